Source: an optimization exercise on an open RTL-to-GDS flow (aim: small area, a short achievable clock period and few clock cycles per item). Production flows keep margins and buffers that such runs may drop. The RTL was checked by simulation tests, not by an equivalence proof against the original design. Order is by start time. A run may have started before the one above it ended, and the first run may already hold edits. Not every run is shown, and edits may drop behaviour that the tests do not exercise.

<file path="design/flow/design.v">
`default_nettype none
module fsqrt0(
  input wire [9:0] i,
  output reg [22:0] o );
  always @* begin
    case (i)
      10'd0: o = 23'h3504f3;
      10'd1: o = 23'h35322f;
      10'd2: o = 23'h355f5f;
      10'd3: o = 23'h358c84;
      10'd4: o = 23'h35b99e;
      10'd5: o = 23'h35e6ad;
      10'd6: o = 23'h3613b0;
      10'd7: o = 23'h3640a9;
      10'd8: o = 23'h366d96;
      10'd9: o = 23'h369a78;
      10'd10: o = 23'h36c74f;
      10'd11: o = 23'h36f41c;
      10'd12: o = 23'h3720dd;
      10'd13: o = 23'h374d93;
      10'd14: o = 23'h377a3f;
      10'd15: o = 23'h37a6df;
      10'd16: o = 23'h37d375;
      10'd17: o = 23'h380000;
      10'd18: o = 23'h382c80;
      10'd19: o = 23'h3858f6;
      10'd20: o = 23'h388560;
      10'd21: o = 23'h38b1c0;
      10'd22: o = 23'h38de16;
      10'd23: o = 23'h390a61;
      10'd24: o = 23'h3936a1;
      10'd25: o = 23'h3962d6;
      10'd26: o = 23'h398f01;
      10'd27: o = 23'h39bb22;
      10'd28: o = 23'h39e738;
      10'd29: o = 23'h3a1344;
      10'd30: o = 23'h3a3f45;
      10'd31: o = 23'h3a6b3c;
      10'd32: o = 23'h3a9728;
      10'd33: o = 23'h3ac30b;
      10'd34: o = 23'h3aeee2;
      10'd35: o = 23'h3b1ab0;
      10'd36: o = 23'h3b4673;
      10'd37: o = 23'h3b722d;
      10'd38: o = 23'h3b9ddb;
      10'd39: o = 23'h3bc980;
      10'd40: o = 23'h3bf51b;
      10'd41: o = 23'h3c20ab;
      10'd42: o = 23'h3c4c32;
      10'd43: o = 23'h3c77ae;
      10'd44: o = 23'h3ca321;
      10'd45: o = 23'h3cce89;
      10'd46: o = 23'h3cf9e8;
      10'd47: o = 23'h3d253c;
      10'd48: o = 23'h3d5087;
      10'd49: o = 23'h3d7bc7;
      10'd50: o = 23'h3da6fe;
      10'd51: o = 23'h3dd22b;
      10'd52: o = 23'h3dfd4e;
      10'd53: o = 23'h3e2867;
      10'd54: o = 23'h3e5377;
      10'd55: o = 23'h3e7e7d;
      10'd56: o = 23'h3ea979;
      10'd57: o = 23'h3ed46c;
      10'd58: o = 23'h3eff54;
      10'd59: o = 23'h3f2a34;
      10'd60: o = 23'h3f5509;
      10'd61: o = 23'h3f7fd5;
      10'd62: o = 23'h3faa98;
      10'd63: o = 23'h3fd551;
      10'd64: o = 23'h400000;
      10'd65: o = 23'h402aa6;
      10'd66: o = 23'h405542;
      10'd67: o = 23'h407fd5;
      10'd68: o = 23'h40aa5f;
      10'd69: o = 23'h40d4df;
      10'd70: o = 23'h40ff56;
      10'd71: o = 23'h4129c4;
      10'd72: o = 23'h415428;
      10'd73: o = 23'h417e83;
      10'd74: o = 23'h41a8d5;
      10'd75: o = 23'h41d31d;
      10'd76: o = 23'h41fd5c;
      10'd77: o = 23'h422792;
      10'd78: o = 23'h4251bf;
      10'd79: o = 23'h427be3;
      10'd80: o = 23'h42a5fe;
      10'd81: o = 23'h42d00f;
      10'd82: o = 23'h42fa18;
      10'd83: o = 23'h432417;
      10'd84: o = 23'h434e0d;
      10'd85: o = 23'h4377fb;
      10'd86: o = 23'h43a1df;
      10'd87: o = 23'h43cbba;
      10'd88: o = 23'h43f58d;
      10'd89: o = 23'h441f56;
      10'd90: o = 23'h444917;
      10'd91: o = 23'h4472cf;
      10'd92: o = 23'h449c7e;
      10'd93: o = 23'h44c624;
      10'd94: o = 23'h44efc1;
      10'd95: o = 23'h451955;
      10'd96: o = 23'h4542e1;
      10'd97: o = 23'h456c64;
      10'd98: o = 23'h4595de;
      10'd99: o = 23'h45bf50;
      10'd100: o = 23'h45e8b9;
      10'd101: o = 23'h461219;
      10'd102: o = 23'h463b71;
      10'd103: o = 23'h4664c0;
      10'd104: o = 23'h468e06;
      10'd105: o = 23'h46b744;
      10'd106: o = 23'h46e079;
      10'd107: o = 23'h4709a6;
      10'd108: o = 23'h4732ca;
      10'd109: o = 23'h475be6;
      10'd110: o = 23'h4784f9;
      10'd111: o = 23'h47ae04;
      10'd112: o = 23'h47d706;
      10'd113: o = 23'h480000;
      10'd114: o = 23'h4828f2;
      10'd115: o = 23'h4851db;
      10'd116: o = 23'h487abc;
      10'd117: o = 23'h48a394;
      10'd118: o = 23'h48cc64;
      10'd119: o = 23'h48f52c;
      10'd120: o = 23'h491dec;
      10'd121: o = 23'h4946a3;
      10'd122: o = 23'h496f53;
      10'd123: o = 23'h4997f9;
      10'd124: o = 23'h49c098;
      10'd125: o = 23'h49e92f;
      10'd126: o = 23'h4a11bd;
      10'd127: o = 23'h4a3a44;
      10'd128: o = 23'h4a62c2;
      10'd129: o = 23'h4a8b38;
      10'd130: o = 23'h4ab3a6;
      10'd131: o = 23'h4adc0c;
      10'd132: o = 23'h4b046a;
      10'd133: o = 23'h4b2cc0;
      10'd134: o = 23'h4b550e;
      10'd135: o = 23'h4b7d54;
      10'd136: o = 23'h4ba592;
      10'd137: o = 23'h4bcdc8;
      10'd138: o = 23'h4bf5f6;
      10'd139: o = 23'h4c1e1c;
      10'd140: o = 23'h4c463a;
      10'd141: o = 23'h4c6e51;
      10'd142: o = 23'h4c965f;
      10'd143: o = 23'h4cbe66;
      10'd144: o = 23'h4ce665;
      10'd145: o = 23'h4d0e5c;
      10'd146: o = 23'h4d364b;
      10'd147: o = 23'h4d5e33;
      10'd148: o = 23'h4d8613;
      10'd149: o = 23'h4dadeb;
      10'd150: o = 23'h4dd5bb;
      10'd151: o = 23'h4dfd84;
      10'd152: o = 23'h4e2545;
      10'd153: o = 23'h4e4cfe;
      10'd154: o = 23'h4e74b0;
      10'd155: o = 23'h4e9c5a;
      10'd156: o = 23'h4ec3fc;
      10'd157: o = 23'h4eeb97;
      10'd158: o = 23'h4f132a;
      10'd159: o = 23'h4f3ab6;
      10'd160: o = 23'h4f623a;
      10'd161: o = 23'h4f89b7;
      10'd162: o = 23'h4fb12c;
      10'd163: o = 23'h4fd89a;
      10'd164: o = 23'h500000;
      10'd165: o = 23'h50275f;
      10'd166: o = 23'h504eb6;
      10'd167: o = 23'h507606;
      10'd168: o = 23'h509d4e;
      10'd169: o = 23'h50c48f;
      10'd170: o = 23'h50ebc9;
      10'd171: o = 23'h5112fb;
      10'd172: o = 23'h513a26;
      10'd173: o = 23'h51614a;
      10'd174: o = 23'h518866;
      10'd175: o = 23'h51af7c;
      10'd176: o = 23'h51d689;
      10'd177: o = 23'h51fd90;
      10'd178: o = 23'h52248f;
      10'd179: o = 23'h524b87;
      10'd180: o = 23'h527278;
      10'd181: o = 23'h529962;
      10'd182: o = 23'h52c044;
      10'd183: o = 23'h52e71f;
      10'd184: o = 23'h530df3;
      10'd185: o = 23'h5334c0;
      10'd186: o = 23'h535b86;
      10'd187: o = 23'h538245;
      10'd188: o = 23'h53a8fd;
      10'd189: o = 23'h53cfad;
      10'd190: o = 23'h53f657;
      10'd191: o = 23'h541cf9;
      10'd192: o = 23'h544395;
      10'd193: o = 23'h546a29;
      10'd194: o = 23'h5490b6;
      10'd195: o = 23'h54b73d;
      10'd196: o = 23'h54ddbc;
      10'd197: o = 23'h550435;
      10'd198: o = 23'h552aa6;
      10'd199: o = 23'h555111;
      10'd200: o = 23'h557775;
      10'd201: o = 23'h559dd2;
      10'd202: o = 23'h55c427;
      10'd203: o = 23'h55ea77;
      10'd204: o = 23'h5610bf;
      10'd205: o = 23'h563700;
      10'd206: o = 23'h565d3b;
      10'd207: o = 23'h56836e;
      10'd208: o = 23'h56a99b;
      10'd209: o = 23'h56cfc1;
      10'd210: o = 23'h56f5e1;
      10'd211: o = 23'h571bf9;
      10'd212: o = 23'h57420b;
      10'd213: o = 23'h576816;
      10'd214: o = 23'h578e1b;
      10'd215: o = 23'h57b419;
      10'd216: o = 23'h57da10;
      10'd217: o = 23'h580000;
      10'd218: o = 23'h5825ea;
      10'd219: o = 23'h584bcd;
      10'd220: o = 23'h5871a9;
      10'd221: o = 23'h58977f;
      10'd222: o = 23'h58bd4e;
      10'd223: o = 23'h58e317;
      10'd224: o = 23'h5908d9;
      10'd225: o = 23'h592e94;
      10'd226: o = 23'h595449;
      10'd227: o = 23'h5979f8;
      10'd228: o = 23'h599fa0;
      10'd229: o = 23'h59c541;
      10'd230: o = 23'h59eadc;
      10'd231: o = 23'h5a1070;
      10'd232: o = 23'h5a35fe;
      10'd233: o = 23'h5a5b85;
      10'd234: o = 23'h5a8106;
      10'd235: o = 23'h5aa681;
      10'd236: o = 23'h5acbf5;
      10'd237: o = 23'h5af163;
      10'd238: o = 23'h5b16ca;
      10'd239: o = 23'h5b3c2b;
      10'd240: o = 23'h5b6186;
      10'd241: o = 23'h5b86da;
      10'd242: o = 23'h5bac28;
      10'd243: o = 23'h5bd16f;
      10'd244: o = 23'h5bf6b1;
      10'd245: o = 23'h5c1bec;
      10'd246: o = 23'h5c4120;
      10'd247: o = 23'h5c664f;
      10'd248: o = 23'h5c8b77;
      10'd249: o = 23'h5cb099;
      10'd250: o = 23'h5cd5b4;
      10'd251: o = 23'h5cfac9;
      10'd252: o = 23'h5d1fd9;
      10'd253: o = 23'h5d44e2;
      10'd254: o = 23'h5d69e4;
      10'd255: o = 23'h5d8ee1;
      10'd256: o = 23'h5db3d7;
      10'd257: o = 23'h5dd8c7;
      10'd258: o = 23'h5dfdb2;
      10'd259: o = 23'h5e2296;
      10'd260: o = 23'h5e4773;
      10'd261: o = 23'h5e6c4b;
      10'd262: o = 23'h5e911d;
      10'd263: o = 23'h5eb5e8;
      10'd264: o = 23'h5edaae;
      10'd265: o = 23'h5eff6d;
      10'd266: o = 23'h5f2426;
      10'd267: o = 23'h5f48da;
      10'd268: o = 23'h5f6d87;
      10'd269: o = 23'h5f922e;
      10'd270: o = 23'h5fb6cf;
      10'd271: o = 23'h5fdb6b;
      10'd272: o = 23'h600000;
      10'd273: o = 23'h60248f;
      10'd274: o = 23'h604919;
      10'd275: o = 23'h606d9c;
      10'd276: o = 23'h609219;
      10'd277: o = 23'h60b691;
      10'd278: o = 23'h60db03;
      10'd279: o = 23'h60ff6e;
      10'd280: o = 23'h6123d4;
      10'd281: o = 23'h614834;
      10'd282: o = 23'h616c8e;
      10'd283: o = 23'h6190e2;
      10'd284: o = 23'h61b531;
      10'd285: o = 23'h61d979;
      10'd286: o = 23'h61fdbc;
      10'd287: o = 23'h6221f9;
      10'd288: o = 23'h624630;
      10'd289: o = 23'h626a61;
      10'd290: o = 23'h628e8d;
      10'd291: o = 23'h62b2b3;
      10'd292: o = 23'h62d6d3;
      10'd293: o = 23'h62faed;
      10'd294: o = 23'h631f01;
      10'd295: o = 23'h634310;
      10'd296: o = 23'h636719;
      10'd297: o = 23'h638b1c;
      10'd298: o = 23'h63af1a;
      10'd299: o = 23'h63d312;
      10'd300: o = 23'h63f704;
      10'd301: o = 23'h641af1;
      10'd302: o = 23'h643ed8;
      10'd303: o = 23'h6462b9;
      10'd304: o = 23'h648695;
      10'd305: o = 23'h64aa6b;
      10'd306: o = 23'h64ce3b;
      10'd307: o = 23'h64f206;
      10'd308: o = 23'h6515cc;
      10'd309: o = 23'h65398b;
      10'd310: o = 23'h655d45;
      10'd311: o = 23'h6580fa;
      10'd312: o = 23'h65a4a9;
      10'd313: o = 23'h65c852;
      10'd314: o = 23'h65ebf6;
      10'd315: o = 23'h660f95;
      10'd316: o = 23'h66332e;
      10'd317: o = 23'h6656c1;
      10'd318: o = 23'h667a4f;
      10'd319: o = 23'h669dd7;
      10'd320: o = 23'h66c15a;
      10'd321: o = 23'h66e4d8;
      10'd322: o = 23'h670850;
      10'd323: o = 23'h672bc2;
      10'd324: o = 23'h674f2f;
      10'd325: o = 23'h677297;
      10'd326: o = 23'h6795f9;
      10'd327: o = 23'h67b956;
      10'd328: o = 23'h67dcae;
      10'd329: o = 23'h680000;
      10'd330: o = 23'h68234d;
      10'd331: o = 23'h684694;
      10'd332: o = 23'h6869d6;
      10'd333: o = 23'h688d13;
      10'd334: o = 23'h68b04a;
      10'd335: o = 23'h68d37c;
      10'd336: o = 23'h68f6a9;
      10'd337: o = 23'h6919d0;
      10'd338: o = 23'h693cf3;
      10'd339: o = 23'h69600f;
      10'd340: o = 23'h698327;
      10'd341: o = 23'h69a639;
      10'd342: o = 23'h69c946;
      10'd343: o = 23'h69ec4e;
      10'd344: o = 23'h6a0f50;
      10'd345: o = 23'h6a324e;
      10'd346: o = 23'h6a5546;
      10'd347: o = 23'h6a7839;
      10'd348: o = 23'h6a9b26;
      10'd349: o = 23'h6abe0f;
      10'd350: o = 23'h6ae0f2;
      10'd351: o = 23'h6b03d0;
      10'd352: o = 23'h6b26a9;
      10'd353: o = 23'h6b497d;
      10'd354: o = 23'h6b6c4b;
      10'd355: o = 23'h6b8f15;
      10'd356: o = 23'h6bb1d9;
      10'd357: o = 23'h6bd498;
      10'd358: o = 23'h6bf752;
      10'd359: o = 23'h6c1a07;
      10'd360: o = 23'h6c3cb7;
      10'd361: o = 23'h6c5f62;
      10'd362: o = 23'h6c8208;
      10'd363: o = 23'h6ca4a8;
      10'd364: o = 23'h6cc744;
      10'd365: o = 23'h6ce9da;
      10'd366: o = 23'h6d0c6c;
      10'd367: o = 23'h6d2ef8;
      10'd368: o = 23'h6d517f;
      10'd369: o = 23'h6d7402;
      10'd370: o = 23'h6d967f;
      10'd371: o = 23'h6db8f8;
      10'd372: o = 23'h6ddb6b;
      10'd373: o = 23'h6dfdd9;
      10'd374: o = 23'h6e2043;
      10'd375: o = 23'h6e42a7;
      10'd376: o = 23'h6e6507;
      10'd377: o = 23'h6e8761;
      10'd378: o = 23'h6ea9b7;
      10'd379: o = 23'h6ecc07;
      10'd380: o = 23'h6eee53;
      10'd381: o = 23'h6f109a;
      10'd382: o = 23'h6f32dc;
      10'd383: o = 23'h6f5518;
      10'd384: o = 23'h6f7751;
      10'd385: o = 23'h6f9984;
      10'd386: o = 23'h6fbbb2;
      10'd387: o = 23'h6fdddb;
      10'd388: o = 23'h700000;
      10'd389: o = 23'h702220;
      10'd390: o = 23'h70443b;
      10'd391: o = 23'h706651;
      10'd392: o = 23'h708862;
      10'd393: o = 23'h70aa6e;
      10'd394: o = 23'h70cc76;
      10'd395: o = 23'h70ee78;
      10'd396: o = 23'h711076;
      10'd397: o = 23'h713270;
      10'd398: o = 23'h715464;
      10'd399: o = 23'h717654;
      10'd400: o = 23'h71983e;
      10'd401: o = 23'h71ba24;
      10'd402: o = 23'h71dc06;
      10'd403: o = 23'h71fde2;
      10'd404: o = 23'h721fba;
      10'd405: o = 23'h72418d;
      10'd406: o = 23'h72635c;
      10'd407: o = 23'h728525;
      10'd408: o = 23'h72a6ea;
      10'd409: o = 23'h72c8ab;
      10'd410: o = 23'h72ea66;
      10'd411: o = 23'h730c1d;
      10'd412: o = 23'h732dcf;
      10'd413: o = 23'h734f7d;
      10'd414: o = 23'h737126;
      10'd415: o = 23'h7392ca;
      10'd416: o = 23'h73b46a;
      10'd417: o = 23'h73d605;
      10'd418: o = 23'h73f79b;
      10'd419: o = 23'h74192d;
      10'd420: o = 23'h743aba;
      10'd421: o = 23'h745c42;
      10'd422: o = 23'h747dc6;
      10'd423: o = 23'h749f46;
      10'd424: o = 23'h74c0c0;
      10'd425: o = 23'h74e237;
      10'd426: o = 23'h7503a8;
      10'd427: o = 23'h752515;
      10'd428: o = 23'h75467e;
      10'd429: o = 23'h7567e2;
      10'd430: o = 23'h758941;
      10'd431: o = 23'h75aa9c;
      10'd432: o = 23'h75cbf2;
      10'd433: o = 23'h75ed44;
      10'd434: o = 23'h760e91;
      10'd435: o = 23'h762fda;
      10'd436: o = 23'h76511e;
      10'd437: o = 23'h76725e;
      10'd438: o = 23'h769399;
      10'd439: o = 23'h76b4d0;
      10'd440: o = 23'h76d603;
      10'd441: o = 23'h76f731;
      10'd442: o = 23'h77185a;
      10'd443: o = 23'h77397f;
      10'd444: o = 23'h775aa0;
      10'd445: o = 23'h777bbc;
      10'd446: o = 23'h779cd3;
      10'd447: o = 23'h77bde7;
      10'd448: o = 23'h77def6;
      10'd449: o = 23'h780000;
      10'd450: o = 23'h782106;
      10'd451: o = 23'h784208;
      10'd452: o = 23'h786305;
      10'd453: o = 23'h7883fe;
      10'd454: o = 23'h78a4f2;
      10'd455: o = 23'h78c5e3;
      10'd456: o = 23'h78e6ce;
      10'd457: o = 23'h7907b6;
      10'd458: o = 23'h792899;
      10'd459: o = 23'h794978;
      10'd460: o = 23'h796a52;
      10'd461: o = 23'h798b28;
      10'd462: o = 23'h79abfa;
      10'd463: o = 23'h79ccc8;
      10'd464: o = 23'h79ed91;
      10'd465: o = 23'h7a0e56;
      10'd466: o = 23'h7a2f16;
      10'd467: o = 23'h7a4fd2;
      10'd468: o = 23'h7a708b;
      10'd469: o = 23'h7a913e;
      10'd470: o = 23'h7ab1ee;
      10'd471: o = 23'h7ad299;
      10'd472: o = 23'h7af340;
      10'd473: o = 23'h7b13e3;
      10'd474: o = 23'h7b3481;
      10'd475: o = 23'h7b551b;
      10'd476: o = 23'h7b75b1;
      10'd477: o = 23'h7b9643;
      10'd478: o = 23'h7bb6d1;
      10'd479: o = 23'h7bd75a;
      10'd480: o = 23'h7bf7df;
      10'd481: o = 23'h7c1860;
      10'd482: o = 23'h7c38dd;
      10'd483: o = 23'h7c5956;
      10'd484: o = 23'h7c79ca;
      10'd485: o = 23'h7c9a3a;
      10'd486: o = 23'h7cbaa7;
      10'd487: o = 23'h7cdb0f;
      10'd488: o = 23'h7cfb72;
      10'd489: o = 23'h7d1bd2;
      10'd490: o = 23'h7d3c2d;
      10'd491: o = 23'h7d5c85;
      10'd492: o = 23'h7d7cd8;
      10'd493: o = 23'h7d9d27;
      10'd494: o = 23'h7dbd72;
      10'd495: o = 23'h7dddb9;
      10'd496: o = 23'h7dfdfc;
      10'd497: o = 23'h7e1e3b;
      10'd498: o = 23'h7e3e75;
      10'd499: o = 23'h7e5eac;
      10'd500: o = 23'h7e7ede;
      10'd501: o = 23'h7e9f0d;
      10'd502: o = 23'h7ebf37;
      10'd503: o = 23'h7edf5d;
      10'd504: o = 23'h7eff7f;
      10'd505: o = 23'h7f1f9e;
      10'd506: o = 23'h7f3fb8;
      10'd507: o = 23'h7f5fce;
      10'd508: o = 23'h7f7fe0;
      10'd509: o = 23'h7f9fee;
      10'd510: o = 23'h7fbff8;
      10'd511: o = 23'h7fdffe;
      10'd512: o = 23'h0;
      10'd513: o = 23'h1ffc;
      10'd514: o = 23'h3ff0;
      10'd515: o = 23'h5fdc;
      10'd516: o = 23'h7fc0;
      10'd517: o = 23'h9f9c;
      10'd518: o = 23'hbf71;
      10'd519: o = 23'hdf3d;
      10'd520: o = 23'hff02;
      10'd521: o = 23'h11ebf;
      10'd522: o = 23'h13e74;
      10'd523: o = 23'h15e21;
      10'd524: o = 23'h17dc7;
      10'd525: o = 23'h19d64;
      10'd526: o = 23'h1bcfb;
      10'd527: o = 23'h1dc89;
      10'd528: o = 23'h1fc10;
      10'd529: o = 23'h21b8f;
      10'd530: o = 23'h23b06;
      10'd531: o = 23'h25a76;
      10'd532: o = 23'h279df;
      10'd533: o = 23'h2993f;
      10'd534: o = 23'h2b899;
      10'd535: o = 23'h2d7ea;
      10'd536: o = 23'h2f734;
      10'd537: o = 23'h31677;
      10'd538: o = 23'h335b3;
      10'd539: o = 23'h354e6;
      10'd540: o = 23'h37413;
      10'd541: o = 23'h39338;
      10'd542: o = 23'h3b256;
      10'd543: o = 23'h3d16c;
      10'd544: o = 23'h3f07b;
      10'd545: o = 23'h40f83;
      10'd546: o = 23'h42e83;
      10'd547: o = 23'h44d7d;
      10'd548: o = 23'h46c6f;
      10'd549: o = 23'h48b59;
      10'd550: o = 23'h4aa3d;
      10'd551: o = 23'h4c919;
      10'd552: o = 23'h4e7ee;
      10'd553: o = 23'h506bc;
      10'd554: o = 23'h52583;
      10'd555: o = 23'h54443;
      10'd556: o = 23'h562fc;
      10'd557: o = 23'h581ae;
      10'd558: o = 23'h5a058;
      10'd559: o = 23'h5befc;
      10'd560: o = 23'h5dd98;
      10'd561: o = 23'h5fc2e;
      10'd562: o = 23'h61abc;
      10'd563: o = 23'h63944;
      10'd564: o = 23'h657c5;
      10'd565: o = 23'h6763e;
      10'd566: o = 23'h694b1;
      10'd567: o = 23'h6b31d;
      10'd568: o = 23'h6d182;
      10'd569: o = 23'h6efe1;
      10'd570: o = 23'h70e38;
      10'd571: o = 23'h72c89;
      10'd572: o = 23'h74ad3;
      10'd573: o = 23'h76916;
      10'd574: o = 23'h78752;
      10'd575: o = 23'h7a588;
      10'd576: o = 23'h7c3b6;
      10'd577: o = 23'h7e1df;
      10'd578: o = 23'h80000;
      10'd579: o = 23'h81e1b;
      10'd580: o = 23'h83c2f;
      10'd581: o = 23'h85a3c;
      10'd582: o = 23'h87843;
      10'd583: o = 23'h89644;
      10'd584: o = 23'h8b43d;
      10'd585: o = 23'h8d230;
      10'd586: o = 23'h8f01d;
      10'd587: o = 23'h90e03;
      10'd588: o = 23'h92be3;
      10'd589: o = 23'h949bc;
      10'd590: o = 23'h9678e;
      10'd591: o = 23'h9855a;
      10'd592: o = 23'h9a320;
      10'd593: o = 23'h9c0df;
      10'd594: o = 23'h9de98;
      10'd595: o = 23'h9fc4a;
      10'd596: o = 23'ha19f6;
      10'd597: o = 23'ha379c;
      10'd598: o = 23'ha553b;
      10'd599: o = 23'ha72d4;
      10'd600: o = 23'ha9067;
      10'd601: o = 23'haadf3;
      10'd602: o = 23'hacb79;
      10'd603: o = 23'hae8f9;
      10'd604: o = 23'hb0672;
      10'd605: o = 23'hb23e5;
      10'd606: o = 23'hb4152;
      10'd607: o = 23'hb5eb9;
      10'd608: o = 23'hb7c1a;
      10'd609: o = 23'hb9974;
      10'd610: o = 23'hbb6c8;
      10'd611: o = 23'hbd416;
      10'd612: o = 23'hbf15e;
      10'd613: o = 23'hc0ea0;
      10'd614: o = 23'hc2bdc;
      10'd615: o = 23'hc4912;
      10'd616: o = 23'hc6641;
      10'd617: o = 23'hc836b;
      10'd618: o = 23'hca08e;
      10'd619: o = 23'hcbdab;
      10'd620: o = 23'hcdac3;
      10'd621: o = 23'hcf7d4;
      10'd622: o = 23'hd14e0;
      10'd623: o = 23'hd31e5;
      10'd624: o = 23'hd4ee4;
      10'd625: o = 23'hd6bde;
      10'd626: o = 23'hd88d2;
      10'd627: o = 23'hda5bf;
      10'd628: o = 23'hdc2a7;
      10'd629: o = 23'hddf89;
      10'd630: o = 23'hdfc65;
      10'd631: o = 23'he193b;
      10'd632: o = 23'he360b;
      10'd633: o = 23'he52d6;
      10'd634: o = 23'he6f9a;
      10'd635: o = 23'he8c59;
      10'd636: o = 23'hea912;
      10'd637: o = 23'hec5c6;
      10'd638: o = 23'hee273;
      10'd639: o = 23'heff1b;
      10'd640: o = 23'hf1bbd;
      10'd641: o = 23'hf3859;
      10'd642: o = 23'hf54f0;
      10'd643: o = 23'hf7181;
      10'd644: o = 23'hf8e0c;
      10'd645: o = 23'hfaa91;
      10'd646: o = 23'hfc711;
      10'd647: o = 23'hfe38b;
      10'd648: o = 23'h100000;
      10'd649: o = 23'h101c6f;
      10'd650: o = 23'h1038d8;
      10'd651: o = 23'h10553c;
      10'd652: o = 23'h10719a;
      10'd653: o = 23'h108df3;
      10'd654: o = 23'h10aa46;
      10'd655: o = 23'h10c694;
      10'd656: o = 23'h10e2dc;
      10'd657: o = 23'h10ff1e;
      10'd658: o = 23'h111b5b;
      10'd659: o = 23'h113792;
      10'd660: o = 23'h1153c4;
      10'd661: o = 23'h116ff1;
      10'd662: o = 23'h118c18;
      10'd663: o = 23'h11a83a;
      10'd664: o = 23'h11c456;
      10'd665: o = 23'h11e06d;
      10'd666: o = 23'h11fc7e;
      10'd667: o = 23'h12188a;
      10'd668: o = 23'h123491;
      10'd669: o = 23'h125092;
      10'd670: o = 23'h126c8e;
      10'd671: o = 23'h128885;
      10'd672: o = 23'h12a476;
      10'd673: o = 23'h12c062;
      10'd674: o = 23'h12dc48;
      10'd675: o = 23'h12f82a;
      10'd676: o = 23'h131406;
      10'd677: o = 23'h132fdc;
      10'd678: o = 23'h134bae;
      10'd679: o = 23'h13677a;
      10'd680: o = 23'h138341;
      10'd681: o = 23'h139f03;
      10'd682: o = 23'h13babf;
      10'd683: o = 23'h13d677;
      10'd684: o = 23'h13f229;
      10'd685: o = 23'h140dd6;
      10'd686: o = 23'h14297e;
      10'd687: o = 23'h144520;
      10'd688: o = 23'h1460be;
      10'd689: o = 23'h147c56;
      10'd690: o = 23'h1497e9;
      10'd691: o = 23'h14b378;
      10'd692: o = 23'h14cf01;
      10'd693: o = 23'h14ea84;
      10'd694: o = 23'h150603;
      10'd695: o = 23'h15217d;
      10'd696: o = 23'h153cf2;
      10'd697: o = 23'h155861;
      10'd698: o = 23'h1573cc;
      10'd699: o = 23'h158f32;
      10'd700: o = 23'h15aa92;
      10'd701: o = 23'h15c5ee;
      10'd702: o = 23'h15e145;
      10'd703: o = 23'h15fc96;
      10'd704: o = 23'h1617e3;
      10'd705: o = 23'h16332a;
      10'd706: o = 23'h164e6d;
      10'd707: o = 23'h1669ab;
      10'd708: o = 23'h1684e4;
      10'd709: o = 23'h16a018;
      10'd710: o = 23'h16bb47;
      10'd711: o = 23'h16d671;
      10'd712: o = 23'h16f196;
      10'd713: o = 23'h170cb7;
      10'd714: o = 23'h1727d2;
      10'd715: o = 23'h1742e9;
      10'd716: o = 23'h175dfa;
      10'd717: o = 23'h177907;
      10'd718: o = 23'h179410;
      10'd719: o = 23'h17af13;
      10'd720: o = 23'h17ca11;
      10'd721: o = 23'h17e50b;
      10'd722: o = 23'h180000;
      10'd723: o = 23'h181af0;
      10'd724: o = 23'h1835dc;
      10'd725: o = 23'h1850c2;
      10'd726: o = 23'h186ba4;
      10'd727: o = 23'h188681;
      10'd728: o = 23'h18a15a;
      10'd729: o = 23'h18bc2d;
      10'd730: o = 23'h18d6fc;
      10'd731: o = 23'h18f1c6;
      10'd732: o = 23'h190c8c;
      10'd733: o = 23'h19274d;
      10'd734: o = 23'h194209;
      10'd735: o = 23'h195cc1;
      10'd736: o = 23'h197774;
      10'd737: o = 23'h199222;
      10'd738: o = 23'h19accc;
      10'd739: o = 23'h19c771;
      10'd740: o = 23'h19e211;
      10'd741: o = 23'h19fcad;
      10'd742: o = 23'h1a1744;
      10'd743: o = 23'h1a31d7;
      10'd744: o = 23'h1a4c65;
      10'd745: o = 23'h1a66ee;
      10'd746: o = 23'h1a8173;
      10'd747: o = 23'h1a9bf4;
      10'd748: o = 23'h1ab66f;
      10'd749: o = 23'h1ad0e7;
      10'd750: o = 23'h1aeb59;
      10'd751: o = 23'h1b05c8;
      10'd752: o = 23'h1b2032;
      10'd753: o = 23'h1b3a97;
      10'd754: o = 23'h1b54f8;
      10'd755: o = 23'h1b6f54;
      10'd756: o = 23'h1b89ac;
      10'd757: o = 23'h1ba3ff;
      10'd758: o = 23'h1bbe4e;
      10'd759: o = 23'h1bd899;
      10'd760: o = 23'h1bf2df;
      10'd761: o = 23'h1c0d20;
      10'd762: o = 23'h1c275d;
      10'd763: o = 23'h1c4196;
      10'd764: o = 23'h1c5bcb;
      10'd765: o = 23'h1c75fb;
      10'd766: o = 23'h1c9026;
      10'd767: o = 23'h1caa4e;
      10'd768: o = 23'h1cc471;
      10'd769: o = 23'h1cde8f;
      10'd770: o = 23'h1cf8a9;
      10'd771: o = 23'h1d12bf;
      10'd772: o = 23'h1d2cd1;
      10'd773: o = 23'h1d46de;
      10'd774: o = 23'h1d60e7;
      10'd775: o = 23'h1d7aec;
      10'd776: o = 23'h1d94ec;
      10'd777: o = 23'h1daee8;
      10'd778: o = 23'h1dc8e0;
      10'd779: o = 23'h1de2d3;
      10'd780: o = 23'h1dfcc2;
      10'd781: o = 23'h1e16ad;
      10'd782: o = 23'h1e3094;
      10'd783: o = 23'h1e4a77;
      10'd784: o = 23'h1e6455;
      10'd785: o = 23'h1e7e2f;
      10'd786: o = 23'h1e9805;
      10'd787: o = 23'h1eb1d6;
      10'd788: o = 23'h1ecba4;
      10'd789: o = 23'h1ee56d;
      10'd790: o = 23'h1eff32;
      10'd791: o = 23'h1f18f3;
      10'd792: o = 23'h1f32af;
      10'd793: o = 23'h1f4c68;
      10'd794: o = 23'h1f661c;
      10'd795: o = 23'h1f7fcd;
      10'd796: o = 23'h1f9979;
      10'd797: o = 23'h1fb321;
      10'd798: o = 23'h1fccc5;
      10'd799: o = 23'h1fe664;
      10'd800: o = 23'h200000;
      10'd801: o = 23'h201998;
      10'd802: o = 23'h20332b;
      10'd803: o = 23'h204cba;
      10'd804: o = 23'h206646;
      10'd805: o = 23'h207fcd;
      10'd806: o = 23'h209950;
      10'd807: o = 23'h20b2cf;
      10'd808: o = 23'h20cc4a;
      10'd809: o = 23'h20e5c1;
      10'd810: o = 23'h20ff34;
      10'd811: o = 23'h2118a3;
      10'd812: o = 23'h21320e;
      10'd813: o = 23'h214b75;
      10'd814: o = 23'h2164d8;
      10'd815: o = 23'h217e37;
      10'd816: o = 23'h219792;
      10'd817: o = 23'h21b0ea;
      10'd818: o = 23'h21ca3d;
      10'd819: o = 23'h21e38c;
      10'd820: o = 23'h21fcd7;
      10'd821: o = 23'h22161e;
      10'd822: o = 23'h222f61;
      10'd823: o = 23'h2248a1;
      10'd824: o = 23'h2261dc;
      10'd825: o = 23'h227b14;
      10'd826: o = 23'h229447;
      10'd827: o = 23'h22ad77;
      10'd828: o = 23'h22c6a3;
      10'd829: o = 23'h22dfcb;
      10'd830: o = 23'h22f8ef;
      10'd831: o = 23'h23120f;
      10'd832: o = 23'h232b2b;
      10'd833: o = 23'h234443;
      10'd834: o = 23'h235d58;
      10'd835: o = 23'h237669;
      10'd836: o = 23'h238f75;
      10'd837: o = 23'h23a87f;
      10'd838: o = 23'h23c184;
      10'd839: o = 23'h23da85;
      10'd840: o = 23'h23f383;
      10'd841: o = 23'h240c7c;
      10'd842: o = 23'h242572;
      10'd843: o = 23'h243e65;
      10'd844: o = 23'h245753;
      10'd845: o = 23'h24703d;
      10'd846: o = 23'h248924;
      10'd847: o = 23'h24a207;
      10'd848: o = 23'h24bae7;
      10'd849: o = 23'h24d3c2;
      10'd850: o = 23'h24ec9a;
      10'd851: o = 23'h25056e;
      10'd852: o = 23'h251e3e;
      10'd853: o = 23'h25370b;
      10'd854: o = 23'h254fd4;
      10'd855: o = 23'h256899;
      10'd856: o = 23'h25815a;
      10'd857: o = 23'h259a18;
      10'd858: o = 23'h25b2d2;
      10'd859: o = 23'h25cb89;
      10'd860: o = 23'h25e43b;
      10'd861: o = 23'h25fcea;
      10'd862: o = 23'h261596;
      10'd863: o = 23'h262e3d;
      10'd864: o = 23'h2646e1;
      10'd865: o = 23'h265f82;
      10'd866: o = 23'h26781f;
      10'd867: o = 23'h2690b8;
      10'd868: o = 23'h26a94d;
      10'd869: o = 23'h26c1df;
      10'd870: o = 23'h26da6d;
      10'd871: o = 23'h26f2f8;
      10'd872: o = 23'h270b7f;
      10'd873: o = 23'h272402;
      10'd874: o = 23'h273c82;
      10'd875: o = 23'h2754fe;
      10'd876: o = 23'h276d77;
      10'd877: o = 23'h2785ec;
      10'd878: o = 23'h279e5e;
      10'd879: o = 23'h27b6cb;
      10'd880: o = 23'h27cf36;
      10'd881: o = 23'h27e79d;
      10'd882: o = 23'h280000;
      10'd883: o = 23'h281860;
      10'd884: o = 23'h2830bc;
      10'd885: o = 23'h284915;
      10'd886: o = 23'h28616a;
      10'd887: o = 23'h2879bc;
      10'd888: o = 23'h28920a;
      10'd889: o = 23'h28aa54;
      10'd890: o = 23'h28c29b;
      10'd891: o = 23'h28dadf;
      10'd892: o = 23'h28f31f;
      10'd893: o = 23'h290b5c;
      10'd894: o = 23'h292395;
      10'd895: o = 23'h293bcb;
      10'd896: o = 23'h2953fd;
      10'd897: o = 23'h296c2c;
      10'd898: o = 23'h298458;
      10'd899: o = 23'h299c7f;
      10'd900: o = 23'h29b4a4;
      10'd901: o = 23'h29ccc5;
      10'd902: o = 23'h29e4e3;
      10'd903: o = 23'h29fcfd;
      10'd904: o = 23'h2a1514;
      10'd905: o = 23'h2a2d27;
      10'd906: o = 23'h2a4537;
      10'd907: o = 23'h2a5d44;
      10'd908: o = 23'h2a754d;
      10'd909: o = 23'h2a8d53;
      10'd910: o = 23'h2aa555;
      10'd911: o = 23'h2abd54;
      10'd912: o = 23'h2ad550;
      10'd913: o = 23'h2aed48;
      10'd914: o = 23'h2b053d;
      10'd915: o = 23'h2b1d2f;
      10'd916: o = 23'h2b351d;
      10'd917: o = 23'h2b4d08;
      10'd918: o = 23'h2b64f0;
      10'd919: o = 23'h2b7cd4;
      10'd920: o = 23'h2b94b5;
      10'd921: o = 23'h2bac92;
      10'd922: o = 23'h2bc46d;
      10'd923: o = 23'h2bdc44;
      10'd924: o = 23'h2bf417;
      10'd925: o = 23'h2c0be8;
      10'd926: o = 23'h2c23b5;
      10'd927: o = 23'h2c3b7f;
      10'd928: o = 23'h2c5345;
      10'd929: o = 23'h2c6b08;
      10'd930: o = 23'h2c82c8;
      10'd931: o = 23'h2c9a85;
      10'd932: o = 23'h2cb23e;
      10'd933: o = 23'h2cc9f5;
      10'd934: o = 23'h2ce1a8;
      10'd935: o = 23'h2cf957;
      10'd936: o = 23'h2d1104;
      10'd937: o = 23'h2d28ad;
      10'd938: o = 23'h2d4053;
      10'd939: o = 23'h2d57f5;
      10'd940: o = 23'h2d6f95;
      10'd941: o = 23'h2d8731;
      10'd942: o = 23'h2d9eca;
      10'd943: o = 23'h2db660;
      10'd944: o = 23'h2dcdf3;
      10'd945: o = 23'h2de582;
      10'd946: o = 23'h2dfd0f;
      10'd947: o = 23'h2e1498;
      10'd948: o = 23'h2e2c1e;
      10'd949: o = 23'h2e43a0;
      10'd950: o = 23'h2e5b20;
      10'd951: o = 23'h2e729c;
      10'd952: o = 23'h2e8a16;
      10'd953: o = 23'h2ea18c;
      10'd954: o = 23'h2eb8ff;
      10'd955: o = 23'h2ed06f;
      10'd956: o = 23'h2ee7db;
      10'd957: o = 23'h2eff45;
      10'd958: o = 23'h2f16ab;
      10'd959: o = 23'h2f2e0e;
      10'd960: o = 23'h2f456f;
      10'd961: o = 23'h2f5ccc;
      10'd962: o = 23'h2f7426;
      10'd963: o = 23'h2f8b7c;
      10'd964: o = 23'h2fa2d0;
      10'd965: o = 23'h2fba21;
      10'd966: o = 23'h2fd16e;
      10'd967: o = 23'h2fe8b9;
      10'd968: o = 23'h300000;
      10'd969: o = 23'h301744;
      10'd970: o = 23'h302e85;
      10'd971: o = 23'h3045c4;
      10'd972: o = 23'h305cff;
      10'd973: o = 23'h307437;
      10'd974: o = 23'h308b6c;
      10'd975: o = 23'h30a29e;
      10'd976: o = 23'h30b9cc;
      10'd977: o = 23'h30d0f8;
      10'd978: o = 23'h30e821;
      10'd979: o = 23'h30ff47;
      10'd980: o = 23'h31166a;
      10'd981: o = 23'h312d89;
      10'd982: o = 23'h3144a6;
      10'd983: o = 23'h315bc0;
      10'd984: o = 23'h3172d6;
      10'd985: o = 23'h3189ea;
      10'd986: o = 23'h31a0fb;
      10'd987: o = 23'h31b808;
      10'd988: o = 23'h31cf13;
      10'd989: o = 23'h31e61b;
      10'd990: o = 23'h31fd20;
      10'd991: o = 23'h321421;
      10'd992: o = 23'h322b20;
      10'd993: o = 23'h32421c;
      10'd994: o = 23'h325915;
      10'd995: o = 23'h32700b;
      10'd996: o = 23'h3286fe;
      10'd997: o = 23'h329dee;
      10'd998: o = 23'h32b4db;
      10'd999: o = 23'h32cbc5;
      10'd1000: o = 23'h32e2ac;
      10'd1001: o = 23'h32f990;
      10'd1002: o = 23'h331072;
      10'd1003: o = 23'h332750;
      10'd1004: o = 23'h333e2c;
      10'd1005: o = 23'h335504;
      10'd1006: o = 23'h336bda;
      10'd1007: o = 23'h3382ad;
      10'd1008: o = 23'h33997c;
      10'd1009: o = 23'h33b049;
      10'd1010: o = 23'h33c713;
      10'd1011: o = 23'h33dddb;
      10'd1012: o = 23'h33f49f;
      10'd1013: o = 23'h340b60;
      10'd1014: o = 23'h34221f;
      10'd1015: o = 23'h3438db;
      10'd1016: o = 23'h344f93;
      10'd1017: o = 23'h346649;
      10'd1018: o = 23'h347cfc;
      10'd1019: o = 23'h3493ad;
      10'd1020: o = 23'h34aa5a;
      10'd1021: o = 23'h34c105;
      10'd1022: o = 23'h34d7ac;
      10'd1023: o = 23'h34ee51;
      default: o = {23{1'b0}};
    endcase
  end
endmodule
`default_nettype wire
`default_nettype none
module fsqrt1(
  input wire [9:0] i,
  output reg [22:0] o );
  always @* begin
    case (i)
      10'd0: o = 23'h3504f3;
      10'd1: o = 23'h34d7c3;
      10'd2: o = 23'h34aab4;
      10'd3: o = 23'h347dc7;
      10'd4: o = 23'h3450fc;
      10'd5: o = 23'h342452;
      10'd6: o = 23'h33f7c9;
      10'd7: o = 23'h33cb61;
      10'd8: o = 23'h339f19;
      10'd9: o = 23'h3372f3;
      10'd10: o = 23'h3346ed;
      10'd11: o = 23'h331b07;
      10'd12: o = 23'h32ef41;
      10'd13: o = 23'h32c39c;
      10'd14: o = 23'h329816;
      10'd15: o = 23'h326cb0;
      10'd16: o = 23'h32416a;
      10'd17: o = 23'h321643;
      10'd18: o = 23'h31eb3b;
      10'd19: o = 23'h31c053;
      10'd20: o = 23'h319589;
      10'd21: o = 23'h316ade;
      10'd22: o = 23'h314052;
      10'd23: o = 23'h3115e5;
      10'd24: o = 23'h30eb96;
      10'd25: o = 23'h30c165;
      10'd26: o = 23'h309752;
      10'd27: o = 23'h306d5e;
      10'd28: o = 23'h304387;
      10'd29: o = 23'h3019ce;
      10'd30: o = 23'h2ff032;
      10'd31: o = 23'h2fc6b4;
      10'd32: o = 23'h2f9d53;
      10'd33: o = 23'h2f7410;
      10'd34: o = 23'h2f4ae9;
      10'd35: o = 23'h2f21df;
      10'd36: o = 23'h2ef8f2;
      10'd37: o = 23'h2ed022;
      10'd38: o = 23'h2ea76e;
      10'd39: o = 23'h2e7ed7;
      10'd40: o = 23'h2e565c;
      10'd41: o = 23'h2e2dfd;
      10'd42: o = 23'h2e05ba;
      10'd43: o = 23'h2ddd93;
      10'd44: o = 23'h2db587;
      10'd45: o = 23'h2d8d97;
      10'd46: o = 23'h2d65c3;
      10'd47: o = 23'h2d3e0a;
      10'd48: o = 23'h2d166c;
      10'd49: o = 23'h2ceeea;
      10'd50: o = 23'h2cc782;
      10'd51: o = 23'h2ca036;
      10'd52: o = 23'h2c7904;
      10'd53: o = 23'h2c51ed;
      10'd54: o = 23'h2c2af0;
      10'd55: o = 23'h2c040e;
      10'd56: o = 23'h2bdd46;
      10'd57: o = 23'h2bb698;
      10'd58: o = 23'h2b9004;
      10'd59: o = 23'h2b698a;
      10'd60: o = 23'h2b432a;
      10'd61: o = 23'h2b1ce4;
      10'd62: o = 23'h2af6b7;
      10'd63: o = 23'h2ad0a4;
      10'd64: o = 23'h2aaaab;
      10'd65: o = 23'h2a84ca;
      10'd66: o = 23'h2a5f03;
      10'd67: o = 23'h2a3955;
      10'd68: o = 23'h2a13c0;
      10'd69: o = 23'h29ee43;
      10'd70: o = 23'h29c8e0;
      10'd71: o = 23'h29a395;
      10'd72: o = 23'h297e62;
      10'd73: o = 23'h295948;
      10'd74: o = 23'h293446;
      10'd75: o = 23'h290f5d;
      10'd76: o = 23'h28ea8c;
      10'd77: o = 23'h28c5d2;
      10'd78: o = 23'h28a131;
      10'd79: o = 23'h287ca7;
      10'd80: o = 23'h285835;
      10'd81: o = 23'h2833db;
      10'd82: o = 23'h280f98;
      10'd83: o = 23'h27eb6d;
      10'd84: o = 23'h27c759;
      10'd85: o = 23'h27a35c;
      10'd86: o = 23'h277f76;
      10'd87: o = 23'h275ba7;
      10'd88: o = 23'h2737f0;
      10'd89: o = 23'h27144f;
      10'd90: o = 23'h26f0c4;
      10'd91: o = 23'h26cd51;
      10'd92: o = 23'h26a9f4;
      10'd93: o = 23'h2686ad;
      10'd94: o = 23'h26637d;
      10'd95: o = 23'h264063;
      10'd96: o = 23'h261d5f;
      10'd97: o = 23'h25fa72;
      10'd98: o = 23'h25d79a;
      10'd99: o = 23'h25b4d8;
      10'd100: o = 23'h25922c;
      10'd101: o = 23'h256f96;
      10'd102: o = 23'h254d15;
      10'd103: o = 23'h252aaa;
      10'd104: o = 23'h250855;
      10'd105: o = 23'h24e615;
      10'd106: o = 23'h24c3ea;
      10'd107: o = 23'h24a1d4;
      10'd108: o = 23'h247fd3;
      10'd109: o = 23'h245de8;
      10'd110: o = 23'h243c11;
      10'd111: o = 23'h241a4f;
      10'd112: o = 23'h23f8a2;
      10'd113: o = 23'h23d70a;
      10'd114: o = 23'h23b587;
      10'd115: o = 23'h239417;
      10'd116: o = 23'h2372bd;
      10'd117: o = 23'h235177;
      10'd118: o = 23'h233045;
      10'd119: o = 23'h230f27;
      10'd120: o = 23'h22ee1d;
      10'd121: o = 23'h22cd28;
      10'd122: o = 23'h22ac46;
      10'd123: o = 23'h228b78;
      10'd124: o = 23'h226abe;
      10'd125: o = 23'h224a18;
      10'd126: o = 23'h222985;
      10'd127: o = 23'h220907;
      10'd128: o = 23'h21e89b;
      10'd129: o = 23'h21c843;
      10'd130: o = 23'h21a7fe;
      10'd131: o = 23'h2187cd;
      10'd132: o = 23'h2167af;
      10'd133: o = 23'h2147a4;
      10'd134: o = 23'h2127ac;
      10'd135: o = 23'h2107c7;
      10'd136: o = 23'h20e7f5;
      10'd137: o = 23'h20c835;
      10'd138: o = 23'h20a889;
      10'd139: o = 23'h2088ef;
      10'd140: o = 23'h206968;
      10'd141: o = 23'h2049f3;
      10'd142: o = 23'h202a91;
      10'd143: o = 23'h200b41;
      10'd144: o = 23'h1fec04;
      10'd145: o = 23'h1fccd9;
      10'd146: o = 23'h1fadc0;
      10'd147: o = 23'h1f8eb9;
      10'd148: o = 23'h1f6fc4;
      10'd149: o = 23'h1f50e1;
      10'd150: o = 23'h1f3210;
      10'd151: o = 23'h1f1351;
      10'd152: o = 23'h1ef4a4;
      10'd153: o = 23'h1ed608;
      10'd154: o = 23'h1eb77f;
      10'd155: o = 23'h1e9906;
      10'd156: o = 23'h1e7aa0;
      10'd157: o = 23'h1e5c4a;
      10'd158: o = 23'h1e3e06;
      10'd159: o = 23'h1e1fd4;
      10'd160: o = 23'h1e01b3;
      10'd161: o = 23'h1de3a2;
      10'd162: o = 23'h1dc5a3;
      10'd163: o = 23'h1da7b6;
      10'd164: o = 23'h1d89d9;
      10'd165: o = 23'h1d6c0d;
      10'd166: o = 23'h1d4e52;
      10'd167: o = 23'h1d30a7;
      10'd168: o = 23'h1d130e;
      10'd169: o = 23'h1cf585;
      10'd170: o = 23'h1cd80d;
      10'd171: o = 23'h1cbaa5;
      10'd172: o = 23'h1c9d4e;
      10'd173: o = 23'h1c8008;
      10'd174: o = 23'h1c62d1;
      10'd175: o = 23'h1c45ab;
      10'd176: o = 23'h1c2896;
      10'd177: o = 23'h1c0b90;
      10'd178: o = 23'h1bee9b;
      10'd179: o = 23'h1bd1b6;
      10'd180: o = 23'h1bb4e1;
      10'd181: o = 23'h1b981c;
      10'd182: o = 23'h1b7b67;
      10'd183: o = 23'h1b5ec1;
      10'd184: o = 23'h1b422c;
      10'd185: o = 23'h1b25a6;
      10'd186: o = 23'h1b0930;
      10'd187: o = 23'h1aecc9;
      10'd188: o = 23'h1ad073;
      10'd189: o = 23'h1ab42b;
      10'd190: o = 23'h1a97f3;
      10'd191: o = 23'h1a7bcb;
      10'd192: o = 23'h1a5fb2;
      10'd193: o = 23'h1a43a8;
      10'd194: o = 23'h1a27ae;
      10'd195: o = 23'h1a0bc2;
      10'd196: o = 23'h19efe6;
      10'd197: o = 23'h19d419;
      10'd198: o = 23'h19b85b;
      10'd199: o = 23'h199cac;
      10'd200: o = 23'h19810c;
      10'd201: o = 23'h19657b;
      10'd202: o = 23'h1949f8;
      10'd203: o = 23'h192e85;
      10'd204: o = 23'h191320;
      10'd205: o = 23'h18f7ca;
      10'd206: o = 23'h18dc82;
      10'd207: o = 23'h18c149;
      10'd208: o = 23'h18a61f;
      10'd209: o = 23'h188b03;
      10'd210: o = 23'h186ff5;
      10'd211: o = 23'h1854f6;
      10'd212: o = 23'h183a05;
      10'd213: o = 23'h181f23;
      10'd214: o = 23'h18044e;
      10'd215: o = 23'h17e988;
      10'd216: o = 23'h17ced0;
      10'd217: o = 23'h17b426;
      10'd218: o = 23'h17998a;
      10'd219: o = 23'h177efc;
      10'd220: o = 23'h17647c;
      10'd221: o = 23'h174a0a;
      10'd222: o = 23'h172fa5;
      10'd223: o = 23'h17154f;
      10'd224: o = 23'h16fb06;
      10'd225: o = 23'h16e0cb;
      10'd226: o = 23'h16c69e;
      10'd227: o = 23'h16ac7e;
      10'd228: o = 23'h16926c;
      10'd229: o = 23'h167867;
      10'd230: o = 23'h165e70;
      10'd231: o = 23'h164486;
      10'd232: o = 23'h162aa9;
      10'd233: o = 23'h1610da;
      10'd234: o = 23'h15f718;
      10'd235: o = 23'h15dd64;
      10'd236: o = 23'h15c3bc;
      10'd237: o = 23'h15aa22;
      10'd238: o = 23'h159095;
      10'd239: o = 23'h157715;
      10'd240: o = 23'h155da2;
      10'd241: o = 23'h15443c;
      10'd242: o = 23'h152ae3;
      10'd243: o = 23'h151197;
      10'd244: o = 23'h14f857;
      10'd245: o = 23'h14df25;
      10'd246: o = 23'h14c5ff;
      10'd247: o = 23'h14ace6;
      10'd248: o = 23'h1493d9;
      10'd249: o = 23'h147ada;
      10'd250: o = 23'h1461e7;
      10'd251: o = 23'h144900;
      10'd252: o = 23'h143026;
      10'd253: o = 23'h141758;
      10'd254: o = 23'h13fe97;
      10'd255: o = 23'h13e5e3;
      10'd256: o = 23'h13cd3a;
      10'd257: o = 23'h13b49e;
      10'd258: o = 23'h139c0e;
      10'd259: o = 23'h13838b;
      10'd260: o = 23'h136b13;
      10'd261: o = 23'h1352a8;
      10'd262: o = 23'h133a49;
      10'd263: o = 23'h1321f6;
      10'd264: o = 23'h1309af;
      10'd265: o = 23'h12f174;
      10'd266: o = 23'h12d945;
      10'd267: o = 23'h12c122;
      10'd268: o = 23'h12a90b;
      10'd269: o = 23'h129100;
      10'd270: o = 23'h127900;
      10'd271: o = 23'h12610d;
      10'd272: o = 23'h124925;
      10'd273: o = 23'h123148;
      10'd274: o = 23'h121978;
      10'd275: o = 23'h1201b3;
      10'd276: o = 23'h11e9f9;
      10'd277: o = 23'h11d24b;
      10'd278: o = 23'h11baa9;
      10'd279: o = 23'h11a312;
      10'd280: o = 23'h118b87;
      10'd281: o = 23'h117407;
      10'd282: o = 23'h115c92;
      10'd283: o = 23'h114529;
      10'd284: o = 23'h112dca;
      10'd285: o = 23'h111678;
      10'd286: o = 23'h10ff30;
      10'd287: o = 23'h10e7f4;
      10'd288: o = 23'h10d0c3;
      10'd289: o = 23'h10b99c;
      10'd290: o = 23'h10a281;
      10'd291: o = 23'h108b72;
      10'd292: o = 23'h10746d;
      10'd293: o = 23'h105d73;
      10'd294: o = 23'h104684;
      10'd295: o = 23'h102fa0;
      10'd296: o = 23'h1018c6;
      10'd297: o = 23'h1001f8;
      10'd298: o = 23'hfeb35;
      10'd299: o = 23'hfd47c;
      10'd300: o = 23'hfbdce;
      10'd301: o = 23'hfa72a;
      10'd302: o = 23'hf9092;
      10'd303: o = 23'hf7a04;
      10'd304: o = 23'hf6381;
      10'd305: o = 23'hf4d08;
      10'd306: o = 23'hf369a;
      10'd307: o = 23'hf2036;
      10'd308: o = 23'hf09dd;
      10'd309: o = 23'hef38e;
      10'd310: o = 23'hedd4a;
      10'd311: o = 23'hec710;
      10'd312: o = 23'heb0e0;
      10'd313: o = 23'he9abb;
      10'd314: o = 23'he84a0;
      10'd315: o = 23'he6e8f;
      10'd316: o = 23'he5889;
      10'd317: o = 23'he428d;
      10'd318: o = 23'he2c9b;
      10'd319: o = 23'he16b3;
      10'd320: o = 23'he00d5;
      10'd321: o = 23'hdeb01;
      10'd322: o = 23'hdd538;
      10'd323: o = 23'hdbf78;
      10'd324: o = 23'hda9c2;
      10'd325: o = 23'hd9417;
      10'd326: o = 23'hd7e75;
      10'd327: o = 23'hd68dd;
      10'd328: o = 23'hd534f;
      10'd329: o = 23'hd3dcb;
      10'd330: o = 23'hd2851;
      10'd331: o = 23'hd12e0;
      10'd332: o = 23'hcfd79;
      10'd333: o = 23'hce81c;
      10'd334: o = 23'hcd2c9;
      10'd335: o = 23'hcbd7f;
      10'd336: o = 23'hca83f;
      10'd337: o = 23'hc9309;
      10'd338: o = 23'hc7ddc;
      10'd339: o = 23'hc68b9;
      10'd340: o = 23'hc539f;
      10'd341: o = 23'hc3e8f;
      10'd342: o = 23'hc2988;
      10'd343: o = 23'hc148b;
      10'd344: o = 23'hbff97;
      10'd345: o = 23'hbeaad;
      10'd346: o = 23'hbd5cb;
      10'd347: o = 23'hbc0f4;
      10'd348: o = 23'hbac25;
      10'd349: o = 23'hb9760;
      10'd350: o = 23'hb82a4;
      10'd351: o = 23'hb6df1;
      10'd352: o = 23'hb5948;
      10'd353: o = 23'hb44a7;
      10'd354: o = 23'hb3010;
      10'd355: o = 23'hb1b82;
      10'd356: o = 23'hb06fd;
      10'd357: o = 23'haf281;
      10'd358: o = 23'hade0e;
      10'd359: o = 23'hac9a4;
      10'd360: o = 23'hab544;
      10'd361: o = 23'haa0ec;
      10'd362: o = 23'ha8c9d;
      10'd363: o = 23'ha7857;
      10'd364: o = 23'ha641a;
      10'd365: o = 23'ha4fe5;
      10'd366: o = 23'ha3bba;
      10'd367: o = 23'ha2797;
      10'd368: o = 23'ha137d;
      10'd369: o = 23'h9ff6c;
      10'd370: o = 23'h9eb64;
      10'd371: o = 23'h9d764;
      10'd372: o = 23'h9c36d;
      10'd373: o = 23'h9af7f;
      10'd374: o = 23'h99b9a;
      10'd375: o = 23'h987bd;
      10'd376: o = 23'h973e8;
      10'd377: o = 23'h9601c;
      10'd378: o = 23'h94c59;
      10'd379: o = 23'h9389e;
      10'd380: o = 23'h924ec;
      10'd381: o = 23'h91142;
      10'd382: o = 23'h8fda1;
      10'd383: o = 23'h8ea08;
      10'd384: o = 23'h8d677;
      10'd385: o = 23'h8c2ef;
      10'd386: o = 23'h8af6f;
      10'd387: o = 23'h89bf8;
      10'd388: o = 23'h88889;
      10'd389: o = 23'h87522;
      10'd390: o = 23'h861c3;
      10'd391: o = 23'h84e6d;
      10'd392: o = 23'h83b1e;
      10'd393: o = 23'h827d8;
      10'd394: o = 23'h8149b;
      10'd395: o = 23'h80165;
      10'd396: o = 23'h7ee37;
      10'd397: o = 23'h7db12;
      10'd398: o = 23'h7c7f5;
      10'd399: o = 23'h7b4df;
      10'd400: o = 23'h7a1d2;
      10'd401: o = 23'h78ecd;
      10'd402: o = 23'h77bd0;
      10'd403: o = 23'h768da;
      10'd404: o = 23'h755ed;
      10'd405: o = 23'h74308;
      10'd406: o = 23'h7302a;
      10'd407: o = 23'h71d55;
      10'd408: o = 23'h70a87;
      10'd409: o = 23'h6f7c1;
      10'd410: o = 23'h6e503;
      10'd411: o = 23'h6d24d;
      10'd412: o = 23'h6bf9e;
      10'd413: o = 23'h6acf7;
      10'd414: o = 23'h69a58;
      10'd415: o = 23'h687c1;
      10'd416: o = 23'h67532;
      10'd417: o = 23'h662aa;
      10'd418: o = 23'h65029;
      10'd419: o = 23'h63db1;
      10'd420: o = 23'h62b40;
      10'd421: o = 23'h618d6;
      10'd422: o = 23'h60674;
      10'd423: o = 23'h5f41a;
      10'd424: o = 23'h5e1c7;
      10'd425: o = 23'h5cf7c;
      10'd426: o = 23'h5bd38;
      10'd427: o = 23'h5aafc;
      10'd428: o = 23'h598c7;
      10'd429: o = 23'h5869a;
      10'd430: o = 23'h57474;
      10'd431: o = 23'h56255;
      10'd432: o = 23'h5503e;
      10'd433: o = 23'h53e2e;
      10'd434: o = 23'h52c25;
      10'd435: o = 23'h51a24;
      10'd436: o = 23'h5082a;
      10'd437: o = 23'h4f638;
      10'd438: o = 23'h4e44c;
      10'd439: o = 23'h4d268;
      10'd440: o = 23'h4c08b;
      10'd441: o = 23'h4aeb5;
      10'd442: o = 23'h49ce7;
      10'd443: o = 23'h48b1f;
      10'd444: o = 23'h4795f;
      10'd445: o = 23'h467a6;
      10'd446: o = 23'h455f4;
      10'd447: o = 23'h44449;
      10'd448: o = 23'h432a5;
      10'd449: o = 23'h42108;
      10'd450: o = 23'h40f72;
      10'd451: o = 23'h3fde4;
      10'd452: o = 23'h3ec5c;
      10'd453: o = 23'h3dadb;
      10'd454: o = 23'h3c961;
      10'd455: o = 23'h3b7ee;
      10'd456: o = 23'h3a682;
      10'd457: o = 23'h3951d;
      10'd458: o = 23'h383bf;
      10'd459: o = 23'h37268;
      10'd460: o = 23'h36117;
      10'd461: o = 23'h34fce;
      10'd462: o = 23'h33e8b;
      10'd463: o = 23'h32d4f;
      10'd464: o = 23'h31c1a;
      10'd465: o = 23'h30aeb;
      10'd466: o = 23'h2f9c3;
      10'd467: o = 23'h2e8a2;
      10'd468: o = 23'h2d788;
      10'd469: o = 23'h2c675;
      10'd470: o = 23'h2b568;
      10'd471: o = 23'h2a461;
      10'd472: o = 23'h29362;
      10'd473: o = 23'h28269;
      10'd474: o = 23'h27176;
      10'd475: o = 23'h2608b;
      10'd476: o = 23'h24fa6;
      10'd477: o = 23'h23ec7;
      10'd478: o = 23'h22def;
      10'd479: o = 23'h21d1d;
      10'd480: o = 23'h20c52;
      10'd481: o = 23'h1fb8e;
      10'd482: o = 23'h1ead0;
      10'd483: o = 23'h1da18;
      10'd484: o = 23'h1c967;
      10'd485: o = 23'h1b8bc;
      10'd486: o = 23'h1a818;
      10'd487: o = 23'h1977a;
      10'd488: o = 23'h186e2;
      10'd489: o = 23'h17651;
      10'd490: o = 23'h165c6;
      10'd491: o = 23'h15542;
      10'd492: o = 23'h144c4;
      10'd493: o = 23'h1344c;
      10'd494: o = 23'h123da;
      10'd495: o = 23'h1136f;
      10'd496: o = 23'h1030a;
      10'd497: o = 23'hf2ab;
      10'd498: o = 23'he253;
      10'd499: o = 23'hd200;
      10'd500: o = 23'hc1b4;
      10'd501: o = 23'hb16e;
      10'd502: o = 23'ha12e;
      10'd503: o = 23'h90f5;
      10'd504: o = 23'h80c1;
      10'd505: o = 23'h7094;
      10'd506: o = 23'h606d;
      10'd507: o = 23'h504b;
      10'd508: o = 23'h4030;
      10'd509: o = 23'h301b;
      10'd510: o = 23'h200c;
      10'd511: o = 23'h1003;
      10'd512: o = 23'h0;
      10'd513: o = 23'h7fc018;
      10'd514: o = 23'h7f8060;
      10'd515: o = 23'h7f40d7;
      10'd516: o = 23'h7f017e;
      10'd517: o = 23'h7ec253;
      10'd518: o = 23'h7e8358;
      10'd519: o = 23'h7e448b;
      10'd520: o = 23'h7e05ec;
      10'd521: o = 23'h7dc77c;
      10'd522: o = 23'h7d893a;
      10'd523: o = 23'h7d4b25;
      10'd524: o = 23'h7d0d3e;
      10'd525: o = 23'h7ccf84;
      10'd526: o = 23'h7c91f7;
      10'd527: o = 23'h7c5497;
      10'd528: o = 23'h7c1764;
      10'd529: o = 23'h7bda5d;
      10'd530: o = 23'h7b9d83;
      10'd531: o = 23'h7b60d4;
      10'd532: o = 23'h7b2452;
      10'd533: o = 23'h7ae7fb;
      10'd534: o = 23'h7aabcf;
      10'd535: o = 23'h7a6fcf;
      10'd536: o = 23'h7a33f9;
      10'd537: o = 23'h79f84f;
      10'd538: o = 23'h79bccf;
      10'd539: o = 23'h798179;
      10'd540: o = 23'h79464e;
      10'd541: o = 23'h790b4c;
      10'd542: o = 23'h78d075;
      10'd543: o = 23'h7895c7;
      10'd544: o = 23'h785b42;
      10'd545: o = 23'h7820e7;
      10'd546: o = 23'h77e6b5;
      10'd547: o = 23'h77acac;
      10'd548: o = 23'h7772cb;
      10'd549: o = 23'h773913;
      10'd550: o = 23'h76ff83;
      10'd551: o = 23'h76c61b;
      10'd552: o = 23'h768cdc;
      10'd553: o = 23'h7653c4;
      10'd554: o = 23'h761ad3;
      10'd555: o = 23'h75e20a;
      10'd556: o = 23'h75a969;
      10'd557: o = 23'h7570ee;
      10'd558: o = 23'h75389a;
      10'd559: o = 23'h75006d;
      10'd560: o = 23'h74c867;
      10'd561: o = 23'h749087;
      10'd562: o = 23'h7458cd;
      10'd563: o = 23'h742139;
      10'd564: o = 23'h73e9cb;
      10'd565: o = 23'h73b282;
      10'd566: o = 23'h737b60;
      10'd567: o = 23'h734462;
      10'd568: o = 23'h730d8a;
      10'd569: o = 23'h72d6d7;
      10'd570: o = 23'h72a048;
      10'd571: o = 23'h7269de;
      10'd572: o = 23'h723399;
      10'd573: o = 23'h71fd79;
      10'd574: o = 23'h71c77c;
      10'd575: o = 23'h7191a3;
      10'd576: o = 23'h715bef;
      10'd577: o = 23'h71265e;
      10'd578: o = 23'h70f0f1;
      10'd579: o = 23'h70bba7;
      10'd580: o = 23'h708681;
      10'd581: o = 23'h70517d;
      10'd582: o = 23'h701c9d;
      10'd583: o = 23'h6fe7e0;
      10'd584: o = 23'h6fb345;
      10'd585: o = 23'h6f7ecd;
      10'd586: o = 23'h6f4a77;
      10'd587: o = 23'h6f1643;
      10'd588: o = 23'h6ee232;
      10'd589: o = 23'h6eae42;
      10'd590: o = 23'h6e7a74;
      10'd591: o = 23'h6e46c8;
      10'd592: o = 23'h6e133e;
      10'd593: o = 23'h6ddfd5;
      10'd594: o = 23'h6dac8d;
      10'd595: o = 23'h6d7966;
      10'd596: o = 23'h6d4660;
      10'd597: o = 23'h6d137c;
      10'd598: o = 23'h6ce0b7;
      10'd599: o = 23'h6cae14;
      10'd600: o = 23'h6c7b90;
      10'd601: o = 23'h6c492d;
      10'd602: o = 23'h6c16ea;
      10'd603: o = 23'h6be4c8;
      10'd604: o = 23'h6bb2c5;
      10'd605: o = 23'h6b80e2;
      10'd606: o = 23'h6b4f1e;
      10'd607: o = 23'h6b1d7a;
      10'd608: o = 23'h6aebf5;
      10'd609: o = 23'h6aba90;
      10'd610: o = 23'h6a8949;
      10'd611: o = 23'h6a5822;
      10'd612: o = 23'h6a271a;
      10'd613: o = 23'h69f630;
      10'd614: o = 23'h69c565;
      10'd615: o = 23'h6994b8;
      10'd616: o = 23'h69642a;
      10'd617: o = 23'h6933ba;
      10'd618: o = 23'h690368;
      10'd619: o = 23'h68d334;
      10'd620: o = 23'h68a31d;
      10'd621: o = 23'h687325;
      10'd622: o = 23'h68434a;
      10'd623: o = 23'h68138d;
      10'd624: o = 23'h67e3ed;
      10'd625: o = 23'h67b46a;
      10'd626: o = 23'h678505;
      10'd627: o = 23'h6755bd;
      10'd628: o = 23'h672691;
      10'd629: o = 23'h66f782;
      10'd630: o = 23'h66c891;
      10'd631: o = 23'h6699bb;
      10'd632: o = 23'h666b02;
      10'd633: o = 23'h663c66;
      10'd634: o = 23'h660de5;
      10'd635: o = 23'h65df81;
      10'd636: o = 23'h65b139;
      10'd637: o = 23'h65830d;
      10'd638: o = 23'h6554fc;
      10'd639: o = 23'h652707;
      10'd640: o = 23'h64f92e;
      10'd641: o = 23'h64cb70;
      10'd642: o = 23'h649dce;
      10'd643: o = 23'h647047;
      10'd644: o = 23'h6442db;
      10'd645: o = 23'h64158a;
      10'd646: o = 23'h63e854;
      10'd647: o = 23'h63bb39;
      10'd648: o = 23'h638e39;
      10'd649: o = 23'h636153;
      10'd650: o = 23'h633488;
      10'd651: o = 23'h6307d7;
      10'd652: o = 23'h62db41;
      10'd653: o = 23'h62aec5;
      10'd654: o = 23'h628263;
      10'd655: o = 23'h62561b;
      10'd656: o = 23'h6229ed;
      10'd657: o = 23'h61fdd8;
      10'd658: o = 23'h61d1de;
      10'd659: o = 23'h61a5fd;
      10'd660: o = 23'h617a36;
      10'd661: o = 23'h614e88;
      10'd662: o = 23'h6122f3;
      10'd663: o = 23'h60f778;
      10'd664: o = 23'h60cc16;
      10'd665: o = 23'h60a0cc;
      10'd666: o = 23'h60759c;
      10'd667: o = 23'h604a85;
      10'd668: o = 23'h601f87;
      10'd669: o = 23'h5ff4a1;
      10'd670: o = 23'h5fc9d4;
      10'd671: o = 23'h5f9f1f;
      10'd672: o = 23'h5f7483;
      10'd673: o = 23'h5f49ff;
      10'd674: o = 23'h5f1f93;
      10'd675: o = 23'h5ef53f;
      10'd676: o = 23'h5ecb04;
      10'd677: o = 23'h5ea0e0;
      10'd678: o = 23'h5e76d5;
      10'd679: o = 23'h5e4ce1;
      10'd680: o = 23'h5e2305;
      10'd681: o = 23'h5df940;
      10'd682: o = 23'h5dcf93;
      10'd683: o = 23'h5da5fd;
      10'd684: o = 23'h5d7c7f;
      10'd685: o = 23'h5d5318;
      10'd686: o = 23'h5d29c8;
      10'd687: o = 23'h5d0090;
      10'd688: o = 23'h5cd76e;
      10'd689: o = 23'h5cae63;
      10'd690: o = 23'h5c856f;
      10'd691: o = 23'h5c5c92;
      10'd692: o = 23'h5c33cc;
      10'd693: o = 23'h5c0b1c;
      10'd694: o = 23'h5be282;
      10'd695: o = 23'h5bb9ff;
      10'd696: o = 23'h5b9193;
      10'd697: o = 23'h5b693d;
      10'd698: o = 23'h5b40fd;
      10'd699: o = 23'h5b18d3;
      10'd700: o = 23'h5af0bf;
      10'd701: o = 23'h5ac8c1;
      10'd702: o = 23'h5aa0d9;
      10'd703: o = 23'h5a7906;
      10'd704: o = 23'h5a514a;
      10'd705: o = 23'h5a29a3;
      10'd706: o = 23'h5a0212;
      10'd707: o = 23'h59da96;
      10'd708: o = 23'h59b330;
      10'd709: o = 23'h598bde;
      10'd710: o = 23'h5964a3;
      10'd711: o = 23'h593d7c;
      10'd712: o = 23'h59166b;
      10'd713: o = 23'h58ef6e;
      10'd714: o = 23'h58c887;
      10'd715: o = 23'h58a1b4;
      10'd716: o = 23'h587af7;
      10'd717: o = 23'h58544e;
      10'd718: o = 23'h582dba;
      10'd719: o = 23'h58073a;
      10'd720: o = 23'h57e0cf;
      10'd721: o = 23'h57ba78;
      10'd722: o = 23'h579436;
      10'd723: o = 23'h576e08;
      10'd724: o = 23'h5747ee;
      10'd725: o = 23'h5721e9;
      10'd726: o = 23'h56fbf8;
      10'd727: o = 23'h56d61a;
      10'd728: o = 23'h56b051;
      10'd729: o = 23'h568a9b;
      10'd730: o = 23'h5664fa;
      10'd731: o = 23'h563f6c;
      10'd732: o = 23'h5619f2;
      10'd733: o = 23'h55f48c;
      10'd734: o = 23'h55cf39;
      10'd735: o = 23'h55a9f9;
      10'd736: o = 23'h5584cd;
      10'd737: o = 23'h555fb5;
      10'd738: o = 23'h553ab0;
      10'd739: o = 23'h5515be;
      10'd740: o = 23'h54f0df;
      10'd741: o = 23'h54cc13;
      10'd742: o = 23'h54a75a;
      10'd743: o = 23'h5482b5;
      10'd744: o = 23'h545e22;
      10'd745: o = 23'h5439a2;
      10'd746: o = 23'h541535;
      10'd747: o = 23'h53f0db;
      10'd748: o = 23'h53cc93;
      10'd749: o = 23'h53a85e;
      10'd750: o = 23'h53843b;
      10'd751: o = 23'h53602b;
      10'd752: o = 23'h533c2e;
      10'd753: o = 23'h531842;
      10'd754: o = 23'h52f469;
      10'd755: o = 23'h52d0a3;
      10'd756: o = 23'h52acee;
      10'd757: o = 23'h52894c;
      10'd758: o = 23'h5265bb;
      10'd759: o = 23'h52423d;
      10'd760: o = 23'h521ed0;
      10'd761: o = 23'h51fb76;
      10'd762: o = 23'h51d82d;
      10'd763: o = 23'h51b4f6;
      10'd764: o = 23'h5191d1;
      10'd765: o = 23'h516ebd;
      10'd766: o = 23'h514bbb;
      10'd767: o = 23'h5128cb;
      10'd768: o = 23'h5105ec;
      10'd769: o = 23'h50e31e;
      10'd770: o = 23'h50c062;
      10'd771: o = 23'h509db7;
      10'd772: o = 23'h507b1d;
      10'd773: o = 23'h505894;
      10'd774: o = 23'h50361d;
      10'd775: o = 23'h5013b7;
      10'd776: o = 23'h4ff162;
      10'd777: o = 23'h4fcf1d;
      10'd778: o = 23'h4facea;
      10'd779: o = 23'h4f8ac7;
      10'd780: o = 23'h4f68b6;
      10'd781: o = 23'h4f46b5;
      10'd782: o = 23'h4f24c5;
      10'd783: o = 23'h4f02e5;
      10'd784: o = 23'h4ee116;
      10'd785: o = 23'h4ebf58;
      10'd786: o = 23'h4e9daa;
      10'd787: o = 23'h4e7c0c;
      10'd788: o = 23'h4e5a7f;
      10'd789: o = 23'h4e3902;
      10'd790: o = 23'h4e1796;
      10'd791: o = 23'h4df639;
      10'd792: o = 23'h4dd4ed;
      10'd793: o = 23'h4db3b1;
      10'd794: o = 23'h4d9285;
      10'd795: o = 23'h4d7169;
      10'd796: o = 23'h4d505e;
      10'd797: o = 23'h4d2f62;
      10'd798: o = 23'h4d0e76;
      10'd799: o = 23'h4ced99;
      10'd800: o = 23'h4ccccd;
      10'd801: o = 23'h4cac10;
      10'd802: o = 23'h4c8b63;
      10'd803: o = 23'h4c6ac6;
      10'd804: o = 23'h4c4a38;
      10'd805: o = 23'h4c29b9;
      10'd806: o = 23'h4c094b;
      10'd807: o = 23'h4be8eb;
      10'd808: o = 23'h4bc89b;
      10'd809: o = 23'h4ba85a;
      10'd810: o = 23'h4b8829;
      10'd811: o = 23'h4b6807;
      10'd812: o = 23'h4b47f4;
      10'd813: o = 23'h4b27f0;
      10'd814: o = 23'h4b07fc;
      10'd815: o = 23'h4ae816;
      10'd816: o = 23'h4ac83f;
      10'd817: o = 23'h4aa878;
      10'd818: o = 23'h4a88bf;
      10'd819: o = 23'h4a6915;
      10'd820: o = 23'h4a497a;
      10'd821: o = 23'h4a29ee;
      10'd822: o = 23'h4a0a71;
      10'd823: o = 23'h49eb02;
      10'd824: o = 23'h49cba2;
      10'd825: o = 23'h49ac50;
      10'd826: o = 23'h498d0d;
      10'd827: o = 23'h496dd9;
      10'd828: o = 23'h494eb3;
      10'd829: o = 23'h492f9b;
      10'd830: o = 23'h491092;
      10'd831: o = 23'h48f198;
      10'd832: o = 23'h48d2ab;
      10'd833: o = 23'h48b3cd;
      10'd834: o = 23'h4894fd;
      10'd835: o = 23'h48763b;
      10'd836: o = 23'h485787;
      10'd837: o = 23'h4838e2;
      10'd838: o = 23'h481a4a;
      10'd839: o = 23'h47fbc1;
      10'd840: o = 23'h47dd45;
      10'd841: o = 23'h47bed7;
      10'd842: o = 23'h47a078;
      10'd843: o = 23'h478226;
      10'd844: o = 23'h4763e2;
      10'd845: o = 23'h4745ab;
      10'd846: o = 23'h472783;
      10'd847: o = 23'h470968;
      10'd848: o = 23'h46eb5a;
      10'd849: o = 23'h46cd5a;
      10'd850: o = 23'h46af68;
      10'd851: o = 23'h469184;
      10'd852: o = 23'h4673ac;
      10'd853: o = 23'h4655e3;
      10'd854: o = 23'h463826;
      10'd855: o = 23'h461a77;
      10'd856: o = 23'h45fcd6;
      10'd857: o = 23'h45df41;
      10'd858: o = 23'h45c1ba;
      10'd859: o = 23'h45a440;
      10'd860: o = 23'h4586d3;
      10'd861: o = 23'h456974;
      10'd862: o = 23'h454c21;
      10'd863: o = 23'h452edb;
      10'd864: o = 23'h4511a3;
      10'd865: o = 23'h44f477;
      10'd866: o = 23'h44d759;
      10'd867: o = 23'h44ba47;
      10'd868: o = 23'h449d42;
      10'd869: o = 23'h44804a;
      10'd870: o = 23'h44635f;
      10'd871: o = 23'h444681;
      10'd872: o = 23'h4429af;
      10'd873: o = 23'h440cea;
      10'd874: o = 23'h43f031;
      10'd875: o = 23'h43d385;
      10'd876: o = 23'h43b6e6;
      10'd877: o = 23'h439a54;
      10'd878: o = 23'h437dcd;
      10'd879: o = 23'h436154;
      10'd880: o = 23'h4344e6;
      10'd881: o = 23'h432885;
      10'd882: o = 23'h430c31;
      10'd883: o = 23'h42efe9;
      10'd884: o = 23'h42d3ad;
      10'd885: o = 23'h42b77d;
      10'd886: o = 23'h429b59;
      10'd887: o = 23'h427f42;
      10'd888: o = 23'h426337;
      10'd889: o = 23'h424738;
      10'd890: o = 23'h422b45;
      10'd891: o = 23'h420f5e;
      10'd892: o = 23'h41f383;
      10'd893: o = 23'h41d7b4;
      10'd894: o = 23'h41bbf1;
      10'd895: o = 23'h41a03a;
      10'd896: o = 23'h41848f;
      10'd897: o = 23'h4168f0;
      10'd898: o = 23'h414d5c;
      10'd899: o = 23'h4131d5;
      10'd900: o = 23'h411659;
      10'd901: o = 23'h40fae9;
      10'd902: o = 23'h40df84;
      10'd903: o = 23'h40c42b;
      10'd904: o = 23'h40a8de;
      10'd905: o = 23'h408d9c;
      10'd906: o = 23'h407266;
      10'd907: o = 23'h40573b;
      10'd908: o = 23'h403c1c;
      10'd909: o = 23'h402109;
      10'd910: o = 23'h400600;
      10'd911: o = 23'h3feb03;
      10'd912: o = 23'h3fd012;
      10'd913: o = 23'h3fb52c;
      10'd914: o = 23'h3f9a51;
      10'd915: o = 23'h3f7f81;
      10'd916: o = 23'h3f64bd;
      10'd917: o = 23'h3f4a04;
      10'd918: o = 23'h3f2f56;
      10'd919: o = 23'h3f14b3;
      10'd920: o = 23'h3efa1c;
      10'd921: o = 23'h3edf8f;
      10'd922: o = 23'h3ec50e;
      10'd923: o = 23'h3eaa97;
      10'd924: o = 23'h3e902c;
      10'd925: o = 23'h3e75cb;
      10'd926: o = 23'h3e5b76;
      10'd927: o = 23'h3e412b;
      10'd928: o = 23'h3e26eb;
      10'd929: o = 23'h3e0cb6;
      10'd930: o = 23'h3df28c;
      10'd931: o = 23'h3dd86d;
      10'd932: o = 23'h3dbe58;
      10'd933: o = 23'h3da44f;
      10'd934: o = 23'h3d8a4f;
      10'd935: o = 23'h3d705b;
      10'd936: o = 23'h3d5671;
      10'd937: o = 23'h3d3c92;
      10'd938: o = 23'h3d22be;
      10'd939: o = 23'h3d08f4;
      10'd940: o = 23'h3cef34;
      10'd941: o = 23'h3cd57f;
      10'd942: o = 23'h3cbbd5;
      10'd943: o = 23'h3ca235;
      10'd944: o = 23'h3c889f;
      10'd945: o = 23'h3c6f14;
      10'd946: o = 23'h3c5593;
      10'd947: o = 23'h3c3c1d;
      10'd948: o = 23'h3c22b1;
      10'd949: o = 23'h3c094f;
      10'd950: o = 23'h3beff7;
      10'd951: o = 23'h3bd6aa;
      10'd952: o = 23'h3bbd67;
      10'd953: o = 23'h3ba42e;
      10'd954: o = 23'h3b8aff;
      10'd955: o = 23'h3b71db;
      10'd956: o = 23'h3b58c0;
      10'd957: o = 23'h3b3faf;
      10'd958: o = 23'h3b26a9;
      10'd959: o = 23'h3b0dad;
      10'd960: o = 23'h3af4ba;
      10'd961: o = 23'h3adbd2;
      10'd962: o = 23'h3ac2f3;
      10'd963: o = 23'h3aaa1f;
      10'd964: o = 23'h3a9154;
      10'd965: o = 23'h3a7893;
      10'd966: o = 23'h3a5fdc;
      10'd967: o = 23'h3a472f;
      10'd968: o = 23'h3a2e8c;
      10'd969: o = 23'h3a15f2;
      10'd970: o = 23'h39fd62;
      10'd971: o = 23'h39e4dc;
      10'd972: o = 23'h39cc60;
      10'd973: o = 23'h39b3ed;
      10'd974: o = 23'h399b84;
      10'd975: o = 23'h398324;
      10'd976: o = 23'h396ace;
      10'd977: o = 23'h395282;
      10'd978: o = 23'h393a3f;
      10'd979: o = 23'h392206;
      10'd980: o = 23'h3909d6;
      10'd981: o = 23'h38f1af;
      10'd982: o = 23'h38d993;
      10'd983: o = 23'h38c17f;
      10'd984: o = 23'h38a975;
      10'd985: o = 23'h389174;
      10'd986: o = 23'h38797d;
      10'd987: o = 23'h38618f;
      10'd988: o = 23'h3849aa;
      10'd989: o = 23'h3831cf;
      10'd990: o = 23'h3819fd;
      10'd991: o = 23'h380234;
      10'd992: o = 23'h37ea74;
      10'd993: o = 23'h37d2bd;
      10'd994: o = 23'h37bb10;
      10'd995: o = 23'h37a36c;
      10'd996: o = 23'h378bd0;
      10'd997: o = 23'h37743e;
      10'd998: o = 23'h375cb5;
      10'd999: o = 23'h374535;
      10'd1000: o = 23'h372dbf;
      10'd1001: o = 23'h371651;
      10'd1002: o = 23'h36feec;
      10'd1003: o = 23'h36e790;
      10'd1004: o = 23'h36d03d;
      10'd1005: o = 23'h36b8f3;
      10'd1006: o = 23'h36a1b1;
      10'd1007: o = 23'h368a79;
      10'd1008: o = 23'h36734a;
      10'd1009: o = 23'h365c23;
      10'd1010: o = 23'h364505;
      10'd1011: o = 23'h362df0;
      10'd1012: o = 23'h3616e4;
      10'd1013: o = 23'h35ffe0;
      10'd1014: o = 23'h35e8e5;
      10'd1015: o = 23'h35d1f3;
      10'd1016: o = 23'h35bb09;
      10'd1017: o = 23'h35a429;
      10'd1018: o = 23'h358d50;
      10'd1019: o = 23'h357681;
      10'd1020: o = 23'h355fba;
      10'd1021: o = 23'h3548fb;
      10'd1022: o = 23'h353245;
      10'd1023: o = 23'h351b98;
      default: o = {23{1'b0}};
    endcase
  end
endmodule
`default_nettype wire
`default_nettype none
module fsqrt2(
  input wire [12:0] neg, input wire [12:0] one, input wire [12:0] two,
  input wire [22:0] t1, input wire [22:0] t2,
  output wire [22:0] s, output wire [1:0] top );
  wire pp0_0 = ((one[0] & t2[0]) | (two[0] & 1'b0)) ^ neg[0];
  wire pp0_1 = ((one[0] & t2[1]) | (two[0] & t2[0])) ^ neg[0];
  wire pp0_2 = ((one[0] & t2[2]) | (two[0] & t2[1])) ^ neg[0];
  wire pp0_3 = ((one[0] & t2[3]) | (two[0] & t2[2])) ^ neg[0];
  wire pp0_4 = ((one[0] & t2[4]) | (two[0] & t2[3])) ^ neg[0];
  wire pp0_5 = ((one[0] & t2[5]) | (two[0] & t2[4])) ^ neg[0];
  wire pp0_6 = ((one[0] & t2[6]) | (two[0] & t2[5])) ^ neg[0];
  wire pp0_7 = ((one[0] & t2[7]) | (two[0] & t2[6])) ^ neg[0];
  wire pp0_8 = ((one[0] & t2[8]) | (two[0] & t2[7])) ^ neg[0];
  wire pp0_9 = ((one[0] & t2[9]) | (two[0] & t2[8])) ^ neg[0];
  wire pp0_10 = ((one[0] & t2[10]) | (two[0] & t2[9])) ^ neg[0];
  wire pp0_11 = ((one[0] & t2[11]) | (two[0] & t2[10])) ^ neg[0];
  wire pp0_12 = ((one[0] & t2[12]) | (two[0] & t2[11])) ^ neg[0];
  wire pp0_13 = ((one[0] & t2[13]) | (two[0] & t2[12])) ^ neg[0];
  wire pp0_14 = ((one[0] & t2[14]) | (two[0] & t2[13])) ^ neg[0];
  wire pp0_15 = ((one[0] & t2[15]) | (two[0] & t2[14])) ^ neg[0];
  wire pp0_16 = ((one[0] & t2[16]) | (two[0] & t2[15])) ^ neg[0];
  wire pp0_17 = ((one[0] & t2[17]) | (two[0] & t2[16])) ^ neg[0];
  wire pp0_18 = ((one[0] & t2[18]) | (two[0] & t2[17])) ^ neg[0];
  wire pp0_19 = ((one[0] & t2[19]) | (two[0] & t2[18])) ^ neg[0];
  wire pp0_20 = ((one[0] & t2[20]) | (two[0] & t2[19])) ^ neg[0];
  wire pp0_21 = ((one[0] & t2[21]) | (two[0] & t2[20])) ^ neg[0];
  wire pp0_22 = ((one[0] & t2[22]) | (two[0] & t2[21])) ^ neg[0];
  wire pp0_23 = ((one[0] & 1'b1) | (two[0] & t2[22])) ^ neg[0];
  wire pp0_24 = ((one[0] & 1'b0) | (two[0] & 1'b1)) ^ neg[0];
  wire pp0_25 = ((one[0] & 1'b0) | (two[0] & 1'b0)) ^ neg[0];
  wire nneg0 = ~neg[0];
  wire pp1_0 = ((one[1] & t2[0]) | (two[1] & 1'b0)) ^ neg[1];
  wire pp1_1 = ((one[1] & t2[1]) | (two[1] & t2[0])) ^ neg[1];
  wire pp1_2 = ((one[1] & t2[2]) | (two[1] & t2[1])) ^ neg[1];
  wire pp1_3 = ((one[1] & t2[3]) | (two[1] & t2[2])) ^ neg[1];
  wire pp1_4 = ((one[1] & t2[4]) | (two[1] & t2[3])) ^ neg[1];
  wire pp1_5 = ((one[1] & t2[5]) | (two[1] & t2[4])) ^ neg[1];
  wire pp1_6 = ((one[1] & t2[6]) | (two[1] & t2[5])) ^ neg[1];
  wire pp1_7 = ((one[1] & t2[7]) | (two[1] & t2[6])) ^ neg[1];
  wire pp1_8 = ((one[1] & t2[8]) | (two[1] & t2[7])) ^ neg[1];
  wire pp1_9 = ((one[1] & t2[9]) | (two[1] & t2[8])) ^ neg[1];
  wire pp1_10 = ((one[1] & t2[10]) | (two[1] & t2[9])) ^ neg[1];
  wire pp1_11 = ((one[1] & t2[11]) | (two[1] & t2[10])) ^ neg[1];
  wire pp1_12 = ((one[1] & t2[12]) | (two[1] & t2[11])) ^ neg[1];
  wire pp1_13 = ((one[1] & t2[13]) | (two[1] & t2[12])) ^ neg[1];
  wire pp1_14 = ((one[1] & t2[14]) | (two[1] & t2[13])) ^ neg[1];
  wire pp1_15 = ((one[1] & t2[15]) | (two[1] & t2[14])) ^ neg[1];
  wire pp1_16 = ((one[1] & t2[16]) | (two[1] & t2[15])) ^ neg[1];
  wire pp1_17 = ((one[1] & t2[17]) | (two[1] & t2[16])) ^ neg[1];
  wire pp1_18 = ((one[1] & t2[18]) | (two[1] & t2[17])) ^ neg[1];
  wire pp1_19 = ((one[1] & t2[19]) | (two[1] & t2[18])) ^ neg[1];
  wire pp1_20 = ((one[1] & t2[20]) | (two[1] & t2[19])) ^ neg[1];
  wire pp1_21 = ((one[1] & t2[21]) | (two[1] & t2[20])) ^ neg[1];
  wire pp1_22 = ((one[1] & t2[22]) | (two[1] & t2[21])) ^ neg[1];
  wire pp1_23 = ((one[1] & 1'b1) | (two[1] & t2[22])) ^ neg[1];
  wire pp1_24 = ((one[1] & 1'b0) | (two[1] & 1'b1)) ^ neg[1];
  wire pp1_25 = ((one[1] & 1'b0) | (two[1] & 1'b0)) ^ neg[1];
  wire nneg1 = ~neg[1];
  wire pp2_0 = ((one[2] & t2[0]) | (two[2] & 1'b0)) ^ neg[2];
  wire pp2_1 = ((one[2] & t2[1]) | (two[2] & t2[0])) ^ neg[2];
  wire pp2_2 = ((one[2] & t2[2]) | (two[2] & t2[1])) ^ neg[2];
  wire pp2_3 = ((one[2] & t2[3]) | (two[2] & t2[2])) ^ neg[2];
  wire pp2_4 = ((one[2] & t2[4]) | (two[2] & t2[3])) ^ neg[2];
  wire pp2_5 = ((one[2] & t2[5]) | (two[2] & t2[4])) ^ neg[2];
  wire pp2_6 = ((one[2] & t2[6]) | (two[2] & t2[5])) ^ neg[2];
  wire pp2_7 = ((one[2] & t2[7]) | (two[2] & t2[6])) ^ neg[2];
  wire pp2_8 = ((one[2] & t2[8]) | (two[2] & t2[7])) ^ neg[2];
  wire pp2_9 = ((one[2] & t2[9]) | (two[2] & t2[8])) ^ neg[2];
  wire pp2_10 = ((one[2] & t2[10]) | (two[2] & t2[9])) ^ neg[2];
  wire pp2_11 = ((one[2] & t2[11]) | (two[2] & t2[10])) ^ neg[2];
  wire pp2_12 = ((one[2] & t2[12]) | (two[2] & t2[11])) ^ neg[2];
  wire pp2_13 = ((one[2] & t2[13]) | (two[2] & t2[12])) ^ neg[2];
  wire pp2_14 = ((one[2] & t2[14]) | (two[2] & t2[13])) ^ neg[2];
  wire pp2_15 = ((one[2] & t2[15]) | (two[2] & t2[14])) ^ neg[2];
  wire pp2_16 = ((one[2] & t2[16]) | (two[2] & t2[15])) ^ neg[2];
  wire pp2_17 = ((one[2] & t2[17]) | (two[2] & t2[16])) ^ neg[2];
  wire pp2_18 = ((one[2] & t2[18]) | (two[2] & t2[17])) ^ neg[2];
  wire pp2_19 = ((one[2] & t2[19]) | (two[2] & t2[18])) ^ neg[2];
  wire pp2_20 = ((one[2] & t2[20]) | (two[2] & t2[19])) ^ neg[2];
  wire pp2_21 = ((one[2] & t2[21]) | (two[2] & t2[20])) ^ neg[2];
  wire pp2_22 = ((one[2] & t2[22]) | (two[2] & t2[21])) ^ neg[2];
  wire pp2_23 = ((one[2] & 1'b1) | (two[2] & t2[22])) ^ neg[2];
  wire pp2_24 = ((one[2] & 1'b0) | (two[2] & 1'b1)) ^ neg[2];
  wire pp2_25 = ((one[2] & 1'b0) | (two[2] & 1'b0)) ^ neg[2];
  wire nneg2 = ~neg[2];
  wire pp3_0 = ((one[3] & t2[0]) | (two[3] & 1'b0)) ^ neg[3];
  wire pp3_1 = ((one[3] & t2[1]) | (two[3] & t2[0])) ^ neg[3];
  wire pp3_2 = ((one[3] & t2[2]) | (two[3] & t2[1])) ^ neg[3];
  wire pp3_3 = ((one[3] & t2[3]) | (two[3] & t2[2])) ^ neg[3];
  wire pp3_4 = ((one[3] & t2[4]) | (two[3] & t2[3])) ^ neg[3];
  wire pp3_5 = ((one[3] & t2[5]) | (two[3] & t2[4])) ^ neg[3];
  wire pp3_6 = ((one[3] & t2[6]) | (two[3] & t2[5])) ^ neg[3];
  wire pp3_7 = ((one[3] & t2[7]) | (two[3] & t2[6])) ^ neg[3];
  wire pp3_8 = ((one[3] & t2[8]) | (two[3] & t2[7])) ^ neg[3];
  wire pp3_9 = ((one[3] & t2[9]) | (two[3] & t2[8])) ^ neg[3];
  wire pp3_10 = ((one[3] & t2[10]) | (two[3] & t2[9])) ^ neg[3];
  wire pp3_11 = ((one[3] & t2[11]) | (two[3] & t2[10])) ^ neg[3];
  wire pp3_12 = ((one[3] & t2[12]) | (two[3] & t2[11])) ^ neg[3];
  wire pp3_13 = ((one[3] & t2[13]) | (two[3] & t2[12])) ^ neg[3];
  wire pp3_14 = ((one[3] & t2[14]) | (two[3] & t2[13])) ^ neg[3];
  wire pp3_15 = ((one[3] & t2[15]) | (two[3] & t2[14])) ^ neg[3];
  wire pp3_16 = ((one[3] & t2[16]) | (two[3] & t2[15])) ^ neg[3];
  wire pp3_17 = ((one[3] & t2[17]) | (two[3] & t2[16])) ^ neg[3];
  wire pp3_18 = ((one[3] & t2[18]) | (two[3] & t2[17])) ^ neg[3];
  wire pp3_19 = ((one[3] & t2[19]) | (two[3] & t2[18])) ^ neg[3];
  wire pp3_20 = ((one[3] & t2[20]) | (two[3] & t2[19])) ^ neg[3];
  wire pp3_21 = ((one[3] & t2[21]) | (two[3] & t2[20])) ^ neg[3];
  wire pp3_22 = ((one[3] & t2[22]) | (two[3] & t2[21])) ^ neg[3];
  wire pp3_23 = ((one[3] & 1'b1) | (two[3] & t2[22])) ^ neg[3];
  wire pp3_24 = ((one[3] & 1'b0) | (two[3] & 1'b1)) ^ neg[3];
  wire pp3_25 = ((one[3] & 1'b0) | (two[3] & 1'b0)) ^ neg[3];
  wire nneg3 = ~neg[3];
  wire pp4_0 = ((one[4] & t2[0]) | (two[4] & 1'b0)) ^ neg[4];
  wire pp4_1 = ((one[4] & t2[1]) | (two[4] & t2[0])) ^ neg[4];
  wire pp4_2 = ((one[4] & t2[2]) | (two[4] & t2[1])) ^ neg[4];
  wire pp4_3 = ((one[4] & t2[3]) | (two[4] & t2[2])) ^ neg[4];
  wire pp4_4 = ((one[4] & t2[4]) | (two[4] & t2[3])) ^ neg[4];
  wire pp4_5 = ((one[4] & t2[5]) | (two[4] & t2[4])) ^ neg[4];
  wire pp4_6 = ((one[4] & t2[6]) | (two[4] & t2[5])) ^ neg[4];
  wire pp4_7 = ((one[4] & t2[7]) | (two[4] & t2[6])) ^ neg[4];
  wire pp4_8 = ((one[4] & t2[8]) | (two[4] & t2[7])) ^ neg[4];
  wire pp4_9 = ((one[4] & t2[9]) | (two[4] & t2[8])) ^ neg[4];
  wire pp4_10 = ((one[4] & t2[10]) | (two[4] & t2[9])) ^ neg[4];
  wire pp4_11 = ((one[4] & t2[11]) | (two[4] & t2[10])) ^ neg[4];
  wire pp4_12 = ((one[4] & t2[12]) | (two[4] & t2[11])) ^ neg[4];
  wire pp4_13 = ((one[4] & t2[13]) | (two[4] & t2[12])) ^ neg[4];
  wire pp4_14 = ((one[4] & t2[14]) | (two[4] & t2[13])) ^ neg[4];
  wire pp4_15 = ((one[4] & t2[15]) | (two[4] & t2[14])) ^ neg[4];
  wire pp4_16 = ((one[4] & t2[16]) | (two[4] & t2[15])) ^ neg[4];
  wire pp4_17 = ((one[4] & t2[17]) | (two[4] & t2[16])) ^ neg[4];
  wire pp4_18 = ((one[4] & t2[18]) | (two[4] & t2[17])) ^ neg[4];
  wire pp4_19 = ((one[4] & t2[19]) | (two[4] & t2[18])) ^ neg[4];
  wire pp4_20 = ((one[4] & t2[20]) | (two[4] & t2[19])) ^ neg[4];
  wire pp4_21 = ((one[4] & t2[21]) | (two[4] & t2[20])) ^ neg[4];
  wire pp4_22 = ((one[4] & t2[22]) | (two[4] & t2[21])) ^ neg[4];
  wire pp4_23 = ((one[4] & 1'b1) | (two[4] & t2[22])) ^ neg[4];
  wire pp4_24 = ((one[4] & 1'b0) | (two[4] & 1'b1)) ^ neg[4];
  wire pp4_25 = ((one[4] & 1'b0) | (two[4] & 1'b0)) ^ neg[4];
  wire nneg4 = ~neg[4];
  wire pp5_0 = ((one[5] & t2[0]) | (two[5] & 1'b0)) ^ neg[5];
  wire pp5_1 = ((one[5] & t2[1]) | (two[5] & t2[0])) ^ neg[5];
  wire pp5_2 = ((one[5] & t2[2]) | (two[5] & t2[1])) ^ neg[5];
  wire pp5_3 = ((one[5] & t2[3]) | (two[5] & t2[2])) ^ neg[5];
  wire pp5_4 = ((one[5] & t2[4]) | (two[5] & t2[3])) ^ neg[5];
  wire pp5_5 = ((one[5] & t2[5]) | (two[5] & t2[4])) ^ neg[5];
  wire pp5_6 = ((one[5] & t2[6]) | (two[5] & t2[5])) ^ neg[5];
  wire pp5_7 = ((one[5] & t2[7]) | (two[5] & t2[6])) ^ neg[5];
  wire pp5_8 = ((one[5] & t2[8]) | (two[5] & t2[7])) ^ neg[5];
  wire pp5_9 = ((one[5] & t2[9]) | (two[5] & t2[8])) ^ neg[5];
  wire pp5_10 = ((one[5] & t2[10]) | (two[5] & t2[9])) ^ neg[5];
  wire pp5_11 = ((one[5] & t2[11]) | (two[5] & t2[10])) ^ neg[5];
  wire pp5_12 = ((one[5] & t2[12]) | (two[5] & t2[11])) ^ neg[5];
  wire pp5_13 = ((one[5] & t2[13]) | (two[5] & t2[12])) ^ neg[5];
  wire pp5_14 = ((one[5] & t2[14]) | (two[5] & t2[13])) ^ neg[5];
  wire pp5_15 = ((one[5] & t2[15]) | (two[5] & t2[14])) ^ neg[5];
  wire pp5_16 = ((one[5] & t2[16]) | (two[5] & t2[15])) ^ neg[5];
  wire pp5_17 = ((one[5] & t2[17]) | (two[5] & t2[16])) ^ neg[5];
  wire pp5_18 = ((one[5] & t2[18]) | (two[5] & t2[17])) ^ neg[5];
  wire pp5_19 = ((one[5] & t2[19]) | (two[5] & t2[18])) ^ neg[5];
  wire pp5_20 = ((one[5] & t2[20]) | (two[5] & t2[19])) ^ neg[5];
  wire pp5_21 = ((one[5] & t2[21]) | (two[5] & t2[20])) ^ neg[5];
  wire pp5_22 = ((one[5] & t2[22]) | (two[5] & t2[21])) ^ neg[5];
  wire pp5_23 = ((one[5] & 1'b1) | (two[5] & t2[22])) ^ neg[5];
  wire pp5_24 = ((one[5] & 1'b0) | (two[5] & 1'b1)) ^ neg[5];
  wire pp5_25 = ((one[5] & 1'b0) | (two[5] & 1'b0)) ^ neg[5];
  wire nneg5 = ~neg[5];
  wire pp6_0 = ((one[6] & t2[0]) | (two[6] & 1'b0)) ^ neg[6];
  wire pp6_1 = ((one[6] & t2[1]) | (two[6] & t2[0])) ^ neg[6];
  wire pp6_2 = ((one[6] & t2[2]) | (two[6] & t2[1])) ^ neg[6];
  wire pp6_3 = ((one[6] & t2[3]) | (two[6] & t2[2])) ^ neg[6];
  wire pp6_4 = ((one[6] & t2[4]) | (two[6] & t2[3])) ^ neg[6];
  wire pp6_5 = ((one[6] & t2[5]) | (two[6] & t2[4])) ^ neg[6];
  wire pp6_6 = ((one[6] & t2[6]) | (two[6] & t2[5])) ^ neg[6];
  wire pp6_7 = ((one[6] & t2[7]) | (two[6] & t2[6])) ^ neg[6];
  wire pp6_8 = ((one[6] & t2[8]) | (two[6] & t2[7])) ^ neg[6];
  wire pp6_9 = ((one[6] & t2[9]) | (two[6] & t2[8])) ^ neg[6];
  wire pp6_10 = ((one[6] & t2[10]) | (two[6] & t2[9])) ^ neg[6];
  wire pp6_11 = ((one[6] & t2[11]) | (two[6] & t2[10])) ^ neg[6];
  wire pp6_12 = ((one[6] & t2[12]) | (two[6] & t2[11])) ^ neg[6];
  wire pp6_13 = ((one[6] & t2[13]) | (two[6] & t2[12])) ^ neg[6];
  wire pp6_14 = ((one[6] & t2[14]) | (two[6] & t2[13])) ^ neg[6];
  wire pp6_15 = ((one[6] & t2[15]) | (two[6] & t2[14])) ^ neg[6];
  wire pp6_16 = ((one[6] & t2[16]) | (two[6] & t2[15])) ^ neg[6];
  wire pp6_17 = ((one[6] & t2[17]) | (two[6] & t2[16])) ^ neg[6];
  wire pp6_18 = ((one[6] & t2[18]) | (two[6] & t2[17])) ^ neg[6];
  wire pp6_19 = ((one[6] & t2[19]) | (two[6] & t2[18])) ^ neg[6];
  wire pp6_20 = ((one[6] & t2[20]) | (two[6] & t2[19])) ^ neg[6];
  wire pp6_21 = ((one[6] & t2[21]) | (two[6] & t2[20])) ^ neg[6];
  wire pp6_22 = ((one[6] & t2[22]) | (two[6] & t2[21])) ^ neg[6];
  wire pp6_23 = ((one[6] & 1'b1) | (two[6] & t2[22])) ^ neg[6];
  wire pp6_24 = ((one[6] & 1'b0) | (two[6] & 1'b1)) ^ neg[6];
  wire pp6_25 = ((one[6] & 1'b0) | (two[6] & 1'b0)) ^ neg[6];
  wire nneg6 = ~neg[6];
  wire pp7_0 = ((one[7] & t2[0]) | (two[7] & 1'b0)) ^ neg[7];
  wire pp7_1 = ((one[7] & t2[1]) | (two[7] & t2[0])) ^ neg[7];
  wire pp7_2 = ((one[7] & t2[2]) | (two[7] & t2[1])) ^ neg[7];
  wire pp7_3 = ((one[7] & t2[3]) | (two[7] & t2[2])) ^ neg[7];
  wire pp7_4 = ((one[7] & t2[4]) | (two[7] & t2[3])) ^ neg[7];
  wire pp7_5 = ((one[7] & t2[5]) | (two[7] & t2[4])) ^ neg[7];
  wire pp7_6 = ((one[7] & t2[6]) | (two[7] & t2[5])) ^ neg[7];
  wire pp7_7 = ((one[7] & t2[7]) | (two[7] & t2[6])) ^ neg[7];
  wire pp7_8 = ((one[7] & t2[8]) | (two[7] & t2[7])) ^ neg[7];
  wire pp7_9 = ((one[7] & t2[9]) | (two[7] & t2[8])) ^ neg[7];
  wire pp7_10 = ((one[7] & t2[10]) | (two[7] & t2[9])) ^ neg[7];
  wire pp7_11 = ((one[7] & t2[11]) | (two[7] & t2[10])) ^ neg[7];
  wire pp7_12 = ((one[7] & t2[12]) | (two[7] & t2[11])) ^ neg[7];
  wire pp7_13 = ((one[7] & t2[13]) | (two[7] & t2[12])) ^ neg[7];
  wire pp7_14 = ((one[7] & t2[14]) | (two[7] & t2[13])) ^ neg[7];
  wire pp7_15 = ((one[7] & t2[15]) | (two[7] & t2[14])) ^ neg[7];
  wire pp7_16 = ((one[7] & t2[16]) | (two[7] & t2[15])) ^ neg[7];
  wire pp7_17 = ((one[7] & t2[17]) | (two[7] & t2[16])) ^ neg[7];
  wire pp7_18 = ((one[7] & t2[18]) | (two[7] & t2[17])) ^ neg[7];
  wire pp7_19 = ((one[7] & t2[19]) | (two[7] & t2[18])) ^ neg[7];
  wire pp7_20 = ((one[7] & t2[20]) | (two[7] & t2[19])) ^ neg[7];
  wire pp7_21 = ((one[7] & t2[21]) | (two[7] & t2[20])) ^ neg[7];
  wire pp7_22 = ((one[7] & t2[22]) | (two[7] & t2[21])) ^ neg[7];
  wire pp7_23 = ((one[7] & 1'b1) | (two[7] & t2[22])) ^ neg[7];
  wire pp7_24 = ((one[7] & 1'b0) | (two[7] & 1'b1)) ^ neg[7];
  wire pp7_25 = ((one[7] & 1'b0) | (two[7] & 1'b0)) ^ neg[7];
  wire nneg7 = ~neg[7];
  wire pp8_0 = ((one[8] & t2[0]) | (two[8] & 1'b0)) ^ neg[8];
  wire pp8_1 = ((one[8] & t2[1]) | (two[8] & t2[0])) ^ neg[8];
  wire pp8_2 = ((one[8] & t2[2]) | (two[8] & t2[1])) ^ neg[8];
  wire pp8_3 = ((one[8] & t2[3]) | (two[8] & t2[2])) ^ neg[8];
  wire pp8_4 = ((one[8] & t2[4]) | (two[8] & t2[3])) ^ neg[8];
  wire pp8_5 = ((one[8] & t2[5]) | (two[8] & t2[4])) ^ neg[8];
  wire pp8_6 = ((one[8] & t2[6]) | (two[8] & t2[5])) ^ neg[8];
  wire pp8_7 = ((one[8] & t2[7]) | (two[8] & t2[6])) ^ neg[8];
  wire pp8_8 = ((one[8] & t2[8]) | (two[8] & t2[7])) ^ neg[8];
  wire pp8_9 = ((one[8] & t2[9]) | (two[8] & t2[8])) ^ neg[8];
  wire pp8_10 = ((one[8] & t2[10]) | (two[8] & t2[9])) ^ neg[8];
  wire pp8_11 = ((one[8] & t2[11]) | (two[8] & t2[10])) ^ neg[8];
  wire pp8_12 = ((one[8] & t2[12]) | (two[8] & t2[11])) ^ neg[8];
  wire pp8_13 = ((one[8] & t2[13]) | (two[8] & t2[12])) ^ neg[8];
  wire pp8_14 = ((one[8] & t2[14]) | (two[8] & t2[13])) ^ neg[8];
  wire pp8_15 = ((one[8] & t2[15]) | (two[8] & t2[14])) ^ neg[8];
  wire pp8_16 = ((one[8] & t2[16]) | (two[8] & t2[15])) ^ neg[8];
  wire pp8_17 = ((one[8] & t2[17]) | (two[8] & t2[16])) ^ neg[8];
  wire pp8_18 = ((one[8] & t2[18]) | (two[8] & t2[17])) ^ neg[8];
  wire pp8_19 = ((one[8] & t2[19]) | (two[8] & t2[18])) ^ neg[8];
  wire pp8_20 = ((one[8] & t2[20]) | (two[8] & t2[19])) ^ neg[8];
  wire pp8_21 = ((one[8] & t2[21]) | (two[8] & t2[20])) ^ neg[8];
  wire pp8_22 = ((one[8] & t2[22]) | (two[8] & t2[21])) ^ neg[8];
  wire pp8_23 = ((one[8] & 1'b1) | (two[8] & t2[22])) ^ neg[8];
  wire pp8_24 = ((one[8] & 1'b0) | (two[8] & 1'b1)) ^ neg[8];
  wire pp8_25 = ((one[8] & 1'b0) | (two[8] & 1'b0)) ^ neg[8];
  wire nneg8 = ~neg[8];
  wire pp9_0 = ((one[9] & t2[0]) | (two[9] & 1'b0)) ^ neg[9];
  wire pp9_1 = ((one[9] & t2[1]) | (two[9] & t2[0])) ^ neg[9];
  wire pp9_2 = ((one[9] & t2[2]) | (two[9] & t2[1])) ^ neg[9];
  wire pp9_3 = ((one[9] & t2[3]) | (two[9] & t2[2])) ^ neg[9];
  wire pp9_4 = ((one[9] & t2[4]) | (two[9] & t2[3])) ^ neg[9];
  wire pp9_5 = ((one[9] & t2[5]) | (two[9] & t2[4])) ^ neg[9];
  wire pp9_6 = ((one[9] & t2[6]) | (two[9] & t2[5])) ^ neg[9];
  wire pp9_7 = ((one[9] & t2[7]) | (two[9] & t2[6])) ^ neg[9];
  wire pp9_8 = ((one[9] & t2[8]) | (two[9] & t2[7])) ^ neg[9];
  wire pp9_9 = ((one[9] & t2[9]) | (two[9] & t2[8])) ^ neg[9];
  wire pp9_10 = ((one[9] & t2[10]) | (two[9] & t2[9])) ^ neg[9];
  wire pp9_11 = ((one[9] & t2[11]) | (two[9] & t2[10])) ^ neg[9];
  wire pp9_12 = ((one[9] & t2[12]) | (two[9] & t2[11])) ^ neg[9];
  wire pp9_13 = ((one[9] & t2[13]) | (two[9] & t2[12])) ^ neg[9];
  wire pp9_14 = ((one[9] & t2[14]) | (two[9] & t2[13])) ^ neg[9];
  wire pp9_15 = ((one[9] & t2[15]) | (two[9] & t2[14])) ^ neg[9];
  wire pp9_16 = ((one[9] & t2[16]) | (two[9] & t2[15])) ^ neg[9];
  wire pp9_17 = ((one[9] & t2[17]) | (two[9] & t2[16])) ^ neg[9];
  wire pp9_18 = ((one[9] & t2[18]) | (two[9] & t2[17])) ^ neg[9];
  wire pp9_19 = ((one[9] & t2[19]) | (two[9] & t2[18])) ^ neg[9];
  wire pp9_20 = ((one[9] & t2[20]) | (two[9] & t2[19])) ^ neg[9];
  wire pp9_21 = ((one[9] & t2[21]) | (two[9] & t2[20])) ^ neg[9];
  wire pp9_22 = ((one[9] & t2[22]) | (two[9] & t2[21])) ^ neg[9];
  wire pp9_23 = ((one[9] & 1'b1) | (two[9] & t2[22])) ^ neg[9];
  wire pp9_24 = ((one[9] & 1'b0) | (two[9] & 1'b1)) ^ neg[9];
  wire pp9_25 = ((one[9] & 1'b0) | (two[9] & 1'b0)) ^ neg[9];
  wire nneg9 = ~neg[9];
  wire pp10_0 = ((one[10] & t2[0]) | (two[10] & 1'b0)) ^ neg[10];
  wire pp10_1 = ((one[10] & t2[1]) | (two[10] & t2[0])) ^ neg[10];
  wire pp10_2 = ((one[10] & t2[2]) | (two[10] & t2[1])) ^ neg[10];
  wire pp10_3 = ((one[10] & t2[3]) | (two[10] & t2[2])) ^ neg[10];
  wire pp10_4 = ((one[10] & t2[4]) | (two[10] & t2[3])) ^ neg[10];
  wire pp10_5 = ((one[10] & t2[5]) | (two[10] & t2[4])) ^ neg[10];
  wire pp10_6 = ((one[10] & t2[6]) | (two[10] & t2[5])) ^ neg[10];
  wire pp10_7 = ((one[10] & t2[7]) | (two[10] & t2[6])) ^ neg[10];
  wire pp10_8 = ((one[10] & t2[8]) | (two[10] & t2[7])) ^ neg[10];
  wire pp10_9 = ((one[10] & t2[9]) | (two[10] & t2[8])) ^ neg[10];
  wire pp10_10 = ((one[10] & t2[10]) | (two[10] & t2[9])) ^ neg[10];
  wire pp10_11 = ((one[10] & t2[11]) | (two[10] & t2[10])) ^ neg[10];
  wire pp10_12 = ((one[10] & t2[12]) | (two[10] & t2[11])) ^ neg[10];
  wire pp10_13 = ((one[10] & t2[13]) | (two[10] & t2[12])) ^ neg[10];
  wire pp10_14 = ((one[10] & t2[14]) | (two[10] & t2[13])) ^ neg[10];
  wire pp10_15 = ((one[10] & t2[15]) | (two[10] & t2[14])) ^ neg[10];
  wire pp10_16 = ((one[10] & t2[16]) | (two[10] & t2[15])) ^ neg[10];
  wire pp10_17 = ((one[10] & t2[17]) | (two[10] & t2[16])) ^ neg[10];
  wire pp10_18 = ((one[10] & t2[18]) | (two[10] & t2[17])) ^ neg[10];
  wire pp10_19 = ((one[10] & t2[19]) | (two[10] & t2[18])) ^ neg[10];
  wire pp10_20 = ((one[10] & t2[20]) | (two[10] & t2[19])) ^ neg[10];
  wire pp10_21 = ((one[10] & t2[21]) | (two[10] & t2[20])) ^ neg[10];
  wire pp10_22 = ((one[10] & t2[22]) | (two[10] & t2[21])) ^ neg[10];
  wire pp10_23 = ((one[10] & 1'b1) | (two[10] & t2[22])) ^ neg[10];
  wire pp10_24 = ((one[10] & 1'b0) | (two[10] & 1'b1)) ^ neg[10];
  wire pp10_25 = ((one[10] & 1'b0) | (two[10] & 1'b0)) ^ neg[10];
  wire nneg10 = ~neg[10];
  wire pp11_0 = ((one[11] & t2[0]) | (two[11] & 1'b0)) ^ neg[11];
  wire pp11_1 = ((one[11] & t2[1]) | (two[11] & t2[0])) ^ neg[11];
  wire pp11_2 = ((one[11] & t2[2]) | (two[11] & t2[1])) ^ neg[11];
  wire pp11_3 = ((one[11] & t2[3]) | (two[11] & t2[2])) ^ neg[11];
  wire pp11_4 = ((one[11] & t2[4]) | (two[11] & t2[3])) ^ neg[11];
  wire pp11_5 = ((one[11] & t2[5]) | (two[11] & t2[4])) ^ neg[11];
  wire pp11_6 = ((one[11] & t2[6]) | (two[11] & t2[5])) ^ neg[11];
  wire pp11_7 = ((one[11] & t2[7]) | (two[11] & t2[6])) ^ neg[11];
  wire pp11_8 = ((one[11] & t2[8]) | (two[11] & t2[7])) ^ neg[11];
  wire pp11_9 = ((one[11] & t2[9]) | (two[11] & t2[8])) ^ neg[11];
  wire pp11_10 = ((one[11] & t2[10]) | (two[11] & t2[9])) ^ neg[11];
  wire pp11_11 = ((one[11] & t2[11]) | (two[11] & t2[10])) ^ neg[11];
  wire pp11_12 = ((one[11] & t2[12]) | (two[11] & t2[11])) ^ neg[11];
  wire pp11_13 = ((one[11] & t2[13]) | (two[11] & t2[12])) ^ neg[11];
  wire pp11_14 = ((one[11] & t2[14]) | (two[11] & t2[13])) ^ neg[11];
  wire pp11_15 = ((one[11] & t2[15]) | (two[11] & t2[14])) ^ neg[11];
  wire pp11_16 = ((one[11] & t2[16]) | (two[11] & t2[15])) ^ neg[11];
  wire pp11_17 = ((one[11] & t2[17]) | (two[11] & t2[16])) ^ neg[11];
  wire pp11_18 = ((one[11] & t2[18]) | (two[11] & t2[17])) ^ neg[11];
  wire pp11_19 = ((one[11] & t2[19]) | (two[11] & t2[18])) ^ neg[11];
  wire pp11_20 = ((one[11] & t2[20]) | (two[11] & t2[19])) ^ neg[11];
  wire pp11_21 = ((one[11] & t2[21]) | (two[11] & t2[20])) ^ neg[11];
  wire pp11_22 = ((one[11] & t2[22]) | (two[11] & t2[21])) ^ neg[11];
  wire pp11_23 = ((one[11] & 1'b1) | (two[11] & t2[22])) ^ neg[11];
  wire pp11_24 = ((one[11] & 1'b0) | (two[11] & 1'b1)) ^ neg[11];
  wire pp11_25 = ((one[11] & 1'b0) | (two[11] & 1'b0)) ^ neg[11];
  wire nneg11 = ~neg[11];
  wire pp12_0 = ((one[12] & t2[0]) | (two[12] & 1'b0)) ^ neg[12];
  wire pp12_1 = ((one[12] & t2[1]) | (two[12] & t2[0])) ^ neg[12];
  wire pp12_2 = ((one[12] & t2[2]) | (two[12] & t2[1])) ^ neg[12];
  wire pp12_3 = ((one[12] & t2[3]) | (two[12] & t2[2])) ^ neg[12];
  wire pp12_4 = ((one[12] & t2[4]) | (two[12] & t2[3])) ^ neg[12];
  wire pp12_5 = ((one[12] & t2[5]) | (two[12] & t2[4])) ^ neg[12];
  wire pp12_6 = ((one[12] & t2[6]) | (two[12] & t2[5])) ^ neg[12];
  wire pp12_7 = ((one[12] & t2[7]) | (two[12] & t2[6])) ^ neg[12];
  wire pp12_8 = ((one[12] & t2[8]) | (two[12] & t2[7])) ^ neg[12];
  wire pp12_9 = ((one[12] & t2[9]) | (two[12] & t2[8])) ^ neg[12];
  wire pp12_10 = ((one[12] & t2[10]) | (two[12] & t2[9])) ^ neg[12];
  wire pp12_11 = ((one[12] & t2[11]) | (two[12] & t2[10])) ^ neg[12];
  wire pp12_12 = ((one[12] & t2[12]) | (two[12] & t2[11])) ^ neg[12];
  wire pp12_13 = ((one[12] & t2[13]) | (two[12] & t2[12])) ^ neg[12];
  wire pp12_14 = ((one[12] & t2[14]) | (two[12] & t2[13])) ^ neg[12];
  wire pp12_15 = ((one[12] & t2[15]) | (two[12] & t2[14])) ^ neg[12];
  wire pp12_16 = ((one[12] & t2[16]) | (two[12] & t2[15])) ^ neg[12];
  wire pp12_17 = ((one[12] & t2[17]) | (two[12] & t2[16])) ^ neg[12];
  wire pp12_18 = ((one[12] & t2[18]) | (two[12] & t2[17])) ^ neg[12];
  wire pp12_19 = ((one[12] & t2[19]) | (two[12] & t2[18])) ^ neg[12];
  wire pp12_20 = ((one[12] & t2[20]) | (two[12] & t2[19])) ^ neg[12];
  wire pp12_21 = ((one[12] & t2[21]) | (two[12] & t2[20])) ^ neg[12];
  wire pp12_22 = ((one[12] & t2[22]) | (two[12] & t2[21])) ^ neg[12];
  wire pp12_23 = ((one[12] & 1'b1) | (two[12] & t2[22])) ^ neg[12];
  wire pp12_24 = ((one[12] & 1'b0) | (two[12] & 1'b1)) ^ neg[12];
  wire pp12_25 = ((one[12] & 1'b0) | (two[12] & 1'b0)) ^ neg[12];
  wire nneg12 = ~neg[12];
  wire n1 = pp0_24 ^ pp1_22 ^ pp2_20;
  wire n2 = (pp0_24 & pp1_22) | (pp2_20 & (pp0_24 ^ pp1_22));
  wire n3 = pp0_25 ^ pp1_23 ^ pp2_21;
  wire n4 = (pp0_25 & pp1_23) | (pp2_21 & (pp0_25 ^ pp1_23));
  wire n5 = nneg0 ^ pp1_24 ^ pp2_22;
  wire n6 = (nneg0 & pp1_24) | (pp2_22 & (nneg0 ^ pp1_24));
  wire n7 = pp3_20 ^ pp4_18;
  wire n8 = pp3_20 & pp4_18;
  wire n9 = pp1_25 ^ pp2_23 ^ pp3_21;
  wire n10 = (pp1_25 & pp2_23) | (pp3_21 & (pp1_25 ^ pp2_23));
  wire n11 = pp4_19 ^ pp5_17;
  wire n12 = pp4_19 & pp5_17;
  wire n13 = nneg1 ^ pp2_24 ^ pp3_22;
  wire n14 = (nneg1 & pp2_24) | (pp3_22 & (nneg1 ^ pp2_24));
  wire n15 = pp2_25 ^ pp3_23;
  wire n16 = pp2_25 & pp3_23;
  wire n17 = pp0_16 ^ pp1_14;
  wire n18 = pp0_16 & pp1_14;
  wire n19 = pp0_17 ^ pp1_15;
  wire n20 = pp0_17 & pp1_15;
  wire n21 = pp0_18 ^ pp1_16 ^ pp2_14;
  wire n22 = (pp0_18 & pp1_16) | (pp2_14 & (pp0_18 ^ pp1_16));
  wire n23 = pp3_12 ^ pp4_10;
  wire n24 = pp3_12 & pp4_10;
  wire n25 = pp0_19 ^ pp1_17 ^ pp2_15;
  wire n26 = (pp0_19 & pp1_17) | (pp2_15 & (pp0_19 ^ pp1_17));
  wire n27 = pp3_13 ^ pp4_11;
  wire n28 = pp3_13 & pp4_11;
  wire n29 = pp0_20 ^ pp1_18 ^ pp2_16;
  wire n30 = (pp0_20 & pp1_18) | (pp2_16 & (pp0_20 ^ pp1_18));
  wire n31 = pp3_14 ^ pp4_12 ^ pp5_10;
  wire n32 = (pp3_14 & pp4_12) | (pp5_10 & (pp3_14 ^ pp4_12));
  wire n33 = pp6_8 ^ pp7_6;
  wire n34 = pp6_8 & pp7_6;
  wire n35 = pp0_21 ^ pp1_19 ^ pp2_17;
  wire n36 = (pp0_21 & pp1_19) | (pp2_17 & (pp0_21 ^ pp1_19));
  wire n37 = pp3_15 ^ pp4_13 ^ pp5_11;
  wire n38 = (pp3_15 & pp4_13) | (pp5_11 & (pp3_15 ^ pp4_13));
  wire n39 = pp6_9 ^ pp7_7;
  wire n40 = pp6_9 & pp7_7;
  wire n41 = pp0_22 ^ pp1_20 ^ pp2_18;
  wire n42 = (pp0_22 & pp1_20) | (pp2_18 & (pp0_22 ^ pp1_20));
  wire n43 = pp3_16 ^ pp4_14 ^ pp5_12;
  wire n44 = (pp3_16 & pp4_14) | (pp5_12 & (pp3_16 ^ pp4_14));
  wire n45 = pp6_10 ^ pp7_8 ^ pp8_6;
  wire n46 = (pp6_10 & pp7_8) | (pp8_6 & (pp6_10 ^ pp7_8));
  wire n47 = pp9_4 ^ pp10_2;
  wire n48 = pp9_4 & pp10_2;
  wire n49 = pp0_23 ^ pp1_21 ^ pp2_19;
  wire n50 = (pp0_23 & pp1_21) | (pp2_19 & (pp0_23 ^ pp1_21));
  wire n51 = pp3_17 ^ pp4_15 ^ pp5_13;
  wire n52 = (pp3_17 & pp4_15) | (pp5_13 & (pp3_17 ^ pp4_15));
  wire n53 = pp6_11 ^ pp7_9 ^ pp8_7;
  wire n54 = (pp6_11 & pp7_9) | (pp8_7 & (pp6_11 ^ pp7_9));
  wire n55 = pp9_5 ^ pp10_3;
  wire n56 = pp9_5 & pp10_3;
  wire n57 = n1 ^ pp3_18 ^ pp4_16;
  wire n58 = (n1 & pp3_18) | (pp4_16 & (n1 ^ pp3_18));
  wire n59 = pp5_14 ^ pp6_12 ^ pp7_10;
  wire n60 = (pp5_14 & pp6_12) | (pp7_10 & (pp5_14 ^ pp6_12));
  wire n61 = pp8_8 ^ pp9_6 ^ pp10_4;
  wire n62 = (pp8_8 & pp9_6) | (pp10_4 & (pp8_8 ^ pp9_6));
  wire n63 = pp11_2 ^ pp12_0 ^ neg[12];
  wire n64 = (pp11_2 & pp12_0) | (neg[12] & (pp11_2 ^ pp12_0));
  wire n65 = n2 ^ n3 ^ pp3_19;
  wire n66 = (n2 & n3) | (pp3_19 & (n2 ^ n3));
  wire n67 = pp4_17 ^ pp5_15 ^ pp6_13;
  wire n68 = (pp4_17 & pp5_15) | (pp6_13 & (pp4_17 ^ pp5_15));
  wire n69 = pp7_11 ^ pp8_9 ^ pp9_7;
  wire n70 = (pp7_11 & pp8_9) | (pp9_7 & (pp7_11 ^ pp8_9));
  wire n71 = pp10_5 ^ pp11_3 ^ pp12_1;
  wire n72 = (pp10_5 & pp11_3) | (pp12_1 & (pp10_5 ^ pp11_3));
  wire n73 = n4 ^ n5 ^ n7;
  wire n74 = (n4 & n5) | (n7 & (n4 ^ n5));
  wire n75 = pp5_16 ^ pp6_14 ^ pp7_12;
  wire n76 = (pp5_16 & pp6_14) | (pp7_12 & (pp5_16 ^ pp6_14));
  wire n77 = pp8_10 ^ pp9_8 ^ pp10_6;
  wire n78 = (pp8_10 & pp9_8) | (pp10_6 & (pp8_10 ^ pp9_8));
  wire n79 = pp11_4 ^ pp12_2 ^ t1[2];
  wire n80 = (pp11_4 & pp12_2) | (t1[2] & (pp11_4 ^ pp12_2));
  wire n81 = n6 ^ n8 ^ n9;
  wire n82 = (n6 & n8) | (n9 & (n6 ^ n8));
  wire n83 = n11 ^ pp6_15 ^ pp7_13;
  wire n84 = (n11 & pp6_15) | (pp7_13 & (n11 ^ pp6_15));
  wire n85 = pp8_11 ^ pp9_9 ^ pp10_7;
  wire n86 = (pp8_11 & pp9_9) | (pp10_7 & (pp8_11 ^ pp9_9));
  wire n87 = pp11_5 ^ pp12_3 ^ t1[3];
  wire n88 = (pp11_5 & pp12_3) | (t1[3] & (pp11_5 ^ pp12_3));
  wire n89 = n10 ^ n12 ^ n13;
  wire n90 = (n10 & n12) | (n13 & (n10 ^ n12));
  wire n91 = pp4_20 ^ pp5_18 ^ pp6_16;
  wire n92 = (pp4_20 & pp5_18) | (pp6_16 & (pp4_20 ^ pp5_18));
  wire n93 = pp7_14 ^ pp8_12 ^ pp9_10;
  wire n94 = (pp7_14 & pp8_12) | (pp9_10 & (pp7_14 ^ pp8_12));
  wire n95 = pp10_8 ^ pp11_6 ^ pp12_4;
  wire n96 = (pp10_8 & pp11_6) | (pp12_4 & (pp10_8 ^ pp11_6));
  wire n97 = n14 ^ n15 ^ pp4_21;
  wire n98 = (n14 & n15) | (pp4_21 & (n14 ^ n15));
  wire n99 = pp5_19 ^ pp6_17 ^ pp7_15;
  wire n100 = (pp5_19 & pp6_17) | (pp7_15 & (pp5_19 ^ pp6_17));
  wire n101 = pp8_13 ^ pp9_11 ^ pp10_9;
  wire n102 = (pp8_13 & pp9_11) | (pp10_9 & (pp8_13 ^ pp9_11));
  wire n103 = pp11_7 ^ pp12_5 ^ t1[5];
  wire n104 = (pp11_7 & pp12_5) | (t1[5] & (pp11_7 ^ pp12_5));
  wire n105 = n16 ^ nneg2 ^ pp3_24;
  wire n106 = (n16 & nneg2) | (pp3_24 & (n16 ^ nneg2));
  wire n107 = pp4_22 ^ pp5_20 ^ pp6_18;
  wire n108 = (pp4_22 & pp5_20) | (pp6_18 & (pp4_22 ^ pp5_20));
  wire n109 = pp7_16 ^ pp8_14 ^ pp9_12;
  wire n110 = (pp7_16 & pp8_14) | (pp9_12 & (pp7_16 ^ pp8_14));
  wire n111 = pp10_10 ^ pp11_8 ^ pp12_6;
  wire n112 = (pp10_10 & pp11_8) | (pp12_6 & (pp10_10 ^ pp11_8));
  wire n113 = pp3_25 ^ pp4_23 ^ pp5_21;
  wire n114 = (pp3_25 & pp4_23) | (pp5_21 & (pp3_25 ^ pp4_23));
  wire n115 = pp6_19 ^ pp7_17 ^ pp8_15;
  wire n116 = (pp6_19 & pp7_17) | (pp8_15 & (pp6_19 ^ pp7_17));
  wire n117 = pp9_13 ^ pp10_11 ^ pp11_9;
  wire n118 = (pp9_13 & pp10_11) | (pp11_9 & (pp9_13 ^ pp10_11));
  wire n119 = pp12_7 ^ t1[7];
  wire n120 = pp12_7 & t1[7];
  wire n121 = nneg3 ^ pp4_24 ^ pp5_22;
  wire n122 = (nneg3 & pp4_24) | (pp5_22 & (nneg3 ^ pp4_24));
  wire n123 = pp6_20 ^ pp7_18 ^ pp8_16;
  wire n124 = (pp6_20 & pp7_18) | (pp8_16 & (pp6_20 ^ pp7_18));
  wire n125 = pp9_14 ^ pp10_12 ^ pp11_10;
  wire n126 = (pp9_14 & pp10_12) | (pp11_10 & (pp9_14 ^ pp10_12));
  wire n127 = pp4_25 ^ pp5_23 ^ pp6_21;
  wire n128 = (pp4_25 & pp5_23) | (pp6_21 & (pp4_25 ^ pp5_23));
  wire n129 = pp7_19 ^ pp8_17 ^ pp9_15;
  wire n130 = (pp7_19 & pp8_17) | (pp9_15 & (pp7_19 ^ pp8_17));
  wire n131 = pp10_13 ^ pp11_11;
  wire n132 = pp10_13 & pp11_11;
  wire n133 = nneg4 ^ pp5_24 ^ pp6_22;
  wire n134 = (nneg4 & pp5_24) | (pp6_22 & (nneg4 ^ pp5_24));
  wire n135 = pp7_20 ^ pp8_18 ^ pp9_16;
  wire n136 = (pp7_20 & pp8_18) | (pp9_16 & (pp7_20 ^ pp8_18));
  wire n137 = pp5_25 ^ pp6_23 ^ pp7_21;
  wire n138 = (pp5_25 & pp6_23) | (pp7_21 & (pp5_25 ^ pp6_23));
  wire n139 = pp8_19 ^ pp9_17;
  wire n140 = pp8_19 & pp9_17;
  wire n141 = nneg5 ^ pp6_24 ^ pp7_22;
  wire n142 = (nneg5 & pp6_24) | (pp7_22 & (nneg5 ^ pp6_24));
  wire n143 = pp6_25 ^ pp7_23;
  wire n144 = pp6_25 & pp7_23;
  wire n145 = pp0_10 ^ pp1_8;
  wire n146 = pp0_10 & pp1_8;
  wire n147 = pp0_11 ^ pp1_9;
  wire n148 = pp0_11 & pp1_9;
  wire n149 = pp0_12 ^ pp1_10 ^ pp2_8;
  wire n150 = (pp0_12 & pp1_10) | (pp2_8 & (pp0_12 ^ pp1_10));
  wire n151 = pp3_6 ^ pp4_4;
  wire n152 = pp3_6 & pp4_4;
  wire n153 = pp0_13 ^ pp1_11 ^ pp2_9;
  wire n154 = (pp0_13 & pp1_11) | (pp2_9 & (pp0_13 ^ pp1_11));
  wire n155 = pp3_7 ^ pp4_5;
  wire n156 = pp3_7 & pp4_5;
  wire n157 = pp0_14 ^ pp1_12 ^ pp2_10;
  wire n158 = (pp0_14 & pp1_12) | (pp2_10 & (pp0_14 ^ pp1_12));
  wire n159 = pp3_8 ^ pp4_6 ^ pp5_4;
  wire n160 = (pp3_8 & pp4_6) | (pp5_4 & (pp3_8 ^ pp4_6));
  wire n161 = pp6_2 ^ pp7_0;
  wire n162 = pp6_2 & pp7_0;
  wire n163 = pp0_15 ^ pp1_13 ^ pp2_11;
  wire n164 = (pp0_15 & pp1_13) | (pp2_11 & (pp0_15 ^ pp1_13));
  wire n165 = pp3_9 ^ pp4_7 ^ pp5_5;
  wire n166 = (pp3_9 & pp4_7) | (pp5_5 & (pp3_9 ^ pp4_7));
  wire n167 = pp6_3 ^ pp7_1;
  wire n168 = pp6_3 & pp7_1;
  wire n169 = n17 ^ pp2_12 ^ pp3_10;
  wire n170 = (n17 & pp2_12) | (pp3_10 & (n17 ^ pp2_12));
  wire n171 = pp4_8 ^ pp5_6 ^ pp6_4;
  wire n172 = (pp4_8 & pp5_6) | (pp6_4 & (pp4_8 ^ pp5_6));
  wire n173 = pp7_2 ^ pp8_0 ^ neg[8];
  wire n174 = (pp7_2 & pp8_0) | (neg[8] & (pp7_2 ^ pp8_0));
  wire n175 = n18 ^ n19 ^ pp2_13;
  wire n176 = (n18 & n19) | (pp2_13 & (n18 ^ n19));
  wire n177 = pp3_11 ^ pp4_9 ^ pp5_7;
  wire n178 = (pp3_11 & pp4_9) | (pp5_7 & (pp3_11 ^ pp4_9));
  wire n179 = pp6_5 ^ pp7_3 ^ pp8_1;
  wire n180 = (pp6_5 & pp7_3) | (pp8_1 & (pp6_5 ^ pp7_3));
  wire n181 = n20 ^ n21 ^ n23;
  wire n182 = (n20 & n21) | (n23 & (n20 ^ n21));
  wire n183 = pp5_8 ^ pp6_6 ^ pp7_4;
  wire n184 = (pp5_8 & pp6_6) | (pp7_4 & (pp5_8 ^ pp6_6));
  wire n185 = pp8_2 ^ pp9_0 ^ neg[9];
  wire n186 = (pp8_2 & pp9_0) | (neg[9] & (pp8_2 ^ pp9_0));
  wire n187 = n22 ^ n24 ^ n25;
  wire n188 = (n22 & n24) | (n25 & (n22 ^ n24));
  wire n189 = n27 ^ pp5_9 ^ pp6_7;
  wire n190 = (n27 & pp5_9) | (pp6_7 & (n27 ^ pp5_9));
  wire n191 = pp7_5 ^ pp8_3 ^ pp9_1;
  wire n192 = (pp7_5 & pp8_3) | (pp9_1 & (pp7_5 ^ pp8_3));
  wire n193 = n26 ^ n28 ^ n29;
  wire n194 = (n26 & n28) | (n29 & (n26 ^ n28));
  wire n195 = n31 ^ n33 ^ pp8_4;
  wire n196 = (n31 & n33) | (pp8_4 & (n31 ^ n33));
  wire n197 = pp9_2 ^ pp10_0 ^ neg[10];
  wire n198 = (pp9_2 & pp10_0) | (neg[10] & (pp9_2 ^ pp10_0));
  wire n199 = n30 ^ n32 ^ n34;
  wire n200 = (n30 & n32) | (n34 & (n30 ^ n32));
  wire n201 = n35 ^ n37 ^ n39;
  wire n202 = (n35 & n37) | (n39 & (n35 ^ n37));
  wire n203 = pp8_5 ^ pp9_3 ^ pp10_1;
  wire n204 = (pp8_5 & pp9_3) | (pp10_1 & (pp8_5 ^ pp9_3));
  wire n205 = n36 ^ n38 ^ n40;
  wire n206 = (n36 & n38) | (n40 & (n36 ^ n38));
  wire n207 = n41 ^ n43 ^ n45;
  wire n208 = (n41 & n43) | (n45 & (n41 ^ n43));
  wire n209 = n47 ^ pp11_0 ^ neg[11];
  wire n210 = (n47 & pp11_0) | (neg[11] & (n47 ^ pp11_0));
  wire n211 = n42 ^ n44 ^ n46;
  wire n212 = (n42 & n44) | (n46 & (n42 ^ n44));
  wire n213 = n48 ^ n49 ^ n51;
  wire n214 = (n48 & n49) | (n51 & (n48 ^ n49));
  wire n215 = n53 ^ n55 ^ pp11_1;
  wire n216 = (n53 & n55) | (pp11_1 & (n53 ^ n55));
  wire n217 = n50 ^ n52 ^ n54;
  wire n218 = (n50 & n52) | (n54 & (n50 ^ n52));
  wire n219 = n56 ^ n57 ^ n59;
  wire n220 = (n56 & n57) | (n59 & (n56 ^ n57));
  wire n221 = n61 ^ n63 ^ t1[0];
  wire n222 = (n61 & n63) | (t1[0] & (n61 ^ n63));
  wire n223 = n58 ^ n60 ^ n62;
  wire n224 = (n58 & n60) | (n62 & (n58 ^ n60));
  wire n225 = n64 ^ n65 ^ n67;
  wire n226 = (n64 & n65) | (n67 & (n64 ^ n65));
  wire n227 = n69 ^ n71 ^ t1[1];
  wire n228 = (n69 & n71) | (t1[1] & (n69 ^ n71));
  wire n229 = n66 ^ n68 ^ n70;
  wire n230 = (n66 & n68) | (n70 & (n66 ^ n68));
  wire n231 = n72 ^ n73 ^ n75;
  wire n232 = (n72 & n73) | (n75 & (n72 ^ n73));
  wire n233 = n77 ^ n79 ^ 1'b1;
  wire n234 = (n77 & n79) | (1'b1 & (n77 ^ n79));
  wire n235 = n74 ^ n76 ^ n78;
  wire n236 = (n74 & n76) | (n78 & (n74 ^ n76));
  wire n237 = n80 ^ n81 ^ n83;
  wire n238 = (n80 & n81) | (n83 & (n80 ^ n81));
  wire n239 = n85 ^ n87 ^ 1'b1;
  wire n240 = (n85 & n87) | (1'b1 & (n85 ^ n87));
  wire n241 = n82 ^ n84 ^ n86;
  wire n242 = (n82 & n84) | (n86 & (n82 ^ n84));
  wire n243 = n88 ^ n89 ^ n91;
  wire n244 = (n88 & n89) | (n91 & (n88 ^ n89));
  wire n245 = n93 ^ n95 ^ t1[4];
  wire n246 = (n93 & n95) | (t1[4] & (n93 ^ n95));
  wire n247 = n90 ^ n92 ^ n94;
  wire n248 = (n90 & n92) | (n94 & (n90 ^ n92));
  wire n249 = n96 ^ n97 ^ n99;
  wire n250 = (n96 & n97) | (n99 & (n96 ^ n97));
  wire n251 = n101 ^ n103 ^ 1'b1;
  wire n252 = (n101 & n103) | (1'b1 & (n101 ^ n103));
  wire n253 = n98 ^ n100 ^ n102;
  wire n254 = (n98 & n100) | (n102 & (n98 ^ n100));
  wire n255 = n104 ^ n105 ^ n107;
  wire n256 = (n104 & n105) | (n107 & (n104 ^ n105));
  wire n257 = n109 ^ n111 ^ t1[6];
  wire n258 = (n109 & n111) | (t1[6] & (n109 ^ n111));
  wire n259 = n106 ^ n108 ^ n110;
  wire n260 = (n106 & n108) | (n110 & (n106 ^ n108));
  wire n261 = n112 ^ n113 ^ n115;
  wire n262 = (n112 & n113) | (n115 & (n112 ^ n113));
  wire n263 = n117 ^ n119 ^ 1'b1;
  wire n264 = (n117 & n119) | (1'b1 & (n117 ^ n119));
  wire n265 = n114 ^ n116 ^ n118;
  wire n266 = (n114 & n116) | (n118 & (n114 ^ n116));
  wire n267 = n120 ^ n121 ^ n123;
  wire n268 = (n120 & n121) | (n123 & (n120 ^ n121));
  wire n269 = n125 ^ pp12_8 ^ t1[8];
  wire n270 = (n125 & pp12_8) | (t1[8] & (n125 ^ pp12_8));
  wire n271 = n122 ^ n124 ^ n126;
  wire n272 = (n122 & n124) | (n126 & (n122 ^ n124));
  wire n273 = n127 ^ n129 ^ n131;
  wire n274 = (n127 & n129) | (n131 & (n127 ^ n129));
  wire n275 = pp12_9 ^ t1[9] ^ 1'b1;
  wire n276 = (pp12_9 & t1[9]) | (1'b1 & (pp12_9 ^ t1[9]));
  wire n277 = n128 ^ n130 ^ n132;
  wire n278 = (n128 & n130) | (n132 & (n128 ^ n130));
  wire n279 = n133 ^ n135 ^ pp10_14;
  wire n280 = (n133 & n135) | (pp10_14 & (n133 ^ n135));
  wire n281 = pp11_12 ^ pp12_10 ^ t1[10];
  wire n282 = (pp11_12 & pp12_10) | (t1[10] & (pp11_12 ^ pp12_10));
  wire n283 = n134 ^ n136 ^ n137;
  wire n284 = (n134 & n136) | (n137 & (n134 ^ n136));
  wire n285 = n139 ^ pp10_15 ^ pp11_13;
  wire n286 = (n139 & pp10_15) | (pp11_13 & (n139 ^ pp10_15));
  wire n287 = pp12_11 ^ t1[11] ^ 1'b1;
  wire n288 = (pp12_11 & t1[11]) | (1'b1 & (pp12_11 ^ t1[11]));
  wire n289 = n138 ^ n140 ^ n141;
  wire n290 = (n138 & n140) | (n141 & (n138 ^ n140));
  wire n291 = pp8_20 ^ pp9_18 ^ pp10_16;
  wire n292 = (pp8_20 & pp9_18) | (pp10_16 & (pp8_20 ^ pp9_18));
  wire n293 = pp11_14 ^ pp12_12 ^ t1[12];
  wire n294 = (pp11_14 & pp12_12) | (t1[12] & (pp11_14 ^ pp12_12));
  wire n295 = n142 ^ n143 ^ pp8_21;
  wire n296 = (n142 & n143) | (pp8_21 & (n142 ^ n143));
  wire n297 = pp9_19 ^ pp10_17 ^ pp11_15;
  wire n298 = (pp9_19 & pp10_17) | (pp11_15 & (pp9_19 ^ pp10_17));
  wire n299 = pp12_13 ^ t1[13] ^ 1'b1;
  wire n300 = (pp12_13 & t1[13]) | (1'b1 & (pp12_13 ^ t1[13]));
  wire n301 = n144 ^ nneg6 ^ pp7_24;
  wire n302 = (n144 & nneg6) | (pp7_24 & (n144 ^ nneg6));
  wire n303 = pp8_22 ^ pp9_20 ^ pp10_18;
  wire n304 = (pp8_22 & pp9_20) | (pp10_18 & (pp8_22 ^ pp9_20));
  wire n305 = pp11_16 ^ pp12_14 ^ t1[14];
  wire n306 = (pp11_16 & pp12_14) | (t1[14] & (pp11_16 ^ pp12_14));
  wire n307 = pp7_25 ^ pp8_23 ^ pp9_21;
  wire n308 = (pp7_25 & pp8_23) | (pp9_21 & (pp7_25 ^ pp8_23));
  wire n309 = pp10_19 ^ pp11_17 ^ pp12_15;
  wire n310 = (pp10_19 & pp11_17) | (pp12_15 & (pp10_19 ^ pp11_17));
  wire n311 = t1[15] ^ 1'b1;
  wire n312 = t1[15] & 1'b1;
  wire n313 = nneg7 ^ pp8_24 ^ pp9_22;
  wire n314 = (nneg7 & pp8_24) | (pp9_22 & (nneg7 ^ pp8_24));
  wire n315 = pp10_20 ^ pp11_18 ^ pp12_16;
  wire n316 = (pp10_20 & pp11_18) | (pp12_16 & (pp10_20 ^ pp11_18));
  wire n317 = pp8_25 ^ pp9_23 ^ pp10_21;
  wire n318 = (pp8_25 & pp9_23) | (pp10_21 & (pp8_25 ^ pp9_23));
  wire n319 = pp11_19 ^ pp12_17;
  wire n320 = pp11_19 & pp12_17;
  wire n321 = nneg8 ^ pp9_24 ^ pp10_22;
  wire n322 = (nneg8 & pp9_24) | (pp10_22 & (nneg8 ^ pp9_24));
  wire n323 = pp9_25 ^ pp10_23;
  wire n324 = pp9_25 & pp10_23;
  wire n325 = pp0_6 ^ pp1_4;
  wire n326 = pp0_6 & pp1_4;
  wire n327 = pp0_7 ^ pp1_5;
  wire n328 = pp0_7 & pp1_5;
  wire n329 = pp0_8 ^ pp1_6 ^ pp2_4;
  wire n330 = (pp0_8 & pp1_6) | (pp2_4 & (pp0_8 ^ pp1_6));
  wire n331 = pp3_2 ^ pp4_0;
  wire n332 = pp3_2 & pp4_0;
  wire n333 = pp0_9 ^ pp1_7 ^ pp2_5;
  wire n334 = (pp0_9 & pp1_7) | (pp2_5 & (pp0_9 ^ pp1_7));
  wire n335 = pp3_3 ^ pp4_1;
  wire n336 = pp3_3 & pp4_1;
  wire n337 = n145 ^ pp2_6 ^ pp3_4;
  wire n338 = (n145 & pp2_6) | (pp3_4 & (n145 ^ pp2_6));
  wire n339 = pp4_2 ^ pp5_0 ^ neg[5];
  wire n340 = (pp4_2 & pp5_0) | (neg[5] & (pp4_2 ^ pp5_0));
  wire n341 = n146 ^ n147 ^ pp2_7;
  wire n342 = (n146 & n147) | (pp2_7 & (n146 ^ n147));
  wire n343 = pp3_5 ^ pp4_3 ^ pp5_1;
  wire n344 = (pp3_5 & pp4_3) | (pp5_1 & (pp3_5 ^ pp4_3));
  wire n345 = n148 ^ n149 ^ n151;
  wire n346 = (n148 & n149) | (n151 & (n148 ^ n149));
  wire n347 = pp5_2 ^ pp6_0 ^ neg[6];
  wire n348 = (pp5_2 & pp6_0) | (neg[6] & (pp5_2 ^ pp6_0));
  wire n349 = n150 ^ n152 ^ n153;
  wire n350 = (n150 & n152) | (n153 & (n150 ^ n152));
  wire n351 = n155 ^ pp5_3 ^ pp6_1;
  wire n352 = (n155 & pp5_3) | (pp6_1 & (n155 ^ pp5_3));
  wire n353 = n154 ^ n156 ^ n157;
  wire n354 = (n154 & n156) | (n157 & (n154 ^ n156));
  wire n355 = n159 ^ n161 ^ neg[7];
  wire n356 = (n159 & n161) | (neg[7] & (n159 ^ n161));
  wire n357 = n158 ^ n160 ^ n162;
  wire n358 = (n158 & n160) | (n162 & (n158 ^ n160));
  wire n359 = n163 ^ n165 ^ n167;
  wire n360 = (n163 & n165) | (n167 & (n163 ^ n165));
  wire n361 = n164 ^ n166 ^ n168;
  wire n362 = (n164 & n166) | (n168 & (n164 ^ n166));
  wire n363 = n169 ^ n171 ^ n173;
  wire n364 = (n169 & n171) | (n173 & (n169 ^ n171));
  wire n365 = n170 ^ n172 ^ n174;
  wire n366 = (n170 & n172) | (n174 & (n170 ^ n172));
  wire n367 = n175 ^ n177 ^ n179;
  wire n368 = (n175 & n177) | (n179 & (n175 ^ n177));
  wire n369 = n176 ^ n178 ^ n180;
  wire n370 = (n176 & n178) | (n180 & (n176 ^ n178));
  wire n371 = n181 ^ n183 ^ n185;
  wire n372 = (n181 & n183) | (n185 & (n181 ^ n183));
  wire n373 = n182 ^ n184 ^ n186;
  wire n374 = (n182 & n184) | (n186 & (n182 ^ n184));
  wire n375 = n187 ^ n189 ^ n191;
  wire n376 = (n187 & n189) | (n191 & (n187 ^ n189));
  wire n377 = n188 ^ n190 ^ n192;
  wire n378 = (n188 & n190) | (n192 & (n188 ^ n190));
  wire n379 = n193 ^ n195 ^ n197;
  wire n380 = (n193 & n195) | (n197 & (n193 ^ n195));
  wire n381 = n194 ^ n196 ^ n198;
  wire n382 = (n194 & n196) | (n198 & (n194 ^ n196));
  wire n383 = n199 ^ n201 ^ n203;
  wire n384 = (n199 & n201) | (n203 & (n199 ^ n201));
  wire n385 = n200 ^ n202 ^ n204;
  wire n386 = (n200 & n202) | (n204 & (n200 ^ n202));
  wire n387 = n205 ^ n207 ^ n209;
  wire n388 = (n205 & n207) | (n209 & (n205 ^ n207));
  wire n389 = n206 ^ n208 ^ n210;
  wire n390 = (n206 & n208) | (n210 & (n206 ^ n208));
  wire n391 = n211 ^ n213 ^ n215;
  wire n392 = (n211 & n213) | (n215 & (n211 ^ n213));
  wire n393 = n212 ^ n214 ^ n216;
  wire n394 = (n212 & n214) | (n216 & (n212 ^ n214));
  wire n395 = n217 ^ n219 ^ n221;
  wire n396 = (n217 & n219) | (n221 & (n217 ^ n219));
  wire n397 = n218 ^ n220 ^ n222;
  wire n398 = (n218 & n220) | (n222 & (n218 ^ n220));
  wire n399 = n223 ^ n225 ^ n227;
  wire n400 = (n223 & n225) | (n227 & (n223 ^ n225));
  wire n401 = n224 ^ n226 ^ n228;
  wire n402 = (n224 & n226) | (n228 & (n224 ^ n226));
  wire n403 = n229 ^ n231 ^ n233;
  wire n404 = (n229 & n231) | (n233 & (n229 ^ n231));
  wire n405 = n230 ^ n232 ^ n234;
  wire n406 = (n230 & n232) | (n234 & (n230 ^ n232));
  wire n407 = n235 ^ n237 ^ n239;
  wire n408 = (n235 & n237) | (n239 & (n235 ^ n237));
  wire n409 = n236 ^ n238 ^ n240;
  wire n410 = (n236 & n238) | (n240 & (n236 ^ n238));
  wire n411 = n241 ^ n243 ^ n245;
  wire n412 = (n241 & n243) | (n245 & (n241 ^ n243));
  wire n413 = n242 ^ n244 ^ n246;
  wire n414 = (n242 & n244) | (n246 & (n242 ^ n244));
  wire n415 = n247 ^ n249 ^ n251;
  wire n416 = (n247 & n249) | (n251 & (n247 ^ n249));
  wire n417 = n248 ^ n250 ^ n252;
  wire n418 = (n248 & n250) | (n252 & (n248 ^ n250));
  wire n419 = n253 ^ n255 ^ n257;
  wire n420 = (n253 & n255) | (n257 & (n253 ^ n255));
  wire n421 = n254 ^ n256 ^ n258;
  wire n422 = (n254 & n256) | (n258 & (n254 ^ n256));
  wire n423 = n259 ^ n261 ^ n263;
  wire n424 = (n259 & n261) | (n263 & (n259 ^ n261));
  wire n425 = n260 ^ n262 ^ n264;
  wire n426 = (n260 & n262) | (n264 & (n260 ^ n262));
  wire n427 = n265 ^ n267 ^ n269;
  wire n428 = (n265 & n267) | (n269 & (n265 ^ n267));
  wire n429 = n266 ^ n268 ^ n270;
  wire n430 = (n266 & n268) | (n270 & (n266 ^ n268));
  wire n431 = n271 ^ n273 ^ n275;
  wire n432 = (n271 & n273) | (n275 & (n271 ^ n273));
  wire n433 = n272 ^ n274 ^ n276;
  wire n434 = (n272 & n274) | (n276 & (n272 ^ n274));
  wire n435 = n277 ^ n279 ^ n281;
  wire n436 = (n277 & n279) | (n281 & (n277 ^ n279));
  wire n437 = n278 ^ n280 ^ n282;
  wire n438 = (n278 & n280) | (n282 & (n278 ^ n280));
  wire n439 = n283 ^ n285 ^ n287;
  wire n440 = (n283 & n285) | (n287 & (n283 ^ n285));
  wire n441 = n284 ^ n286 ^ n288;
  wire n442 = (n284 & n286) | (n288 & (n284 ^ n286));
  wire n443 = n289 ^ n291 ^ n293;
  wire n444 = (n289 & n291) | (n293 & (n289 ^ n291));
  wire n445 = n290 ^ n292 ^ n294;
  wire n446 = (n290 & n292) | (n294 & (n290 ^ n292));
  wire n447 = n295 ^ n297 ^ n299;
  wire n448 = (n295 & n297) | (n299 & (n295 ^ n297));
  wire n449 = n296 ^ n298 ^ n300;
  wire n450 = (n296 & n298) | (n300 & (n296 ^ n298));
  wire n451 = n301 ^ n303 ^ n305;
  wire n452 = (n301 & n303) | (n305 & (n301 ^ n303));
  wire n453 = n302 ^ n304 ^ n306;
  wire n454 = (n302 & n304) | (n306 & (n302 ^ n304));
  wire n455 = n307 ^ n309 ^ n311;
  wire n456 = (n307 & n309) | (n311 & (n307 ^ n309));
  wire n457 = n308 ^ n310 ^ n312;
  wire n458 = (n308 & n310) | (n312 & (n308 ^ n310));
  wire n459 = n313 ^ n315 ^ t1[16];
  wire n460 = (n313 & n315) | (t1[16] & (n313 ^ n315));
  wire n461 = n314 ^ n316 ^ n317;
  wire n462 = (n314 & n316) | (n317 & (n314 ^ n316));
  wire n463 = n319 ^ t1[17] ^ 1'b1;
  wire n464 = (n319 & t1[17]) | (1'b1 & (n319 ^ t1[17]));
  wire n465 = n318 ^ n320 ^ n321;
  wire n466 = (n318 & n320) | (n321 & (n318 ^ n320));
  wire n467 = pp11_20 ^ pp12_18 ^ t1[18];
  wire n468 = (pp11_20 & pp12_18) | (t1[18] & (pp11_20 ^ pp12_18));
  wire n469 = n322 ^ n323 ^ pp11_21;
  wire n470 = (n322 & n323) | (pp11_21 & (n322 ^ n323));
  wire n471 = pp12_19 ^ t1[19] ^ 1'b1;
  wire n472 = (pp12_19 & t1[19]) | (1'b1 & (pp12_19 ^ t1[19]));
  wire n473 = n324 ^ nneg9 ^ pp10_24;
  wire n474 = (n324 & nneg9) | (pp10_24 & (n324 ^ nneg9));
  wire n475 = pp11_22 ^ pp12_20 ^ t1[20];
  wire n476 = (pp11_22 & pp12_20) | (t1[20] & (pp11_22 ^ pp12_20));
  wire n477 = pp10_25 ^ pp11_23 ^ pp12_21;
  wire n478 = (pp10_25 & pp11_23) | (pp12_21 & (pp10_25 ^ pp11_23));
  wire n479 = t1[21] ^ 1'b1;
  wire n480 = t1[21] & 1'b1;
  wire n481 = nneg10 ^ pp11_24 ^ pp12_22;
  wire n482 = (nneg10 & pp11_24) | (pp12_22 & (nneg10 ^ pp11_24));
  wire n483 = pp0_4 ^ pp1_2;
  wire n484 = pp0_4 & pp1_2;
  wire n485 = pp0_5 ^ pp1_3;
  wire n486 = pp0_5 & pp1_3;
  wire n487 = n325 ^ pp2_2 ^ pp3_0;
  wire n488 = (n325 & pp2_2) | (pp3_0 & (n325 ^ pp2_2));
  wire n489 = n326 ^ n327 ^ pp2_3;
  wire n490 = (n326 & n327) | (pp2_3 & (n326 ^ n327));
  wire n491 = n328 ^ n329 ^ n331;
  wire n492 = (n328 & n329) | (n331 & (n328 ^ n329));
  wire n493 = n330 ^ n332 ^ n333;
  wire n494 = (n330 & n332) | (n333 & (n330 ^ n332));
  wire n495 = n334 ^ n336 ^ n337;
  wire n496 = (n334 & n336) | (n337 & (n334 ^ n336));
  wire n497 = n338 ^ n340 ^ n341;
  wire n498 = (n338 & n340) | (n341 & (n338 ^ n340));
  wire n499 = n342 ^ n344 ^ n345;
  wire n500 = (n342 & n344) | (n345 & (n342 ^ n344));
  wire n501 = n346 ^ n348 ^ n349;
  wire n502 = (n346 & n348) | (n349 & (n346 ^ n348));
  wire n503 = n350 ^ n352 ^ n353;
  wire n504 = (n350 & n352) | (n353 & (n350 ^ n352));
  wire n505 = n354 ^ n356 ^ n357;
  wire n506 = (n354 & n356) | (n357 & (n354 ^ n356));
  wire n507 = n358 ^ n360 ^ n361;
  wire n508 = (n358 & n360) | (n361 & (n358 ^ n360));
  wire n509 = n362 ^ n364 ^ n365;
  wire n510 = (n362 & n364) | (n365 & (n362 ^ n364));
  wire n511 = n366 ^ n368 ^ n369;
  wire n512 = (n366 & n368) | (n369 & (n366 ^ n368));
  wire n513 = n370 ^ n372 ^ n373;
  wire n514 = (n370 & n372) | (n373 & (n370 ^ n372));
  wire n515 = n374 ^ n376 ^ n377;
  wire n516 = (n374 & n376) | (n377 & (n374 ^ n376));
  wire n517 = n378 ^ n380 ^ n381;
  wire n518 = (n378 & n380) | (n381 & (n378 ^ n380));
  wire n519 = n382 ^ n384 ^ n385;
  wire n520 = (n382 & n384) | (n385 & (n382 ^ n384));
  wire n521 = n386 ^ n388 ^ n389;
  wire n522 = (n386 & n388) | (n389 & (n386 ^ n388));
  wire n523 = n390 ^ n392 ^ n393;
  wire n524 = (n390 & n392) | (n393 & (n390 ^ n392));
  wire n525 = n394 ^ n396 ^ n397;
  wire n526 = (n394 & n396) | (n397 & (n394 ^ n396));
  wire n527 = n398 ^ n400 ^ n401;
  wire n528 = (n398 & n400) | (n401 & (n398 ^ n400));
  wire n529 = n402 ^ n404 ^ n405;
  wire n530 = (n402 & n404) | (n405 & (n402 ^ n404));
  wire n531 = n406 ^ n408 ^ n409;
  wire n532 = (n406 & n408) | (n409 & (n406 ^ n408));
  wire n533 = n410 ^ n412 ^ n413;
  wire n534 = (n410 & n412) | (n413 & (n410 ^ n412));
  wire n535 = n414 ^ n416 ^ n417;
  wire n536 = (n414 & n416) | (n417 & (n414 ^ n416));
  wire n537 = n418 ^ n420 ^ n421;
  wire n538 = (n418 & n420) | (n421 & (n418 ^ n420));
  wire n539 = n422 ^ n424 ^ n425;
  wire n540 = (n422 & n424) | (n425 & (n422 ^ n424));
  wire n541 = n426 ^ n428 ^ n429;
  wire n542 = (n426 & n428) | (n429 & (n426 ^ n428));
  wire n543 = n430 ^ n432 ^ n433;
  wire n544 = (n430 & n432) | (n433 & (n430 ^ n432));
  wire n545 = n434 ^ n436 ^ n437;
  wire n546 = (n434 & n436) | (n437 & (n434 ^ n436));
  wire n547 = n438 ^ n440 ^ n441;
  wire n548 = (n438 & n440) | (n441 & (n438 ^ n440));
  wire n549 = n442 ^ n444 ^ n445;
  wire n550 = (n442 & n444) | (n445 & (n442 ^ n444));
  wire n551 = n446 ^ n448 ^ n449;
  wire n552 = (n446 & n448) | (n449 & (n446 ^ n448));
  wire n553 = n450 ^ n452 ^ n453;
  wire n554 = (n450 & n452) | (n453 & (n450 ^ n452));
  wire n555 = n454 ^ n456 ^ n457;
  wire n556 = (n454 & n456) | (n457 & (n454 ^ n456));
  wire n557 = n458 ^ n460 ^ n461;
  wire n558 = (n458 & n460) | (n461 & (n458 ^ n460));
  wire n559 = n462 ^ n464 ^ n465;
  wire n560 = (n462 & n464) | (n465 & (n462 ^ n464));
  wire n561 = n466 ^ n468 ^ n469;
  wire n562 = (n466 & n468) | (n469 & (n466 ^ n468));
  wire n563 = n470 ^ n472 ^ n473;
  wire n564 = (n470 & n472) | (n473 & (n470 ^ n472));
  wire n565 = n474 ^ n476 ^ n477;
  wire n566 = (n474 & n476) | (n477 & (n474 ^ n476));
  wire n567 = n478 ^ n480 ^ n481;
  wire n568 = (n478 & n480) | (n481 & (n478 ^ n480));
  wire n569 = n482 ^ pp11_25;
  wire n570 = n482 & pp11_25;
  wire n571 = pp0_2 ^ pp1_0;
  wire n572 = pp0_2 & pp1_0;
  wire n573 = pp0_3 ^ pp1_1;
  wire n574 = pp0_3 & pp1_1;
  wire n575 = n483 ^ pp2_0 ^ neg[2];
  wire n576 = (n483 & pp2_0) | (neg[2] & (n483 ^ pp2_0));
  wire n577 = n484 ^ n485 ^ pp2_1;
  wire n578 = (n484 & n485) | (pp2_1 & (n484 ^ n485));
  wire n579 = n486 ^ n487 ^ neg[3];
  wire n580 = (n486 & n487) | (neg[3] & (n486 ^ n487));
  wire n581 = n488 ^ n489 ^ pp3_1;
  wire n582 = (n488 & n489) | (pp3_1 & (n488 ^ n489));
  wire n583 = n490 ^ n491 ^ neg[4];
  wire n584 = (n490 & n491) | (neg[4] & (n490 ^ n491));
  wire n585 = n492 ^ n493 ^ n335;
  wire n586 = (n492 & n493) | (n335 & (n492 ^ n493));
  wire n587 = n494 ^ n495 ^ n339;
  wire n588 = (n494 & n495) | (n339 & (n494 ^ n495));
  wire n589 = n496 ^ n497 ^ n343;
  wire n590 = (n496 & n497) | (n343 & (n496 ^ n497));
  wire n591 = n498 ^ n499 ^ n347;
  wire n592 = (n498 & n499) | (n347 & (n498 ^ n499));
  wire n593 = n500 ^ n501 ^ n351;
  wire n594 = (n500 & n501) | (n351 & (n500 ^ n501));
  wire n595 = n502 ^ n503 ^ n355;
  wire n596 = (n502 & n503) | (n355 & (n502 ^ n503));
  wire n597 = n504 ^ n505 ^ n359;
  wire n598 = (n504 & n505) | (n359 & (n504 ^ n505));
  wire n599 = n506 ^ n507 ^ n363;
  wire n600 = (n506 & n507) | (n363 & (n506 ^ n507));
  wire n601 = n508 ^ n509 ^ n367;
  wire n602 = (n508 & n509) | (n367 & (n508 ^ n509));
  wire n603 = n510 ^ n511 ^ n371;
  wire n604 = (n510 & n511) | (n371 & (n510 ^ n511));
  wire n605 = n512 ^ n513 ^ n375;
  wire n606 = (n512 & n513) | (n375 & (n512 ^ n513));
  wire n607 = n514 ^ n515 ^ n379;
  wire n608 = (n514 & n515) | (n379 & (n514 ^ n515));
  wire n609 = n516 ^ n517 ^ n383;
  wire n610 = (n516 & n517) | (n383 & (n516 ^ n517));
  wire n611 = n518 ^ n519 ^ n387;
  wire n612 = (n518 & n519) | (n387 & (n518 ^ n519));
  wire n613 = n520 ^ n521 ^ n391;
  wire n614 = (n520 & n521) | (n391 & (n520 ^ n521));
  wire n615 = n522 ^ n523 ^ n395;
  wire n616 = (n522 & n523) | (n395 & (n522 ^ n523));
  wire n617 = n524 ^ n525 ^ n399;
  wire n618 = (n524 & n525) | (n399 & (n524 ^ n525));
  wire n619 = n526 ^ n527 ^ n403;
  wire n620 = (n526 & n527) | (n403 & (n526 ^ n527));
  wire n621 = n528 ^ n529 ^ n407;
  wire n622 = (n528 & n529) | (n407 & (n528 ^ n529));
  wire n623 = n530 ^ n531 ^ n411;
  wire n624 = (n530 & n531) | (n411 & (n530 ^ n531));
  wire n625 = n532 ^ n533 ^ n415;
  wire n626 = (n532 & n533) | (n415 & (n532 ^ n533));
  wire n627 = n534 ^ n535 ^ n419;
  wire n628 = (n534 & n535) | (n419 & (n534 ^ n535));
  wire n629 = n536 ^ n537 ^ n423;
  wire n630 = (n536 & n537) | (n423 & (n536 ^ n537));
  wire n631 = n538 ^ n539 ^ n427;
  wire n632 = (n538 & n539) | (n427 & (n538 ^ n539));
  wire n633 = n540 ^ n541 ^ n431;
  wire n634 = (n540 & n541) | (n431 & (n540 ^ n541));
  wire n635 = n542 ^ n543 ^ n435;
  wire n636 = (n542 & n543) | (n435 & (n542 ^ n543));
  wire n637 = n544 ^ n545 ^ n439;
  wire n638 = (n544 & n545) | (n439 & (n544 ^ n545));
  wire n639 = n546 ^ n547 ^ n443;
  wire n640 = (n546 & n547) | (n443 & (n546 ^ n547));
  wire n641 = n548 ^ n549 ^ n447;
  wire n642 = (n548 & n549) | (n447 & (n548 ^ n549));
  wire n643 = n550 ^ n551 ^ n451;
  wire n644 = (n550 & n551) | (n451 & (n550 ^ n551));
  wire n645 = n552 ^ n553 ^ n455;
  wire n646 = (n552 & n553) | (n455 & (n552 ^ n553));
  wire n647 = n554 ^ n555 ^ n459;
  wire n648 = (n554 & n555) | (n459 & (n554 ^ n555));
  wire n649 = n556 ^ n557 ^ n463;
  wire n650 = (n556 & n557) | (n463 & (n556 ^ n557));
  wire n651 = n558 ^ n559 ^ n467;
  wire n652 = (n558 & n559) | (n467 & (n558 ^ n559));
  wire n653 = n560 ^ n561 ^ n471;
  wire n654 = (n560 & n561) | (n471 & (n560 ^ n561));
  wire n655 = n562 ^ n563 ^ n475;
  wire n656 = (n562 & n563) | (n475 & (n562 ^ n563));
  wire n657 = n564 ^ n565 ^ n479;
  wire n658 = (n564 & n565) | (n479 & (n564 ^ n565));
  wire n659 = n566 ^ n567 ^ t1[22];
  wire n660 = (n566 & n567) | (t1[22] & (n566 ^ n567));
  wire n661 = n568 ^ n569 ^ pp12_23;
  wire n662 = (n568 & n569) | (pp12_23 & (n568 ^ n569));
  wire [47:0] ra = {n660, n658, n656, n654, n652, n650, n648, n646, n644, n642, n640, n638, n636, n634, n632, n630, n628, n626, n624, n622, n620, n618, n616, n614, n612, n610, n608, n606, n604, n602, n600, n598, n596, n594, n592, n590, n588, n586, n584, n582, n580, n578, n576, n574, n572, n571, pp0_1, pp0_0};
  wire [47:0] rb = {n661, n659, n657, n655, n653, n651, n649, n647, n645, n643, n641, n639, n637, n635, n633, n631, n629, n627, n625, n623, n621, n619, n617, n615, n613, n611, n609, n607, n605, n603, n601, n599, n597, n595, n593, n591, n589, n587, n585, n583, n581, n579, n577, n575, n573, neg[1], 1'b0, neg[0]};
  wire [47:0] sum = ra + rb;
  assign s = sum[47:25];
  assign top = sum[47:46];
endmodule
`default_nettype wire
`default_nettype none
module fsqrt (
  input wire clk,
  input wire ready,
  input wire [31:0] x1,
  output reg [31:0] y_reg,
  output reg valid
  );
  wire [9:0] idx = {x1[23], x1[22:14]};
  wire [22:0] t1, t2;
  fsqrt0 u0(idx, t1);
  fsqrt1 u1(idx, t2);
  wire [7:0] e1 = x1[30:23];
  wire [7:0] eabs = e1[7] ? e1 - 8'd127 : 8'd128 - e1;
  wire [7:0] ehalf = eabs >> 1;
  wire [7:0] e = e1[7] ? 8'd127 + ehalf : 8'd127 - ehalf;
  wire sh24 = x1[23] & (|x1[22:14]);
  wire [25:0] mp = sh24 ? {2'b01, x1[22:0], 1'b0} : {1'b1, x1[22:0], 2'b0};   
  wire [26:0] mb = {1'b0, mp};
  reg [12:0] neg, one, two;
  integer j;
  always @* begin
    for (j = 0; j < 13; j = j + 1) begin
      neg[j] = mb[2*j+2] & ~(mb[2*j+1] & mb[2*j]);
      one[j] = mb[2*j+1] ^ mb[2*j];
      two[j] = (mb[2*j+2] & ~mb[2*j+1] & ~mb[2*j]) | (~mb[2*j+2] & mb[2*j+1] & mb[2*j]);
    end
  end
  reg s_r, ones_r;
  reg [7:0] e_r;
  reg [22:0] y1_r, y2_r;
  reg [12:0] neg_r, one_r, two_r;
  always @(posedge clk) begin
    valid <= ready;
    s_r <= x1[31];
    e_r <= e;
    ones_r <= &x1[22:2];
    y1_r <= t1;
    y2_r <= t2;
    neg_r <= neg;
    one_r <= one;
    two_r <= two;
  end
  wire [22:0] sm;
  wire [1:0] top;
  fsqrt2 u2(neg_r, one_r, two_r, y1_r, y2_r, sm, top);
  wire [22:0] r = (ones_r && top == 2'b00) ? 23'h7fffff : sm;
  always @* y_reg = {s_r, e_r, r};
endmodule
`default_nettype wire
</file>
<file path="design/flow/constraint.sdc">
create_clock -name core_clock -period 8.0 [get_ports {clk}]
set_input_delay 1.6000 -clock core_clock [delete_from_list [all_inputs] [get_ports {clk}]]
set_output_delay 1.6000 -clock core_clock [all_outputs]
set_load 0.01 [all_outputs]
</file>
<file path="design/flow/config.mk">
export PLATFORM = sky130hd
export DESIGN_NAME = fsqrt
export DESIGN_NICKNAME = fsqrt
export VERILOG_FILES = /design/flow/design.v
export SDC_FILE = /design/flow/constraint.sdc
export NUM_CORES = 4
export LEC_CHECK = 0
export CAP_MARGIN = 40
export CORE_MARGIN = 2
export CORE_UTILIZATION = 35
export PLACE_DENSITY = 0.55
export SLEW_MARGIN = 40
export SYNTH_MEMORY_MAX_BITS = 262144
</file>
<file path="design/flow/run.sh">
#!/bin/bash
# synth_recipe.tcl (not shown) runs the flow's synth.tcl, then flattens the netlist and writes it again
# the make line also repeats each setting of config.mk as NAME=value (left out here)
make -C /OpenROAD-flow-scripts/flow DESIGN_CONFIG=/design/flow/config.mk WORK_HOME=/design/flow/orfs CLKGATE_MAP_FILE= SYNTH_SCRIPT=/design/flow/synth_recipe.tcl finish
</file>
==> flow_metrics.env, run 1 <==
export IMPL_grt_pass1_wl_um=949000
export IMPL_cts_root_buf="clkbuf_16"
export IMPL_clock_sinks=95
export IMPL_syn_area_um2=49100
export IMPL_chipHeight_um=378
export IMPL_gp_congestion=1.51
export IMPL_cts_buffers=9
export IMPL_grt_overflow_total=4695
export IMPL_yosysWarnings=3
export IMPL_synth_xor_area_frac=0.0596
export IMPL_syn_inst=7412
export IMPL_synth_nets=7858
export IMPL_synth_top_family_by_area="compound AO/OA/AOI/OAI gates"
export IMPL_synth_edf_count=0
export IMPL_syn_area_per_cell_um2=6.62
export IMPL_synth_seq_cells=95
export IMPL_stop_error="[ERROR GRT-0116] Global routing finished with congestion. Check the congestion regions in the DRC Viewer."
export IMPL_stop_stage="5_1_grt"
export IMPL_ys_seq_area_frac=0.0388
export IMPL_die_x_um=378
export IMPL_ioPinCount=67
export IMPL_synthMuxAreaShare=0.0219
export IMPL_ctsHoldBuffers=0
export IMPL_synth_simple_gate_area_frac=0.202
export IMPL_rows=137
export IMPL_cts_buffer_depth=2
export IMPL_dp_cells=9463
export IMPL_yosys_area_share_adder=0.148
export IMPL_synth_distinct_cells=109
export IMPL_io_buffers=66
export IMPL_initial_core_util=0.352
export IMPL_synth_ff_type="dfxtp_1"
export IMPL_synth_compound_area_frac=0.421
export IMPL_status="aborted with a tool error"
export IMPL_grtUsageTotal=0.939
export IMPL_synthArstFlopShare=0
export IMPL_place_hpwl_um=454000
export IMPL_grt_pass1_vias=92091
export IMPL_grt_max_degree=120
export IMPL_htreeDepth=3
-- per-stage QoR --
stage	setup WS (ns)	hold WS [ns]	area, um^2	utilization
after floorplan	0.00589	1.63	49100	-
after global placement	-0.337	2.05	57100	0.410
after detailed placement	-0.431	2.06	57700	0.414
after CTS	-0.265	1.59	58400	0.419
-- cell families after synthesis --
kind of cell,count (synthesis)
flops,95
xor+xnor,333
compound gates,3089
mux,73
simple gates,2124
buf+inv,1285
fa+ha+maj,413
-- worst min-delay path by stage --
stage	endpoint	startpoint	slack, ns
3_3_place_gp	valid	ready	2.05
4_1_cts	valid	ready	1.59
2_1_floorplan	s_r	x1[31]	1.63
3_5_place_dp	s_r	x1[31]	2.06
-- repair_timing --
item / CTS
buffers inserted: 8
endpoints found under the setup margin: 23
cloned: 2
gates resized for setup: 156
pin swaps: 47
-- cells in the mapped netlist, drive strengths merged (40+ instances only) --
cell type | n | share of area
buf | 399 | 0.041
clkbuf | 497 | 0.038
xnor2 | 303 | 0.054
nor2b | 55 | 0.0072
a221oi | 68 | 0.012
nand2b | 70 | 0.0091
mux2i | 40 | 0.0082
a211oi | 131 | 0.020
a31oi | 156 | 0.020
nor3 | 303 | 0.032
o211ai | 115 | 0.018
nand2 | 607 | 0.047
a21o | 45 | 0.0069
a21oi | 686 | 0.072
o221ai | 65 | 0.012
nor2 | 556 | 0.043
or3 | 46 | 0.0059
o311ai | 123 | 0.022
nand4 | 52 | 0.0066
o32ai | 46 | 0.0082
o31ai | 60 | 0.0095
a22oi | 297 | 0.045
dfxtp | 95 | 0.039
o22ai | 66 | 0.0084
ha | 136 | 0.035
fa | 276 | 0.11
nand3 | 273 | 0.028
inv | 385 | 0.029
o21ai | 739 | 0.076
a311oi | 114 | 0.020
-- metal layers --
layer	track usage	GRT overflow
met5	0.739	59
met4	0.941	1078
met3	0.876	674
met2	1.03	2213
met1	0.919	671
Testbench counts, summed over its fixed seeds: cycles 12,000, items 12,000.
==> run 2: too many edits to list; what changed since run 1 <==
design/flow/design.v: 3145 -> 4315 lines; modules unchanged: 0
  fsqrt0: edited, 1033 -> 1613 lines, not shown
  fsqrt1: edited, 1033 -> 1625 lines, shown in part
  fsqrt2: edited, 1023 -> 1021 lines
  fsqrt: edited, 48 -> 48 lines
==> module fsqrt1 as of run 2, first 57 of 1625 lines <==
module fsqrt1(
  input wire [9:0] i,
  output wire [22:0] o );
  wire [6:0] h = i[9:3];
  wire [2:0] l = i[2:0];
  function [22:0] ta(input [6:0] k);
    begin
      case (k)
        7'd0: ta = 23'd4913932;
        7'd1: ta = 23'd5005542;
        7'd2: ta = 23'd5095061;
        7'd3: ta = 23'd5182569;
        7'd4: ta = 23'd5268140;
        7'd5: ta = 23'd5351843;
        7'd6: ta = 23'd5433747;
        7'd7: ta = 23'd5513913;
        7'd8: ta = 23'd5592404;
        7'd9: ta = 23'd5669277;
        7'd10: ta = 23'd5744586;
        7'd11: ta = 23'd5818383;
        7'd12: ta = 23'd5890720;
        7'd13: ta = 23'd5961642;
        7'd14: ta = 23'd6031197;
        7'd15: ta = 23'd6099426;
        7'd16: ta = 23'd6166372;
        7'd17: ta = 23'd6232074;
        7'd18: ta = 23'd6296571;
        7'd19: ta = 23'd6359899;
        7'd20: ta = 23'd6422092;
        7'd21: ta = 23'd6483185;
        7'd22: ta = 23'd6543209;
        7'd23: ta = 23'd6602195;
        7'd24: ta = 23'd6660173;
        7'd25: ta = 23'd6717171;
        7'd26: ta = 23'd6773216;
        7'd27: ta = 23'd6828335;
        7'd28: ta = 23'd6882553;
        7'd29: ta = 23'd6935894;
        7'd30: ta = 23'd6988381;
        7'd31: ta = 23'd7040038;
        7'd32: ta = 23'd7090885;
        7'd33: ta = 23'd7140944;
        7'd34: ta = 23'd7190234;
        7'd35: ta = 23'd7238776;
        7'd36: ta = 23'd7286588;
        7'd37: ta = 23'd7333689;
        7'd38: ta = 23'd7380094;
        7'd39: ta = 23'd7425823;
        7'd40: ta = 23'd7470890;
        7'd41: ta = 23'd7515312;
        7'd42: ta = 23'd7559104;
        7'd43: ta = 23'd7602280;
        7'd44: ta = 23'd7644855;
        7'd45: ta = 23'd7686843;
        7'd46: ta = 23'd7728258;
        7'd47: ta = 23'd7769111;
        7'd48: ta = 23'd7809416;
==> module fsqrt2, changes in run 2 <==
@@ -325,7 +325,6 @@
   wire pp11_23 = ((one[11] & 1'b1) | (two[11] & t2[22])) ^ neg[11];
   wire pp11_24 = ((one[11] & 1'b0) | (two[11] & 1'b1)) ^ neg[11];
   wire pp11_25 = ((one[11] & 1'b0) | (two[11] & 1'b0)) ^ neg[11];
-  wire nneg11 = ~neg[11];
   wire pp12_0 = ((one[12] & t2[0]) | (two[12] & 1'b0)) ^ neg[12];
   wire pp12_1 = ((one[12] & t2[1]) | (two[12] & t2[0])) ^ neg[12];
   wire pp12_2 = ((one[12] & t2[2]) | (two[12] & t2[1])) ^ neg[12];
@@ -352,7 +351,6 @@
   wire pp12_23 = ((one[12] & 1'b1) | (two[12] & t2[22])) ^ neg[12];
   wire pp12_24 = ((one[12] & 1'b0) | (two[12] & 1'b1)) ^ neg[12];
   wire pp12_25 = ((one[12] & 1'b0) | (two[12] & 1'b0)) ^ neg[12];
-  wire nneg12 = ~neg[12];
   wire n1 = pp0_24 ^ pp1_22 ^ pp2_20;
   wire n2 = (pp0_24 & pp1_22) | (pp2_20 & (pp0_24 ^ pp1_22));
   wire n3 = pp0_25 ^ pp1_23 ^ pp2_21;
@@ -1015,9 +1013,9 @@
   wire n660 = (n566 & n567) | (t1[22] & (n566 ^ n567));
   wire n661 = n568 ^ n569 ^ pp12_23;
   wire n662 = (n568 & n569) | (pp12_23 & (n568 ^ n569));
-  wire [47:0] ra = {n660, n658, n656, n654, n652, n650, n648, n646, n644, n642, n640, n638, n636, n634, n632, n630, n628, n626, n624, n622, n620, n618, n616, n614, n612, n610, n608, n606, n604, n602, n600, n598, n596, n594, n592, n590, n588, n586, n584, n582, n580, n578, n576, n574, n572, n571, pp0_1, pp0_0};
-  wire [47:0] rb = {n661, n659, n657, n655, n653, n651, n649, n647, n645, n643, n641, n639, n637, n635, n633, n631, n629, n627, n625, n623, n621, n619, n617, n615, n613, n611, n609, n607, n605, n603, n601, n599, n597, n595, n593, n591, n589, n587, n585, n583, n581, n579, n577, n575, n573, neg[1], 1'b0, neg[0]};
-  wire [47:0] sum = ra + rb;
+  wire [47:0] nra = {n660, n658, n656, n654, n652, n650, n648, n646, n644, n642, n640, n638, n636, n634, n632, n630, n628, n626, n624, n622, n620, n618, n616, n614, n612, n610, n608, n606, n604, n602, n600, n598, n596, n594, n592, n590, n588, n586, n584, n582, n580, n578, n576, n574, n572, n571, pp0_1, pp0_0};
+  wire [47:0] nrb = {n661, n659, n657, n655, n653, n651, n649, n647, n645, n643, n641, n639, n637, n635, n633, n631, n629, n627, n625, n623, n621, n619, n617, n615, n613, n611, n609, n607, n605, n603, n601, n599, n597, n595, n593, n591, n589, n587, n585, n583, n581, n579, n577, n575, n573, neg[1], 1'b0, neg[0]};
+  wire [47:0] sum = nra + nrb;
   assign s = sum[47:25];
   assign top = sum[47:46];
 endmodule
==> module fsqrt, changes in run 2 <==
@@ -25,7 +25,7 @@
       two[j] = (mb[2*j+2] & ~mb[2*j+1] & ~mb[2*j]) | (~mb[2*j+2] & mb[2*j+1] & mb[2*j]);
     end
   end
-  reg s_r, ones_r;
+  reg s_r, sat_r;
   reg [7:0] e_r;
   reg [22:0] y1_r, y2_r;
   reg [12:0] neg_r, one_r, two_r;
@@ -33,7 +33,7 @@
     valid <= ready;
     s_r <= x1[31];
     e_r <= e;
-    ones_r <= &x1[22:2];
+    sat_r <= ~x1[23] & (&x1[22:2]) & (x1[1] | x1[0]);
     y1_r <= t1;
     y2_r <= t2;
     neg_r <= neg;
@@ -43,6 +43,6 @@
   wire [22:0] sm;
   wire [1:0] top;
   fsqrt2 u2(neg_r, one_r, two_r, y1_r, y2_r, sm, top);
-  wire [22:0] r = (ones_r && top == 2'b00) ? 23'h7fffff : sm;
+  wire [22:0] r = sm | {23{sat_r}};
   always @* y_reg = {s_r, e_r, r};
 endmodule
--- a/design/flow/config.mk
+++ b/design/flow/config.mk
@@ -7,7 +7,7 @@
 export LEC_CHECK = 0
 export CAP_MARGIN = 40
 export CORE_MARGIN = 2
-export CORE_UTILIZATION = 35
-export PLACE_DENSITY = 0.55
+export CORE_UTILIZATION = 25
+export PLACE_DENSITY = 0.35
 export SLEW_MARGIN = 40
 export SYNTH_MEMORY_MAX_BITS = 262144
==> run 2 against run 1 <==
Now fails the layout checks on negative setup slack. Synthesized area shrank 26%. Synthesized cell count shrank 33%.
==> flow_metrics.env, run 2 <==
export IMPL_worstMarginPinSlew_ns=0.957
export IMPL_cts_buffers=9
export IMPL_ys_seq_area_frac=0.0524
export IMPL_period_minus_slack_ns=8.31
export IMPL_grtUsageTotal=0.379
export IMPL_grt_pass1_vias=45349
export IMPL_viasPerCell=5.65
export IMPL_grt_pass1_wl_um=386000
export IMPL_layout_setup_ws_ns=-0.307
export IMPL_reg_top3="y1_r: 23 flops, y2_r: 23 flops"
export IMPL_yosysMostFrequentCell="inv_1"
export IMPL_crit_type="reg2out"
export IMPL_synth_ff_type="dfxtp_1"
export IMPL_synth_edf_count=0
export IMPL_clk_pin_slew_ns=0.09
export IMPL_final_cell_mix="1298 x buf_4, 539 x inv_1, 372 x fa_1, 346 x nand2_1, 336 x o21ai_0"
export IMPL_critPathLaunchType="flip-flop"
export IMPL_hp_class="in2reg"
export IMPL_post_drt_wl_per_cell_um=36.1
export IMPL_die_x_um=385
export IMPL_place_hpwl_um=236000
export IMPL_antenna_found_initial=28
export IMPL_synth_seq_cells=95
export IMPL_synth_top_cell_area_share=0.214
export IMPL_max_stage_delay_ns=0.63
export IMPL_critPathRequiredTime_ns=6.40
export IMPL_synth_nets=5578
export IMPL_drtAntennaViolNets=0
export IMPL_ff_latch_area_um2=1950
export IMPL_finalCritPeriodShare=1.04
export IMPL_synthTopCellsByCount="558 x inv_1, 388 x fa_1, 374 x o21ai_0"
export IMPL_timing_hold_violations_final=0
export IMPL_fill_cells=15516
export IMPL_rows=139
export IMPL_min_from="x1[31]"
export IMPL_finalWirelength_um=286000
export IMPL_drc_errors=0
export IMPL_chipHeight_um=385
export IMPL_first_pass_iters=7
export IMPL_drt_iter0_drc=4929
export IMPL_synthTopCellsByArea="fa_1 21%, xnor2_1 8.0%, ha_1 7.0%, a22oi_1 5.9%, inv_1 5.8%"
export IMPL_rsz0062_at_grt="yes"
export IMPL_yosysWarnings=3
export IMPL_layout_commonest_cell="buf_4"
export IMPL_fmax_mhz=120
export IMPL_drv_slew=0
export IMPL_io_buffers=66
export IMPL_cp_arrival_ns=6.71
export IMPL_synth_distinct_cells=90
export IMPL_critPathMaxFanout=4
export IMPL_crit_end="y_reg[16]"
export IMPL_syn_to_final_growth_pct=41.7
export IMPL_status="failed layout checks"
export IMPL_initial_core_util=0.252
export IMPL_via_count=44669
export IMPL_synthArstFlopShare=0
export IMPL_critPathMostFrequentCell="fa_1"
export IMPL_syn_area_um2=36300
export IMPL_core_area_um2=144000
export IMPL_utilization=0.358
export IMPL_slowest_stage="fa_1"
export IMPL_ioPinCount=67
export IMPL_fin_setup_tns_ns=-3.06
export IMPL_clock_sinks=95
export IMPL_setup_worst_path_start="y2_r[20]"
export IMPL_htreeDepth=3
export IMPL_drive_gt1_frac=0.304
export IMPL_syn_inst=4953
export IMPL_grt_max_degree=68
export IMPL_final_nets=6611
export IMPL_synth_top_cell_by_area="fa_1"
export IMPL_tritoncts="done"
export IMPL_fin_cells=7906
export IMPL_grt_overflow_total=0
export IMPL_cts_buffer_depth=2
export IMPL_gp_congestion=1.06
export IMPL_pre_cts_slack_ns=-1.61
export IMPL_dp_cells=7846
export IMPL_setup_viol_count_final=14
export IMPL_syn_area_per_cell_um2=7.33
export IMPL_die_area_um2=148000
export IMPL_cts_root_buf="clkbuf_16"
export IMPL_multi_input_area_um2=31600
export IMPL_critical_path_endpoint_type="output port"
export IMPL_ctsHoldBuffers=0
export IMPL_drv_cap=0
export IMPL_so_faults="negative setup slack"
export IMPL_maxSlewHeadroom=0.355
run 2: changes by cell type after synthesis, moves of 170 or more:
cell	change
nor3_1	-201
inv_1	+186
o21ai_0	-329
a21oi_1	-316
nor2_1	-219
nand3_1	-170
clkbuf_1	-183
nand2_1	-235
run 2: worst max-delay path, delay by kind of cell (launching register included):
family | cells | cell delay (ns)
adders and majority gates | 7 | 3.16
buffers and inverters | 9 | 0.91
AOI/OAI and AO/OA | 7 | 1.14
xor gates and xnor gates | 2 | 0.29
and+or+nand+nor | 3 | 0.45
DFF | 1 | 0.37
run 2: area by class of cell:
cell class / instances / share of cell area
Clock inverter: 7 / 0.00187
Tap cell: 1903 / 0.0463
Inverter: 573 / 0.0420
Timing Repair Buffer: 1513 / 0.253
Clock buffer: 9 / 0.00438
Multi-Input combinational cell: 3794 / 0.614
Antenna cell: 12 / 0.000583
Sequential cell: 95 / 0.0378
run 2: kinds of logic after synthesis:
group           count (synthesis)  synth area share
buf+inv                      1064             0.116
mux                            42            0.0155
flops                          95            0.0524
xor+xnor                      374            0.0902
compound gates               1625             0.294
fa+ha+maj                     591             0.284
simple gates                 1162             0.148
run 2: per-layer routing:
layer | vias up | track usage | wire length, um
met5 | - | 0 | 99
met2 | 2453 | 0.591 | 125000
met1 | 22166 | 0.463 | 113000
li1 | 19251 | - | -
met3 | 785 | 0.0656 | 20400
met4 | 14 | 0.293 | 27400
run 2: worst min-delay path by stage:
stage	cells past startpoint	endpoint	slack (ns)
after CTS	1	s_r	1.62
after floorplan	0	s_r	1.63
after detailed placement	1	s_r	2.05
final	1	s_r	1.64
after global routing	1	s_r	1.63
after global placement	1	s_r	2.05
run 2: timing repair:
action                     in CTS  in global routing
setup endpoints to repair      50                 53
setup buffers                  11                 17
pin swaps                      64                 90
resized for setup             244                228
cloned                          0                  3
run 2: metrics by stage:
| stage | cell area, um^2 | hold slack, ns |
|---|---|---|
| 6_report | 51500 | 1.64 |
| 5_1_grt | 51400 | 1.63 |
| 4_1_cts | 50300 | 1.62 |
| 3_5_place_dp | 49200 | 2.05 |
| 3_3_place_gp | 49200 | 2.05 |
| 2_1_floorplan | 36400 | 1.63 |
Testbench counts for the RTL of run 2, summed over its fixed seeds: cycles 12,000, items 12,000.
Power of run 2 is not shown: default switching activity piles up to over one toggle a cycle in this logic, so the estimate is an artifact.
==> run 3: changes to the inputs <==
--- a/design/flow/config.mk
+++ b/design/flow/config.mk
@@ -7,7 +7,7 @@
 export LEC_CHECK = 0
 export CAP_MARGIN = 40
 export CORE_MARGIN = 2
-export CORE_UTILIZATION = 25
-export PLACE_DENSITY = 0.35
+export CORE_UTILIZATION = 12
+export PLACE_DENSITY = 0.2
 export SLEW_MARGIN = 40
 export SYNTH_MEMORY_MAX_BITS = 262144
==> run 3 against run 2 <==
The layout still fails its checks (negative setup slack). Fmax rose by 2.6%. Count of clock-buffer cells in the layout did not move. Cell count rose by 28%. Non-clock buffer count rose by 162. Critical path depth did not move. Flip-flop and latch count did not move. Critical path type unchanged.
==> flow_metrics.env, run 3 <==
export IMPL_synth_top_family_by_area="compound AO/OA/AOI/OAI gates"
export IMPL_core_area_um2=301000
export IMPL_finalWirelength_um=326000
export IMPL_cts_buffer_depth=2
export IMPL_syn_to_final_growth_pct=54.2
export IMPL_cp_arrival_ns=6.50
export IMPL_viasPerCell=4.42
export IMPL_critPathRequiredTime_ns=6.40
export IMPL_so_faults="negative setup slack"
export IMPL_rsz0062_at_grt="yes"
export IMPL_place_hpwl_um=273000
export IMPL_die_x_um=554
export IMPL_finalCritPeriodShare=1.01
export IMPL_synth_nets=5578
export IMPL_htreeDepth=3
export IMPL_synthTopCellsByCount="558 x inv_1, 388 x fa_1, 374 x o21ai_0"
export IMPL_syn_area_um2=36300
export IMPL_synthMuxAreaShare=0.0155
export IMPL_synth_top_cell_by_area="fa_1"
export IMPL_synth_seq_cells=95
export IMPL_worstMarginPinSlew_ns=0.989
export IMPL_syn_area_per_cell_um2=7.33
export IMPL_status="failed layout checks"
export IMPL_initial_core_util=0.121
export IMPL_setup_viol_count_final=8
export IMPL_die_area_um2=307000
export IMPL_syn_inst=4953
export IMPL_grt_pass1_wl_um=434000
export IMPL_yosysWarnings=3
export IMPL_layout_setup_ws_ns=-0.0993
export IMPL_yosys_area_share_adder=0.284
export IMPL_cts_buffers=9
export IMPL_grt_overflow_total=0
export IMPL_ctsHoldBuffers=0
export IMPL_clock_sinks=95
export IMPL_drt_iter0_drc=4097
export IMPL_synth_ff_type="dfxtp_1"
export IMPL_maxSlewHeadroom=0.334
export IMPL_critPathMaxFanout=7
export IMPL_critPathLaunchType="flip-flop"
export IMPL_synth_top_cell_area_share=0.214
export IMPL_grt_max_degree=61
export IMPL_crit_type="reg2out"
export IMPL_final_cell_mix="1430 x buf_4, 530 x inv_1, 363 x fa_1, 342 x nand2_1, 319 x o21ai_0"
export IMPL_drtAntennaViolNets=0
export IMPL_drc_errors=0
export IMPL_reg_top3="y1_r: 23 flops, y2_r: 23 flops"
export IMPL_layout_commonest_cell="buf_4"
export IMPL_synth_simple_gate_area_frac=0.148
export IMPL_clk_pin_slew_ns=0.08
export IMPL_hp_class="in2reg"
export IMPL_fin_cells=10122
export IMPL_io_buffers=66
export IMPL_timing_hold_violations_final=0
export IMPL_tritoncts="done"
export IMPL_synth_distinct_cells=90
export IMPL_fmax_mhz=123
export IMPL_synth_edf_count=0
export IMPL_yosysMostFrequentCell="inv_1"
export IMPL_first_pass_iters=6
export IMPL_slowest_stage="fa_2"
export IMPL_final_nets=6773
export IMPL_grtUsageTotal=0.206
export IMPL_ys_seq_area_frac=0.0524
export IMPL_synth_xor_area_frac=0.0902
export IMPL_post_drt_wl_per_cell_um=32.2
export IMPL_synthArstFlopShare=0
export IMPL_antenna_found_initial=23
export IMPL_via_count=44690
export IMPL_drv_cap=0
export IMPL_ioPinCount=67
export IMPL_dp_cells=10062
export IMPL_drive_gt1_frac=0.339
export IMPL_critical_path_endpoint_type="output port"
export IMPL_cts_root_buf="clkbuf_16"
export IMPL_chipHeight_um=554
export IMPL_rows=201
export IMPL_synthTopCellsByArea="fa_1 21%, xnor2_1 8.0%, ha_1 7.0%, a22oi_1 5.9%, inv_1 5.8%"
export IMPL_period_minus_slack_ns=8.10
export IMPL_grt_pass1_vias=46586
export IMPL_synth_compound_area_frac=0.294
export IMPL_drv_slew=0
export IMPL_gp_congestion=0.974
export IMPL_max_stage_delay_ns=0.58
[run 3: critical path, delay by kind of cell (launching register included)]
kind,cells,cell delay [ns]
fa+ha+maj,7,3.06
flops,1,0.39
simple gates,1,0.07
compound gates,8,1.35
buf+inv,10,1.00
xor+xnor,2,0.24
[run 3: layer usage]
layer / track usage / vias to the layer above / routed length [um]
li1: - / 19557 / -
met1: 0.269 / 22995 / 144000
met2: 0.335 / 1661 / 147000
met3: 0.0199 / 469 / 14400
met4: 0.107 / 8 / 21200
met5: 0 / - / 65
[run 3: worst paths after layout]
check / to / from / cells past startpoint
setup / recovery: y_reg[14] / y2_r[22] / 28
hold / removal: valid / ready / 1
[run 3: final cells by class]
cell class              instances  area, um^2
clock inverters                 7        72.6
diodes                         11        27.5
clock buffers                   9         225
inverters                     573        2170
well taps                    3958        4950
flip-flops and latches         95        1950
repair buffers               1675       14500
multi-input cells            3794       32100
fillers                     34046      245000
[run 3: per-stage QoR]
stage	setup slack [ns]	hold WS, ns	cell area [um^2]	util	setup TNS (ns)
finish	-0.0993	1.64	56000	0.186	-0.548
global route	-0.425	1.62	56000	0.186	-4.71
CTS	-0.390	1.60	54600	0.182	-3.62
detailed placement	-1.33	2.05	53200	0.177	-49.66
global placement	-1.36	2.05	53200	0.177	-55.55
floorplan	-0.00985	1.63	36400	-	-0.00985
[run 3: cell families (layout without fill, tap and decap cells)]
group,Yosys count,in the layout
compound gates,1625,1625
xor+xnor,374,374
fa+ha+maj,591,591
buf+inv,1064,2264
flops,95,95
mux,42,42
other cells,0,11
simple gates,1162,1162
[run 3: repair_timing]
action | in CTS | in global routing
pin swaps | 74 | 126
gates cloned | 2 | 2
buffers inserted | 7 | 24
setup endpoints to repair | 57 | 52
gates resized for setup | 323 | 298
Power of run 3 is left out for the same reason.
--- run 4: outline of the changes from run 3 ---
design/flow/design.v: 4315 -> 3145 lines; modules unchanged: 1
  fsqrt0: edited, 1613 -> 1033 lines, shown in part
  fsqrt1: edited, 1625 -> 1033 lines, not shown
  fsqrt2: edited, 1021 -> 1023 lines
==> module fsqrt0 as of run 4, first 62 of 1033 lines <==
module fsqrt0(
  input wire [9:0] i,
  output reg [22:0] o );
  always @* begin
    case (i)
      10'd0: o = 23'h3504f3;
      10'd1: o = 23'h35322f;
      10'd2: o = 23'h355f5f;
      10'd3: o = 23'h358c84;
      10'd4: o = 23'h35b99e;
      10'd5: o = 23'h35e6ad;
      10'd6: o = 23'h3613b0;
      10'd7: o = 23'h3640a9;
      10'd8: o = 23'h366d96;
      10'd9: o = 23'h369a78;
      10'd10: o = 23'h36c74f;
      10'd11: o = 23'h36f41c;
      10'd12: o = 23'h3720dd;
      10'd13: o = 23'h374d93;
      10'd14: o = 23'h377a3f;
      10'd15: o = 23'h37a6df;
      10'd16: o = 23'h37d375;
      10'd17: o = 23'h380000;
      10'd18: o = 23'h382c80;
      10'd19: o = 23'h3858f6;
      10'd20: o = 23'h388560;
      10'd21: o = 23'h38b1c0;
      10'd22: o = 23'h38de16;
      10'd23: o = 23'h390a61;
      10'd24: o = 23'h3936a1;
      10'd25: o = 23'h3962d6;
      10'd26: o = 23'h398f01;
      10'd27: o = 23'h39bb22;
      10'd28: o = 23'h39e738;
      10'd29: o = 23'h3a1344;
      10'd30: o = 23'h3a3f45;
      10'd31: o = 23'h3a6b3c;
      10'd32: o = 23'h3a9728;
      10'd33: o = 23'h3ac30b;
      10'd34: o = 23'h3aeee2;
      10'd35: o = 23'h3b1ab0;
      10'd36: o = 23'h3b4673;
      10'd37: o = 23'h3b722d;
      10'd38: o = 23'h3b9ddb;
      10'd39: o = 23'h3bc980;
      10'd40: o = 23'h3bf51b;
      10'd41: o = 23'h3c20ab;
      10'd42: o = 23'h3c4c32;
      10'd43: o = 23'h3c77ae;
      10'd44: o = 23'h3ca321;
      10'd45: o = 23'h3cce89;
      10'd46: o = 23'h3cf9e8;
      10'd47: o = 23'h3d253c;
      10'd48: o = 23'h3d5087;
      10'd49: o = 23'h3d7bc7;
      10'd50: o = 23'h3da6fe;
      10'd51: o = 23'h3dd22b;
      10'd52: o = 23'h3dfd4e;
      10'd53: o = 23'h3e2867;
      10'd54: o = 23'h3e5377;
      10'd55: o = 23'h3e7e7d;
      10'd56: o = 23'h3ea979;
==> module fsqrt2, changes in run 4 <==
@@ -325,6 +325,7 @@
   wire pp11_23 = ((one[11] & 1'b1) | (two[11] & t2[22])) ^ neg[11];
   wire pp11_24 = ((one[11] & 1'b0) | (two[11] & 1'b1)) ^ neg[11];
   wire pp11_25 = ((one[11] & 1'b0) | (two[11] & 1'b0)) ^ neg[11];
+  wire nneg11 = ~neg[11];
   wire pp12_0 = ((one[12] & t2[0]) | (two[12] & 1'b0)) ^ neg[12];
   wire pp12_1 = ((one[12] & t2[1]) | (two[12] & t2[0])) ^ neg[12];
   wire pp12_2 = ((one[12] & t2[2]) | (two[12] & t2[1])) ^ neg[12];
@@ -351,6 +352,7 @@
   wire pp12_23 = ((one[12] & 1'b1) | (two[12] & t2[22])) ^ neg[12];
   wire pp12_24 = ((one[12] & 1'b0) | (two[12] & 1'b1)) ^ neg[12];
   wire pp12_25 = ((one[12] & 1'b0) | (two[12] & 1'b0)) ^ neg[12];
+  wire nneg12 = ~neg[12];
   wire n1 = pp0_24 ^ pp1_22 ^ pp2_20;
   wire n2 = (pp0_24 & pp1_22) | (pp2_20 & (pp0_24 ^ pp1_22));
   wire n3 = pp0_25 ^ pp1_23 ^ pp2_21;
@@ -1013,9 +1015,9 @@
   wire n660 = (n566 & n567) | (t1[22] & (n566 ^ n567));
   wire n661 = n568 ^ n569 ^ pp12_23;
   wire n662 = (n568 & n569) | (pp12_23 & (n568 ^ n569));
-  wire [47:0] nra = {n660, n658, n656, n654, n652, n650, n648, n646, n644, n642, n640, n638, n636, n634, n632, n630, n628, n626, n624, n622, n620, n618, n616, n614, n612, n610, n608, n606, n604, n602, n600, n598, n596, n594, n592, n590, n588, n586, n584, n582, n580, n578, n576, n574, n572, n571, pp0_1, pp0_0};
-  wire [47:0] nrb = {n661, n659, n657, n655, n653, n651, n649, n647, n645, n643, n641, n639, n637, n635, n633, n631, n629, n627, n625, n623, n621, n619, n617, n615, n613, n611, n609, n607, n605, n603, n601, n599, n597, n595, n593, n591, n589, n587, n585, n583, n581, n579, n577, n575, n573, neg[1], 1'b0, neg[0]};
-  wire [47:0] sum = nra + nrb;
+  wire [47:0] ra = {n660, n658, n656, n654, n652, n650, n648, n646, n644, n642, n640, n638, n636, n634, n632, n630, n628, n626, n624, n622, n620, n618, n616, n614, n612, n610, n608, n606, n604, n602, n600, n598, n596, n594, n592, n590, n588, n586, n584, n582, n580, n578, n576, n574, n572, n571, pp0_1, pp0_0};
+  wire [47:0] rb = {n661, n659, n657, n655, n653, n651, n649, n647, n645, n643, n641, n639, n637, n635, n633, n631, n629, n627, n625, n623, n621, n619, n617, n615, n613, n611, n609, n607, n605, n603, n601, n599, n597, n595, n593, n591, n589, n587, n585, n583, n581, n579, n577, n575, n573, neg[1], 1'b0, neg[0]};
+  wire [47:0] sum = ra + rb;
   assign s = sum[47:25];
   assign top = sum[47:46];
 endmodule
--- a/design/flow/config.mk
+++ b/design/flow/config.mk
@@ -7,7 +7,7 @@
 export LEC_CHECK = 0
 export CAP_MARGIN = 40
 export CORE_MARGIN = 2
-export CORE_UTILIZATION = 12
-export PLACE_DENSITY = 0.2
+export CORE_UTILIZATION = 25
+export PLACE_DENSITY = 0.35
 export SLEW_MARGIN = 40
 export SYNTH_MEMORY_MAX_BITS = 262144
==> run 4 against run 3 <==
The run now fails in 5_1_grt. Synthesized cell count rose by 48%. Synthesized area grew 36%.
==> flow_metrics.env, run 4 <==
export IMPL_cts_buffer_depth=2
export IMPL_stop_stage="5_1_grt"
export IMPL_cts_buffers=9
export IMPL_gp_congestion=1.33
export IMPL_grtUsageTotal=0.716
export IMPL_grt_max_degree=146
export IMPL_synth_nets=7762
export IMPL_syn_area_um2=49300
export IMPL_synth_seq_cells=95
export IMPL_ioPinCount=67
export IMPL_synth_top_cell_area_share=0.112
export IMPL_io_buffers=66
export IMPL_place_hpwl_um=511000
export IMPL_cts_root_buf="clkbuf_16"
export IMPL_synth_edf_count=0
export IMPL_yosysMostFrequentCell="a21oi_1"
export IMPL_synthTopCellsByCount="700 x a21oi_1, 671 x o21ai_0, 551 x nand2_1"
export IMPL_synthTopCellsByArea="fa_1 11%, a21oi_1 7.1%, o21ai_0 6.8%, xnor2_1 5.5%, a22oi_1 4.5%"
export IMPL_status="aborted with a tool error"
export IMPL_syn_inst=7316
export IMPL_syn_area_per_cell_um2=6.73
export IMPL_die_x_um=448
export IMPL_htreeDepth=3
export IMPL_synth_distinct_cells=125
export IMPL_chipHeight_um=448
export IMPL_synth_top_cell_by_area="fa_1"
export IMPL_yosysWarnings=3
export IMPL_clock_sinks=95
export IMPL_synthArstFlopShare=0
export IMPL_grt_pass1_wl_um=953000
export IMPL_ys_seq_area_frac=0.0386
export IMPL_rows=162
export IMPL_grt_overflow_total=137
export IMPL_stop_error="[ERROR GRT-0116] Global routing finished with congestion. Check the congestion regions in the DRC Viewer."
export IMPL_synth_ff_type="dfxtp_1"
export IMPL_initial_core_util=0.252
export IMPL_grt_pass1_vias=84794
run 4: cell types whose count changed after synthesis, moves of 96 or more:
| cell | before | now |
|---|---|---|
| a21oi_1 | 354 | 700 |
| a311oi_1 | 36 | 138 |
| a31oi_1 | 65 | 161 |
| buf_2 | 114 | 296 |
| clkbuf_1 | 314 | 451 |
| fa_1 | 388 | 276 |
| inv_1 | 558 | 359 |
| nand2_1 | 361 | 551 |
| nand3_1 | 102 | 236 |
| nor2_1 | 326 | 516 |
| nor3_1 | 89 | 268 |
| o21ai_0 | 374 | 671 |
run 4: logic make-up after synthesis:
family | share of synthesized area
AO/OA/AOI/OAI | 0.430
XOR/XNOR | 0.0599
adder cells (fa/ha/maj) | 0.147
AND/OR/NAND/NOR | 0.190
flip-flops | 0.0386
buffers and inverters | 0.113
multiplexers | 0.0215
run 4: worst min-delay path by stage:
stage,depth (start not counted),end,slack (ns),startpoint
2_1_floorplan,0,s_r,1.63,x1[31]
3_3_place_gp,1,s_r,2.05,x1[31]
3_5_place_dp,1,valid,2.05,ready
4_1_cts,1,valid,1.56,ready
run 4: timing repair:
action / in CTS
setup buffers: 21
gates resized for setup: 178
pin swaps: 61
endpoints found under the setup margin: 23
hold buffers: 0
run 4: metal layers:
metal  overflow  track usage
met5          0        0.423
met4         54        0.671
met2         82        0.851
met3          1        0.585
met1          0        0.728
run 4: per-stage QoR:
stage,instance area [um^2],util,setup slack (ns),TNS [ns],instances
after floorplan,49300,-,0.000148,0,7316
after global placement,60700,0.311,-1.16,-10.69,10424
after detailed placement,61200,0.313,-0.792,-6.15,10435
after CTS,62100,0.318,-0.262,-1.80,10472
Testbench counts for the RTL of run 4, summed over its fixed seeds: cycles 12,000, items 12,000.
==> run 5: changes to the inputs <==
==> design/flow/design.v: back to that of run 2 <==
==> design/flow/config.mk (replaced) <==
export PLATFORM = sky130hd
export DESIGN_NAME = fsqrt
export DESIGN_NICKNAME = fsqrt
export VERILOG_FILES = /design/flow/design.v
export SDC_FILE = /design/flow/constraint.sdc
export NUM_CORES = 4
export LEC_CHECK = 0
export CAP_MARGIN = 10
export CORE_MARGIN = 2
export CORE_UTILIZATION = 25
export PLACE_DENSITY = 0.35
export SLEW_MARGIN = 10
export SYNTH_MEMORY_MAX_BITS = 262144
==> run 5 against run 4 <==
The layout now fails its checks (negative setup slack). Synthesized cell count fell by 32%. Synthesized area shrank 26%.
==> flow_metrics.env, run 5 <==
export IMPL_status="failed layout checks"
export IMPL_so_faults="negative setup slack"
export IMPL_max_stage_delay_ns=0.55
export IMPL_viasPerCell=5.68
export IMPL_gp_congestion=1.06
export IMPL_whs_ns=1.65
export IMPL_setup_viol_count_final=14
export IMPL_drc_errors=0
export IMPL_antenna_found_initial=18
export IMPL_drive_gt1_frac=0.302
export IMPL_die_area_um2=148000
export IMPL_synthMuxAreaShare=0.0155
export IMPL_clk_pin_slew_ns=0.08
export IMPL_synth_xor_area_frac=0.0902
export IMPL_synthTopCellsByArea="fa_1 21%, xnor2_1 8.0%, ha_1 7.0%, a22oi_1 5.9%, inv_1 5.8%"
export IMPL_fmax_mhz=120
export IMPL_hp_class="in2reg"
export IMPL_rsz0062_at_grt="yes"
export IMPL_synth_distinct_cells=90
export IMPL_reg_top3="y1_r: 23 flops, y2_r: 23 flops"
export IMPL_worstMarginPinSlew_ns=1.31
export IMPL_cts_root_buf="clkbuf_16"
export IMPL_yosys_area_share_adder=0.284
export IMPL_post_drt_wl_per_cell_um=36.2
export IMPL_hold_depth=1
export IMPL_synth_top_cell_area_share=0.214
export IMPL_dp_cells=7845
export IMPL_grt_overflow_total=0
export IMPL_grt_max_degree=68
export IMPL_synth_edf_count=0
export IMPL_drv_cap=0
export IMPL_synth_compound_area_frac=0.294
export IMPL_core_area_um2=144000
export IMPL_cp_arrival_ns=6.71
export IMPL_period_minus_slack_ns=8.31
export IMPL_io_buffers=66
export IMPL_syn_to_final_growth_pct=41.4
export IMPL_critPathMostFrequentCell="fa_1"
export IMPL_finalCritPeriodShare=1.04
export IMPL_layout_commonest_cell="buf_4"
export IMPL_ioPinCount=67
export IMPL_fin_setup_tns_ns=-2.97
export IMPL_htreeDepth=3
export IMPL_fin_cells=7897
export IMPL_fill_cells=15649
export IMPL_place_hpwl_um=237000
export IMPL_synth_top_cell_by_area="fa_1"
export IMPL_drv_slew=0
export IMPL_chipHeight_um=385
export IMPL_grt_pass1_wl_um=386000
export IMPL_timing_hold_violations_final=0
export IMPL_holdPathEnd="valid"
export IMPL_ff_latch_area_um2=1940
export IMPL_critPathMaxFanout=5
export IMPL_crit_type="reg2out"
export IMPL_yosysMostFrequentCell="inv_1"
export IMPL_cts_buffers=9
export IMPL_synth_nets=5578
export IMPL_syn_area_per_cell_um2=7.33
export IMPL_layout_setup_ws_ns=-0.311
export IMPL_synth_simple_gate_area_frac=0.148
export IMPL_maxSlewHeadroom=0.120
export IMPL_final_nets=6603
export IMPL_critPathLaunchType="flip-flop"
export IMPL_clock_sinks=95
export IMPL_first_pass_iters=7
export IMPL_synthArstFlopShare=0
export IMPL_syn_area_um2=36300
export IMPL_critical_path_endpoint_type="output port"
export IMPL_multi_input_area_um2=31600
export IMPL_grtUsageTotal=0.377
export IMPL_synth_top_family_by_area="compound AO/OA/AOI/OAI gates"
export IMPL_final_cell_mix="1293 x buf_4, 543 x inv_1, 376 x fa_1, 350 x nand2_1, 337 x o21ai_0"
export IMPL_synth_seq_cells=95
export IMPL_min_from="ready"
export IMPL_syn_inst=4953
export IMPL_slowest_stage="fa_1"
export IMPL_drtAntennaViolNets=0
export IMPL_yosysWarnings=3
export IMPL_via_count=44832
export IMPL_cts_buffer_depth=2
export IMPL_drt_iter0_drc=4866
export IMPL_critPathRequiredTime_ns=6.40
export IMPL_ys_seq_area_frac=0.0524
export IMPL_rows=139
export IMPL_grt_pass1_vias=45257
export IMPL_die_x_um=385
export IMPL_tritoncts="done"
export IMPL_initial_core_util=0.252
export IMPL_synth_ff_type="dfxtp_1"
export IMPL_synthTopCellsByCount="558 x inv_1, 388 x fa_1, 374 x o21ai_0"
export IMPL_finalWirelength_um=286000
-- run 5: cell types whose count changed after synthesis, sizes merged, moves of 134 or more --
cell	delta
nor3	-187
nor2	-203
buf	-273
nand2	-197
nand3	-134
a21oi	-355
o21ai	-328
clkbuf	-138
inv	+192
-- run 5: worst max-delay path by stage --
stage	endpoint	slack, ns	startpoint
4_1_cts	y_reg[22]	-0.48	y2_r[20]
3_5_place_dp	y_reg[16]	-1.60	neg_r[3]
2_1_floorplan	y2_r[22]	-0.01	x1[19]
3_3_place_gp	y_reg[16]	-1.62	neg_r[1]
5_1_grt	y_reg[22]	-0.61	two_r[1]
6_report	y_reg[14]	-0.31	y2_r[22]
-- run 5: cells by family after synthesis --
logic type                 count (synthesis)
AOI/OAI and AO/OA                       1625
DFF                                       95
xor gates and xnor gates                 374
and+or+nand+nor                         1162
muxes                                     42
buffers and inverters                   1064
adders and majority gates                591
-- run 5: cell type report --
class	instances	share of cell area
antenna	11	0.000536
clock buffer	9	0.00439
clock inverter	7	0.00151
inverter	573	0.0421
multi-input combinational	3794	0.615
sequential	95	0.0379
tap	1903	0.0464
timing repair buffer	1505	0.252
-- run 5: through the flow --
stage / instance area [um^2] / utilization / setup slack, ns
2_1_floorplan: 36400 / - / -0.00985
6_report: 51300 / 0.357 / -0.311
3_5_place_dp: 49200 / 0.342 / -1.60
3_3_place_gp: 49200 / 0.342 / -1.62
4_1_cts: 50100 / 0.349 / -0.484
5_1_grt: 51300 / 0.357 / -0.612
-- run 5: worst max-delay path: cells and delay by family (launching register included) --
family,cells,cell delay (ns)
flops,1,0.37
simple gates,3,0.30
compound gates,6,1.27
buf+inv,11,1.33
xor+xnor,2,0.28
fa+ha+maj,6,2.78
-- run 5: routing by layer --
layer | track usage | share of wire
met4 | 0.295 | 0.095
met3 | 0.0600 | 0.066
met1 | 0.461 | 0.40
met2 | 0.591 | 0.44
met5 | 0 | 0.00014
-- run 5: timing repair --
| action | 4_1_cts | 5_1_grt |
|---|---|---|
| pin swaps | 57 | 76 |
| gates resized for setup | 249 | 228 |
| gates cloned | 0 | 3 |
| hold buffers | 0 | 0 |
| endpoints found under the setup margin | 52 | 52 |
| buffers inserted | 7 | 16 |
Testbench counts for the RTL of run 5, summed over its fixed seeds: cycles 12,000, items 12,000.
Power of run 5 is left out for the same reason.
--- run 6: outline of the changes from run 5 ---
design/flow/design.v: 4315 -> 4760 lines; modules unchanged: 0
  fsqrt0: edited, 1613 -> 1844 lines, not shown
  fsqrt1: edited, 1625 -> 1781 lines, not shown
  fsqrt2: edited, 1021 -> 1075 lines, shown in part
  fsqrt: edited, 48 -> 52 lines
==> module fsqrt2 as of run 6, first 21 of 1075 lines <==
module fsqrt2(
  input wire [7:0] ng, input wire [7:0] x1, input wire [7:0] x2,
  input wire [7:0] x3, input wire [7:0] x4,
  input wire [24:0] m1, input wire [26:0] m3, input wire [23:0] y1m,
  output wire [22:0] s );
  wire pp0_0 = ((x1[0] & m1[0]) | (x3[0] & m3[0])) ^ ng[0];
  wire pp0_1 = ((x1[0] & m1[1]) | (x2[0] & m1[0]) | (x3[0] & m3[1])) ^ ng[0];
  wire pp0_2 = ((x1[0] & m1[2]) | (x2[0] & m1[1]) | (x3[0] & m3[2]) | (x4[0] & m1[0])) ^ ng[0];
  wire pp0_3 = ((x1[0] & m1[3]) | (x2[0] & m1[2]) | (x3[0] & m3[3]) | (x4[0] & m1[1])) ^ ng[0];
  wire pp0_4 = ((x1[0] & m1[4]) | (x2[0] & m1[3]) | (x3[0] & m3[4]) | (x4[0] & m1[2])) ^ ng[0];
  wire pp0_5 = ((x1[0] & m1[5]) | (x2[0] & m1[4]) | (x3[0] & m3[5]) | (x4[0] & m1[3])) ^ ng[0];
  wire pp0_6 = ((x1[0] & m1[6]) | (x2[0] & m1[5]) | (x3[0] & m3[6]) | (x4[0] & m1[4])) ^ ng[0];
  wire pp0_7 = ((x1[0] & m1[7]) | (x2[0] & m1[6]) | (x3[0] & m3[7]) | (x4[0] & m1[5])) ^ ng[0];
  wire pp0_8 = ((x1[0] & m1[8]) | (x2[0] & m1[7]) | (x3[0] & m3[8]) | (x4[0] & m1[6])) ^ ng[0];
  wire pp0_9 = ((x1[0] & m1[9]) | (x2[0] & m1[8]) | (x3[0] & m3[9]) | (x4[0] & m1[7])) ^ ng[0];
  wire pp0_10 = ((x1[0] & m1[10]) | (x2[0] & m1[9]) | (x3[0] & m3[10]) | (x4[0] & m1[8])) ^ ng[0];
  wire pp0_11 = ((x1[0] & m1[11]) | (x2[0] & m1[10]) | (x3[0] & m3[11]) | (x4[0] & m1[9])) ^ ng[0];
  wire pp0_12 = ((x1[0] & m1[12]) | (x2[0] & m1[11]) | (x3[0] & m3[12]) | (x4[0] & m1[10])) ^ ng[0];
  wire pp0_13 = ((x1[0] & m1[13]) | (x2[0] & m1[12]) | (x3[0] & m3[13]) | (x4[0] & m1[11])) ^ ng[0];
  wire pp0_14 = ((x1[0] & m1[14]) | (x2[0] & m1[13]) | (x3[0] & m3[14]) | (x4[0] & m1[12])) ^ ng[0];
  wire pp0_15 = ((x1[0] & m1[15]) | (x2[0] & m1[14]) | (x3[0] & m3[15]) | (x4[0] & m1[13])) ^ ng[0];
==> module fsqrt as of run 6 <==
module fsqrt (
  input wire clk,
  input wire ready,
  input wire [31:0] x1,
  output reg [31:0] y_reg,
  output reg valid
  );
  wire [9:0] idx = {x1[23], x1[22:14]};
  wire sh24 = x1[23] & (|x1[22:14]);
  wire [24:0] mp = sh24 ? {2'b01, x1[22:0]} : {1'b1, x1[22:0], 1'b0};
  wire [26:0] m3 = {2'b00, mp} + {1'b0, mp, 1'b0};
  wire [23:0] y1m;
  wire [22:0] t2;
  fsqrt0 u0(idx, mp[23:0], y1m);
  fsqrt1 u1(idx, t2);
  wire [7:0] e1 = x1[30:23];
  wire [7:0] eabs = e1[7] ? e1 - 8'd127 : 8'd128 - e1;
  wire [7:0] ehalf = eabs >> 1;
  wire [7:0] e = e1[7] ? 8'd127 + ehalf : 8'd127 - ehalf;
  reg s_r, sat_r;
  reg [7:0] e_r;
  reg [24:0] m1_r;
  reg [26:0] m3_r;
  reg [23:0] y1m_r;
  reg [22:0] y2_r;
  always @(posedge clk) begin
    valid <= ready;
    s_r <= x1[31];
    e_r <= e;
    sat_r <= ~x1[23] & (&x1[22:2]) & (x1[1] | x1[0]);
    m1_r <= mp;
    m3_r <= m3;
    y1m_r <= y1m;
    y2_r <= t2;
  end
  wire [24:0] yb = {1'b1, y2_r, 1'b0};
  reg [7:0] ng, x1s, x2s, x3s, x4s;
  integer j;
  always @* begin
    for (j = 0; j < 8; j = j + 1) begin
      ng[j] = yb[3*j+3];
      x1s[j] = (yb[3*j+1] ^ yb[3*j]) & ~(yb[3*j+2] ^ yb[3*j+3]);
      x2s[j] = ~(yb[3*j+1] ^ yb[3*j]) & (yb[3*j+2] ^ yb[3*j+1]);
      x3s[j] = (yb[3*j+1] ^ yb[3*j]) & (yb[3*j+2] ^ yb[3*j+3]);
      x4s[j] = ~(yb[3*j+1] ^ yb[3*j]) & ~(yb[3*j+2] ^ yb[3*j+1]) & (yb[3*j+3] ^ yb[3*j+2]);
    end
  end
  wire [22:0] sm;
  fsqrt2 u2(ng, x1s, x2s, x3s, x4s, m1_r, m3_r, y1m_r, sm);
  wire [22:0] r = sm | {23{sat_r}};
  always @* y_reg = {s_r, e_r, r};
endmodule
==> run 6 against run 5 <==
Still fails the layout checks on negative setup slack. Fmax increased by 0.61%. First-iteration DRC count grew 8.1%. Core utilization is 0.93 points higher. Flip-flop and latch count up 14. Worst hold slack worse by 0.0049 ns. Sequential share of layout area is 0.53 points higher. Via count rose by 4.9%. Synthesized cell count up 1.6%.
==> flow_metrics.env, run 6 <==
export IMPL_syn_inst=5032
export IMPL_synth_edf_count=0
export IMPL_largest_reg_flops=27
export IMPL_critPathLaunchType="flip-flop"
export IMPL_die_x_um=380
export IMPL_so_faults="negative setup slack"
export IMPL_viasPerCell=5.85
export IMPL_cts_buffers=9
export IMPL_critPathRequiredTime_ns=6.40
export IMPL_hp_class="in2reg"
export IMPL_layout_commonest_cell="buf_4"
export IMPL_syn_area_per_cell_um2=7.02
export IMPL_final_cell_mix="1426 x buf_4, 464 x nand2_1, 445 x inv_1, 402 x o21ai_0, 333 x a21oi_1"
export IMPL_layout_setup_ws_ns=-0.261
export IMPL_critical_path_endpoint_type="output port"
export IMPL_grtUsageTotal=0.389
export IMPL_syn_area_um2=35300
export IMPL_critPathMaxFanout=5
export IMPL_reg_top3="m3_r: 27 flops, m1_r: 24 flops, y1m_r: 24 flops"
export IMPL_dp_cells=7975
export IMPL_maxSlewHeadroom=0.229
export IMPL_htreeDepth=3
export IMPL_drt_iter0_drc=5258
export IMPL_ys_seq_area_frac=0.0617
export IMPL_yosysMostFrequentCell="nand2_1"
export IMPL_drv_cap=0
export IMPL_fmax_mhz=121
export IMPL_synth_ff_type="dfxtp_1"
export IMPL_fin_cells=8035
export IMPL_status="failed layout checks"
export IMPL_syn_to_final_growth_pct=44.9
export IMPL_gp_congestion=1.08
export IMPL_synth_top_cell_by_area="fa_1"
export IMPL_grt_pass1_wl_um=394000
export IMPL_die_area_um2=144000
export IMPL_period_minus_slack_ns=8.26
export IMPL_drc_errors=0
export IMPL_critPathMostFrequentCell="fa_1"
export IMPL_grt_pass1_vias=46683
export IMPL_io_buffers=66
export IMPL_post_drt_wl_per_cell_um=36.1
export IMPL_ctsHoldBuffers=0
export IMPL_timing_hold_violations_final=0
export IMPL_grt_max_degree=71
export IMPL_ioPinCount=67
export IMPL_regMostFlops="m3_r"
export IMPL_clk_pin_slew_ns=0.09
export IMPL_rows=137
export IMPL_grt_overflow_total=0
export IMPL_rsz0062_at_grt="yes"
export IMPL_dpl_instance_area_um2=49000
export IMPL_fin_area_um2=51200
export IMPL_max_stage_delay_ns=0.51
export IMPL_synth_distinct_cells=92
export IMPL_drive_gt1_frac=0.318
export IMPL_place_hpwl_um=239000
export IMPL_final_nets=6639
export IMPL_synth_nets=5524
export IMPL_synth_seq_cells=109
export IMPL_slowest_stage="fa_1"
export IMPL_finalWirelength_um=290000
export IMPL_utilization=0.366
export IMPL_worstMarginPinSlew_ns=1.14
export IMPL_drtAntennaViolNets=0
export IMPL_crit_type="reg2out"
export IMPL_synth_top_cell_area_share=0.137
export IMPL_cts_buffer_depth=2
export IMPL_chipHeight_um=380
export IMPL_via_count=47022
export IMPL_synthArstFlopShare=0
export IMPL_synthTopCellsByArea="fa_1 14%, ha_1 7.6%, dfxtp_1 6.2%, xnor2_1 6.1%, o21ai_0 6.1%"
export IMPL_synthTopCellsByCount="481 x nand2_1, 461 x inv_1, 430 x o21ai_0"
export IMPL_tritoncts="done"
export IMPL_first_pass_iters=6
export IMPL_cts_root_buf="clkbuf_16"
export IMPL_antenna_found_initial=30
export IMPL_drv_slew=0
export IMPL_initial_core_util=0.253
export IMPL_finalCritPeriodShare=1.03
export IMPL_fin_setup_tns_ns=-1.50
export IMPL_clock_sinks=109
export IMPL_core_area_um2=140000
export IMPL_yosysWarnings=3
export IMPL_cp_arrival_ns=6.66
export IMPL_setup_viol_count_final=11
==> run 6: cell count changes in the layout (fill, tap and decap cells not counted), sizes merged, moves of 52 or more <==
cell    change
inv        -99
and2       -52
a22oi     -195
nand2     +119
o21ai      +64
fa        -146
xnor2      -86
a221oi    +159
a22o      +165
buf       +128
==> run 6: final cells by class <==
cell class | count | area, um^2
Tap cell | 1876 | 2350
Antenna cell | 7 | 17.5
Timing Repair Buffer | 1631 | 13800
Clock buffer | 9 | 225
Fill cell | 15261 | 88700
Clock inverter | 7 | 77.6
Multi-Input combinational cell | 3928 | 30800
Inverter | 468 | 1770
Sequential cell | 109 | 2210
==> run 6: path summary, 6_finish.rpt <==
path / depth (start not counted) / end / slack, ns / startpoint
worst max-delay path: 28 / y_reg[14] / -0.26 / y2_r[8]
worst min-delay path: 1 / valid / 1.64 / ready
==> run 6: worst max-delay path: cells and delay by family (launching register included) <==
family | cells | cell delay, ns
and+or+nand+nor | 7 | 1.76
xor gates and xnor gates | 2 | 0.27
adders and majority gates | 5 | 2.15
DFF | 1 | 0.38
buffers and inverters | 8 | 0.75
AOI/OAI and AO/OA | 6 | 0.94
==> run 6: through the flow <==
step	setup WS [ns]	hold slack (ns)
final	-0.261	1.64
after floorplan	-0.0126	1.63
after CTS	-0.276	1.63
after global routing	-0.479	1.64
after global placement	-1.13	2.05
after detailed placement	-1.04	2.06
==> run 6: timing repair <==
item                       in CTS  in global routing
gates resized for setup       278                170
setup buffers                  29                 13
setup endpoints to repair      54                 58
gates cloned                    1                  1
pin swaps                      77                 56
==> run 6: logic make-up after synthesis <==
logic type / after synthesis / share of synthesized area
flops: 109 / 0.0617
simple gates: 1210 / 0.151
fa+ha+maj: 458 / 0.214
buf+inv: 995 / 0.109
mux: 81 / 0.0283
compound gates: 1876 / 0.361
xor+xnor: 303 / 0.0751
==> run 6: metal layers <==
metal | up-vias | global-route usage | part of all wire
met5 | - | 0 | 0.00068
met4 | 32 | 0.326 | 0.10
met3 | 906 | 0.0585 | 0.070
met2 | 2680 | 0.631 | 0.45
met1 | 23034 | 0.453 | 0.38
li1 | 20370 | - | -
Testbench counts for the RTL of run 6, summed over its fixed seeds: cycles 12,000, items 12,000.
Power of run 6 is left out for the same reason.
==> run 7: changes to the inputs <==
==> design/flow/config.mk (replaced) <==
export PLATFORM = sky130hd
export DESIGN_NAME = fsqrt
export DESIGN_NICKNAME = fsqrt
export VERILOG_FILES = /design/flow/design.v
export SDC_FILE = /design/flow/constraint.sdc
export NUM_CORES = 4
export LEC_CHECK = 0
export ABC_AREA = 1
export CAP_MARGIN = 20
export CORE_MARGIN = 2
export CORE_UTILIZATION = 25
export CTS_CLUSTER_DIAMETER = 150
export CTS_CLUSTER_SIZE = 40
export PLACE_DENSITY = 0.35
export SETUP_SLACK_MARGIN = 0.2
export SLEW_MARGIN = 20
export SYNTH_MEMORY_MAX_BITS = 262144
==> run 7 against run 6 <==
The run now finishes clean. Synthesized area rose by 1.5%. Fmax is 5.9% higher. Critical path depth increased by 4. First-iteration DRC count is 26% higher. Worst hold slack got worse by 0.037 ns. Non-clock buffer count shrank 158. Cell area grew 0.34%. Core utilization decreased by 0.41 points. Die area up 1.5%. Sequential share of layout area hardly changed. Flip-flop and latch count did not move. Largest cell class unchanged. Highest routed layer unchanged.
==> flow_metrics.env, run 7 <==
export IMPL_ys_seq_area_frac=0.0608
export IMPL_tritoncts="done"
export IMPL_yosysWarnings=3
export IMPL_syn_area_um2=35900
export IMPL_pre_cts_slack_ns=-0.707
export IMPL_drtAntennaViolNets=0
export IMPL_hp_class="in2reg"
export IMPL_largest_reg_flops=27
export IMPL_viasPerCell=5.75
export IMPL_chipHeight_um=383
export IMPL_critPathMaxFanout=3
export IMPL_cts_buffers=9
export IMPL_final_cell_mix="1347 x nand2_1, 1297 x buf_4, 860 x inv_1, 388 x a21oi_1, 383 x nor2_1"
export IMPL_highest_layer="met5"
export IMPL_wirelength_met1_um=122000
export IMPL_antenna_found_initial=29
export IMPL_synth_ff_type="dfxtp_1"
export IMPL_finalWirelength_um=335000
export IMPL_grt_pass1_vias=50531
export IMPL_fin_cells=8987
export IMPL_synth_simple_gate_area_frac=0.261
export IMPL_cts_buffer_depth=2
export IMPL_wl_met2_um=144000
export IMPL_period_minus_slack_ns=7.80
export IMPL_fill_cells=15877
export IMPL_fmax_mhz=128
export IMPL_yosysMostFrequentCell="nand2_1"
export IMPL_critPathRequiredTime_ns=6.40
export IMPL_synthMuxAreaShare=0.000279
export IMPL_gp_congestion=1.12
export IMPL_via_count=51673
export IMPL_clock_sinks=109
export IMPL_synth_seq_cells=109
export IMPL_post_drt_wl_per_cell_um=37.3
export IMPL_reg_top3="m3_r: 27 flops, m1_r: 24 flops, y1m_r: 24 flops"
export IMPL_final_nets=7574
export IMPL_status="finished clean"
export IMPL_htreeDepth=3
export IMPL_rows=138
export IMPL_clk_pin_slew_ns=0.09
export IMPL_ctsHoldBuffers=0
export IMPL_worstMarginPinSlew_ns=1.19
export IMPL_setup_viol_count_final=0
export IMPL_die_area_um2=147000
export IMPL_synth_edf_count=0
export IMPL_grt_max_degree=81
export IMPL_place_hpwl_um=275000
export IMPL_core_area_um2=142000
export IMPL_drc_errors=0
export IMPL_syn_inst=5922
export IMPL_drt_iter0_drc=6644
export IMPL_drv_slew=0
export IMPL_synth_top_family_by_area="simple AND/OR/NAND/NOR gates"
export IMPL_dpl_instance_area_um2=48800
export IMPL_dp_cells=8904
export IMPL_grt_overflow_total=0
export IMPL_syn_to_final_growth_pct=43.3
export IMPL_syn_area_per_cell_um2=6.06
export IMPL_synth_nets=6414
export IMPL_max_stage_delay_ns=0.52
export IMPL_synth_compound_area_frac=0.259
export IMPL_synthTopCellsByArea="nand2_1 14%, fa_1 14%, inv_1 9.5%, ha_1 7.5%, xor2_1 6.3%"
export IMPL_synth_top_cell_by_area="nand2_1"
export IMPL_synth_distinct_cells=72
export IMPL_initial_core_util=0.253
export IMPL_slowest_stage="fa_1"
export IMPL_rsz0062_at_grt="yes"
export IMPL_dr_wl_met3_um=29400
export IMPL_synthArstFlopShare=0
export IMPL_cp_arrival_ns=6.20
export IMPL_synthTopCellsByCount="1385 x nand2_1, 906 x inv_1, 448 x nor2_1"
export IMPL_fin_area_um2=51400
export IMPL_layout_commonest_cell="nand2_1"
export IMPL_whs_ns=1.61
export IMPL_crit_type="reg2out"
export IMPL_critPathMostFrequentCell="inv_1"
export IMPL_ioPinCount=67
export IMPL_io_buffers=66
export IMPL_drv_cap=0
export IMPL_grt_pass1_wl_um=446000
export IMPL_cts_root_buf="clkbuf_16"
export IMPL_die_x_um=383
export IMPL_finalCritPeriodShare=0.975
export IMPL_yosys_area_share_adder=0.210
export IMPL_drive_gt1_frac=0.265
export IMPL_synth_top_cell_area_share=0.145
export IMPL_timing_hold_violations_final=0
export IMPL_maxSlewHeadroom=0.207
export IMPL_first_pass_iters=8
export IMPL_regMostFlops="m3_r"
export IMPL_critPathLaunchType="flip-flop"
export IMPL_layout_setup_ws_ns=0.200
export IMPL_grtUsageTotal=0.448
export IMPL_synth_xor_area_frac=0.0708
export IMPL_critical_path_endpoint_type="output port"
==> run 7: cell count changes after synthesis, sizes merged, moves of 94 or more <==
| cell | before | now |
|---|---|---|
| xnor2 | 246 | 34 |
| a22o | 185 | 7 |
| xor2 | 57 | 256 |
| nor2 | 341 | 461 |
| nand2 | 481 | 1397 |
| inv | 466 | 927 |
| o2111ai | 10 | 104 |
| a221oi | 190 | 36 |
| nand3 | 96 | 318 |
| clkbuf | 400 | 185 |
==> run 7: cells by family (layout without fill, tap and decap cells) <==
family	after synthesis	count (layout)
AO/OA/AOI/OAI	1498	1498
XOR/XNOR	290	290
adder cells (fa/ha/maj)	458	458
buffers and inverters	1270	2434
flip-flops	109	109
multiplexers	1	1
other	0	11
AND/OR/NAND/NOR	2296	2296
==> run 7: path summary, 6_finish.rpt <==
path / from / to / slack, ns / depth (start not counted)
setup / recovery: y2_r[8] / y_reg[22] / 0.20 / 32
hold / removal: x1[31] / s_r / 1.61 / 1
==> run 7: per-stage QoR <==
stage / utilization / TNS (ns)
after floorplan: - / 0
after global placement: 0.344 / -35.80
after detailed placement: 0.344 / -16.29
after CTS: 0.352 / 0
after global routing: 0.362 / -0.0182
final: 0.362 / 0
==> run 7: worst max-delay path, delay by kind of cell, from the launching register on <==
kind	cells	cell delay, ns
xor gates and xnor gates	1	0.18
adders and majority gates	5	2.08
buffers and inverters	11	1.10
AOI/OAI and AO/OA	6	0.92
and+or+nand+nor	9	1.06
DFF	1	0.40
==> run 7: layout make-up <==
class | instances | area (um^2) | share of cell area
diodes | 11 | 27.5 | 0.000536
inverters | 946 | 3580 | 0.0697
repair buffers | 1473 | 12400 | 0.241
multi-input cells | 4543 | 30500 | 0.594
flip-flops and latches | 109 | 2210 | 0.0430
clock buffers | 9 | 225 | 0.00438
well taps | 1890 | 2360 | 0.0460
clock inverters | 6 | 48.8 | 0.000950
==> run 7: timing repair <==
| item | in CTS | in global routing |
|---|---|---|
| hold endpoints to repair | 0 | 0 |
| resized for setup | 271 | 309 |
| setup buffers | 28 | 26 |
| gates cloned | 1 | 1 |
| pin swaps | 39 | 118 |
| endpoints found under the setup margin | 25 | 62 |
==> run 7: metal layers <==
metal,vias up,track usage
met5,-,0
li1,22026,-
met3,1149,0.115
met4,26,0.425
met2,3260,0.693
met1,25212,0.500
Power of run 7 is left out for the same reason.
==> run 8: changes to the inputs <==
--- a/design/flow/config.mk
+++ b/design/flow/config.mk
@@ -8,10 +8,10 @@
 export ABC_AREA = 1
 export CAP_MARGIN = 20
 export CORE_MARGIN = 2
-export CORE_UTILIZATION = 25
+export CORE_UTILIZATION = 40
 export CTS_CLUSTER_DIAMETER = 150
 export CTS_CLUSTER_SIZE = 40
-export PLACE_DENSITY = 0.35
+export PLACE_DENSITY = 0.55
 export SETUP_SLACK_MARGIN = 0.2
 export SLEW_MARGIN = 20
 export SYNTH_MEMORY_MAX_BITS = 262144
==> run 8 against run 7 <==
The flow now stops in 5_1_grt. Synthesized area unchanged. Synthesized cell count unchanged.
==> flow_metrics.env, run 8 <==
export IMPL_stop_error="[ERROR GRT-0116] Global routing finished with congestion. Check the congestion regions in the DRC Viewer."
export IMPL_gp_congestion=1.30
export IMPL_cts_buffer_depth=2
export IMPL_htreeDepth=3
export IMPL_grt_max_degree=79
export IMPL_cts_buffers=9
export IMPL_cts_root_buf="clkbuf_16"
export IMPL_yosysMostFrequentCell="nand2_1"
export IMPL_synthTopCellsByArea="nand2_1 14%, fa_1 14%, inv_1 9.5%, ha_1 7.5%, xor2_1 6.3%"
export IMPL_dpl_instance_area_um2=44300
export IMPL_rows=109
export IMPL_synth_nets=6414
export IMPL_synth_distinct_cells=72
export IMPL_initial_core_util=0.405
export IMPL_synthArstFlopShare=0
export IMPL_synth_top_cell_area_share=0.145
export IMPL_place_hpwl_um=218000
export IMPL_synthTopCellsByCount="1385 x nand2_1, 906 x inv_1, 448 x nor2_1"
export IMPL_status="aborted with a tool error"
export IMPL_synth_edf_count=0
export IMPL_yosysWarnings=3
export IMPL_syn_inst=5922
export IMPL_ioPinCount=67
export IMPL_chipHeight_um=303
export IMPL_ys_seq_area_frac=0.0608
export IMPL_die_x_um=303
export IMPL_stop_stage="5_1_grt"
export IMPL_clock_sinks=109
export IMPL_io_buffers=66
export IMPL_synth_seq_cells=109
export IMPL_syn_area_per_cell_um2=6.06
export IMPL_synth_top_cell_by_area="nand2_1"
export IMPL_syn_area_um2=35900
export IMPL_synth_ff_type="dfxtp_1"
export IMPL_ctsHoldBuffers=0
run 8: cell counts after synthesis:
Identical to the previous run, type by type.
run 8: per-stage QoR:
step / setup slack (ns) / util / std cells / setup TNS (ns)
after floorplan: 0.763 / - / 5922 / 0
after global placement: -0.167 / 0.500 / 7777 / -1.41
after detailed placement: -0.180 / 0.500 / 7777 / -2.30
after CTS: 0.0106 / 0.509 / 7803 / 0
run 8: cells by family after synthesis:
kind of cell | after synthesis | share of synthesized area
AND/OR/NAND/NOR | 2296 | 0.261
AO/OA/AOI/OAI | 1498 | 0.259
buffers and inverters | 1270 | 0.138
adder cells (fa/ha/maj) | 458 | 0.210
XOR/XNOR | 290 | 0.0708
flip-flops | 109 | 0.0608
multiplexers | 1 | 0.000279
run 8: how the worst max path moves through the flow:
| stage | depth (start not counted) | from | to |
|---|---|---|---|
| global placement | 22 | y2_r[5] | y_reg[21] |
| detailed placement | 22 | y2_r[5] | y_reg[21] |
| CTS | 27 | y2_r[2] | y_reg[21] |
| floorplan | 31 | x1[19] | y1m_r[22] |
run 8: what timing repair did:
| item | 4_1_cts |
|---|---|
| endpoints found under the setup margin | 23 |
| gates cloned | 1 |
| resized for setup | 152 |
| endpoints found under the hold margin | 0 |
| buffers inserted | 9 |
| pin swaps | 7 |
==> run 9: changes to the inputs <==
--- a/design/flow/config.mk
+++ b/design/flow/config.mk
@@ -8,10 +8,11 @@
 export ABC_AREA = 1
 export CAP_MARGIN = 20
 export CORE_MARGIN = 2
-export CORE_UTILIZATION = 40
+export CORE_UTILIZATION = 33
 export CTS_CLUSTER_DIAMETER = 150
 export CTS_CLUSTER_SIZE = 40
-export PLACE_DENSITY = 0.55
+export GPL_ROUTABILITY_DRIVEN = 1
+export PLACE_DENSITY = 0.45
 export SETUP_SLACK_MARGIN = 0.2
 export SLEW_MARGIN = 20
 export SYNTH_MEMORY_MAX_BITS = 262144
==> run 9 against run 8 <==
Now clean on timing, DRC and antenna. Synthesized area stayed put. Synthesized cell count unchanged.
==> flow_metrics.env, run 9 <==
export IMPL_status="finished clean"
export IMPL_synthTopCellsByCount="1385 x nand2_1, 906 x inv_1, 448 x nor2_1"
export IMPL_die_x_um=334
export IMPL_hold_depth=1
export IMPL_clock_sinks=109
export IMPL_first_pass_iters=10
export IMPL_slowest_stage="fa_1"
export IMPL_htreeDepth=3
export IMPL_cts_buffer_depth=2
export IMPL_setup_worst_path_start="y2_r[17]"
export IMPL_via_count=54485
export IMPL_syn_to_final_growth_pct=40.6
export IMPL_syn_inst=5922
export IMPL_ctsHoldBuffers=0
export IMPL_yosysWarnings=3
export IMPL_rsz0062_at_grt="yes"
export IMPL_critPathMostFrequentCell="fa_1"
export IMPL_rows=120
export IMPL_post_drt_wl_per_cell_um=36.8
export IMPL_max_stage_delay_ns=0.49
export IMPL_synth_xor_area_frac=0.0708
export IMPL_tritoncts="done"
export IMPL_synth_edf_count=0
export IMPL_drv_slew=0
export IMPL_period_minus_slack_ns=7.86
export IMPL_io_buffers=66
export IMPL_cts_root_buf="clkbuf_16"
export IMPL_fill_cells=11245
export IMPL_ioPinCount=67
export IMPL_yosys_area_share_adder=0.210
export IMPL_fmax_mhz=127
export IMPL_synth_seq_cells=109
export IMPL_largest_reg_flops=27
export IMPL_critical_path_endpoint_type="output port"
export IMPL_drc_errors=0
export IMPL_ys_seq_area_frac=0.0608
export IMPL_synthMuxAreaShare=0.000279
export IMPL_clk_pin_slew_ns=0.09
export IMPL_syn_area_um2=35900
export IMPL_setup_viol_count_final=0
export IMPL_synthArstFlopShare=0
export IMPL_synth_simple_gate_area_frac=0.261
export IMPL_drive_gt1_frac=0.260
export IMPL_grtUsageTotal=0.545
export IMPL_hp_class="in2reg"
export IMPL_final_cell_mix="1348 x nand2_1, 1224 x buf_4, 846 x inv_1, 403 x a21oi_1, 380 x nor2_1"
export IMPL_ff_latch_area_um2=2220
export IMPL_worstMarginPinSlew_ns=1.37
export IMPL_fin_setup_tns_ns=0
export IMPL_synth_nets=6414
export IMPL_synth_compound_area_frac=0.259
export IMPL_reg_top3="m3_r: 27 flops, m1_r: 24 flops, y1m_r: 24 flops"
export IMPL_crit_type="reg2out"
export IMPL_timing_hold_violations_final=0
export IMPL_drt_iter0_drc=9415
export IMPL_critPathLaunchType="flip-flop"
export IMPL_finalWirelength_um=310000
export IMPL_maxSlewHeadroom=0.0764
export IMPL_cp_arrival_ns=6.26
export IMPL_grt_pass1_wl_um=424000
export IMPL_die_area_um2=111000
export IMPL_place_hpwl_um=243000
export IMPL_synth_ff_type="dfxtp_1"
export IMPL_chipHeight_um=334
export IMPL_synth_distinct_cells=72
export IMPL_gp_congestion=1.22
export IMPL_multi_input_area_um2=30700
export IMPL_syn_area_per_cell_um2=6.06
export IMPL_grt_max_degree=69
export IMPL_min_from="x1[31]"
export IMPL_initial_core_util=0.334
export IMPL_synth_top_cell_area_share=0.145
export IMPL_critPathMaxFanout=11
export IMPL_yosysMostFrequentCell="nand2_1"
export IMPL_antenna_found_initial=31
export IMPL_layout_commonest_cell="nand2_1"
export IMPL_synth_top_cell_by_area="nand2_1"
export IMPL_synth_top_family_by_area="simple AND/OR/NAND/NOR gates"
export IMPL_viasPerCell=6.46
export IMPL_regMostFlops="m3_r"
export IMPL_final_nets=7500
export IMPL_finalCritPeriodShare=0.983
export IMPL_drv_cap=0
export IMPL_cts_buffers=9
export IMPL_critPathRequiredTime_ns=6.40
export IMPL_synthTopCellsByArea="nand2_1 14%, fa_1 14%, inv_1 9.5%, ha_1 7.5%, xor2_1 6.3%"
export IMPL_drtAntennaViolNets=0
export IMPL_core_area_um2=108000
export IMPL_grt_pass1_vias=51990
export IMPL_grt_overflow_total=0
run 9: cell counts after synthesis:
No cell type changed its count.
run 9: layout make-up:
class / instances / share of cell area
Antenna cell: 20 / 0.000992
Clock buffer: 10 / 0.00474
Clock inverter: 6 / 0.00109
Inverter: 946 / 0.0716
Multi-Input combinational cell: 4543 / 0.609
Sequential cell: 109 / 0.0441
Tap cell: 1403 / 0.0348
Timing Repair Buffer: 1399 / 0.234
run 9: stage by stage:
step                      cells  hold WS, ns  cell area [um^2]  setup slack, ns  utilization
after floorplan            5922         1.63             35900            0.763            -
after global placement     8322         2.05             47200           -0.530        0.439
after detailed placement   8322         2.06             47200           -0.495        0.439
after CTS                  8357         1.58             48300            0.111        0.449
after global routing       8419         1.60             50400          -0.0193        0.469
final                      8436         1.60             50400            0.138        0.469
run 9: critical path, delay by kind of cell (launching register included):
kind,cells,cell delay [ns]
adder cells (fa/ha/maj),5,2.32
buffers and inverters,11,1.46
XOR/XNOR,2,0.37
AND/OR/NAND/NOR,3,0.34
flip-flops,1,0.34
AO/OA/AOI/OAI,7,0.94
run 9: kinds of logic (layout without fill, tap and decap cells):
logic type	Yosys count	in the layout
AOI/OAI and AO/OA	1498	1498
and+or+nand+nor	2296	2296
muxes	1	1
DFF	109	109
other	0	20
buffers and inverters	1270	2361
xor gates and xnor gates	290	290
adders and majority gates	458	458
run 9: layer usage:
layer / wire, um / share of wire / track usage
met1: 102000 / 0.33 / 0.573
met5: 123 / 0.00040 / 0.00651
met3: 42000 / 0.14 / 0.259
met4: 39900 / 0.13 / 0.519
met2: 126000 / 0.41 / 0.793
run 9: timing repair:
action / 4_1_cts / 5_1_grt
buffers inserted: 15 / 51
gates resized for setup: 190 / 445
cloned: 4 / 6
pin swaps: 36 / 133
endpoints found under the setup margin: 28 / 65
run 9: final timing paths:
kind / end / slack, ns
setup / recovery: y_reg[10] / 0.14
hold / removal: s_r / 1.60
Power of run 9 is left out for the same reason.
==> run 10: changes to the inputs <==
--- a/design/flow/config.mk
+++ b/design/flow/config.mk
@@ -8,11 +8,12 @@
 export ABC_AREA = 1
 export CAP_MARGIN = 20
 export CORE_MARGIN = 2
-export CORE_UTILIZATION = 33
+export CORE_UTILIZATION = 30
 export CTS_CLUSTER_DIAMETER = 150
 export CTS_CLUSTER_SIZE = 40
-export GPL_ROUTABILITY_DRIVEN = 1
-export PLACE_DENSITY = 0.45
+export GPL_TIMING_DRIVEN = 0
+export PLACE_DENSITY = 0.42
 export SETUP_SLACK_MARGIN = 0.2
 export SLEW_MARGIN = 20
 export SYNTH_MEMORY_MAX_BITS = 262144
+export TNS_END_PERCENT = 0
==> run 10 against run 9 <==
The run now fails in 5_1_grt. Synthesized cell count stayed put. Synthesized area stayed put.
==> flow_metrics.env, run 10 <==
export IMPL_initial_core_util=0.303
export IMPL_status="aborted with a tool error"
export IMPL_clock_sinks=109
export IMPL_die_x_um=350
export IMPL_stop_stage="5_1_grt"
export IMPL_synthTopCellsByCount="1385 x nand2_1, 906 x inv_1, 448 x nor2_1"
export IMPL_yosysWarnings=3
export IMPL_ctsHoldBuffers=0
export IMPL_cts_buffer_depth=2
export IMPL_syn_area_per_cell_um2=6.06
export IMPL_gp_congestion=1.23
export IMPL_cts_root_buf="clkbuf_16"
export IMPL_ioPinCount=67
export IMPL_chipHeight_um=350
export IMPL_cts_buffers=9
export IMPL_rows=126
export IMPL_synth_nets=6414
export IMPL_synthTopCellsByArea="nand2_1 14%, fa_1 14%, inv_1 9.5%, ha_1 7.5%, xor2_1 6.3%"
export IMPL_dp_cells=7612
export IMPL_place_hpwl_um=287000
export IMPL_grt_max_degree=23
export IMPL_synth_seq_cells=109
export IMPL_synth_ff_type="dfxtp_1"
export IMPL_ys_seq_area_frac=0.0608
export IMPL_yosysMostFrequentCell="nand2_1"
export IMPL_io_buffers=64
export IMPL_synth_top_cell_area_share=0.145
export IMPL_stop_error="[ERROR GRT-0116] Global routing finished with congestion. Check the congestion regions in the DRC Viewer."
export IMPL_synthArstFlopShare=0
export IMPL_syn_inst=5922
export IMPL_synth_edf_count=0
export IMPL_synth_top_cell_by_area="nand2_1"
export IMPL_synth_distinct_cells=72
export IMPL_syn_area_um2=35900
export IMPL_htreeDepth=3
run 10: worst max path at each step:
stage | end | slack [ns] | depth (start not counted)
4_1_cts | y2_r[22] | -0.04 | 30
3_5_place_dp | y2_r[22] | -4.73 | 35
3_3_place_gp | y2_r[22] | -5.61 | 34
2_1_floorplan | y1m_r[22] | 0.76 | 31
run 10: logic make-up after synthesis:
group                    synth area share
AND/OR/NAND/NOR                     0.261
AO/OA/AOI/OAI                       0.259
buffers and inverters               0.138
adder cells (fa/ha/maj)             0.210
XOR/XNOR                           0.0708
flip-flops                         0.0608
multiplexers                     0.000279
run 10: repair_timing:
item	CTS
cloned	0
setup endpoints to repair	93
buffers inserted	108
resized for setup	999
pin swaps	97
hold endpoints to repair	0
run 10: metrics by stage:
step                      instance area [um^2]  utilization  setup slack (ns)
after floorplan                          35900            -             0.763
after global placement                   38500        0.325             -5.61
after detailed placement                 39000        0.330             -4.73
after CTS                                43500        0.368           -0.0426
==> run 11: changes to the inputs <==
==> design/flow/config.mk (replaced) <==
export PLATFORM = sky130hd
export DESIGN_NAME = fsqrt
export DESIGN_NICKNAME = fsqrt
export VERILOG_FILES = /design/flow/design.v
export SDC_FILE = /design/flow/constraint.sdc
export NUM_CORES = 4
export LEC_CHECK = 0
export ABC_AREA = 1
export CAP_MARGIN = 25
export CORE_MARGIN = 2
export CORE_UTILIZATION = 36
export CTS_CLUSTER_DIAMETER = 150
export CTS_CLUSTER_SIZE = 40
export GPL_ROUTABILITY_DRIVEN = 1
export PLACE_DENSITY = 0.5
export SETUP_SLACK_MARGIN = 0.15
export SLEW_MARGIN = 25
export SYNTH_MEMORY_MAX_BITS = 262144
export TNS_END_PERCENT = 0
==> run 11 against run 10 <==
Synthesized area stayed put. The run again fails in 5_1_grt. Synthesized cell count stayed put.
==> flow_metrics.env, run 11 <==
export IMPL_grt_max_degree=89
export IMPL_die_x_um=320
export IMPL_cts_buffers=9
export IMPL_cts_buffer_depth=2
export IMPL_synth_nets=6414
export IMPL_syn_inst=5922
export IMPL_synthTopCellsByCount="1385 x nand2_1, 906 x inv_1, 448 x nor2_1"
export IMPL_stop_error="[ERROR GRT-0232] Routing congestion too high. Check the congestion heatmap in the GUI."
export IMPL_pre_cts_slack_ns=-0.505
export IMPL_ys_seq_area_frac=0.0608
export IMPL_yosysWarnings=3
export IMPL_yosysMostFrequentCell="nand2_1"
export IMPL_stop_stage="5_1_grt"
export IMPL_chipHeight_um=320
export IMPL_synth_edf_count=0
export IMPL_synthTopCellsByArea="nand2_1 14%, fa_1 14%, inv_1 9.5%, ha_1 7.5%, xor2_1 6.3%"
export IMPL_synthArstFlopShare=0
export IMPL_worst_ep_kind="register data pin"
export IMPL_dp_cells=8057
export IMPL_syn_area_um2=35900
export IMPL_initial_core_util=0.364
export IMPL_rows=115
export IMPL_ctsHoldBuffers=0
export IMPL_synth_top_cell_by_area="nand2_1"
export IMPL_clock_sinks=109
export IMPL_synth_top_cell_area_share=0.145
export IMPL_status="aborted with a tool error"
export IMPL_synth_ff_type="dfxtp_1"
export IMPL_synth_seq_cells=109
export IMPL_place_hpwl_um=233000
export IMPL_grt_worst_endpoint="y2_r[17]$_DFF_P_/D"
export IMPL_ioPinCount=67
export IMPL_cts_root_buf="clkbuf_16"
export IMPL_io_buffers=66
export IMPL_synth_distinct_cells=72
export IMPL_htreeDepth=3
export IMPL_gp_congestion=1.24
export IMPL_syn_area_per_cell_um2=6.06
==> run 11: cells by family after synthesis <==
kind of cell               synth area share
and+or+nand+nor                       0.261
AOI/OAI and AO/OA                     0.259
buffers and inverters                 0.138
adders and majority gates             0.210
xor gates and xnor gates             0.0708
DFF                                  0.0608
muxes                              0.000279
==> run 11: stage by stage <==
stage                     area [um^2]  TNS [ns]
after detailed placement        45800     -5.69
after CTS                       46600    -0.152
after global placement          45800     -3.69
after floorplan                 35900         0
==> run 11: worst max path at each step <==
stage / from / end / slack, ns
CTS: y2_r[18] / y_reg[20] / -0.07
detailed placement: x1[17] / y2_r[5] / -0.51
global placement: x1[17] / y2_r[5] / -0.57
floorplan: x1[19] / y1m_r[22] / 0.76
==> run 11: what timing repair did <==
action,in CTS
pin swaps,13
gates cloned,2
setup endpoints to repair,29
gates resized for setup,111
setup buffers,12
==> run 12: changes to the inputs <==
--- a/design/flow/config.mk
+++ b/design/flow/config.mk
@@ -8,12 +8,11 @@
 export ABC_AREA = 1
 export CAP_MARGIN = 25
 export CORE_MARGIN = 2
-export CORE_UTILIZATION = 36
+export CORE_UTILIZATION = 25
 export CTS_CLUSTER_DIAMETER = 150
 export CTS_CLUSTER_SIZE = 40
-export GPL_ROUTABILITY_DRIVEN = 1
-export PLACE_DENSITY = 0.5
-export SETUP_SLACK_MARGIN = 0.15
+export PLACE_DENSITY = 0.35
+export SETUP_SLACK_MARGIN = 0.0
 export SLEW_MARGIN = 25
 export SYNTH_MEMORY_MAX_BITS = 262144
 export TNS_END_PERCENT = 0
==> run 12 against run 11 <==
The run now finishes clean. Synthesized area unchanged. Synthesized cell count unchanged.
==> flow_metrics.env, run 12 <==
export IMPL_fmax_mhz=127
export IMPL_ys_seq_area_frac=0.0608
export IMPL_critPathMaxFanout=20
export IMPL_drtAntennaViolNets=0
export IMPL_via_count=51802
export IMPL_synthTopCellsByCount="1385 x nand2_1, 906 x inv_1, 448 x nor2_1"
export IMPL_die_x_um=383
export IMPL_finalCritPeriodShare=0.984
export IMPL_synthTopCellsByArea="nand2_1 14%, fa_1 14%, inv_1 9.5%, ha_1 7.5%, xor2_1 6.3%"
export IMPL_ctsHoldBuffers=0
export IMPL_status="finished clean"
export IMPL_synth_distinct_cells=72
export IMPL_drive_gt1_frac=0.237
export IMPL_yosysWarnings=3
export IMPL_finalWirelength_um=336000
export IMPL_io_buffers=66
export IMPL_gp_congestion=1.12
export IMPL_cts_buffers=9
export IMPL_syn_area_um2=35900
export IMPL_grt_pass1_wl_um=446000
export IMPL_synth_seq_cells=109
export IMPL_layout_commonest_cell="nand2_1"
export IMPL_worstMarginPinSlew_ns=1.25
export IMPL_rsz0062_at_grt="yes"
export IMPL_clk_pin_slew_ns=0.09
export IMPL_initial_core_util=0.253
export IMPL_drv_slew=0
export IMPL_grt_max_degree=81
export IMPL_grt_overflow_total=0
export IMPL_crit_type="reg2out"
export IMPL_htreeDepth=3
export IMPL_critical_path_endpoint_type="output port"
export IMPL_timing_hold_violations_final=0
export IMPL_ioPinCount=67
export IMPL_synth_nets=6414
export IMPL_clock_sinks=109
export IMPL_setup_worst_path_start="y2_r[6]"
export IMPL_antenna_found_initial=26
export IMPL_critPathMostFrequentCell="nand2_1"
export IMPL_cp_top_family="adder cells"
export IMPL_final_nets=7541
export IMPL_dp_cells=8905
export IMPL_path_buf_inv=7
export IMPL_grtUsageTotal=0.448
export IMPL_pre_cts_slack_ns=-0.744
export IMPL_fill_cells=15926
export IMPL_synth_top_cell_area_share=0.145
export IMPL_critPathLaunchType="flip-flop"
export IMPL_setup_viol_count_final=0
export IMPL_synth_ff_type="dfxtp_1"
export IMPL_ff_latch_area_um2=2200
export IMPL_chipHeight_um=383
export IMPL_drt_iter0_drc=6535
export IMPL_synth_edf_count=0
export IMPL_cp_arrival_ns=6.27
export IMPL_fin_cells=8967
export IMPL_synthArstFlopShare=0
export IMPL_critPathRequiredTime_ns=6.40
export IMPL_die_area_um2=147000
export IMPL_multi_input_area_um2=29700
export IMPL_hp_class="in2reg"
export IMPL_syn_inst=5922
export IMPL_largest_reg_flops=27
export IMPL_post_drt_wl_per_cell_um=37.5
export IMPL_synth_top_cell_by_area="nand2_1"
export IMPL_first_pass_iters=6
export IMPL_tritoncts="done"
export IMPL_grt_pass1_vias=50374
export IMPL_syn_to_final_growth_pct=40.1
export IMPL_reg_top3="m3_r: 27 flops, m1_r: 24 flops, y1m_r: 24 flops"
export IMPL_final_cell_mix="1371 x nand2_1, 1279 x buf_4, 893 x inv_1, 405 x a21oi_1, 404 x nor2_1"
export IMPL_min_from="x1[31]"
export IMPL_regMostFlops="m3_r"
export IMPL_max_stage_delay_ns=0.60
export IMPL_maxSlewHeadroom=0.170
export IMPL_drv_cap=0
export IMPL_syn_area_per_cell_um2=6.06
export IMPL_period_minus_slack_ns=7.87
export IMPL_layout_setup_ws_ns=0.126
export IMPL_yosysMostFrequentCell="nand2_1"
export IMPL_cts_buffer_depth=2
export IMPL_slowest_stage="fa_2"
export IMPL_core_area_um2=142000
export IMPL_cts_root_buf="clkbuf_16"
export IMPL_viasPerCell=5.78
export IMPL_drc_errors=0
export IMPL_place_hpwl_um=275000
export IMPL_rows=138
## run 12: cell families after synthesis
| family | Yosys count | share of synthesized area |
|---|---|---|
| fa+ha+maj | 458 | 0.210 |
| simple gates | 2296 | 0.261 |
| flops | 109 | 0.0608 |
| buf+inv | 1270 | 0.138 |
| mux | 1 | 0.000279 |
| xor+xnor | 290 | 0.0708 |
| compound gates | 1498 | 0.259 |
## run 12: metal layers
layer / track usage / up-vias / part of all wire
met3: 0.110 / 1075 / 0.088
li1: - / 21988 / -
met4: 0.428 / 18 / 0.12
met5: 0 / - / 0.00033
met2: 0.692 / 3452 / 0.43
met1: 0.503 / 25269 / 0.36
## run 12: stage by stage
step / utilization / TNS, ns / hold WS (ns) / area (um^2)
2_1_floorplan: - / 0 / 1.63 / 35900
5_1_grt: 0.354 / -0.771 / 1.59 / 50200
6_report: 0.354 / 0 / 1.60 / 50300
3_3_place_gp: 0.344 / -35.80 / 2.05 / 48800
3_5_place_dp: 0.344 / -17.49 / 2.06 / 48800
4_1_cts: 0.348 / -4.05 / 1.58 / 49400
## run 12: final timing paths
check | endpoint | slack, ns | cells after the start
max | y_reg[14] | 0.13 | 26
min | s_r | 1.60 | 1
## run 12: timing repair
action / CTS / global route
gates resized for setup: 78 / 214
endpoints found under the hold margin: 0 / 0
setup endpoints to repair: 25 / 50
gates cloned: 0 / 2
buffers inserted: 12 / 7
pin swaps: 4 / 37
## run 12: area by class of cell
cell class / count / share of cell area
antenna: 24 / 0.00119
sequential: 109 / 0.0437
clock buffer: 9 / 0.00448
timing repair buffer: 1440 / 0.240
tap: 1890 / 0.0470
clock inverter: 6 / 0.000971
inverter: 946 / 0.0710
multi-input combinational: 4543 / 0.591
Power of run 12 is left out for the same reason.
==> run 13: changes to the inputs <==
--- a/design/flow/design.v
+++ b/design/flow/design.v
@@ -4729,7 +4729,8 @@
   reg [24:0] m1_r;
   reg [26:0] m3_r;
   reg [23:0] y1m_r;
-  reg [22:0] y2_r;
+  reg [23:0] ex_r;    
+  reg [6:0] yn_r;     
   always @(posedge clk) begin
     valid <= ready;
     s_r <= x1[31];
@@ -4738,18 +4739,18 @@
     m1_r <= mp;
     m3_r <= m3;
     y1m_r <= y1m;
-    y2_r <= t2;
+    ex_r <= {1'b1, t2} ^ {t2, 1'b0};
+    yn_r <= {t2[20], t2[17], t2[14], t2[11], t2[8], t2[5], t2[2]};
   end
-  wire [24:0] yb = {1'b1, y2_r, 1'b0};
-  reg [7:0] ng, x1s, x2s, x3s, x4s;
+  wire [7:0] ng = {1'b1, yn_r};
+  reg [7:0] x1s, x2s, x3s, x4s;
   integer j;
   always @* begin
     for (j = 0; j < 8; j = j + 1) begin
-      ng[j] = yb[3*j+3];
-      x1s[j] = (yb[3*j+1] ^ yb[3*j]) & ~(yb[3*j+2] ^ yb[3*j+3]);
-      x2s[j] = ~(yb[3*j+1] ^ yb[3*j]) & (yb[3*j+2] ^ yb[3*j+1]);
-      x3s[j] = (yb[3*j+1] ^ yb[3*j]) & (yb[3*j+2] ^ yb[3*j+3]);
-      x4s[j] = ~(yb[3*j+1] ^ yb[3*j]) & ~(yb[3*j+2] ^ yb[3*j+1]) & (yb[3*j+3] ^ yb[3*j+2]);
+      x1s[j] = ex_r[3*j] & ~ex_r[3*j+2];
+      x2s[j] = ~ex_r[3*j] & ex_r[3*j+1];
+      x3s[j] = ex_r[3*j] & ex_r[3*j+2];
+      x4s[j] = ~ex_r[3*j] & ~ex_r[3*j+1] & ex_r[3*j+2];
     end
   end
   wire [22:0] sm;
==> design/flow/config.mk (replaced) <==
export PLATFORM = sky130hd
export DESIGN_NAME = fsqrt
export DESIGN_NICKNAME = fsqrt
export VERILOG_FILES = /design/flow/design.v
export SDC_FILE = /design/flow/constraint.sdc
export NUM_CORES = 4
export LEC_CHECK = 0
export ABC_AREA = 1
export CAP_MARGIN = 20
export CORE_MARGIN = 2
export CORE_UTILIZATION = 25
export CTS_CLUSTER_DIAMETER = 150
export CTS_CLUSTER_SIZE = 40
export PLACE_DENSITY = 0.35
export SETUP_SLACK_MARGIN = 0.2
export SLEW_MARGIN = 20
export SYNTH_MEMORY_MAX_BITS = 262144
==> run 13 against run 12 <==
Worst setup slack improved by 0.055 ns. Global-route usage up 1.3 points. Flip-flop and latch count rose by 8. Non-clock buffer count down 11. Via count barely moved. Count of clock-buffer cells in the layout grew 9. Worst hold slack got worse by 0.084 ns. Still clean on timing, DRC and antenna. Die area up 0.19%. First-iteration DRC count grew 1.0%. Core utilization rose by 0.19 points. Critical path depth grew 7.
==> flow_metrics.env, run 13 <==
export IMPL_synth_ff_type="dfxtp_1"
export IMPL_fin_area_um2=51000
export IMPL_ioPinCount=67
export IMPL_synth_simple_gate_area_frac=0.237
export IMPL_yosysMostFrequentCell="inv_1"
export IMPL_initial_core_util=0.251
export IMPL_synth_distinct_cells=72
export IMPL_critPathLaunchType="primary input"
export IMPL_hp_class="in2reg"
export IMPL_synth_top_family_by_area="compound AO/OA/AOI/OAI gates"
export IMPL_synth_nets=6267
export IMPL_drt_iter0_drc=6602
export IMPL_antenna_found_initial=40
export IMPL_setup_viol_count_final=0
export IMPL_synthTopCellsByCount="953 x inv_1, 924 x nand2_1, 621 x nor2_1"
export IMPL_cp_top_family="buffers and inverters"
export IMPL_drive_gt1_frac=0.267
export IMPL_clock_sinks=117
export IMPL_period_minus_slack_ns=7.82
export IMPL_grt_pass1_vias=50513
export IMPL_htreeDepth=4
export IMPL_maxSlewHeadroom=0.0674
export IMPL_path_buf_inv=14
export IMPL_drv_cap=0
export IMPL_tritoncts="done"
export IMPL_layout_commonest_cell="buf_4"
export IMPL_status="finished clean"
export IMPL_syn_area_um2=35900
export IMPL_grt_overflow_total=0
export IMPL_ys_seq_area_frac=0.0652
export IMPL_synthTopCellsByArea="fa_1 13%, inv_1 10%, nand2_1 9.7%, ha_1 7.4%, o21ai_0 7.1%"
export IMPL_grtUsageTotal=0.461
export IMPL_rows=139
export IMPL_synth_seq_cells=117
export IMPL_synth_xor_area_frac=0.0732
export IMPL_critPathMostFrequentCell="buf_4"
export IMPL_synthMuxAreaShare=0.000557
export IMPL_gp_congestion=1.12
export IMPL_syn_to_final_growth_pct=41.8
export IMPL_fill_cells=16014
export IMPL_final_cell_mix="1258 x buf_4, 917 x inv_1, 896 x nand2_1, 564 x nor2_1, 439 x o21ai_0"
export IMPL_syn_area_per_cell_um2=6.22
export IMPL_synth_edf_count=0
export IMPL_max_stage_delay_ns=0.55
export IMPL_synth_top_cell_area_share=0.135
export IMPL_synth_compound_area_frac=0.268
export IMPL_worstMarginPinSlew_ns=1.39
export IMPL_slowest_stage="fa_1"
export IMPL_cts_root_buf="clkbuf_16"
export IMPL_die_x_um=383
export IMPL_final_nets=7391
export IMPL_synth_top_cell_by_area="fa_1"
export IMPL_regMostFlops="m3_r"
export IMPL_utilization=0.356
export IMPL_die_area_um2=147000
export IMPL_clk_pin_slew_ns=0.08
export IMPL_drc_errors=0
export IMPL_io_buffers=66
export IMPL_synthArstFlopShare=0
export IMPL_viasPerCell=5.87
export IMPL_critical_path_endpoint_type="flip-flop"
export IMPL_ctsHoldBuffers=0
export IMPL_first_pass_iters=9
export IMPL_grt_pass1_wl_um=455000
export IMPL_dpl_instance_area_um2=48400
export IMPL_core_area_um2=143000
export IMPL_via_count=51818
export IMPL_yosys_area_share_adder=0.209
export IMPL_fmax_mhz=128
export IMPL_largest_reg_flops=27
export IMPL_finalCritPeriodShare=0.977
export IMPL_chipHeight_um=383
export IMPL_yosysWarnings=3
export IMPL_cp_arrival_ns=8.25
export IMPL_post_drt_wl_per_cell_um=39.2
export IMPL_critPathRequiredTime_ns=8.43
export IMPL_critPathMaxFanout=6
export IMPL_cts_buffers=17
export IMPL_place_hpwl_um=286000
export IMPL_grt_max_degree=49
export IMPL_syn_inst=5779
export IMPL_finalWirelength_um=346000
export IMPL_drv_slew=0
export IMPL_drtAntennaViolNets=0
export IMPL_timing_hold_violations_final=0
export IMPL_rsz0062_at_grt="yes"
export IMPL_cts_buffer_depth=2
export IMPL_crit_type="in2reg"
-- run 13: cell count changes in the layout (fill, tap and decap cells not counted), moves of 23 or more --
| cell | change |
|---|---|
| nand2_1 | -475 |
| nor2_1 | +160 |
| a221oi_1 | +119 |
| a21oi_1 | -103 |
| o21ai_0 | +80 |
| o2111ai_1 | -77 |
| o221ai_1 | -48 |
| o21ai_1 | +30 |
| inv_2 | +28 |
| a221oi_2 | +26 |
| inv_1 | +24 |
| o22ai_1 | +23 |
-- run 13: area by class of cell --
type	instances	area [um^2]	share of cell area
Sequential cell	117	2360	0.0463
Antenna cell	16	40.0	0.000786
Multi-Input combinational cell	4331	29800	0.584
Tap cell	1903	2380	0.0467
Clock buffer	18	429	0.00842
Inverter	1007	3840	0.0753
Timing Repair Buffer	1429	12000	0.235
Clock inverter	14	175	0.00344
-- run 13: timing repair --
item                                    4_1_cts  5_1_grt
gates resized for setup                     193      313
buffers inserted                             17       32
hold endpoints to repair                      0        0
pin swaps                                    26       59
endpoints found under the setup margin       23       64
-- run 13: stage by stage --
step / setup TNS, ns / setup slack [ns] / hold slack (ns) / cells
floorplan: 0 / 0.480 / 1.63 / 5779
global placement: -4.45 / -0.285 / 2.05 / 8735
detailed placement: -3.22 / -0.230 / 2.05 / 8736
CTS: 0 / 0.0120 / 1.49 / 8785
global route: 0 / 0.0613 / 1.53 / 8821
finish: 0 / 0.181 / 1.52 / 8835
-- run 13: metal layers --
layer / GRT usage / vias up / wire, um / part of all wire
li1: - / 21610 / - / -
met1: 0.497 / 25200 / 121000 / 0.35
met2: 0.728 / 3566 / 150000 / 0.43
met3: 0.106 / 1406 / 29500 / 0.085
met4: 0.472 / 36 / 45700 / 0.13
met5: 0 / - / 246 / 0.00071
-- run 13: logic make-up after synthesis --
kind of cell	Yosys count
compound gates	1550
xor+xnor	297
fa+ha+maj	454
buf+inv	1331
flops	117
mux	2
simple gates	2028
-- run 13: final timing paths --
path / depth (start not counted) / start / end
setup / recovery: 33 / x1[17] / ex_r[16]
hold / removal: 1 / x1[31] / s_r
Testbench counts for the RTL of run 13, summed over its fixed seeds: cycles 12,000, items 12,000.
Power of run 13 is left out for the same reason.
==> run 14: changes to the inputs <==
--- a/design/flow/config.mk
+++ b/design/flow/config.mk
@@ -6,12 +6,13 @@
 export NUM_CORES = 4
 export LEC_CHECK = 0
 export ABC_AREA = 1
-export CAP_MARGIN = 20
+export CAP_MARGIN = 25
 export CORE_MARGIN = 2
 export CORE_UTILIZATION = 25
 export CTS_CLUSTER_DIAMETER = 150
 export CTS_CLUSTER_SIZE = 40
 export PLACE_DENSITY = 0.35
-export SETUP_SLACK_MARGIN = 0.2
-export SLEW_MARGIN = 20
+export SETUP_SLACK_MARGIN = 0.0
+export SLEW_MARGIN = 25
 export SYNTH_MEMORY_MAX_BITS = 262144
+export TNS_END_PERCENT = 0
==> run 14 against run 13 <==
Now fails the layout checks on negative setup slack. Count of clock-buffer cells in the layout up 1. Via count decreased by 0.94%. Core utilization is 0.96 points lower. Global-route usage is essentially flat. Synthesized area stayed put. Worst hold slack lost 0.012 ns. Flip-flop and latch count did not move. Cell count shrank 0.48%. Routed wire length decreased by 0.59%.
==> flow_metrics.env, run 14 <==
export IMPL_status="failed layout checks"
export IMPL_so_faults="negative setup slack"
export IMPL_largest_reg_flops=27
export IMPL_synth_edf_count=0
export IMPL_die_x_um=383
export IMPL_cts_root_buf="clkbuf_16"
export IMPL_synthArstFlopShare=0
export IMPL_chipHeight_um=383
export IMPL_hold_depth=1
export IMPL_holdPathEnd="s_r"
export IMPL_synth_seq_cells=117
export IMPL_antenna_found_initial=33
export IMPL_cp_top_family="adder cells"
export IMPL_cts_buffers=17
export IMPL_hp_class="in2reg"
export IMPL_rows=139
export IMPL_post_drt_wl_per_cell_um=39.2
export IMPL_slowest_stage="fa_2"
export IMPL_grtUsageTotal=0.461
export IMPL_tritoncts="done"
export IMPL_synth_ff_type="dfxtp_1"
export IMPL_finalCritPeriodShare=1.01
export IMPL_syn_inst=5779
export IMPL_synthTopCellsByCount="953 x inv_1, 924 x nand2_1, 621 x nor2_1"
export IMPL_critPathMaxFanout=10
export IMPL_drt_iter0_drc=6991
export IMPL_grt_pass1_vias=50314
export IMPL_critical_path_endpoint_type="output port"
export IMPL_crit_type="reg2out"
export IMPL_via_count=51331
export IMPL_initial_core_util=0.251
export IMPL_final_nets=7353
export IMPL_critPathRequiredTime_ns=6.40
export IMPL_io_buffers=66
export IMPL_grt_max_degree=49
export IMPL_crit_chain="inv_1 > buf_4 > nor2_1 > a221oi_1 > o21ai_0 > xor2_1 > fa_2 > inv_1 > fa_1 > fa_2 > inv_1 > fa_1 > inv_1 > ha_4 > a21oi_4 > o21a_1 > inv_1 > a21oi_1 > o21ai_0 > a221oi_2 > a21oi_1 > nor2_1 > nand2_1 > clkdlybuf4s50_1"
export IMPL_drv_cap=0
export IMPL_regMostFlops="m3_r"
export IMPL_worstMarginPinSlew_ns=1.20
export IMPL_clk_pin_slew_ns=0.09
export IMPL_synth_distinct_cells=72
export IMPL_cts_buffer_depth=2
export IMPL_final_cell_mix="1237 x buf_4, 947 x inv_1, 914 x nand2_1, 592 x nor2_1, 474 x o21ai_0"
export IMPL_critPathLaunchType="flip-flop"
export IMPL_synth_top_cell_by_area="fa_1"
export IMPL_path_buf_inv=7
export IMPL_clock_sinks=117
export IMPL_critPathMostFrequentCell="inv_1"
export IMPL_timing_hold_violations_final=0
export IMPL_place_hpwl_um=286000
export IMPL_gp_congestion=1.12
export IMPL_htreeDepth=4
export IMPL_grt_pass1_wl_um=455000
export IMPL_period_minus_slack_ns=8.07
export IMPL_yosysWarnings=3
export IMPL_max_stage_delay_ns=0.60
export IMPL_viasPerCell=5.84
export IMPL_synth_top_cell_area_share=0.135
export IMPL_synthTopCellsByArea="fa_1 13%, inv_1 10%, nand2_1 9.7%, ha_1 7.4%, o21ai_0 7.1%"
export IMPL_layout_setup_ws_ns=-0.0685
export IMPL_setup_viol_count_final=8
export IMPL_min_from="x1[31]"
export IMPL_core_area_um2=143000
export IMPL_drv_slew=0
export IMPL_syn_to_final_growth_pct=38.0
export IMPL_ys_seq_area_frac=0.0652
export IMPL_syn_area_um2=35900
export IMPL_drc_errors=0
export IMPL_rsz0062_at_grt="yes"
export IMPL_layout_commonest_cell="buf_4"
export IMPL_whs_ns=1.51
export IMPL_grt_overflow_total=0
export IMPL_ctsHoldBuffers=0
export IMPL_synth_nets=6267
export IMPL_drtAntennaViolNets=0
export IMPL_ioPinCount=67
export IMPL_yosysMostFrequentCell="inv_1"
export IMPL_die_area_um2=147000
export IMPL_maxSlewHeadroom=0.193
export IMPL_first_pass_iters=8
export IMPL_cp_arrival_ns=6.47
export IMPL_syn_area_per_cell_um2=6.22
export IMPL_fmax_mhz=124
export IMPL_drive_gt1_frac=0.236
export IMPL_finalWirelength_um=344000
run 14: cell counts after synthesis:
Identical to the previous run, type by type.
run 14: worst max-delay path by stage:
stage               slack [ns]     start  depth (start not counted)   endpoint
finish                   -0.07  m1_r[12]                         24  y_reg[15]
global placement         -0.29    x1[17]                         30    ex_r[5]
detailed placement       -0.28    x1[17]                         31    ex_r[9]
global route             -0.30  ex_r[12]                         30   y_reg[0]
floorplan                 0.48    x1[15]                         30  y1m_r[21]
CTS                      -0.15  ex_r[12]                         28  y_reg[13]
run 14: what timing repair did:
action / CTS / global route
buffers inserted: 7 / 2
pin swaps: 7 / 7
resized for setup: 100 / 86
setup endpoints to repair: 23 / 50
cloned: 0 / 0
run 14: kinds of logic (layout without fill, tap and decap cells):
logic type	count (synthesis)	after routing	share of synthesized area
buffers and inverters	1331	2430	0.147
XOR/XNOR	297	297	0.0732
other	0	12	0
flip-flops	117	117	0.0652
adder cells (fa/ha/maj)	454	454	0.209
AND/OR/NAND/NOR	2028	2028	0.237
AO/OA/AOI/OAI	1550	1550	0.268
multiplexers	2	2	0.000557
run 14: cell type report:
type / count / area [um^2]
repair buffers: 1391 / 11600
fillers: 16012 / 93500
clock buffers: 19 / 443
inverters: 1007 / 3810
well taps: 1903 / 2380
multi-input cells: 4331 / 28800
flip-flops and latches: 117 / 2350
diodes: 12 / 30.0
clock inverters: 13 / 100
run 14: layer usage:
layer	track usage	vias up	share of wire
met5	0.000331	-	0.00044
met4	0.473	24	0.13
met3	0.106	1323	0.083
met2	0.722	3472	0.44
met1	0.501	24963	0.35
li1	-	21549	-
run 14: metrics by stage:
stage           util  setup slack, ns  cell area (um^2)  instances  setup TNS, ns
6_report       0.347          -0.0685             49600       8793         -0.287
5_1_grt        0.346           -0.295             49600       8782          -5.67
4_1_cts        0.344           -0.145             49300       8776         -0.958
3_5_place_dp   0.338           -0.277             48400       8737          -4.17
3_3_place_gp   0.338           -0.285             48400       8735          -4.45
2_1_floorplan      -            0.480             35900       5779              0
Power of run 14 is left out for the same reason.

re-timing with driven ports:
Ports are ideal in the flow. The routed layouts listed here were re-timed in OpenROAD.
Step 1: set_driving_cell puts a clkbuf_16 on clk and a buf_2 on each other input, an assumption about the parent block.
Step 2 adds t to the input delays and takes it off the output delays; t is the mean of the earliest and latest rising clock arrival at the registers after step 1. Input paths then give back, and output paths get back, about the clock's delay inside the block.
a / b / c = no drivers / after step 1 / after step 2; a / b = the first two.
run | shift t [ns] | slack for setup (ns) | clock arrival spread, ns | cell pins on the clock port's net
run 2 | 0.434 | -0.307 / -0.363 / -0.324 | 0.021 / 0.021 | 1
run 3 | 0.452 | -0.099 / -0.167 / -0.309 | 0.020 / 0.020 | 1
run 5 | 0.438 | -0.311 / -0.372 / -0.333 | 0.018 / 0.017 | 1
run 6 | 0.446 | -0.261 / -0.324 / -0.334 | 0.028 / 0.027 | 1
run 7 | 0.521 | 0.200 / 0.108 / -0.076 | 0.028 / 0.028 | 1
run 9 | 0.522 | 0.138 / 0.053 / -0.171 | 0.022 / 0.021 | 1
run 12 | 0.516 | 0.126 / 0.038 / -0.267 | 0.024 / 0.023 | 1
run 13 | 0.593 | 0.181 / 0.186 / -0.349 | 0.029 / 0.029 | 1
run 14 | 0.585 | -0.068 / -0.142 / -0.537 | 0.031 / 0.031 | 1
Met with ideal ports but missed after step 2: setup timing in run 7, run 9, run 12 and run 13. The setup slack of run 13, which loses most, moves by +0.005 ns with the drivers and by -0.530 ns with both steps.
